From an optimization exercise on the open Yosys and OpenROAD flow, aimed at small area and a short achievable clock period; shortcuts taken in it are not production practice. RTL that was checked went through simulation tests only; none was proved equivalent to the original. The runs stand in the order in which they began. Some may have run side by side, so a run need not build on the results above it, and the first need not be the original design. The series may have gaps, and a smaller design here may also do less where the tests do not look. Only the layout flow was run in runs 2 and 10; the RTL was not checked for function there. No activity file was given, so power comes from the tool's default toggle rates.

==> flow/design.v <==
`timescale 1ns / 1ps
module if_layer
(
    input clk,
    input rst,
    input [7:0] spike_in,
    output [1:0] spike_out,
    input [27:0] mem_addr,
    input [31:0] mem_din,
    input mem_wen,
    output [31:0] mem_dout
);
wire        acc_ok = (mem_addr[9:3] == 7'd0);       
wire [2:0]  acc_a  = mem_addr[2:0];
wire        sel1   = (mem_addr[27:10] == 18'd1);
wire        sel0   = (mem_addr[27:10] == 18'd0);
reg  [1:0]  clr;
wire [31:0] rd [0:1];
genvar n;
generate
    for (n = 0; n < 2; n = n + 1) begin : neuron
        wire wsel = mem_wen & acc_ok & (n == 0 ? sel0 : sel1);
        reg [31:0] w [0:7];
        reg [31:0] rdata;
        reg [63:0] pot;
        integer k;
        always @(posedge clk) begin
            for (k = 0; k < 8; k = k + 1)
                if (wsel && acc_a == k)
                    w[k] <= mem_din;
            if (acc_ok)
                rdata <= w[acc_a];
        end
        assign rd[n] = rdata;
        reg [35:0] lo;
        reg [3:0]  negs;
        always @(*) begin
            lo = {4'd0, pot[31:0]};
            negs = 4'd0;
            for (k = 0; k < 8; k = k + 1) begin
                lo = lo + (spike_in[k] ? {4'd0, w[k]} : 36'd0);
                negs = negs + (spike_in[k] & w[k][31]);
            end
        end
        wire [4:0]  delta = {1'b0, lo[35:32]} - {1'b0, negs};
        wire [31:0] hi = pot[63:32] + {{27{delta[4]}}, delta};
        always @(posedge clk) begin
            if (rst | clr[n])
                pot <= 64'd0;
            else
                pot <= {hi, lo[31:0]};
        end
        assign spike_out[n] = (pot >= 64'd15);
    end
endgenerate
always @(posedge clk) begin
    if (rst)
        clr <= 2'b11;
    else if (|clr)
        clr <= 2'b00;
    else
        clr <= spike_out;
end
assign mem_dout = sel1 ? rd[1] : rd[0];
endmodule
==> flow/run.sh <==
#!/bin/bash
# synth_recipe.tcl (not shown) runs the flow's synth.tcl, then flattens the netlist and writes it again
# the make line also repeats each setting of config.mk as NAME=value (left out here)
make -C /OpenROAD-flow-scripts/flow DESIGN_CONFIG=/design/flow/config.mk WORK_HOME=/design/flow/orfs CLKGATE_MAP_FILE= SYNTH_SCRIPT=/design/flow/synth_recipe.tcl finish
==> flow/config.mk <==
export PLATFORM = sky130hd
export DESIGN_NAME = if_layer
export DESIGN_NICKNAME = if_layer
export VERILOG_FILES = /design/flow/design.v
export SDC_FILE = /design/flow/constraint.sdc
export NUM_CORES = 4
export LEC_CHECK = 0
export CAP_MARGIN = 20
export CORE_MARGIN = 2
export CORE_UTILIZATION = 40
export PLACE_DENSITY = 0.6
export SLEW_MARGIN = 20
==> flow/constraint.sdc <==
create_clock -name core_clock -period 12.0 [get_ports {clk}]
set_input_delay 2.4000 -clock core_clock [delete_from_list [all_inputs] [get_ports {clk}]]
set_output_delay 2.4000 -clock core_clock [all_outputs]
set_load 0.01 [all_outputs]
==> metrics.cfg, run 1 <==
[synth]
synth_seq_cells = 706
ys.warnings.count = 3
ys_seq_area_share_pct = 42.7
syn_area_per_cell_sq_um = 11.8
synth_cell_type_count = 90
synth_compound_area_share_pct = 7.65
synth-async-reset-ratio_pct = 0
synth_flop_cell = edfxtp_1
syn_area_sq_um = 46500
synth-xor-area-share_pct = 1.71
synth_edf_count = 576
synth_top_family_by_area = adder cells
netlist_instances = 3940
synth_fa_ha_area_share_pct = 23.7
syn-num-nets = 4613
synth.area.mux_share_pct = 6.07
yosys.area_share.simple_pct = 12.3

[detailed_routing]
drc = 0
routed_via_density = 5.35
wire_per_inst_um = 23.1
drt_pass1_iterations = 5
drtAntennaViolNets = 0
drtIter0Drc = 2518
num_vias = 31600
wl_um = 136000

[worst_setup_path]
worst_setup_path_start_kind = input port
cp_data_required_time_ns = 12.54
arrival_ns = 12.18
path_max_fanout = 21
crit_top_cell = fa_1
crit_slowest_cell = fa_1
crit_path_max_incr_delay_ns = 0.55
cp-end-kind = flop
crit_type = in2reg

[sta]
slew_headroom_pct = 21.9
min_period_ns = 11.64
fin_crit_sh_pct = 97.0
tightest_slew_ns = 1.17
skew_ns = 0.0355
slew_violations = 0
finalSetupViolCount = 0
timing_hold_violations_final = 0
timing.fmax_ghz = 0.0859

[grt]
antenna_found_initial = 10
grt_max_degree = 89
grt_pass1_wl_um = 204000
grt-ovfl-total = 0
grt_util_all_layers_pct = 22.8
grt_pass1_vias = 32700

[pwr]
combPwrFrac_pct = 63.9
irDropWorstVdd_mv = 0.255
finalPower_mw = 15.1
pwr-share-clk_pct = 17.2
p_int_mw = 8.89
p_sw_mw = 6.21
p_leak_nw = 22.4
power_density_nw_per_um2 = 277
p_sw_share_pct = 41.1
pwr-share-seq_pct = 18.9

[clock_network]
clk_pin_slew_worst_paths_ns = 0.06
insertion_delay_ns = 0.68
clock_sinks = 706
postCtsHoldBufs = 0
cts_max_path_buffers = 3
cts_buffers = 83
cts_max_level = 3
cts_tree = built
cts_root_buf = clkbuf_16

[worst_hold_path]
hp-class = reg2reg

[run_status]
status = timing/DRC/antenna clean

[cells_and_area]
final_cell_mix = edfxtp_1, inv_1, fa_1
final_cell_count_no_fill = 5905
finalNetCount = 4983
drive_gt1_share_pct = 15.3
syn2layout_area_growth_pct = 17.3
mostFrequentLayoutCell = edfxtp_1
fill_cells = 10500

[run]
maxCapViolations = 0

[floorplan]
dieArea_sq_um = 119000
rows = 125
core_sq_um = 116000
io-pin-count = 105
die_w_um = 345
fp.dieH_um = 345
start_util_pct = 40.2

[place]
dp_cells = 5746
gp_congestion = 0.882
numPortBuffers = 104
hpwl_um = 97900

==> logic make-up (layout without fill, tap and decap cells) <==
family | count (synthesis) | count (layout)
buf+inv | 721 | 1159
flops | 706 | 706
mux | 184 | 184
other cells | 0 | 3
xor+xnor | 91 | 91
simple gates | 1120 | 1120
compound gates | 514 | 514
fa+ha+maj | 604 | 604
==> layout make-up <==
class / instances / area [sq um] / area share [%]
clock buffers: 107 / 2240 / 4.10
inverters: 569 / 2140 / 3.91
well taps: 1524 / 1910 / 3.49
repair buffers: 437 / 3720 / 6.81
clock inverters: 46 / 553 / 1.01
diodes: 3 / 7.51 / 0.0137
flip-flops and latches: 706 / 19900 / 36.4
multi-input cells: 2513 / 24100 / 44.2
==> per-stage QoR <==
step                area [sq um]  setup TNS, ns  utilization, %  hold WS [ns]  setup slack [ns]
floorplan                  46600              0               -         0.531           0.00455
global placement           51700          -4.14            44.6         0.546            -0.322
detailed placement         51700          -6.36            44.6         0.548            -0.415
CTS                        54500              0            47.1         0.562             0.270
global route               54600       -0.00784            47.2         0.600          -0.00784
finish                     54600              0            47.2         0.561             0.364
==> timing repair <==
item | 4_1_cts | 5_1_grt
resized for setup | 0 | 28
setup buffers | 0 | 2
endpoints found under the setup margin | 0 | 29
==> state kept, by name, indices dropped and copies added, names as in the netlist <==
register / count
clr: 2
neuron.w: 512
neuron.rdata: 64
neuron.pot: 128
==> worst max-delay path, delay by kind of cell <==
family	cells	cell delay, ns
fa+ha+maj	11	4.69
compound gates	14	3.02
buf+inv	6	1.14
xor+xnor	3	0.51
simple gates	3	0.40
==> worst paths after layout <==
kind | startpoint | endpoint | slack [ns] | depth (start not counted)
worst max-delay path | spike_in[5] | neuron[1].pot[63] | 0.36 | 37
worst min-delay path | neuron[1].w[0][22] | neuron[1].rdata[22] | 0.56 | 2
worst max register to register | neuron[0].w[0][22] | neuron[0].pot[63] | 2.00 | 37
worst min register to register | neuron[1].w[0][22] | neuron[1].rdata[22] | 0.56 | 2
==> power groups by stage <==
stage	Clock (mW)	Sequential, mW	Combinational, mW
2_1_floorplan	0	2.86	6.12
3_3_place_gp	0	2.90	9.38
3_5_place_dp	0	2.90	9.49
4_1_cts	2.64	2.85	9.56
5_1_grt	2.74	2.86	10.8
6_report	2.60	2.85	9.65
==> cell usage after synthesis (19+ instances only) <==
cell type	number	area, sq um
a211oi_1	29	218
a21o_1	56	420
a21oi_1	142	711
a221oi_1	25	219
and2_1	377	2360
clkbuf_1	128	480
dfxtp_1	130	2600
edfxtp_1	576	17300
fa_1	462	9250
ha_1	140	1750
inv_1	568	2130
mux2_2	75	845
mux2i_1	38	380
mux4_2	71	1600
nand2_1	256	961
nand2b_1	19	119
nand3_1	29	145
nand4_1	27	169
nor2_1	240	901
nor2b_1	24	150
nor3_1	48	240
nor4_1	41	257
o21ai_0	68	340
o21bai_1	19	143
xnor2_1	53	464
xor2_1	38	333
==> metal layers <==
metal | track usage [%] | wire length, um | part of all wire (%)
met2 | 36.5 | 62600 | 46
met5 | 0.400 | 121 | 0.089
met3 | 4.70 | 10600 | 7.8
met1 | 31.8 | 59800 | 44
met4 | 5.64 | 3110 | 2.3
==> run 2: too many edits to list; what changed since run 1 <==
flow/design.v: 65 -> 1388 lines; modules unchanged: 0
  if_layer: edited, 64 -> 1387 lines, shown in part
==> module if_layer, changes in run 2, first 57 of 1413 lines <==
@@ -14,44 +14,1367 @@
 wire        sel1   = (mem_addr[27:10] == 18'd1);
 wire        sel0   = (mem_addr[27:10] == 18'd0);
 reg  [1:0]  clr;
-wire [31:0] rd [0:1];
-genvar n;
-generate
-    for (n = 0; n < 2; n = n + 1) begin : neuron
-        wire wsel = mem_wen & acc_ok & (n == 0 ? sel0 : sel1);
-        reg [31:0] w [0:7];
-        reg [31:0] rdata;
-        reg [63:0] pot;
-        integer k;
-        always @(posedge clk) begin
-            for (k = 0; k < 8; k = k + 1)
-                if (wsel && acc_a == k)
-                    w[k] <= mem_din;
-            if (acc_ok)
-                rdata <= w[acc_a];
-        end
-        assign rd[n] = rdata;
-        reg [35:0] lo;
-        reg [3:0]  negs;
-        always @(*) begin
-            lo = {4'd0, pot[31:0]};
-            negs = 4'd0;
-            for (k = 0; k < 8; k = k + 1) begin
-                lo = lo + (spike_in[k] ? {4'd0, w[k]} : 36'd0);
-                negs = negs + (spike_in[k] & w[k][31]);
-            end
-        end
-        wire [4:0]  delta = {1'b0, lo[35:32]} - {1'b0, negs};
-        wire [31:0] hi = pot[63:32] + {{27{delta[4]}}, delta};
-        always @(posedge clk) begin
-            if (rst | clr[n])
-                pot <= 64'd0;
-            else
-                pot <= {hi, lo[31:0]};
-        end
-        assign spike_out[n] = (pot >= 64'd15);
-    end
-endgenerate
+wire [31:0] rd0, rd1;
+wire n0_wsel = mem_wen & acc_ok & sel0;
+reg [31:0] n0_w0;
+reg [31:0] n0_w1;
+reg [31:0] n0_w2;
+reg [31:0] n0_w3;
+reg [31:0] n0_w4;
+reg [31:0] n0_w5;
+reg [31:0] n0_w6;
+reg [31:0] n0_w7;
+reg [31:0] n0_rdata;
+always @(posedge clk) begin
+    if (n0_wsel && acc_a == 3'd0) n0_w0 <= mem_din;
+    if (n0_wsel && acc_a == 3'd1) n0_w1 <= mem_din;
+    if (n0_wsel && acc_a == 3'd2) n0_w2 <= mem_din;
--- a/flow/config.mk
+++ b/flow/config.mk
@@ -9,4 +9,5 @@
 export CORE_MARGIN = 2
 export CORE_UTILIZATION = 40
 export PLACE_DENSITY = 0.6
+export SETUP_SLACK_MARGIN = 5
 export SLEW_MARGIN = 20
==> run 2 against run 1 <==
  * The layout now fails its checks (setup timing)
  * Clock power grew 7%
  * Critical endpoint is now n1_ps[63]
  * Critical path type unchanged
  * Power shrank 37%
  * Synthesized cell count shrank 4.4%
  * Worst setup slack lost 2.5 ns
  * Largest cell class unchanged
  * Non-clock buffer count shrank 219
  * Cell area shrank 1.6%
  * Highest routed layer unchanged
  * Utilization shrank 1.0 points
  * Register-to-register slack lost 2.7 ns
  * Count of clock-buffer cells in the layout grew 14
==> metrics.cfg, run 2 <==
[clock_network]
cts_max_level = 3
insertion_delay_ns = 0.67
postCtsHoldBufs = 0
clk_pin_slew_worst_paths_ns = 0.06
clock_sinks = 772
cts_buffers = 89
cts_root_buf = clkbuf_16
cts_max_path_buffers = 3
cts_tree = built

[grt]
grt_util_all_layers_pct = 23.1
antenna_found_initial = 18
grt_pass1_wl_um = 203000
grt-ovfl-total = 0
grt_max_degree = 76
grt_pass1_vias = 30900

[floorplan]
fp.dieH_um = 347
dieArea_sq_um = 120000
core_sq_um = 116000
io-pin-count = 105
die_w_um = 347
start_util_pct = 40.4
rows = 125

[synth]
synth_area_leaders = edfxtp_1, fa_1, dfxtp_1
syn_area_sq_um = 47000
syn_area_per_cell_sq_um = 12.5
synth_edf_count = 576
yosysTopAreaCell = edfxtp_1
synth-async-reset-ratio_pct = 0
syn-num-nets = 4528
synth_top_area_share_pct = 36.8
netlist_top_cells_count = inv_1, edfxtp_1, and2_1, fa_1, dfxtp_1
synth_cell_type_count = 54
ys_seq_area_share_pct = 45.1
ys.warnings.count = 1
synth_seq_cells = 772
netlist_instances = 3765
synth_flop_cell = edfxtp_1
yosysMostFrequentCell = inv_1

[sta]
timing_hold_violations_final = 0
min_period_ns = 14.17
timing.fmax_ghz = 0.0706
tightest_slew_ns = 1.08
setup-tns-final_ns = -19.09
skew_ns = 0.0370
fin_ws_ns = -2.17
slew_headroom_pct = 27.9
rsz0062_at_grt = yes
slew_violations = 0
fin_crit_sh_pct = 118
finalSetupViolCount = 16

[worst_setup_path]
cp-end-kind = flop
crit_path_max_incr_delay_ns = 0.47
arrival_ns = 14.67
worst_setup_path_start_kind = input port
crit_top_cell = fa_2
rrSetupSlack_ns = -0.69
timing.critical_path.buf_inv = 5
crit_type = in2reg
path_max_fanout = 10
cp_data_required_time_ns = 12.50
crit_slowest_cell = fa_1
crit_family = adder cells

[cells_and_area]
final_cell_mix = inv_1, edfxtp_1, and2_1
drive_gt1_share_pct = 12.3
finalNetCount = 4686
mostFrequentLayoutCell = inv_1
largest_registers = n0_ps: 64 flops, n1_ps: 64 flops
syn2layout_area_growth_pct = 14.3
final_util_pct = 46.2

[worst_hold_path]
hp-class = reg2reg

[pwr]
p_int_mw = 6.23
p_leak_nw = 21.1
irDropWorstVdd_mv = 0.113
p_sw_share_pct = 35.0
pwr-share-seq_pct = 33.7
pwr-share-clk_pct = 29.0
combPwrFrac_pct = 37.3
finalPower_mw = 9.58
power_density_nw_per_um2 = 178
p_sw_mw = 3.35

[detailed_routing]
drc = 0
num_vias = 28800
drtIter0Drc = 2835
wl_um = 137000
wire_per_inst_um = 24.9
routed_via_density = 5.21
drtAntennaViolNets = 0
drt_pass1_iterations = 7

[run_status]
status = complete, but fails checks
so_faults = setup timing

[place]
gp_congestion = 0.865
numPortBuffers = 104
hpwl_um = 93500

[run]
maxCapViolations = 0

run 2: cell families (layout without fill, tap and decap cells):
logic type	Yosys count	in the layout	share of synthesized area [%]
AOI/OAI and AO/OA	260	260	3.78
xor gates and xnor gates	70	70	1.30
adders and majority gates	692	692	27.5
buffers and inverters	849	1080	6.85
DFF	772	772	45.1
muxes	128	128	3.77
other	0	2	0
and+or+nand+nor	994	994	11.7
run 2: worst paths after layout:
path,startpoint,endpoint,cells past startpoint
setup / recovery,spike_in[3],n1_ps[63],42
hold / removal,n1_w0[17],n1_rdata[17],2
setup reg to reg,n1_w2[30],n1_ps[63],41
hold reg to reg,n1_w0[17],n1_rdata[17],2
run 2: cell type report:
| cell class | count | area (sq um) |
|---|---|---|
| clock buffer | 121 | 2490 |
| sequential | 772 | 21200 |
| tap | 1524 | 1910 |
| inverter | 698 | 2620 |
| multi-input combinational | 2144 | 23000 |
| fill | 10500 | 62600 |
| antenna | 2 | 5.00 |
| timing repair buffer | 218 | 1990 |
| clock inverter | 43 | 449 |
run 2: layer usage:
metal | part of all wire, % | global-route usage [%]
met1 | 42 | 32.5
met2 | 46 | 36.4
met3 | 9.4 | 4.59
met4 | 2.7 | 6.56
met5 | 0.029 | 0
run 2: tightest hold or removal path, delay by kind of cell (launching register included):
family           cells  cell delay, ns
DFF                  1            0.34
and+or+nand+nor      2            0.14
run 2: stage by stage:
step	hold WS (ns)	worst slack (ns)	instances	cell area (sq um)
after floorplan	0.527	-2.59	3765	47400
after global placement	0.569	-3.06	5343	50400
after global routing	0.621	-2.40	5521	53700
final	0.602	-2.17	5522	53700
after CTS	0.594	-2.14	5518	53700
after detailed placement	0.575	-3.12	5343	50400
run 2: power by group through the flow:
stage	Clock, mW	Sequential [mW]	Combinational [mW]
after global placement	0	3.28	3.46
after floorplan	0	3.23	2.50
after detailed placement	0	3.28	3.55
after global routing	2.92	3.26	4.17
final	2.78	3.23	3.57
after CTS	2.81	3.23	3.60
run 2: what timing repair did:
| item | CTS | global route |
|---|---|---|
| gates cloned | 2 | 1 |
| resized for setup | 122 | 7 |
| pin swaps | 28 | 9 |
| endpoints found under the setup margin | 78 | 76 |
| setup buffers | 9 | 1 |
--- run 3: outline of the changes from run 2 ---
flow/design.v: 1388 -> 1054 lines; modules unchanged: 0
  if_layer: edited, 1387 -> 1053 lines, shown in part
==> module if_layer as of run 3, first 52 of 1053 lines <==
module if_layer
(
    input clk,
    input rst,
    input [7:0] spike_in,
    output [1:0] spike_out,
    input [27:0] mem_addr,
    input [31:0] mem_din,
    input mem_wen,
    output [31:0] mem_dout
);
wire        acc_ok = (mem_addr[9:3] == 7'd0);       
wire [2:0]  acc_a  = mem_addr[2:0];
wire        sel1   = (mem_addr[27:10] == 18'd1);
wire        sel0   = (mem_addr[27:10] == 18'd0);
reg  [1:0]  clr;
wire [31:0] rd0, rd1;
wire n0_wsel = mem_wen & acc_ok & sel0;
reg [31:0] n0_w0;
reg [31:0] n0_w1;
reg [31:0] n0_w2;
reg [31:0] n0_w3;
reg [31:0] n0_w4;
reg [31:0] n0_w5;
reg [31:0] n0_w6;
reg [31:0] n0_w7;
reg [31:0] n0_rdata;
always @(posedge clk) begin
    if (n0_wsel && acc_a == 3'd0) n0_w0 <= mem_din;
    if (n0_wsel && acc_a == 3'd1) n0_w1 <= mem_din;
    if (n0_wsel && acc_a == 3'd2) n0_w2 <= mem_din;
    if (n0_wsel && acc_a == 3'd3) n0_w3 <= mem_din;
    if (n0_wsel && acc_a == 3'd4) n0_w4 <= mem_din;
    if (n0_wsel && acc_a == 3'd5) n0_w5 <= mem_din;
    if (n0_wsel && acc_a == 3'd6) n0_w6 <= mem_din;
    if (n0_wsel && acc_a == 3'd7) n0_w7 <= mem_din;
    if (acc_ok) case (acc_a)
        3'd0: n0_rdata <= n0_w0;
        3'd1: n0_rdata <= n0_w1;
        3'd2: n0_rdata <= n0_w2;
        3'd3: n0_rdata <= n0_w3;
        3'd4: n0_rdata <= n0_w4;
        3'd5: n0_rdata <= n0_w5;
        3'd6: n0_rdata <= n0_w6;
        3'd7: n0_rdata <= n0_w7;
    endcase
end
assign rd0 = n0_rdata;
wire [31:0] n0_y0 = {spike_in[0] & n0_w0[31], ~({31{spike_in[0]}} & n0_w0[30:0])};   
wire [31:0] n0_y1 = {spike_in[1] & n0_w1[31], ~({31{spike_in[1]}} & n0_w1[30:0])};   
wire [31:0] n0_y2 = {spike_in[2] & n0_w2[31], ~({31{spike_in[2]}} & n0_w2[30:0])};   
wire [31:0] n0_y3 = {spike_in[3] & n0_w3[31], ~({31{spike_in[3]}} & n0_w3[30:0])};   
removed: flow/run.sh
==> flow/flow/run.sh (new file) <==
#!/bin/bash
# Own flow: the standard layout (standard.sh), with a larger setup
# margin for repair_timing so that the layout is optimised beyond the 12 ns
# target. The SDC (clock period, I/O delays, loads) is the standard flow's, unchanged.
set -euo pipefail
bash standard.sh SETUP_SLACK_MARGIN=6.0 CTS_BUF_LIST=sky130_fd_sc_hd__clkbuf_8 finish > standard_flow.log 2>&1
==> flow/standard.sh (new file) <==
#!/bin/bash
# synth_recipe.tcl (not shown) runs the flow's synth.tcl, then flattens the netlist and writes it again
# the make line also repeats each setting of config.mk as NAME=value (left out here)
make -C /OpenROAD-flow-scripts/flow DESIGN_CONFIG=/design/flow/config.mk WORK_HOME=/design/flow/orfs CLKGATE_MAP_FILE= SYNTH_SCRIPT=/design/flow/synth_recipe.tcl "${@:-finish}"
--- a/flow/config.mk
+++ b/flow/config.mk
@@ -9,5 +9,4 @@
 export CORE_MARGIN = 2
 export CORE_UTILIZATION = 40
 export PLACE_DENSITY = 0.6
-export SETUP_SLACK_MARGIN = 5
 export SLEW_MARGIN = 20
==> run 3 against run 2 <==
  * Now clean on timing, DRC and antenna
  * Synthesized cell count up 2.4%
  * Clock power down 15%
  * Global-route usage up 3.4 points
  * Area after synthesis down 4.3%
  * Clock skew up 0.028 ns
  * Flip-flop and latch count down 66
  * Power up 40%
  * Combinational power up 120%
  * Wire length up 12%
  * Fmax up 100%
  * Sequential power down 6.8%
  * Critical path type unchanged
  * Largest cell class unchanged
==> metrics.cfg, run 3 <==
[synth]
synth_cell_type_count = 87
synth_edf_count = 576
yosysMostFrequentCell = edfxtp_1
synth_area_leaders = edfxtp_1, fa_1, and2_1
synth_top_area_share_pct = 38.5
synth_top_family_by_area = adder cells
synth-xor-area-share_pct = 0.896
yosysTopAreaCell = edfxtp_1
netlist_instances = 3857
synth_flop_cell = edfxtp_1
synth_compound_area_share_pct = 8.14
synth_fa_ha_area_share_pct = 21.9
syn_area_sq_um = 45000
yosys.area_share.simple_pct = 14.6
synth-async-reset-ratio_pct = 0
synth_seq_cells = 706
syn-num-nets = 4446
netlist_top_cells_count = edfxtp_1, and2_1, inv_1, fa_1, nand2_1
ys.warnings.count = 1
synth.area.mux_share_pct = 4.73
syn_area_per_cell_sq_um = 11.7
ys_seq_area_share_pct = 44.2

[detailed_routing]
routed_via_density = 5.59
wire_per_inst_um = 26.1
num_vias = 32900
drtAntennaViolNets = 0
drc = 0
drtIter0Drc = 3429
wl_um = 154000
drt_pass1_iterations = 6

[sta]
slew_headroom_pct = 29.5
timing_hold_violations_final = 0
fin_crit_sh_pct = 57.9
rsz0062_at_grt = yes
min_period_ns = 6.95
setup-tns-final_ns = 0
timing.fmax_ghz = 0.144
hold-worst-slack_ns = 0.540
tightest_slew_ns = 1.06
slew_violations = 0
finalSetupViolCount = 0
skew_ns = 0.0650

[floorplan]
rows = 123
start_util_pct = 40.2
core_sq_um = 112000
fp.dieH_um = 339
io-pin-count = 105
dieArea_sq_um = 115000
die_w_um = 339

[worst_setup_path]
arrival_ns = 7.71
r2r_cells = 20
path_max_fanout = 7
crit_slowest_cell = fa_1
cp-end-kind = flop
crit_chain = buf_16, buf_16, buf_12, and2_1, fa_2, fa_1, inv_2, fa_2, fa_1, inv_1, ha_4, a21oi_1, o31ai_4, a22oi_2, a2111oi_4, o2111a_2, buf_6, o2111ai_4, or4_1, and3_1, o21ai_1
rrSetupSlack_ns = 6.49
worst_setup_path_start_kind = input port
crit_path_max_incr_delay_ns = 0.56
crit_type = in2reg
r2r-start = n0_w5[2]
r2r-end = n0_npot[58]
cp_data_required_time_ns = 12.76

[cells_and_area]
fin_area_sq_um = 56900
drive_gt1_share_pct = 26.9
register_area_sq_um = 19900
syn2layout_area_growth_pct = 26.5
largest_registers = n0_npot: 64 flops, n1_npot: 64 flops
final_cell_count_no_fill = 5874
fill_cells = 9723
multi_input_area_sq_um = 25400
final_cell_mix = edfxtp_1, inv_1, and2_1
finalNetCount = 4850
mostFrequentLayoutCell = edfxtp_1

[place]
hpwl_um = 90600
dp_cells = 5348
gp_congestion = 0.862
numPortBuffers = 104
place_area_sq_um = 48100

[clock_network]
cts_buffers = 133
cts_root_buf = clkbuf_8
cts_max_level = 4
clock_sinks = 706
insertion_delay_ns = 0.84
cts_max_path_buffers = 3
clk_pin_slew_worst_paths_ns = 0.06
cts_tree = built

[run]
maxCapViolations = 0

[grt]
grt_pass1_wl_um = 223000
grt_util_all_layers_pct = 26.5
grt_max_degree = 87
antenna_found_initial = 22
grt_pass1_vias = 33500
grt-ovfl-total = 0

[worst_hold_path]
min_from = n0_npot[62]
holdPathEnd = n0_npot[62]
hold_depth = 2
hp-class = reg2reg

[run_status]
status = timing/DRC/antenna clean

[pwr]
power_density_nw_per_um2 = 235
finalPower_mw = 13.4
p_leak_nw = 22.6
irDropWorstVdd_mv = 0.135

-- run 3: changes by cell type in the layout (fill, tap and decap cells not counted), sizes merged, moves of 35 or more --
cell / delta
buf: +234
inv: -174
fa: -118
nand2: +117
and2: -76
o21ai: +68
dfxtp: -66
a21oi: +62
ha: -56
mux2i: +49
a21o: +35
nor3: +35
-- run 3: power breakdown --
part	internal [mW]	switching [mW]
sequential	2.82	0.192
clock	1.27	1.10
combinational	3.84	4.14
total	7.92	5.44
-- run 3: cell families after synthesis --
group,Yosys count
XOR/XNOR,46
adder cells (fa/ha/maj),518
multiplexers,168
buffers and inverters,650
AO/OA/AOI/OAI,544
AND/OR/NAND/NOR,1225
flip-flops,706
-- run 3: routing by layer --
metal | track usage, % | wire, um
met3 | 6.75 | 16700
met1 | 36.6 | 62200
met4 | 8.78 | 4700
met5 | 0 | 100
met2 | 40.8 | 69800
-- run 3: cell type report --
type | count | share of cell area [%]
Antenna cell | 10 | 0.0440
Timing Repair Buffer | 429 | 9.26
Multi-Input combinational cell | 2504 | 44.6
Tap cell | 1500 | 3.30
Inverter | 487 | 3.21
Sequential cell | 706 | 35.0
Clock inverter | 100 | 1.22
Clock buffer | 138 | 3.34
-- run 3: metrics by stage --
| step | setup slack (ns) | util (%) |
|---|---|---|
| CTS | 5.09 | 49.7 |
| finish | 5.05 | 50.8 |
| floorplan | 4.66 | - |
| detailed placement | 2.94 | 42.9 |
| global placement | 2.91 | 42.9 |
| global route | 4.96 | 50.8 |
-- run 3: worst max path at each step --
stage / start / endpoint / slack [ns] / depth (start not counted)
floorplan: spike_in[4] / n0_npot[58] / 4.66 / 20
global placement: spike_in[6] / n1_npot[59] / 2.91 / 20
detailed placement: spike_in[6] / n1_npot[43] / 2.94 / 19
CTS: mem_addr[15] / mem_dout[0] / 5.09 / 12
global route: spike_in[4] / n1_npot[39] / 4.96 / 24
finish: spike_in[4] / n0_npot[58] / 5.05 / 21
-- run 3: worst max-delay path: cells and delay by family --
family | cells | cell delay (ns)
and+or+nand+nor | 3 | 0.81
buffers and inverters | 6 | 0.70
adders and majority gates | 5 | 2.17
AOI/OAI and AO/OA | 7 | 1.59
-- run 3: timing repair --
action | CTS | global route
hold buffers | 0 | 0
endpoints found under the hold margin | 0 | 0
buffers inserted | 180 | 59
setup endpoints to repair | 148 | 136
gates resized for setup | 804 | 195
pin swaps | 270 | 158
gates cloned | 39 | 0
==> inputs of run 4 (changes only) <==
==> flow/flow/run.sh (replaced) <==
#!/bin/bash
# Own flow: the standard layout (standard.sh), with a larger setup
# margin for repair_timing so that the layout is optimised beyond the 12 ns
# target. The SDC (clock period, I/O delays, loads) is the standard flow's, unchanged.
set -euo pipefail
bash standard.sh SETUP_SLACK_MARGIN=6.0 finish > standard_flow.log 2>&1
==> run 4 against run 3 <==
  * Still clean
  * Power down 0.11%
  * Flip-flop and latch count unchanged
  * First-iteration DRC count grew 3.8%
  * Wire length shrank 1.5%
  * Synthesized cell count stayed put
  * Register-to-register slack barely moved
  * Cell area decreased by 1.5%
  * Area after synthesis stayed put
==> metrics.cfg, run 4 <==
[synth]
syn-num-nets = 4446
syn_area_per_cell_sq_um = 11.7
ys_seq_area_share_pct = 44.2
synth_cell_type_count = 87
synth-async-reset-ratio_pct = 0
synth_top_area_share_pct = 38.5
netlist_instances = 3857
yosysTopAreaCell = edfxtp_1
synth_area_leaders = edfxtp_1, fa_1, and2_1
netlist_top_cells_count = edfxtp_1, and2_1, inv_1, fa_1, nand2_1
synth_flop_cell = edfxtp_1
synth_edf_count = 576
yosysMostFrequentCell = edfxtp_1
ys.warnings.count = 1
synth_seq_cells = 706
syn_area_sq_um = 45000

[sta]
slew_violations = 0
skew_ns = 0.0360
slew_headroom_pct = 27.7
min_period_ns = 7.19
fin_crit_sh_pct = 59.9
finalSetupViolCount = 0
timing.fmax_ghz = 0.139
tightest_slew_ns = 1.07
setup-tns-final_ns = 0
rsz0062_at_grt = yes
timing_hold_violations_final = 0

[cells_and_area]
final_cell_count_no_fill = 5739
mostFrequentLayoutCell = edfxtp_1
final_cell_mix = edfxtp_1, and2_1, inv_1
finalNetCount = 4747
fin_area_sq_um = 56100
final_util_pct = 50.0
register_area_sq_um = 19900
drive_gt1_share_pct = 23.0
multi_input_area_sq_um = 25200
syn2layout_area_growth_pct = 24.6
largest_registers = n0_npot: 64 flops, n1_npot: 64 flops
fill_cells = 9701

[clock_network]
cts_buffers = 83
clock_sinks = 706
clk_pin_slew_worst_paths_ns = 0.06
cts_max_level = 3
cts_max_path_buffers = 3
insertion_delay_ns = 0.68
cts_tree = built
postCtsHoldBufs = 0
cts_root_buf = clkbuf_16

[grt]
grt_util_all_layers_pct = 25.5
grt_max_degree = 87
grt-ovfl-total = 0
grt_pass1_wl_um = 216000
grt_pass1_vias = 32400
antenna_found_initial = 16

[floorplan]
io-pin-count = 105
die_w_um = 339
core_sq_um = 112000
fp.dieH_um = 339
rows = 123
dieArea_sq_um = 115000
start_util_pct = 40.2

[run]
maxCapViolations = 0

[place]
dp_cells = 5348
gp_congestion = 0.862
numPortBuffers = 104
hpwl_um = 90600
place_area_sq_um = 48100

[worst_setup_path]
cp_data_required_time_ns = 12.60
rrSetupSlack_ns = 6.48
cp-end-kind = flop
endpoint = n0_npot[53]
worst_setup_path_start_kind = input port
r2r-end = n0_npot[53]
setup.worst_path.start = spike_in[7]
arrival_ns = 7.78
r2r_cells = 21
r2r-start = n0_w7[2]
path_max_fanout = 7
crit_type = in2reg

[pwr]
p_leak_nw = 22.1
irDropWorstVdd_mv = 0.184
power_density_nw_per_um2 = 238

[detailed_routing]
routed_via_density = 5.62
drtIter0Drc = 3559
met2WireLength_um = 68800
top_layer = met5
drtAntennaViolNets = 0
drt-met1-wl_um = 62000
wl_met3_um = 16200
num_vias = 32300
wl_um = 151000
drt_pass1_iterations = 6
drc = 0
wire_per_inst_um = 26.4

[worst_hold_path]
hp-class = reg2reg

[run_status]
status = timing/DRC/antenna clean

==> run 4: cell counts after synthesis <==
No cell type changed its count.
==> run 4: power breakdown <==
| part | total, mW | internal, mW | switching, mW |
|---|---|---|---|
| clock network | 2.61 | 1.52 | 1.09 |
| logic | 7.74 | 3.63 | 4.11 |
| registers | 3.00 | 2.81 | 0.191 |
==> run 4: worst min path at each step <==
stage                      from     endpoint  cells after the start
CTS                 n0_npot[62]  n0_npot[62]                      2
global placement    n0_npot[62]  n0_npot[62]                      2
global route        n0_npot[41]  n0_npot[41]                      2
finish              n0_npot[62]  n0_npot[62]                      2
detailed placement  n0_npot[63]  n0_npot[63]                      2
floorplan                clr[0]   n0_npot[0]                      1
==> run 4: final cells by class <==
| cell class | count | area share [%] |
|---|---|---|
| clock buffer | 108 | 3.93 |
| clock inverter | 46 | 0.966 |
| inverter | 487 | 3.26 |
| timing repair buffer | 374 | 8.02 |
| multi-input combinational | 2506 | 44.9 |
| tap | 1500 | 3.35 |
| antenna | 12 | 0.0536 |
| sequential | 706 | 35.5 |
==> run 4: metrics by stage <==
step / worst slack [ns] / hold WS, ns / power (mW)
2_1_floorplan: 4.66 / 0.488 / 7.03
3_3_place_gp: 2.91 / 0.520 / 8.19
3_5_place_dp: 2.94 / 0.529 / 8.24
4_1_cts: 4.93 / 0.546 / 12.2
5_1_grt: 4.70 / 0.588 / 14.1
6_report: 4.81 / 0.535 / 13.4
==> run 4: kinds of logic after synthesis <==
group           after synthesis  share of synthesized area, %
flops                       706                          44.2
mux                         168                          4.73
fa+ha+maj                   518                          21.9
compound gates              544                          8.14
buf+inv                     650                          5.51
xor+xnor                     46                         0.896
simple gates               1225                          14.6
==> run 4: worst max-delay path, cell delays in order <==
cell and delay (ns):
buf_16 0.14, buf_16 0.17, and2_4 0.15, fa_2 0.38, fa_1 0.55, inv_1 0.05, fa_1 0.53, inv_2 0.05
fa_1 0.58, ha_4 0.15, fa_2 0.24, a211oi_4 0.07, o21ai_2 0.17, nand4_1 0.13, buf_6 0.15, a2111oi_4 0.39
o2111a_2 0.32, buf_6 0.12, o21ai_4 0.07, buf_6 0.16, or4_4 0.43, and3b_1 0.21, o21ai_2 0.12
==> run 4: repair_timing <==
| item | in CTS | in global routing |
|---|---|---|
| endpoints found under the hold margin | 0 | 0 |
| setup buffers | 122 | 69 |
| resized for setup | 622 | 244 |
| setup endpoints to repair | 151 | 142 |
| pin swaps | 126 | 188 |
| gates cloned | 30 | 4 |
==> run 4: metal layers <==
| metal | vias to the layer above | global-route usage, % |
|---|---|---|
| met5 | - | 0 |
| met4 | 10 | 7.15 |
| met3 | 266 | 6.06 |
| met2 | 1599 | 39.6 |
| met1 | 16600 | 35.8 |
| li1 | 13800 | - |
==> inputs of run 5 (changes only) <==
==> flow/run.sh (new file) <==
#!/bin/bash
# synth_recipe.tcl (not shown) runs the flow's synth.tcl, then flattens the netlist and writes it again
# the make line also repeats each setting of config.mk as NAME=value (left out here)
make -C /OpenROAD-flow-scripts/flow DESIGN_CONFIG=/design/flow/config.mk WORK_HOME=/design/flow/orfs CLKGATE_MAP_FILE= SYNTH_SCRIPT=/design/flow/synth_recipe.tcl finish
--- a/flow/config.mk
+++ b/flow/config.mk
@@ -9,4 +9,5 @@
 export CORE_MARGIN = 2
 export CORE_UTILIZATION = 40
 export PLACE_DENSITY = 0.6
+export SETUP_SLACK_MARGIN = 5
 export SLEW_MARGIN = 20
removed: flow/flow/run.sh
removed: flow/standard.sh
==> run 5 against run 4 <==
  * Clock skew decreased by 0.0057 ns
  * Flip-flop and latch count unchanged
  * Cell count decreased by 1.4%
  * Worst setup slack improved by 0.063 ns
  * Still clean on timing, DRC and antenna
  * Die area unchanged
  * Highest routed layer unchanged
  * Fmax increased by 0.89%
  * Clock power decreased by 5%
  * Sequential share of layout area increased by 1.0 points
==> metrics.cfg, run 5 <==
[run_status]
status = timing/DRC/antenna clean

[sta]
slew_headroom_pct = 26.1
tightest_slew_ns = 1.11
hold-worst-slack_ns = 0.539
timing_hold_violations_final = 0
fin_crit_sh_pct = 59.4
rsz0062_at_grt = yes
timing.fmax_ghz = 0.140
setup-tns-final_ns = 0
finalSetupViolCount = 0
slew_violations = 0
skew_ns = 0.0303
min_period_ns = 7.12

[pwr]
finalPower_mw = 12.2
power_density_nw_per_um2 = 225
irDropWorstVdd_mv = 0.177
p_leak_nw = 21.5

[detailed_routing]
wire_per_inst_um = 26.1
drtAntennaViolNets = 0
routed_via_density = 5.58
wl_um = 148000
num_vias = 31600
drc = 0
drt_pass1_iterations = 6
drtIter0Drc = 3078

[grt]
grt_pass1_vias = 32100
grt_util_all_layers_pct = 25.0
grt_max_degree = 88
grt_pass1_wl_um = 212000
antenna_found_initial = 12
grt-ovfl-total = 0

[clock_network]
cts_buffers = 82
postCtsHoldBufs = 0
cts_max_path_buffers = 3
clock_sinks = 706
clk_pin_slew_worst_paths_ns = 0.06
cts_root_buf = clkbuf_16
cts_max_level = 3
insertion_delay_ns = 0.65
cts_tree = built

[place]
place_area_sq_um = 48600
dp_cells = 5348
gp_congestion = 0.846
numPortBuffers = 104
hpwl_um = 91400

[synth]
syn-num-nets = 4446
synth_seq_cells = 706
netlist_instances = 3857
synth_area_leaders = edfxtp_1, fa_1, and2_1
synth_top_area_share_pct = 38.5
ys_seq_area_share_pct = 44.2
synth_edf_count = 576
netlist_top_cells_count = edfxtp_1, and2_1, inv_1, fa_1, nand2_1
synth_flop_cell = edfxtp_1
syn_area_sq_um = 45000
synth_cell_type_count = 87
ys.warnings.count = 1
syn_area_per_cell_sq_um = 11.7
yosysMostFrequentCell = edfxtp_1
yosysTopAreaCell = edfxtp_1
synth-async-reset-ratio_pct = 0

[cells_and_area]
fin_area_sq_um = 54400
drive_gt1_share_pct = 19.0
mostFrequentLayoutCell = edfxtp_1
largest_registers = n0_npot: 64 flops, n1_npot: 64 flops
final_cell_count_no_fill = 5661
fill_cells = 9870
multi_input_area_sq_um = 24500
final_cell_mix = edfxtp_1, inv_1, and2_1
register_area_sq_um = 19900
syn2layout_area_growth_pct = 21.0
finalNetCount = 4682

[worst_setup_path]
crit_family = adder cells
cp-end-kind = flop
path_max_fanout = 5
crit_slowest_cell = fa_2
crit_type = in2reg
worst_setup_path_start_kind = input port
timing.critical_path.buf_inv = 6
crit_path_max_incr_delay_ns = 0.59
arrival_ns = 7.71
cp_data_required_time_ns = 12.59
crit_chain = buf_12, buf_16, buf_16, and2_1, fa_2, fa_1, inv_1, fa_1, inv_1, fa_2, fa_2, a211oi_4, o21ai_2, nand4_1, buf_6, a2111oi_4, o2111a_2, o21ai_4, or4_4, and3_4, o21ai_1
crit_top_cell = fa_2
rrSetupSlack_ns = 6.61

[floorplan]
start_util_pct = 40.2
rows = 123
die_w_um = 339
io-pin-count = 105
fp.dieH_um = 339
core_sq_um = 112000
dieArea_sq_um = 115000

[run]
maxCapViolations = 0

[worst_hold_path]
hp-class = reg2reg

==> run 5: through the flow <==
stage	worst slack (ns)	util [%]
2_1_floorplan	4.56	-
3_3_place_gp	2.88	43.3
3_5_place_dp	2.82	43.3
4_1_cts	4.93	47.5
5_1_grt	4.75	48.6
6_report	4.88	48.6
==> run 5: final timing paths <==
kind                from          end  depth (start not counted)
max          spike_in[1]  n0_npot[47]                         21
min          n1_npot[46]  n1_npot[46]                          2
max reg2reg     n0_w4[3]  n0_npot[47]                         18
min reg2reg  n1_npot[46]  n1_npot[46]                          2
==> run 5: power breakdown <==
group	internal [mW]	switching, mW	total, mW
clock network	1.43	1.05	2.48
registers	2.81	0.187	3.00
logic	3.09	3.67	6.77
==> run 5: logic make-up (layout without fill, tap and decap cells) <==
| logic type | count (synthesis) | after routing | share of synthesized area (%) |
|---|---|---|---|
| buf+inv | 650 | 945 | 5.51 |
| simple gates | 1225 | 1227 | 14.6 |
| fa+ha+maj | 518 | 518 | 21.9 |
| compound gates | 544 | 547 | 8.14 |
| mux | 168 | 168 | 4.73 |
| flops | 706 | 706 | 44.2 |
| xor+xnor | 46 | 46 | 0.896 |
| other cells | 0 | 4 | 0 |
==> run 5: final cells by class <==
cell class,instances,area share (%)
sequential,706,36.6
multi-input combinational,2506,45.1
antenna,4,0.0184
timing repair buffer,310,6.74
inverter,487,3.36
tap,1500,3.45
clock inverter,48,0.770
clock buffer,100,4.01
==> run 5: metal layers <==
layer,GRT usage (%),up-vias,wire length [um]
met4,7.10,6,4510
met1,34.2,16200,60800
met3,4.84,248,13400
met5,0,-,33
li1,-,13700,-
met2,40.5,1476,69200
==> run 5: worst min-delay path, cell delays in order (launching register included) <==
cell     delay, ns
dfxtp_1       0.33
nor2_1        0.10
mux2i_1       0.06
==> run 5: repair_timing <==
action / CTS / global route
endpoints found under the hold margin: 0 / 0
buffers inserted: 66 / 58
setup endpoints to repair: 130 / 91
cloned: 26 / 11
resized for setup: 356 / 131
pin swaps: 86 / 110
==> inputs of run 6 (changes only) <==
--- a/flow/config.mk
+++ b/flow/config.mk
@@ -5,6 +5,7 @@
 export SDC_FILE = /design/flow/constraint.sdc
 export NUM_CORES = 4
 export LEC_CHECK = 0
+export ABC_CLOCK_PERIOD_IN_PS = 3000
 export CAP_MARGIN = 20
 export CORE_MARGIN = 2
 export CORE_UTILIZATION = 40
==> run 6 against run 5 <==
  * Utilization unchanged
  * Still clean on timing, DRC and antenna
  * Clock power about the same
  * Combinational power about the same
  * Highest routed layer unchanged
  * Power unchanged
  * Die area did not move
  * Wire length is the same
  * Worst setup slack unchanged
  * Via count unchanged
  * Critical path depth stayed put
  * Largest power group unchanged
  * Count of clock-buffer cells in the layout stayed put
  * Register-to-register slack barely moved
  * Fmax did not move
==> metrics.cfg, run 6 <==
[clock_network]
cts_max_path_buffers = 3
cts_root_buf = clkbuf_16
postCtsHoldBufs = 0
clk_pin_slew_worst_paths_ns = 0.06
cts_buffers = 82
insertion_delay_ns = 0.65
clock_sinks = 706
cts_tree = built
cts_max_level = 3

[synth]
synth_top_area_share_pct = 38.5
synth_seq_cells = 706
synth-async-reset-ratio_pct = 0
synth_cell_type_count = 87
synth_area_leaders = edfxtp_1, fa_1, and2_1
synth_compound_area_share_pct = 8.14
synth_flop_cell = edfxtp_1
netlist_instances = 3857
syn_area_sq_um = 45000
syn_area_per_cell_sq_um = 11.7
ys.warnings.count = 1
synth_top_family_by_area = adder cells
yosysTopAreaCell = edfxtp_1
yosysMostFrequentCell = edfxtp_1
synth_edf_count = 576
netlist_top_cells_count = edfxtp_1, and2_1, inv_1, fa_1, nand2_1
synth-xor-area-share_pct = 0.896
ys_seq_area_share_pct = 44.2
synth.area.mux_share_pct = 4.73
yosys.area_share.simple_pct = 14.6
syn-num-nets = 4446
synth_fa_ha_area_share_pct = 21.9

[cells_and_area]
final_cell_count_no_fill = 5661
syn2layout_area_growth_pct = 21.0
drive_gt1_share_pct = 19.0
finalNetCount = 4682
final_cell_mix = edfxtp_1, inv_1, and2_1
largest_registers = n0_npot: 64 flops, n1_npot: 64 flops
mostFrequentLayoutCell = edfxtp_1

[detailed_routing]
wire_per_inst_um = 26.1
drt_pass1_iterations = 6
routed_via_density = 5.58
drc = 0
drtIter0Drc = 3078
drtAntennaViolNets = 0
num_vias = 31600
wl_um = 148000

[worst_setup_path]
worst_setup_path_start_kind = input port
cp_data_required_time_ns = 12.59
arrival_ns = 7.71
cp-end-kind = flop
path_max_fanout = 5
crit_type = in2reg

[pwr]
finalPower_mw = 12.2
irDropWorstVdd_mv = 0.177
p_leak_nw = 21.5
power_density_nw_per_um2 = 225

[sta]
finalSetupViolCount = 0
tightest_slew_ns = 1.11
timing_hold_violations_final = 0
fin_crit_sh_pct = 59.4
min_period_ns = 7.12
skew_ns = 0.0303
rsz0062_at_grt = yes
setup-tns-final_ns = 0
slew_violations = 0
slew_headroom_pct = 26.1
timing.fmax_ghz = 0.140

[place]
hpwl_um = 91400
dp_cells = 5348
numPortBuffers = 104
gp_congestion = 0.846

[grt]
grt_pass1_wl_um = 212000
grt-ovfl-total = 0
grt_util_all_layers_pct = 25.0
grt_max_degree = 88
antenna_found_initial = 12
grt_pass1_vias = 32100

[run]
maxCapViolations = 0

[floorplan]
dieArea_sq_um = 115000
core_sq_um = 112000
die_w_um = 339
fp.dieH_um = 339
io-pin-count = 105
start_util_pct = 40.2
rows = 123

[worst_hold_path]
hp-class = reg2reg

[run_status]
status = timing/DRC/antenna clean

==> run 6: cell counts after synthesis <==
Identical to the previous run, type by type.
==> run 6: logic make-up after synthesis <==
family | after synthesis
AND/OR/NAND/NOR | 1225
flip-flops | 706
buffers and inverters | 650
AO/OA/AOI/OAI | 544
adder cells (fa/ha/maj) | 518
multiplexers | 168
XOR/XNOR | 46
==> run 6: cell type report <==
class / instances / area, sq um
tap: 1500 / 1880
inverter: 487 / 1830
sequential: 706 / 19900
timing repair buffer: 310 / 3670
antenna: 4 / 10.0
clock buffer: 100 / 2180
clock inverter: 48 / 419
multi-input combinational: 2506 / 24500
fill: 9870 / 57600
==> run 6: metrics by stage <==
step	area, sq um	worst slack, ns	utilization (%)	hold WS, ns
after floorplan	46200	4.56	-	0.488
after global placement	48600	2.88	43.3	0.515
after detailed placement	48600	2.82	43.3	0.533
after CTS	53200	4.93	47.5	0.546
after global routing	54400	4.75	48.6	0.582
final	54400	4.88	48.6	0.539
==> run 6: final timing paths <==
path	start	endpoint	slack, ns	cells after the start
worst max-delay path	spike_in[1]	n0_npot[47]	4.88	21
worst min-delay path	n1_npot[46]	n1_npot[46]	0.54	2
worst max register to register	n0_w4[3]	n0_npot[47]	6.61	18
worst min register to register	n1_npot[46]	n1_npot[46]	0.54	2
==> run 6: worst max-delay path, cell delays in order <==
cell	delay, ns
buf_12	0.13
buf_16	0.15
buf_16	0.18
and2_1	0.16
fa_2	0.36
fa_1	0.50
inv_1	0.07
fa_1	0.53
inv_1	0.07
fa_2	0.59
fa_2	0.25
a211oi_4	0.08
o21ai_2	0.15
nand4_1	0.13
buf_6	0.16
a2111oi_4	0.41
o2111a_2	0.41
o21ai_4	0.11
or4_4	0.54
and3_4	0.18
o21ai_1	0.11
==> run 6: power by group <==
group	leakage, nW	internal, mW	total (mW)	switching, mW
Sequential	6.26	2.81	3.00	0.187
Combinational	14.0	3.09	6.77	3.67
Clock	1.26	1.43	2.48	1.05
==> run 6: repair_timing <==
item / 4_1_cts / 5_1_grt
gates resized for setup: 356 / 131
endpoints found under the setup margin: 130 / 91
gates cloned: 26 / 11
pin swaps: 86 / 110
setup buffers: 66 / 58
==> run 6: layer usage <==
layer | global-route usage, % | vias to the layer above | wire length, um
met2 | 40.5 | 1476 | 69200
met4 | 7.10 | 6 | 4510
li1 | - | 13700 | -
met1 | 34.2 | 16200 | 60800
met3 | 4.84 | 248 | 13400
met5 | 0 | - | 33
==> inputs of run 7 (changes only) <==
==> flow/flow/run.sh (new file) <==
#!/bin/bash
# Own flow: the standard synthesis and layout (standard.sh), with one
# netlist clean-up in between: flow/polarity.py flips full adders (self-dual)
# and 2-input gates to their complements where that removes inverters. It
# changes no register and no port. Each tool's output goes to a log here.
set -euo pipefail
R=orfs/results/sky130hd/if_layer/base
bash standard.sh synth > synth_standard.log 2>&1
cp $R/1_2_yosys.v 1_2_yosys.standard.v
python3 flow/polarity.py 1_2_yosys.standard.v $R/1_2_yosys.v > polarity.log 2>&1
rm -f $R/1_synth.odb $R/1_synth.sdc
bash standard.sh "BUFFER_PORTS_ARGS=-buffer_cell sky130_fd_sc_hd__buf_2" finish > layout_standard.log 2>&1
==> flow/flow/polarity.py (new file) <==
#!/usr/bin/env python3
"""Polarity clean-up of a Yosys netlist written by ORFS synthesis (1_2_yosys.v).

Yosys's extract_fa finds full adders in either polarity and leaves inverters
between them, and ABC maps AND gates feeding adders as and2 where a nand2
would do. A full adder is self-dual (FA(~a,~b,~c) = ~FA(a,b,c)), so each
adder may be flipped: all of its inputs and both of its outputs inverted.
Likewise and2/nand2, or2/nor2 and xor2/xnor2 may be swapped for their
complement. This script chooses a flip for every such cell that minimises
the cell area of the flipped cells plus the inverters still needed, and
rewrites the netlist. Registers and ports are untouched.

usage: polarity.py IN.v OUT.v
"""
import re, sys, collections, random

AREA = {"inv_1": 3.7536, "and2_1": 6.256, "nand2_1": 3.7536, "or2_1": 6.256,
        "nor2_1": 3.7536, "xor2_1": 8.7584, "xnor2_1": 8.7584, "fa_1": 20.0192}
COMP = {"and2_1": "nand2_1", "nand2_1": "and2_1", "or2_1": "nor2_1", "nor2_1": "or2_1",
        "xor2_1": "xnor2_1", "xnor2_1": "xor2_1", "fa_1": "fa_1"}
OUTPINS = {"X", "Y", "Q", "Q_N", "SUM", "COUT", "HI", "LO"}
P = "sky130_fd_sc_hd__"

src = open(sys.argv[1]).read()
inst_re = re.compile(r"^  (\S+) (\S+ ?) ?\(\n(.*?)\n  \);\n", re.S | re.M)
pin_re = re.compile(r"\.(\w+)\((.*?)\)(?:,)?\s*$")

cells = []   # dict(type, name, pins: list of [pin, net])
spans = []
for m in inst_re.finditer(src):
    typ, name, body = m.group(1), m.group(2), m.group(3)
    pins = []
    for line in body.split("\n"):
        pm = pin_re.search(line.strip())
        if not pm:
            raise SystemExit("cannot parse pin line: " + line)
        pins.append([pm.group(1), pm.group(2).strip()])
    cells.append({"type": typ, "name": name, "pins": pins})
    spans.append((m.start(), m.end()))

ports = set()
for m in re.finditer(r"^\s*(input|output)\s*(\[\d+:\d+\])?\s*(\S+);", src, re.M):
    rng, nm = m.group(2), m.group(3)
    if rng:
        hi, lo = map(int, rng[1:-1].split(":"))
        for k in range(min(hi, lo), max(hi, lo) + 1):
            ports.add(f"{nm}[{k}]")
    ports.add(nm)

def short(t):
    return t[len(P):] if t.startswith(P) else None

driver = {}
for ci, c in enumerate(cells):
    for pin, net in c["pins"]:
        if pin in OUTPINS:
            driver[net] = (ci, pin)

isinv = [short(c["type"]) == "inv_1" for c in cells]
def pin_of(c, p):
    for q, n in c["pins"]:
        if q == p:
            return n
    return None

def base(net):
    """(base net, parity) stripping inverters."""
    q = 0
    seen = 0
    while net in driver and isinv[driver[net][0]] and net not in ports and seen < 10:
        net = pin_of(cells[driver[net][0]], "A")
        q ^= 1
        seen += 1
    return net, q

flippable = []
for ci, c in enumerate(cells):
    s = short(c["type"])
    if s in COMP and (s in __import__("os").environ.get("ONLY", s)):
        outs = [n for p, n in c["pins"] if p in OUTPINS]
        if any(o in ports for o in outs):
            continue
        flippable.append(ci)
fidx = {ci: k for k, ci in enumerate(flippable)}
isfa = set(ci for ci in flippable if short(cells[ci]["type"]) == "fa_1")
def flin(ci):
    """does flipping cell ci invert what it needs at its inputs (full adders only)"""
    return flip[fidx[ci]] if ci in isfa else 0

# loads: every non-inverter input pin, expressed on its base net
# net_loads[base] = list of (load cell index or -1, parity q)
net_loads = collections.defaultdict(list)
for ci, c in enumerate(cells):
    if isinv[ci]:
        continue
    for pin, net in c["pins"]:
        if pin in OUTPINS:
            continue
        b, q = base(net)
        net_loads[b].append((ci, q))
# output ports driven through inverters count as loads
port_loads = []
for ci, c in enumerate(cells):
    if isinv[ci]:
        y = pin_of(c, "Y")
        if y in ports:
            b, q = base(y)
            net_loads[b].append((-1, q))

# nets by driver: base nets driven by flippable cells
drv_of = {}
for b in net_loads:
    if b in driver and driver[b][0] in fidx:
        drv_of[b] = driver[b][0]

flip = [0] * len(flippable)
def fl(ci):
    return flip[fidx[ci]] if ci in fidx else 0

def net_cost(b):
    d = fl(drv_of[b]) if b in drv_of else 0
    need = False
    for ci, q in net_loads[b]:
        r = q ^ d ^ (flin(ci) if ci >= 0 else 0)
        if r:
            need = True
            break
    return AREA["inv_1"] if need else 0.0

def cell_cost(ci):
    s = short(cells[ci]["type"])
    return AREA[COMP[s]] if fl(ci) else AREA[s]

# nets touching each flippable cell
touch = collections.defaultdict(set)
for b, loads in net_loads.items():
    for ci, q in loads:
        if ci in fidx:
            touch[ci].add(b)
    if b in drv_of:
        touch[drv_of[b]].add(b)

def total():
    return sum(net_cost(b) for b in net_loads) + sum(cell_cost(ci) for ci in flippable)

orig_inv = sum(isinv) * AREA["inv_1"] + sum(AREA[short(cells[ci]["type"])] for ci in flippable)
def optimise(allflip):
    global flip
    start = total()
    import math
    if allflip:
        for ci in flippable:
            if short(cells[ci]["type"]) in ("fa_1", "and2_1"):
                flip[fidx[ci]] = 1
        cur0 = total()
        sys.stderr.write(f"all flipped start {cur0:.1f}\n")
        start = cur0
    def delta_flip(ci):
        before = sum(net_cost(b) for b in touch[ci]) + cell_cost(ci)
        flip[fidx[ci]] ^= 1
        after = sum(net_cost(b) for b in touch[ci]) + cell_cost(ci)
        return after - before
    rng = random.Random(1)
    cur = start
    best = cur
    best_flip = list(flip)
    moves = 400 * len(flippable)
    T0, T1 = 3.0, 0.02
    for it in range(moves):
        T = T0 * (T1 / T0) ** (it / moves)
        ci = flippable[rng.randrange(len(flippable))]
        d = delta_flip(ci)
        if d <= 0 or rng.random() < math.exp(-d / T):
            cur += d
            if cur < best - 1e-9:
                best = cur
                best_flip = list(flip)
        else:
            flip[fidx[ci]] ^= 1
    flip[:] = best_flip
    improved = True
    rounds = 0
    while improved and rounds < 50:
        improved = False
        rounds += 1
        for ci in flippable:
            if delta_flip(ci) < -1e-9:
                improved = True
            else:
                flip[fidx[ci]] ^= 1
    
    return total(), list(flip), start

results = []
for af in (False, True):
    flip[:] = [0] * len(flippable)
    results.append(optimise(af))
best = min(results, key=lambda r: r[0])
flip[:] = best[1]
start = best[2]
rounds = 0
end = total()
sys.stderr.write(f"polarity: inverters+flippable area before {orig_inv:.1f}, model start {start:.1f}, after {end:.1f}, flipped {sum(flip)} of {len(flippable)}, rounds {rounds}\n")

# rewrite
newcells = []
extra_wires = []
ninv = 0
phys_inv = {}   # base net -> inverted net name
def inverted(b):
    global ninv
    if b not in phys_inv:
        nm = f"_pol_n{len(phys_inv)}_"
        phys_inv[b] = nm
        extra_wires.append(nm)
    return phys_inv[b]

# physical net of a base net b carries b ^ flip(driver)
flipnet = {}
for b, ci in drv_of.items():
    if fl(ci):
        flipnet[b] = f"_pol_f{len(flipnet)}_"
        extra_wires.append(flipnet[b])

def phys(b):
    return flipnet.get(b, b)

def phys_parity(b):
    return fl(drv_of[b]) if b in drv_of else 0

def connect(b, want):
    """net carrying value (b ^ want) physically"""
    r = want ^ phys_parity(b)
    return inverted(b) if r else phys(b)

out_cells = []
for ci, c in enumerate(cells):
    if isinv[ci]:
        y = pin_of(c, "Y")
        if y in ports:
            b, q = base(y)
            # drive the port from the right polarity: buffer-free, keep an inverter if needed
            r = q ^ phys_parity(b)
            if r:
                out_cells.append((P + "inv_1", c["name"], [["A", phys(b)], ["Y", y]]))
            else:
                out_cells.append((P + "buf_1", c["name"], [["A", phys(b)], ["X", y]]))
        continue
    s = short(c["type"])
    f = fl(ci)
    typ = P + COMP[s] if (ci in fidx and f) else c["type"]
    pins = []
    for pin, net in c["pins"]:
        if pin in OUTPINS:
            if typ != c["type"] and pin in ("X", "Y"):
                pin = "Y" if short(typ) in ("nand2_1", "nor2_1", "xnor2_1") else "X"
            pins.append([pin, flipnet.get(net, net) if ci in fidx else net])
        else:
            b, q = base(net)
            pins.append([pin, connect(b, q ^ (f if ci in isfa else 0))])
    out_cells.append((typ, c["name"], pins))
for b, nm in phys_inv.items():
    out_cells.append((P + "inv_1", f"_pol_i{nm[6:-1]}_ ", [["A", phys(b)], ["Y", nm]]))

def fmt(t, n, pins):
    body = ",\n".join(f"    .{p}({net}{' ' if net.startswith(chr(92)) else ''})" for p, net in pins)
    if not n.endswith(" "):
        n = n + " "
    return f"  {t} {n}(\n{body}\n  );\n"

first, last = spans[0][0], spans[-1][1]
for (a1, b1), (a2, b2) in zip(spans, spans[1:]):
    assert src[b1:a2].strip() == "", "unparsed text between cells: " + src[b1:a2][:200]
head = src[:first]
# declare new wires after the last existing wire declaration in head
decl = "".join(f"  wire {w};\n" for w in extra_wires)
out = head + decl + "".join(fmt(*x) for x in out_cells) + src[last:]
open(sys.argv[2], "w").write(out)
newarea = sum(AREA.get(short(t), 0) for t, n, p in out_cells if short(t) in ("inv_1",) ) + \
    sum(AREA[short(t)] for t, n, p in out_cells if short(t) in AREA and short(t) != "inv_1")
sys.stderr.write(f"polarity: inverters now {sum(1 for t,n,p in out_cells if short(t)=='inv_1')} (were {sum(isinv)})\n")
if len(sys.argv) > 3:  # diagnostics
    c = collections.Counter()
    for b in net_loads:
        if net_cost(b) > 0:
            dt = short(cells[driver[b][0]]["type"]) if b in driver else ("port" if b in ports else "?")
            lt = tuple(sorted(set((short(cells[ci]["type"]) if ci >= 0 else "port") + ("*" if (q ^ (fl(drv_of[b]) if b in drv_of else 0) ^ (flin(ci) if ci >= 0 else 0)) else "") for ci, q in net_loads[b])))
            c[(dt, lt)] += 1
    for k, v in c.most_common(20):
        print(v, k)
    c2 = collections.Counter((short(cells[ci]["type"]), fl(ci)) for ci in flippable)
    print(c2)
==> flow/standard.sh (new file) <==
#!/bin/bash
# synth_recipe.tcl (not shown) runs the flow's synth.tcl, then flattens the netlist and writes it again
# the make line also repeats each setting of config.mk as NAME=value (left out here)
make -C /OpenROAD-flow-scripts/flow DESIGN_CONFIG=/design/flow/config.mk WORK_HOME=/design/flow/orfs CLKGATE_MAP_FILE= SYNTH_SCRIPT=/design/flow/synth_recipe.tcl "${@:-finish}"
--- a/flow/config.mk
+++ b/flow/config.mk
@@ -5,10 +5,11 @@
 export SDC_FILE = /design/flow/constraint.sdc
 export NUM_CORES = 4
 export LEC_CHECK = 0
-export ABC_CLOCK_PERIOD_IN_PS = 3000
 export CAP_MARGIN = 20
 export CORE_MARGIN = 2
 export CORE_UTILIZATION = 40
+export CTS_CLUSTER_DIAMETER = 100
+export CTS_CLUSTER_SIZE = 30
 export PLACE_DENSITY = 0.6
 export SETUP_SLACK_MARGIN = 5
 export SLEW_MARGIN = 20
removed: flow/run.sh
==> run 7 against run 6 <==
  * Flip-flop and latch count unchanged
  * First-iteration DRC count increased by 26%
  * Wire length decreased by 3.7%
  * Sequential power about the same
  * Worst hold slack better by 0.011 ns
  * Synthesized cell count fell by 8.0%
  * Clock skew is 0.0038 ns lower
  * Combinational power decreased by 7.1%
  * Critical path type unchanged
==> metrics.cfg, run 7 <==
[run_status]
status = timing/DRC/antenna clean

[cells_and_area]
largest_registers = n0_npot: 64 flops, n1_npot: 64 flops
mostFrequentLayoutCell = nand2_1
final_cell_mix = nand2_1, edfxtp_1, fa_1
fill_cells = 9409
final_cell_count_no_fill = 5116
drive_gt1_share_pct = 19.4
syn2layout_area_growth_pct = 15.9
finalNetCount = 4282

[detailed_routing]
drtAntennaViolNets = 0
drt_pass1_iterations = 6
drc = 0
drtIter0Drc = 3870
num_vias = 30400
routed_via_density = 5.94
wl_um = 142000
wire_per_inst_um = 27.8

[clock_network]
postCtsHoldBufs = 0
cts_buffers = 34
cts_max_path_buffers = 3
cts_tree = built
cts_max_level = 2
cts_root_buf = clkbuf_16
clk_pin_slew_worst_paths_ns = 0.11
clock_sinks = 706
insertion_delay_ns = 0.62

[sta]
slew_headroom_pct = 7.01
setup-tns-final_ns = 0
rsz0062_at_grt = yes
slew_violations = 0
skew_ns = 0.0265
fin_crit_sh_pct = 58.7
tightest_slew_ns = 1.38
finalSetupViolCount = 0
timing_hold_violations_final = 0
min_period_ns = 7.05
timing.fmax_ghz = 0.142
hold-worst-slack_ns = 0.550

[floorplan]
fp.dieH_um = 331
die_w_um = 331
dieArea_sq_um = 109000
io-pin-count = 105
start_util_pct = 40.5
rows = 119
core_sq_um = 106000

[grt]
grt_pass1_wl_um = 204000
grt_util_all_layers_pct = 25.7
grt_use_met2_pct = 39.5
grt.busiest_layer = met2
use_met3_pct = 4.77
grt-ovfl-total = 0
use_met1_pct = 37.6
grt_max_degree = 94
grt_pass1_vias = 30100
antenna_found_initial = 16

[run]
maxCapViolations = 0

[place]
gp_congestion = 0.898
numPortBuffers = 104
hpwl_um = 89300
dp_cells = 4932

[worst_setup_path]
cp-end-kind = flop
path_max_fanout = 8
cp_data_required_time_ns = 12.55
timing.critical_path.buf_inv = 7
crit_chain = buf_16, buf_16, buf_12, nand2_1, fa_2, fa_2, fa_1, fa_1, inv_1, ha_4, inv_1, o31ai_4, a22oi_2, a2111oi_4, buf_4, o2111a_2, buf_6, o21ai_4, or4_4, and3_4, o21ai_1
arrival_ns = 7.60
worst_setup_path_start_kind = input port
crit_type = in2reg
crit_path_max_incr_delay_ns = 0.55
crit_family = adder cells
crit_slowest_cell = fa_1

[synth]
netlist_instances = 3547
syn_area_sq_um = 42700
syn-num-nets = 4136
ys.warnings.count = 1
syn_area_per_cell_sq_um = 12.0

[pwr]
irDropWorstVdd_mv = 0.150
power_density_nw_per_um2 = 218
p_leak_nw = 17.5

[worst_hold_path]
hp-class = reg2reg

## run 7: metal layers
| layer | wire, um | up-vias |
|---|---|---|
| met2 | 63100 | 1726 |
| met3 | 16000 | 227 |
| li1 | - | 12800 |
| met4 | 3870 | 10 |
| met1 | 59400 | 15700 |
| met5 | 64 | - |
## run 7: where the power goes
group / leakage [nW] / switching, mW / internal (mW)
Combinational: 10.7 / 3.50 / 2.79
Sequential: 6.26 / 0.212 / 2.81
Clock: 0.554 / 0.878 / 0.599
Total: 17.5 / 4.59 / 6.20
## run 7: final cells by class
| class | count | area (sq um) | area share, % |
|---|---|---|---|
| diodes | 7 | 17.5 | 0.0354 |
| well taps | 1391 | 1740 | 3.52 |
| repair buffers | 269 | 2980 | 6.01 |
| flip-flops and latches | 706 | 19900 | 40.2 |
| clock buffers | 44 | 941 | 1.90 |
| clock inverters | 17 | 199 | 0.402 |
| multi-input cells | 2505 | 23100 | 46.6 |
| inverters | 177 | 664 | 1.34 |
## run 7: repair_timing
item / 4_1_cts / 5_1_grt
setup buffers: 39 / 44
setup endpoints to repair: 121 / 67
resized for setup: 118 / 150
cloned: 18 / 15
pin swaps: 26 / 83
## run 7: final timing paths
check | startpoint | endpoint | slack (ns) | cells past startpoint
setup / recovery | spike_in[5] | n0_npot[47] | 4.95 | 21
hold / removal | n1_npot[46] | n1_npot[46] | 0.55 | 2
setup reg to reg | n0_w7[4] | n0_npot[47] | 6.66 | 18
hold reg to reg | n1_npot[46] | n1_npot[46] | 0.55 | 2
## run 7: through the flow
step / cell area, sq um / power, mW / setup slack [ns] / utilization, %
floorplan: 44000 / 7.26 / 4.56 / -
global placement: 45600 / 8.45 / 2.82 / 43.2
detailed placement: 45600 / 8.50 / 2.73 / 43.2
CTS: 48200 / 10.3 / 4.97 / 45.7
global route: 49500 / 11.5 / 4.85 / 46.9
finish: 49500 / 10.8 / 4.95 / 46.9
## run 7: worst reg2reg max path, delay by kind of cell (launching register included)
| kind | cells | cell delay [ns] |
|---|---|---|
| AND/OR/NAND/NOR | 4 | 1.07 |
| adder cells (fa/ha/maj) | 5 | 2.23 |
| buffers and inverters | 3 | 0.38 |
| AO/OA/AOI/OAI | 6 | 1.14 |
| flip-flops | 1 | 0.43 |
==> inputs of run 8 (changes only) <==
--- a/flow/config.mk
+++ b/flow/config.mk
@@ -8,8 +8,8 @@
 export CAP_MARGIN = 20
 export CORE_MARGIN = 2
 export CORE_UTILIZATION = 40
-export CTS_CLUSTER_DIAMETER = 100
-export CTS_CLUSTER_SIZE = 30
+export CTS_CLUSTER_DIAMETER = 80
+export CTS_CLUSTER_SIZE = 24
 export PLACE_DENSITY = 0.6
 export SETUP_SLACK_MARGIN = 5
 export SLEW_MARGIN = 20
==> run 8 against run 7 <==
  * Worst hold slack worse by 0.0039 ns
  * Worst setup slack better by 0.077 ns
  * Largest power group unchanged
  * Largest cell class unchanged
  * Cell area up 1.8%
  * Fmax up 1.1%
  * Highest routed layer unchanged
  * Non-clock buffer count up 50
==> metrics.cfg, run 8 <==
[pwr]
combPwrFrac_pct = 58.0
irDropWorstVdd_mv = 0.148
p_leak_nw = 17.9
p_sw_share_pct = 42.2
p_int_mw = 6.45
pwr-share-clk_pct = 14.8
pwr-share-seq_pct = 27.1
power_density_nw_per_um2 = 221
finalPower_mw = 11.2
p_sw_mw = 4.70

[place]
gp_congestion = 0.898
numPortBuffers = 104
hpwl_um = 89300

[cells_and_area]
drive_gt1_share_pct = 21.6
syn2layout_area_growth_pct = 18.0
final_cell_mix = nand2_1, edfxtp_1, fa_1
mostFrequentLayoutCell = nand2_1
largest_registers = n0_npot: 64 flops, n1_npot: 64 flops
final_util_pct = 47.7
finalNetCount = 4339

[clock_network]
cts_max_level = 2
clk_pin_slew_worst_paths_ns = 0.09
cts_buffers = 43
cts_tree = built
postCtsHoldBufs = 0
cts_max_path_buffers = 3
insertion_delay_ns = 0.65
cts_root_buf = clkbuf_16
clock_sinks = 706

[floorplan]
core_sq_um = 106000
dieArea_sq_um = 109000
die_w_um = 331
start_util_pct = 40.5
rows = 119
io-pin-count = 105
fp.dieH_um = 331

[sta]
slew_headroom_pct = 16.1
min_period_ns = 6.97
slew_violations = 0
skew_ns = 0.0415
rsz0062_at_grt = yes
timing.fmax_ghz = 0.143
tightest_slew_ns = 1.24
timing_hold_violations_final = 0
finalSetupViolCount = 0
setup-tns-final_ns = 0
fin_crit_sh_pct = 58.1

[worst_setup_path]
cp-end-kind = flop
r2r_cells = 18
worst_setup_path_start_kind = input port
cp_data_required_time_ns = 12.55
crit_type = in2reg
arrival_ns = 7.52
r2r-end = n0_npot[46]
rrSetupSlack_ns = 6.71
r2r-start = n0_w1[3]
endpoint = n0_npot[46]
setup.worst_path.start = spike_in[3]
path_max_fanout = 8

[grt]
grt_pass1_vias = 30100
grt_max_degree = 94
grt-ovfl-total = 0
grt_use_met2_pct = 39.2
grt_util_all_layers_pct = 25.7
antenna_found_initial = 15
grt_pass1_wl_um = 205000
grt.busiest_layer = met2
use_met1_pct = 37.2
use_met3_pct = 5.62

[synth]
syn_area_sq_um = 42700
syn-num-nets = 4136
netlist_instances = 3547
syn_area_per_cell_sq_um = 12.0
ys.warnings.count = 1

[run]
maxCapViolations = 0

[detailed_routing]
drtIter0Drc = 3674
wire_per_inst_um = 28.1
wl_um = 145000
drt_pass1_iterations = 5
routed_via_density = 5.90
drc = 0
num_vias = 30500
drtAntennaViolNets = 0

[worst_hold_path]
hp-class = reg2reg

[run_status]
status = timing/DRC/antenna clean

[run 8: layer usage]
| layer | vias up | part of all wire (%) |
|---|---|---|
| met3 | 248 | 12 |
| met5 | - | 0.079 |
| li1 | 12900 | - |
| met1 | 15700 | 41 |
| met2 | 1699 | 44 |
| met4 | 18 | 2.9 |
[run 8: worst min-delay path by stage]
| stage | cells after the start | end | start | slack, ns |
|---|---|---|---|---|
| floorplan | 1 | n0_npot[0] | clr[0] | 0.49 |
| global placement | 2 | n1_npot[46] | n1_npot[46] | 0.52 |
| detailed placement | 2 | n0_npot[62] | n0_npot[62] | 0.54 |
| CTS | 2 | n0_npot[62] | n0_npot[62] | 0.55 |
| global route | 2 | n0_npot[62] | n0_npot[62] | 0.56 |
| finish | 2 | n1_npot[46] | n1_npot[46] | 0.55 |
[run 8: layout make-up]
class	instances	area (sq um)
Fill cell	9339	55200
Tap cell	1391	1740
Multi-Input combinational cell	2503	23200
Timing Repair Buffer	319	3470
Sequential cell	706	19900
Inverter	177	664
Clock inverter	22	267
Antenna cell	4	10.0
Clock buffer	52	1140
[run 8: repair_timing]
action,4_1_cts,5_1_grt
setup endpoints to repair,120,70
buffers inserted,37,91
resized for setup,110,216
pin swaps,18,147
gates cloned,19,17
[run 8: critical path, stage by stage]
cell and delay [ns]:
buf_16 0.14, bufbuf_16 0.30, nand2_1 0.07, fa_1 0.43
fa_2 0.56, fa_2 0.44, fa_1 0.60, inv_1 0.09
ha_4 0.27, a21o_1 0.16, a21o_1 0.18, a221oi_2 0.28
o21ai_2 0.13, o2111a_2 0.34, buf_6 0.14, o21ai_4 0.31
nor3_2 0.10, or4_1 0.39, and2_1 0.16
[run 8: power by group through the flow]
stage	Clock (mW)	Sequential (mW)	Combinational [mW]
6_report	1.66	3.02	6.47
5_1_grt	1.75	3.05	7.07
4_1_cts	1.67	3.02	5.73
3_5_place_dp	0	3.07	5.43
3_3_place_gp	0	3.07	5.38
2_1_floorplan	0	2.99	4.27
[run 8: through the flow]
stage / setup slack, ns / instance area (sq um) / hold WS, ns / instances
finish: 5.03 / 50400 / 0.546 / 5174
global route: 4.90 / 50400 / 0.555 / 5172
CTS: 4.97 / 48500 / 0.551 / 5062
detailed placement: 2.73 / 45600 / 0.536 / 4932
global placement: 2.82 / 45600 / 0.522 / 4932
floorplan: 4.56 / 44000 / 0.488 / 3547
==> inputs of run 9 (changes only) <==
--- a/flow/config.mk
+++ b/flow/config.mk
@@ -11,5 +11,5 @@
 export CTS_CLUSTER_DIAMETER = 80
 export CTS_CLUSTER_SIZE = 24
 export PLACE_DENSITY = 0.6
-export SETUP_SLACK_MARGIN = 5
+export SETUP_SLACK_MARGIN = 4.6
 export SLEW_MARGIN = 20
==> run 9 against run 8 <==
  * Cell count is 2.0% lower
  * Count of clock-buffer cells in the layout is 4 higher
  * First-iteration DRC count is 8.7% lower
  * Non-clock buffer count is 111 lower
  * Largest cell class unchanged
  * Critical endpoint is now n0_npot[58]
  * Clock power is 12% higher
  * Clock skew is 0.0053 ns lower
  * Register-to-register slack worse by 0.19 ns
==> metrics.cfg, run 9 <==
[run_status]
status = timing/DRC/antenna clean

[worst_setup_path]
worst_setup_path_start_kind = input port
path_max_fanout = 15
cp-end-kind = flop
crit_type = in2reg
cp_data_required_time_ns = 12.58
r2r_cells = 17
arrival_ns = 7.86

[cells_and_area]
mostFrequentLayoutCell = nand2_1
final_cell_mix = nand2_1, edfxtp_1, fa_1
diodes = 0
drive_gt1_share_pct = 14.2
largest_registers = n0_npot: 64 flops, n1_npot: 64 flops
syn2layout_area_growth_pct = 12.7
finalNetCount = 4231

[sta]
min_period_ns = 7.28
timing_hold_violations_final = 0
fin_crit_sh_pct = 60.7
rsz0062_at_grt = yes
slew_headroom_pct = 9.27
timing.fmax_ghz = 0.137
hold-worst-slack_ns = 0.551
fin_ws_ns = 4.72
tightest_slew_ns = 1.34
skew_ns = 0.0362
finalSetupViolCount = 0
setup-tns-final_ns = 0
slew_violations = 0

[synth]
netlist_instances = 3547
syn_area_sq_um = 42700
syn-num-nets = 4136
syn_area_per_cell_sq_um = 12.0
ys.warnings.count = 1

[floorplan]
core_sq_um = 106000
rows = 119
die_w_um = 331
fp.dieH_um = 331
dieArea_sq_um = 109000
io-pin-count = 105
start_util_pct = 40.5

[clock_network]
cts_root_buf = clkbuf_16
cts_tree = built
insertion_delay_ns = 0.66
cts_max_path_buffers = 3
clk_pin_slew_worst_paths_ns = 0.09
cts_max_level = 2
clock_sinks = 706
cts_buffers = 46
postCtsHoldBufs = 0

[place]
numPortBuffers = 104
hpwl_um = 86700
gp_congestion = 0.878
dp_slack_ns = 2.65

[detailed_routing]
drtIter0Drc = 3356
drc = 0
wire_per_inst_um = 26.5
drtAntennaViolNets = 0
drt_pass1_iterations = 6
wl_um = 134000
routed_via_density = 5.81
num_vias = 29500

[grt]
grt-ovfl-total = 0
grt_util_all_layers_pct = 24.2
use_met1_pct = 34.9
grt_pass1_vias = 29400
grt_use_met2_pct = 38.1
grt_max_degree = 78
antenna_found_initial = 8
grt_pass1_wl_um = 194000
grt.busiest_layer = met2
use_met3_pct = 4.82

[pwr]
pwr-share-clk_pct = 17.8
p_sw_mw = 4.37
combPwrFrac_pct = 53.4
power_density_nw_per_um2 = 217
p_sw_share_pct = 41.8
p_leak_nw = 17.0
irDropWorstVdd_mv = 0.138
p_int_mw = 6.09
pwr-share-seq_pct = 28.9

[run]
maxCapViolations = 0

[worst_hold_path]
hp-class = reg2reg
hold_depth = 2

## run 9: path summary, 6_finish.rpt
check         startpoint          end  slack, ns
min reg2reg  n0_npot[62]  n0_npot[62]       0.55
max reg2reg     n0_w7[4]  n0_npot[58]       6.52
max          spike_in[7]  n0_npot[58]       4.72
min          n0_npot[62]  n0_npot[62]       0.55
## run 9: layer usage
layer,wire [um],part of all wire [%],vias up
met2,61000,45,1497
met1,56400,42,15000
met4,3120,2.3,10
met3,13800,10,210
li1,-,-,12700
met5,55,0.041,-
## run 9: power by group through the flow
stage	clock, mW	combinational (mW)	sequential (mW)
2_1_floorplan	0	3.93	2.99
3_3_place_gp	0	5.01	3.07
3_5_place_dp	0	5.03	3.07
4_1_cts	1.89	5.15	3.02
5_1_grt	1.96	6.21	3.05
6_report	1.86	5.58	3.02
## run 9: per-stage QoR
step           instances  area [sq um]  power [mW]  util (%)
2_1_floorplan       3547         42900        6.92         -
4_1_cts             5030         47100        10.0      44.6
6_report            5069         48100        10.5      45.6
3_5_place_dp        4929         45000        8.10      42.6
3_3_place_gp        4929         45000        8.07      42.6
5_1_grt             5069         48100        11.2      45.6
## run 9: final cells by class
class / instances / area [sq um]
clock buffer: 56 / 1260
clock inverter: 28 / 392
fill: 9550 / 57400
inverter: 177 / 664
multi-input combinational: 2503 / 22200
sequential: 706 / 19900
tap: 1391 / 1740
timing repair buffer: 208 / 1940
## run 9: worst max-delay path: stages
cell and delay (ns):
buf_8 0.21, buf_16 0.19, nand2_1 0.09, fa_1 0.49
fa_2 0.62, fa_2 0.48, fa_1 0.54, inv_1 0.07
ha_4 0.30, a21oi_1 0.10, o31ai_4 0.24, a22oi_2 0.16
a2111oi_4 0.35, buf_4 0.20, o2111a_2 0.33, o2111ai_4 0.18
or4_4 0.58, and3_1 0.18, o21ai_1 0.11
## run 9: what timing repair did
item | in CTS | in global routing
setup buffers | 12 | 29
endpoints found under the setup margin | 88 | 57
pin swaps | 7 | 42
cloned | 5 | 10
gates resized for setup | 57 | 117
endpoints found under the hold margin | 0 | 0
==> inputs of run 10 (changes only) <==
--- a/flow/design.v
+++ b/flow/design.v
@@ -511,7 +511,10 @@
 wire n0_tc225 = (n0_npot[35] & 1'b0) | (n0_tc224 & (n0_npot[35] ^ 1'b0));
 wire [37:0] n0_ra = {1'b1, n0_tc225, n0_ts225, n0_ts224, n0_tc222, n0_tc219, n0_tc212, n0_tc205, n0_tc198, n0_tc191, n0_tc184, n0_tc177, n0_tc170, n0_tc163, n0_tc156, n0_tc149, n0_tc142, n0_tc135, n0_tc128, n0_tc121, n0_tc114, n0_tc107, n0_tc100, n0_tc93, n0_tc86, n0_tc79, n0_tc72, n0_tc65, n0_tc58, n0_tc51, n0_tc44, n0_tc37, n0_tc30, n0_tc23, n0_tc16, n0_ts16, n0_ts9, n0_ts3};
 wire [37:0] n0_rb = {1'b1, 1'b1, 1'b1, 1'b1, n0_ts223, n0_ts222, n0_ts219, n0_ts212, n0_ts205, n0_ts198, n0_ts191, n0_ts184, n0_ts177, n0_ts170, n0_ts163, n0_ts156, n0_ts149, n0_ts142, n0_ts135, n0_ts128, n0_ts121, n0_ts114, n0_ts107, n0_ts100, n0_ts93, n0_ts86, n0_ts79, n0_ts72, n0_ts65, n0_ts58, n0_ts51, n0_ts44, n0_ts37, n0_ts30, n0_ts23, 1'b1, 1'b1, 1'b1};
-wire [37:0] n0_lo = ~n0_ra + ~n0_rb;
+wire [37:0] n0_a = ~n0_ra, n0_b = ~n0_rb;
+wire [36:0] n0_lo = n0_a[35:0] + n0_b[35:0];
+wire n0_c36 = n0_lo[36];
+wire [1:0] n0_t0 = n0_a[37:36] + n0_b[37:36];
 wire [27:0] n0_ph = n0_pot[63:36];
 wire [27:0] n0_ones, n0_zeros;   
 assign n0_ones[0] = 1'b1;
@@ -521,9 +524,11 @@
     assign n0_ones[n0_g] = &n0_ph[n0_g-1:0];
     assign n0_zeros[n0_g] = ~|n0_ph[n0_g-1:0];
 end endgenerate
-wire n0_inc = n0_lo[37];
-wire n0_dec = ~n0_lo[37] & ~n0_lo[36];
-wire [27:0] n0_hi = n0_ph ^ (({28{n0_inc}} & n0_ones) | ({28{n0_dec}} & n0_zeros));
+wire [27:0] n0_pinc = n0_ph ^ n0_ones;
+wire [27:0] n0_pdec = n0_ph ^ n0_zeros;
+wire n0_inc = n0_c36 ? (n0_t0 == 2'd1) : (n0_t0 == 2'd2);
+wire n0_dec = ~n0_c36 & (n0_t0 == 2'd0);
+wire [27:0] n0_hi = n0_inc ? n0_pinc : n0_dec ? n0_pdec : n0_ph;
 always @(posedge clk) begin
     if (rst | clr[0]) n0_npot <= ~64'd0;
     else n0_npot <= ~{n0_hi, n0_lo[35:0]};
@@ -1024,7 +1029,10 @@
 wire n1_tc225 = (n1_npot[35] & 1'b0) | (n1_tc224 & (n1_npot[35] ^ 1'b0));
 wire [37:0] n1_ra = {1'b1, n1_tc225, n1_ts225, n1_ts224, n1_tc222, n1_tc219, n1_tc212, n1_tc205, n1_tc198, n1_tc191, n1_tc184, n1_tc177, n1_tc170, n1_tc163, n1_tc156, n1_tc149, n1_tc142, n1_tc135, n1_tc128, n1_tc121, n1_tc114, n1_tc107, n1_tc100, n1_tc93, n1_tc86, n1_tc79, n1_tc72, n1_tc65, n1_tc58, n1_tc51, n1_tc44, n1_tc37, n1_tc30, n1_tc23, n1_tc16, n1_ts16, n1_ts9, n1_ts3};
 wire [37:0] n1_rb = {1'b1, 1'b1, 1'b1, 1'b1, n1_ts223, n1_ts222, n1_ts219, n1_ts212, n1_ts205, n1_ts198, n1_ts191, n1_ts184, n1_ts177, n1_ts170, n1_ts163, n1_ts156, n1_ts149, n1_ts142, n1_ts135, n1_ts128, n1_ts121, n1_ts114, n1_ts107, n1_ts100, n1_ts93, n1_ts86, n1_ts79, n1_ts72, n1_ts65, n1_ts58, n1_ts51, n1_ts44, n1_ts37, n1_ts30, n1_ts23, 1'b1, 1'b1, 1'b1};
-wire [37:0] n1_lo = ~n1_ra + ~n1_rb;
+wire [37:0] n1_a = ~n1_ra, n1_b = ~n1_rb;
+wire [36:0] n1_lo = n1_a[35:0] + n1_b[35:0];
+wire n1_c36 = n1_lo[36];
+wire [1:0] n1_t0 = n1_a[37:36] + n1_b[37:36];
 wire [27:0] n1_ph = n1_pot[63:36];
 wire [27:0] n1_ones, n1_zeros;   
 assign n1_ones[0] = 1'b1;
@@ -1034,9 +1042,11 @@
     assign n1_ones[n1_g] = &n1_ph[n1_g-1:0];
     assign n1_zeros[n1_g] = ~|n1_ph[n1_g-1:0];
 end endgenerate
-wire n1_inc = n1_lo[37];
-wire n1_dec = ~n1_lo[37] & ~n1_lo[36];
-wire [27:0] n1_hi = n1_ph ^ (({28{n1_inc}} & n1_ones) | ({28{n1_dec}} & n1_zeros));
+wire [27:0] n1_pinc = n1_ph ^ n1_ones;
+wire [27:0] n1_pdec = n1_ph ^ n1_zeros;
+wire n1_inc = n1_c36 ? (n1_t0 == 2'd1) : (n1_t0 == 2'd2);
+wire n1_dec = ~n1_c36 & (n1_t0 == 2'd0);
+wire [27:0] n1_hi = n1_inc ? n1_pinc : n1_dec ? n1_pdec : n1_ph;
 always @(posedge clk) begin
     if (rst | clr[1]) n1_npot <= ~64'd0;
     else n1_npot <= ~{n1_hi, n1_lo[35:0]};
==> flow/flow/run.sh (replaced) <==
#!/bin/bash
# Own flow: the standard synthesis and layout (standard.sh), with one
# netlist clean-up in between: flow/polarity.py flips full adders (self-dual)
# and 2-input gates to their complements where that removes inverters. It
# changes no register and no port. repair_timing aims 5.6 ns above the
# (unchanged) 12 ns constraint. Each tool's output goes to a log here.
set -euo pipefail
R=orfs/results/sky130hd/if_layer/base
bash standard.sh synth > synth_standard.log 2>&1
cp $R/1_2_yosys.v 1_2_yosys.standard.v
python3 flow/polarity.py 1_2_yosys.standard.v $R/1_2_yosys.v > polarity.log 2>&1
rm -f $R/1_synth.odb $R/1_synth.sdc
bash standard.sh SETUP_SLACK_MARGIN=5.6 "BUFFER_PORTS_ARGS=-buffer_cell sky130_fd_sc_hd__buf_2" finish > layout_standard.log 2>&1
--- a/flow/config.mk
+++ b/flow/config.mk
@@ -11,5 +11,4 @@
 export CTS_CLUSTER_DIAMETER = 80
 export CTS_CLUSTER_SIZE = 24
 export PLACE_DENSITY = 0.6
-export SETUP_SLACK_MARGIN = 4.6
 export SLEW_MARGIN = 20
==> run 10 against run 9 <==
  * Worst hold slack got worse by 0.026 ns
  * Non-clock buffer count up 205
  * Fmax grew 3.7%
  * Sequential power about the same
  * Worst setup slack improved by 0.26 ns
  * Global-route usage is 1.8 points higher
  * Register-to-register slack gained 0.10 ns
==> metrics.cfg, run 10 <==
[cells_and_area]
fill_cells = 9200
final_cell_mix = nand2_1, edfxtp_1, fa_1
syn2layout_area_growth_pct = 23.8
largest_registers = n0_npot: 37 flops, n1_npot: 37 flops
final_util_pct = 49.8
drive_gt1_share_pct = 29.3
finalNetCount = 4516
mostFrequentLayoutCell = nand2_1

[detailed_routing]
wl_um = 147000
num_vias = 31500
drc = 0
wire_per_inst_um = 27.6
drtIter0Drc = 3412
drt_pass1_iterations = 6
routed_via_density = 5.89
drtAntennaViolNets = 0

[worst_setup_path]
arrival_ns = 7.56
cp_data_required_time_ns = 12.54
path_max_fanout = 16
worst_setup_path_start_kind = input port
crit_chain = buf_16, buf_6, bufbuf_16, nand2_1, fa_1, fa_2, fa_2, fa_1, inv_1, ha_4, a21oi_4, o21ai_2, a22o_1, a31oi_4, o31a_1, o21ai_2, nand2_2, inv_2, ha_4, buf_6, buf_12, a21o_1, a211o_1, a311o_1
r2r_cells = 23
cp-end-kind = flop
crit_path_max_incr_delay_ns = 0.57
crit_slowest_cell = fa_2
crit_type = in2reg

[floorplan]
start_util_pct = 40.3
core_sq_um = 107000
io-pin-count = 105
rows = 120
fp.dieH_um = 332
die_w_um = 332
dieArea_sq_um = 110000

[pwr]
power_density_nw_per_um2 = 231
p_leak_nw = 19.1
irDropWorstVdd_mv = 0.168

[sta]
hold-worst-slack_ns = 0.525
rsz0062_at_grt = yes
skew_ns = 0.0487
fin_crit_sh_pct = 58.5
timing_hold_violations_final = 0
slew_violations = 0
min_period_ns = 7.02
finalSetupViolCount = 0
tightest_slew_ns = 1.18
timing.fmax_ghz = 0.142
setup-tns-final_ns = 0
slew_headroom_pct = 20.8

[synth]
ys.warnings.count = 1
syn-num-nets = 4249
syn_area_per_cell_sq_um = 11.8
netlist_instances = 3638
syn_area_sq_um = 43100

[place]
numPortBuffers = 104
hpwl_um = 86300
gp_congestion = 0.854

[grt]
grt_pass1_wl_um = 211000
grt_util_all_layers_pct = 26.0
antenna_found_initial = 9
grt_max_degree = 59
grt-ovfl-total = 0
grt_pass1_vias = 31300

[clock_network]
cts_max_level = 2
postCtsHoldBufs = 0
cts_tree = built
clk_pin_slew_worst_paths_ns = 0.10
cts_root_buf = clkbuf_16
cts_max_path_buffers = 3
insertion_delay_ns = 0.65
clock_sinks = 706
cts_buffers = 43

[run]
maxCapViolations = 0

[worst_hold_path]
hold_depth = 2
hp-class = reg2reg

[run_status]
status = timing/DRC/antenna clean

==> run 10: path summary, 6_finish.rpt <==
| check | from | end | slack [ns] |
|---|---|---|---|
| hold reg to reg | flop | flop | 0.52 |
| setup reg to reg | n0_w7[2] | flop | 6.62 |
| setup / recovery | spike_in[0] | flop | 4.98 |
| hold / removal | flop | flop | 0.52 |
==> run 10: power breakdown <==
part	internal [mW]	leakage [nW]	switching, mW
registers	2.79	6.26	0.227
logic	3.66	12.2	3.95
clock network	0.722	0.665	0.943
total	7.17	19.1	5.12
==> run 10: worst max-delay path, delay by kind of cell <==
family / cells / cell delay, ns
AO/OA/AOI/OAI: 9 / 1.66
adder cells (fa/ha/maj): 6 / 2.30
buffers and inverters: 7 / 0.97
AND/OR/NAND/NOR: 2 / 0.20
==> run 10: per-layer routing <==
layer / global-route usage (%) / up-vias / part of all wire (%)
met5: 0 / - / 0.026
li1: - / 13300 / -
met4: 9.43 / 6 / 4.3
met2: 41.7 / 1771 / 47
met3: 4.63 / 317 / 9.7
met1: 35.5 / 16100 / 39
==> run 10: layout make-up <==
class / instances / area (sq um) / area share (%)
multi-input cells: 2552 / 24500 / 46.0
well taps: 1403 / 1760 / 3.29
clock buffers: 51 / 1110 / 2.08
inverters: 189 / 728 / 1.37
flip-flops and latches: 706 / 19900 / 37.3
diodes: 4 / 10.0 / 0.0188
clock inverters: 26 / 293 / 0.550
repair buffers: 413 / 4960 / 9.32
==> run 10: what timing repair did <==
item / CTS / global route
gates cloned: 41 / 10
endpoints found under the setup margin: 144 / 108
setup buffers: 148 / 67
gates resized for setup: 487 / 218
pin swaps: 202 / 168
==> run 10: stage by stage <==
step / total power, mW / cell area, sq um / setup slack [ns] / cells
6_report: 12.3 / 53300 / 4.98 / 5344
5_1_grt: 13.0 / 53300 / 4.89 / 5343
4_1_cts: 11.3 / 51700 / 5.08 / 5263
3_5_place_dp: 8.22 / 45900 / 2.35 / 4997
3_3_place_gp: 8.19 / 45900 / 2.45 / 4997
2_1_floorplan: 7.24 / 44700 / 4.55 / 3638
==> inputs of run 11 (changes only) <==
==> flow/design.v: back to that of run 3 <==
==> flow/flow/run.sh (replaced) <==
#!/bin/bash
# Own flow: the standard synthesis and layout (standard.sh), with one
# netlist clean-up in between: flow/polarity.py flips full adders (self-dual)
# and 2-input gates to their complements where that removes inverters. It
# changes no register and no port. Each tool's output goes to a log here.
set -euo pipefail
R=orfs/results/sky130hd/if_layer/base
bash standard.sh synth > synth_standard.log 2>&1
cp $R/1_2_yosys.v 1_2_yosys.standard.v
python3 flow/polarity.py 1_2_yosys.standard.v $R/1_2_yosys.v > polarity.log 2>&1
rm -f $R/1_synth.odb $R/1_synth.sdc
bash standard.sh "BUFFER_PORTS_ARGS=-buffer_cell sky130_fd_sc_hd__buf_2" finish > layout_standard.log 2>&1
--- a/flow/config.mk
+++ b/flow/config.mk
@@ -7,8 +7,9 @@
 export LEC_CHECK = 0
 export CAP_MARGIN = 20
 export CORE_MARGIN = 2
-export CORE_UTILIZATION = 40
+export CORE_UTILIZATION = 55
 export CTS_CLUSTER_DIAMETER = 80
 export CTS_CLUSTER_SIZE = 24
-export PLACE_DENSITY = 0.6
+export PLACE_DENSITY = 0.72
+export SETUP_SLACK_MARGIN = 5
 export SLEW_MARGIN = 20
==> run 11 against run 10 <==
  * Global-route usage increased by 5.9 points
  * Sequential power barely moved
  * Die area fell by 28%
  * Count of clock-buffer cells in the layout is 2 higher
  * Worst hold slack improved by 0.018 ns
  * Area after synthesis decreased by 0.81%
  * Largest cell class unchanged
  * Highest routed layer unchanged
==> metrics.cfg, run 11 <==
[clock_network]
cts_max_level = 2
clock_sinks = 706
cts_max_path_buffers = 3
cts_tree = built
clk_pin_slew_worst_paths_ns = 0.09
insertion_delay_ns = 0.65
cts_buffers = 43
cts_root_buf = clkbuf_16

[worst_setup_path]
cp-end-kind = flop
crit_top_cell = fa_1
r2r-start = n0_w7[5]
cp_data_required_time_ns = 12.55
r2r-end = n0_npot[58]
timing.critical_path.buf_inv = 3
crit_type = in2reg
crit_slowest_cell = fa_1
crit_path_max_incr_delay_ns = 0.56
cp.depth = 17
worst_setup_path_start_kind = input port
rrSetupSlack_ns = 6.67
crit_family = adder cells
r2r_cells = 16
arrival_ns = 7.56
crit_chain = buf_16, buf_16, nand2_1, fa_1, fa_1, fa_1, fa_1, inv_1, ha_4, and3_4, nand4_1, a2111oi_4, o2111a_2, o2111ai_4, or4_4, and3_4, o21ai_1
path_max_fanout = 14

[sta]
rsz0062_at_grt = yes
setup-tns-final_ns = 0
fin_crit_sh_pct = 58.4
skew_ns = 0.0398
tightest_slew_ns = 1.38
slew_headroom_pct = 6.99
fin_ws_ns = 4.99
timing.fmax_ghz = 0.143
slew_violations = 0
finalSetupViolCount = 0
min_period_ns = 7.01
hold-worst-slack_ns = 0.543
timing_hold_violations_final = 0

[detailed_routing]
routed_via_density = 6.35
drt-met1-wl_um = 48400
met2WireLength_um = 60200
drc = 0
drt_pass1_iterations = 6
drtIter0Drc = 3964
wl_um = 131000
drtAntennaViolNets = 0
top_layer = met5
wire_per_inst_um = 27.5
wl_met3_um = 16700
num_vias = 30300

[pwr]
combPwrFrac_pct = 56.5
p_sw_share_pct = 41.6
pwr-share-clk_pct = 15.7
pwr-share-seq_pct = 27.8
irDropWorstVdd_mv = 0.167
p_leak_nw = 17.5
p_int_mw = 6.35
finalPower_mw = 10.9
p_sw_mw = 4.52
power_density_nw_per_um2 = 220

[floorplan]
fp.dieH_um = 283
core_sq_um = 77200
io-pin-count = 105
start_util_pct = 55.3
rows = 102
dieArea_sq_um = 79900
die_w_um = 283

[run]
maxCapViolations = 0

[place]
dp_cells = 4572
place_area_sq_um = 45100
hpwl_um = 80400
gp_congestion = 0.877
numPortBuffers = 104
dp_slack_ns = 2.73

[worst_hold_path]
hold_depth = 2
holdPathEnd = n1_npot[46]
min_from = n1_npot[46]
hp-class = reg2reg

[cells_and_area]
final_util_pct = 63.8
finalNetCount = 4290
final_cell_count_no_fill = 4776
final_cell_mix = nand2_1, edfxtp_1, fa_1
mostFrequentLayoutCell = nand2_1
fin_area_sq_um = 49300
syn2layout_area_growth_pct = 15.4
fill_cells = 5645
drive_gt1_share_pct = 19.3
largest_registers = n0_npot: 64 flops, n1_npot: 64 flops

[grt]
grt_util_all_layers_pct = 31.9
grt_pass1_wl_um = 187000
grt-ovfl-total = 0
antenna_found_initial = 10
grt_max_degree = 71
grt_pass1_vias = 29800

[synth]
syn_area_sq_um = 42700
syn_area_per_cell_sq_um = 12.0
netlist_instances = 3547
syn-num-nets = 4136
ys.warnings.count = 1

[run_status]
status = timing/DRC/antenna clean

## run 11: tightest hold or removal path: cells and delay by family, from the launching register on
| kind | cells | cell delay (ns) |
|---|---|---|
| flops | 1 | 0.34 |
| simple gates | 1 | 0.10 |
| mux | 1 | 0.06 |
## run 11: final cells by class
class,count,area [sq um],share of cell area [%]
Timing Repair Buffer,266,2860,5.81
Sequential cell,706,19900,40.4
Tap cell,1040,1300,2.64
Multi-Input combinational cell,2507,23100,46.8
Inverter,177,664,1.35
Clock inverter,25,348,0.706
Antenna cell,2,5.00,0.0102
Clock buffer,53,1130,2.30
## run 11: worst max-delay path by stage
stage                      startpoint     endpoint  slack (ns)
final                     spike_in[0]  n0_npot[58]        4.99
after global routing      spike_in[4]  n0_npot[47]        4.87
after CTS                 spike_in[6]  n1_npot[45]        4.98
after detailed placement  spike_in[3]  n1_npot[43]        2.73
after global placement    spike_in[3]  n1_npot[43]        2.83
after floorplan           mem_addr[5]     n1_w5[0]        4.56
## run 11: routing by layer
layer	GRT usage, %	vias to the layer above
met1	43.6	15400
met3	7.08	334
li1	-	12800
met2	50.4	1839
met4	12.1	10
met5	0	-
## run 11: power by group through the flow
stage / Clock [mW] / Sequential (mW) / Combinational (mW)
global placement: 0 / 3.06 / 5.21
global route: 1.79 / 3.05 / 6.75
CTS: 1.71 / 3.01 / 5.53
floorplan: 0 / 2.99 / 4.27
finish: 1.70 / 3.02 / 6.14
detailed placement: 0 / 3.06 / 5.30
## run 11: repair_timing
action	CTS	global route
gates cloned	14	24
pin swaps	16	45
hold buffers	0	0
setup endpoints to repair	133	71
setup buffers	26	60
resized for setup	113	145
==> inputs of run 12 (changes only) <==
--- a/flow/config.mk
+++ b/flow/config.mk
@@ -5,11 +5,12 @@
 export SDC_FILE = /design/flow/constraint.sdc
 export NUM_CORES = 4
 export LEC_CHECK = 0
+export ABC_AREA = 1
 export CAP_MARGIN = 20
 export CORE_MARGIN = 2
-export CORE_UTILIZATION = 55
+export CORE_UTILIZATION = 40
 export CTS_CLUSTER_DIAMETER = 80
 export CTS_CLUSTER_SIZE = 24
-export PLACE_DENSITY = 0.72
+export PLACE_DENSITY = 0.6
 export SETUP_SLACK_MARGIN = 5
 export SLEW_MARGIN = 20
==> run 12 against run 11 <==
  * Global-route usage shrank 7.7 points
  * Area after synthesis rose by 1.8%
  * Utilization down 19 points
  * First-iteration DRC count down 3.9%
  * Clock skew decreased by 0.012 ns
  * Count of clock-buffer cells in the layout down 1
  * Cell count is 19% higher
  * Sequential share of layout area rose by 0.98 points
  * Critical endpoint is now mem_dout[12]
  * Largest cell class unchanged
  * Highest routed layer unchanged
==> metrics.cfg, run 12 <==
[sta]
timing_hold_violations_final = 0
tightest_slew_ns = 0.878
timing.fmax_ghz = 0.144
slew_violations = 0
rsz0062_at_grt = no
setup-tns-final_ns = 0
slew_headroom_pct = 41.4
skew_ns = 0.0280
fin_crit_sh_pct = 57.7
finalSetupViolCount = 0
hold-worst-slack_ns = 0.505
min_period_ns = 6.93

[pwr]
pwr-share-clk_pct = 18.6
irDropWorstVdd_mv = 0.117
pwr-share-seq_pct = 30.3
combPwrFrac_pct = 51.1
power_density_nw_per_um2 = 201
p_sw_share_pct = 44.9
p_sw_mw = 4.35
p_leak_nw = 19.5
p_int_mw = 5.34

[clock_network]
clock_sinks = 706
cts_root_buf = clkbuf_16
insertion_delay_ns = 0.65
cts_max_level = 2
clk_pin_slew_worst_paths_ns = 0.10
cts_tree = built
cts_buffers = 45
cts_max_path_buffers = 3

[cells_and_area]
fill_cells = 10000
drive_gt1_share_pct = 9.46
mostFrequentLayoutCell = nand2_1
final_cell_mix = nand2_1, inv_1, edfxtp_1
finalNetCount = 4826
largest_registers = n0_npot: 64 flops, n1_npot: 64 flops
syn2layout_area_growth_pct = 10.7

[detailed_routing]
routed_via_density = 5.65
drc = 0
drtAntennaViolNets = 0
drt_pass1_iterations = 6
wl_um = 139000
drtIter0Drc = 3808
wire_per_inst_um = 24.5
num_vias = 32100

[grt]
grt-ovfl-total = 0
antenna_found_initial = 14
grt_max_degree = 65
grt_util_all_layers_pct = 24.2
grt_pass1_wl_um = 202000
grt_pass1_vias = 31800

[worst_setup_path]
cp_data_required_time_ns = 9.60
path_max_fanout = 32
setup.worst_path.start = mem_addr[17]
r2r-end = n1_npot[38]
crit_type = in2out
rrSetupSlack_ns = 7.23
arrival_ns = 4.53
cp-end-kind = primary output
worst_setup_path_start_kind = input port
r2r_cells = 15
r2r-start = n1_w6[28]

[floorplan]
io-pin-count = 105
rows = 120
start_util_pct = 40.4
core_sq_um = 108000
fp.dieH_um = 334
dieArea_sq_um = 111000
die_w_um = 334

[synth]
syn-num-nets = 4748
syn_area_per_cell_sq_um = 10.5
ys.warnings.count = 1
netlist_instances = 4159
syn_area_sq_um = 43500

[worst_hold_path]
holdPathEnd = n1_npot[63]
hp-class = reg2reg
hold_depth = 2
min_from = n1_npot[63]

[place]
hpwl_um = 86700
gp_congestion = 0.901
numPortBuffers = 104

[run_status]
status = timing/DRC/antenna clean

[run]
maxCapViolations = 0

==> run 12: cell types whose count changed in the layout (fill, tap and decap cells not counted), sizes merged, moves of 35 or more <==
cell	change
nand4	+66
nand3	+289
o22ai	+68
nand2	+191
a21o	-37
o21ai	-35
inv	+447
mux2	-36
mux2i	-71
buf	-77
==> run 12: through the flow <==
step / worst slack [ns] / cells / utilization, % / power (mW) / cell area [sq um]
final: 5.07 / 5678 / 44.8 / 9.68 / 48100
after global routing: 4.99 / 5675 / 44.8 / 10.5 / 48100
after CTS: 5.01 / 5654 / 44.3 / 9.50 / 47600
after detailed placement: 3.41 / 5560 / 42.5 / 7.65 / 45600
after global placement: 3.48 / 5560 / 42.5 / 7.59 / 45600
after floorplan: 4.55 / 4159 / - / 6.48 / 43500
==> run 12: area by class of cell <==
class / count / area (sq um) / area share, %
sequential: 706 / 19900 / 41.3
antenna: 5 / 12.5 / 0.0260
clock buffer: 52 / 1230 / 2.55
timing repair buffer: 179 / 1500 / 3.11
inverter: 619 / 2320 / 4.83
multi-input combinational: 2686 / 21100 / 43.7
tap: 1403 / 1760 / 3.65
clock inverter: 28 / 363 / 0.754
==> run 12: how the worst max path moves through the flow <==
stage | to | slack [ns] | cells past startpoint
3_5_place_dp | n0_npot[51] | 3.41 | 18
3_3_place_gp | n1_npot[41] | 3.48 | 19
6_report | mem_dout[12] | 5.07 | 6
5_1_grt | n0_npot[35] | 4.99 | 21
2_1_floorplan | n0_w0[0] | 4.55 | 6
4_1_cts | n1_npot[31] | 5.01 | 21
==> run 12: worst max-delay path, stage by stage <==
cell     delay, ns
buf_2         0.10
or4_1         0.54
nor2_1        0.20
nand3_4       0.47
mux2_1        0.61
buf_2         0.18
==> run 12: what timing repair did <==
item                                    in CTS  in global routing
pin swaps                                    3                  3
hold buffers                                 0                  0
buffers inserted                             8                  4
gates cloned                                 6                 14
endpoints found under the setup margin     125                 70
resized for setup                           49                 47
==> run 12: routing by layer <==
layer	GRT usage, %	part of all wire, %
met3	3.65	9.9
met5	0	0.062
met4	6.93	2.9
met1	34.3	41
met2	38.8	46
==> run 12: power groups by stage <==
stage               clock network [mW]  logic, mW  registers, mW
global placement                     0       4.60           2.99
floorplan                            0       3.54           2.94
CTS                               1.82       4.74           2.93
finish                            1.80       4.95           2.93
detailed placement                   0       4.66           2.99
global route                      1.90       5.59           2.95
==> inputs of run 13 (changes only) <==
--- a/flow/config.mk
+++ b/flow/config.mk
@@ -8,9 +8,9 @@
 export ABC_AREA = 1
 export CAP_MARGIN = 20
 export CORE_MARGIN = 2
-export CORE_UTILIZATION = 40
+export CORE_UTILIZATION = 55
 export CTS_CLUSTER_DIAMETER = 80
 export CTS_CLUSTER_SIZE = 24
-export PLACE_DENSITY = 0.6
+export PLACE_DENSITY = 0.72
 export SETUP_SLACK_MARGIN = 5
 export SLEW_MARGIN = 20
==> run 13 against run 12 <==
  * Still clean on timing, DRC and antenna
  * Combinational power shrank 3%
  * Power decreased by 2.2%
  * Clock skew increased by 0.029 ns
  * Count of clock-buffer cells in the layout up 4
  * Register-to-register slack worse by 0.16 ns
  * Non-clock buffer count fell by 13
  * Cell area fell by 1.8%
  * Wire length fell by 6.0%
  * Worst hold slack better by 0.0029 ns
  * Sequential power is essentially flat
  * Largest power group unchanged
  * Highest routed layer unchanged
==> metrics.cfg, run 13 <==
[pwr]
p_leak_nw = 19.2
power_density_nw_per_um2 = 200
irDropWorstVdd_mv = 0.183
pwr-share-seq_pct = 31.0
combPwrFrac_pct = 50.9
p_int_mw = 5.29
p_sw_share_pct = 44.1
pwr-share-clk_pct = 18.1
finalPower_mw = 9.46
p_sw_mw = 4.17

[synth]
netlist_instances = 4159
syn_area_per_cell_sq_um = 10.5
syn_area_sq_um = 43500
syn-num-nets = 4748
ys.warnings.count = 1

[clock_network]
clock_sinks = 706
cts_root_buf = clkbuf_16
cts_max_level = 2
cts_buffers = 42
clk_pin_slew_worst_paths_ns = 0.09
postCtsHoldBufs = 0
cts_max_path_buffers = 3
insertion_delay_ns = 0.64
cts_tree = built

[worst_setup_path]
cp-end-kind = flop
crit_type = in2reg
arrival_ns = 7.40
cp_data_required_time_ns = 12.48
worst_setup_path_start_kind = input port
path_max_fanout = 28

[grt]
grt_pass1_vias = 31900
grt_pass1_wl_um = 192000
grt_util_all_layers_pct = 31.5
grt-ovfl-total = 0
antenna_found_initial = 8
grt_max_degree = 66

[detailed_routing]
drt_pass1_iterations = 9
met2WireLength_um = 60000
top_layer = met5
wire_per_inst_um = 24.7
wl_um = 131000
num_vias = 32100
drtAntennaViolNets = 0
routed_via_density = 6.07
wl_met3_um = 17900
drtIter0Drc = 3948
drc = 0
drt-met1-wl_um = 47700

[floorplan]
fp.dieH_um = 285
io-pin-count = 105
rows = 103
die_w_um = 285
core_sq_um = 78600
dieArea_sq_um = 81300
start_util_pct = 55.3

[sta]
finalSetupViolCount = 0
fin_crit_sh_pct = 57.6
setup-tns-final_ns = 0
fin_ws_ns = 5.09
skew_ns = 0.0567
slew_violations = 0
timing.fmax_ghz = 0.145
slew_headroom_pct = 32.0
min_period_ns = 6.91
rsz0062_at_grt = yes
timing_hold_violations_final = 0
tightest_slew_ns = 1.02

[cells_and_area]
largest_registers = n0_npot: 64 flops, n1_npot: 64 flops
final_cell_mix = nand2_1, inv_1, edfxtp_1
finalNetCount = 4803
fill_cells = 6362
mostFrequentLayoutCell = nand2_1
syn2layout_area_growth_pct = 8.73
fin_area_sq_um = 47300
drive_gt1_share_pct = 8.50
final_util_pct = 60.1

[place]
dp_slack_ns = 3.35
hpwl_um = 81100
numPortBuffers = 104
gp_congestion = 0.953
place_area_sq_um = 45200

[worst_hold_path]
hp-class = reg2reg

[run_status]
status = timing/DRC/antenna clean

[run]
maxCapViolations = 0

-- run 13: path summary, 6_finish.rpt --
kind,startpoint,end,slack (ns),cells after the start
setup / recovery,spike_in[2],n0_npot[35],5.09,20
hold / removal,n1_npot[58],n1_npot[58],0.51,2
setup reg to reg,n0_w7[2],n0_npot[35],7.07,18
hold reg to reg,n1_npot[58],n1_npot[58],0.51,2
-- run 13: final cells by class --
class	instances	area (sq um)	share of cell area (%)
inverter	619	2320	4.91
clock inverter	21	318	0.672
multi-input combinational	2679	20900	44.1
sequential	706	19900	42.1
clock buffer	56	1150	2.44
antenna	1	2.50	0.00529
timing repair buffer	166	1410	2.97
tap	1050	1310	2.78
-- run 13: worst max-delay path, cell delays in order --
cell and delay (ns):
buf_6 0.35, buf_16 0.25, nand2_1 0.09, fa_1 0.40, fa_1 0.50, fa_1 0.52
fa_1 0.56, inv_1 0.04, ha_1 0.28, fa_1 0.51, nand3_1 0.09, nand3_1 0.16
a21oi_2 0.29, inv_1 0.18, a21oi_1 0.21, inv_1 0.11, nand3b_1 0.10, nand2_1 0.08
a21boi_0 0.15, o21ai_0 0.09
-- run 13: power groups by stage --
stage	clock network (mW)	logic, mW	registers, mW
6_report	1.71	4.82	2.94
2_1_floorplan	0	3.54	2.94
4_1_cts	1.72	4.70	2.93
3_5_place_dp	0	4.63	2.99
3_3_place_gp	0	4.53	2.99
5_1_grt	1.80	5.45	2.96
-- run 13: per-stage QoR --
step,cells,hold WS (ns)
after floorplan,4159,0.461
after global placement,5202,0.480
after detailed placement,5202,0.489
after CTS,5283,0.512
after global routing,5297,0.531
final,5298,0.508
-- run 13: what timing repair did --
| action | CTS | global route |
|---|---|---|
| pin swaps | 2 | 5 |
| setup endpoints to repair | 94 | 65 |
| buffers inserted | 0 | 4 |
| gates resized for setup | 41 | 24 |
| gates cloned | 4 | 10 |
-- run 13: per-layer routing --
| layer | global-route usage (%) | vias to the layer above |
|---|---|---|
| met5 | 0 | - |
| met4 | 10.6 | 10 |
| met3 | 6.71 | 356 |
| met2 | 50.5 | 2172 |
| met1 | 43.1 | 15600 |
| li1 | - | 14000 |
==> inputs of run 14 (changes only) <==
==> flow/flow/run.sh (replaced) <==
#!/bin/bash
# Own flow: the standard synthesis and layout (standard.sh), with one
# netlist clean-up in between: flow/polarity2.py re-chooses the polarity of full adders (self-dual)
# and simple gates (complement or De Morgan dual) to remove inverters. It
# changes no register and no port. repair_timing aims 6.0 ns above the
# (unchanged) 12 ns constraint. Each tool's output goes to a log here.
set -euo pipefail
R=orfs/results/sky130hd/if_layer/base
bash standard.sh synth > synth_standard.log 2>&1
cp $R/1_2_yosys.v 1_2_yosys.standard.v
python3 flow/polarity2.py 1_2_yosys.standard.v $R/1_2_yosys.v > polarity.log 2>&1
rm -f $R/1_synth.odb $R/1_synth.sdc
bash standard.sh SETUP_SLACK_MARGIN=6.0 "BUFFER_PORTS_ARGS=-buffer_cell sky130_fd_sc_hd__buf_2" finish > layout_standard.log 2>&1
==> flow/flow/polarity2.py (new file) <==
#!/usr/bin/env python3
"""Polarity clean-up of a Yosys netlist written by ORFS synthesis (1_2_yosys.v).

Yosys's extract_fa finds full adders in either polarity and leaves inverters
between them and the logic around them. This script removes most of those
inverters by re-choosing, for every full adder and every simple gate, which
polarity it works in:
  * a full adder is self-dual, FA(~a,~b,~c) = ~FA(a,b,c), so it may take all
    its inputs inverted and give both outputs inverted;
  * a simple gate may be swapped for its complement (output inverted, e.g.
    nand2 -> and2), its De Morgan dual (all inputs inverted, nand2 -> or2),
    or both (nand2 -> nor2).
The choice minimises the area of these cells plus the inverters still needed
(simulated annealing, then greedy descent). Registers, ports and every other
cell are untouched; the function of the netlist is unchanged.

usage: polarity2.py IN.v OUT.v
"""
import re, sys, collections, random, math

P = "sky130_fd_sc_hd__"
LIB = "/OpenROAD-flow-scripts/flow/platforms/sky130hd/lib/sky130_fd_sc_hd__tt_025C_1v80.lib"
AREA = {}
cur = None
for line in open(LIB):
    m = re.match(r'\s*cell \("sky130_fd_sc_hd__(\w+)"\)', line)
    if m:
        cur = m.group(1)
    m = re.match(r'\s*area : ([\d.]+)', line)
    if m and cur and cur not in AREA:
        AREA[cur] = float(m.group(1))

# families: [base, complement (output inverted), dual (inputs inverted), both]
FAMS = [
    ["nand2", "and2", "or2", "nor2"], ["nand3", "and3", "or3", "nor3"], ["nand4", "and4", "or4", "nor4"],
    ["a21oi", "a21o", "o21a", "o21ai"], ["a22oi", "a22o", "o22a", "o22ai"],
    ["a211oi", "a211o", "o211a", "o211ai"], ["a31oi", "a31o", "o31a", "o31ai"],
    ["a221oi", "a221o", "o221a", "o221ai"], ["a32oi", "a32o", "o32a", "o32ai"],
    ["xor2", "xnor2", "xor2", "xnor2"],
]
VARIANT = {}   # short cell name -> list of 4 short names indexed by state (bit0 out, bit1 in)
def size_of(fn, drive):
    for d in (drive, "1", "0", "2"):
        if fn + "_" + d in AREA:
            return fn + "_" + d
    return None
for fam in FAMS:
    for k, fn in enumerate(fam):
        for drive in ("0", "1"):
            name = fn + "_" + drive
            if name not in AREA:
                continue
            vs = []
            for s in range(4):
                # state s relative to this member: index k ^ s in the family
                vs.append(size_of(fam[k ^ s], drive))
            if all(vs):
                VARIANT[name] = vs
VARIANT["fa_1"] = ["fa_1", None, None, "fa_1"]
INVERTING = lambda fn: fn.startswith(("nand", "nor", "xnor")) or fn.rsplit("_", 1)[0].endswith(("oi", "ai"))

OUTPINS = {"X", "Y", "Q", "Q_N", "SUM", "COUT", "HI", "LO"}
src = open(sys.argv[1]).read()
inst_re = re.compile(r"^  (\S+) (\S+ ?) ?\(\n(.*?)\n  \);\n", re.S | re.M)
pin_re = re.compile(r"\.(\w+)\((.*?)\)(?:,)?\s*$")
cells, spans = [], []
for m in inst_re.finditer(src):
    pins = []
    for line in m.group(3).split("\n"):
        pm = pin_re.search(line.strip())
        if not pm:
            raise SystemExit("cannot parse pin line: " + line)
        pins.append([pm.group(1), pm.group(2).strip()])
    cells.append({"type": m.group(1), "name": m.group(2), "pins": pins})
    spans.append((m.start(), m.end()))
for (a1, b1), (a2, b2) in zip(spans, spans[1:]):
    assert src[b1:a2].strip() == "", "unparsed text between cells"

ports = set()
for m in re.finditer(r"^\s*(input|output)\s*(\[\d+:\d+\])?\s*(\S+);", src, re.M):
    rng, nm = m.group(2), m.group(3)
    if rng:
        hi, lo = map(int, rng[1:-1].split(":"))
        for k in range(min(hi, lo), max(hi, lo) + 1):
            ports.add(f"{nm}[{k}]")
    ports.add(nm)

def short(t):
    return t[len(P):] if t.startswith(P) else None
def pin_of(c, p):
    for q, n in c["pins"]:
        if q == p:
            return n
    return None

driver = {}
for ci, c in enumerate(cells):
    for pin, net in c["pins"]:
        if pin in OUTPINS:
            driver[net] = ci
isinv = [short(c["type"]) == "inv_1" for c in cells]

def base(net):
    q = 0
    for _ in range(10):
        if net in driver and isinv[driver[net]] and net not in ports:
            net = pin_of(cells[driver[net]], "A")
            q ^= 1
        else:
            break
    return net, q

flippable = []
for ci, c in enumerate(cells):
    s = short(c["type"])
    if s in VARIANT:
        outs = [n for p, n in c["pins"] if p in OUTPINS]
        if any(o in ports for o in outs):
            continue
        flippable.append(ci)
fidx = {ci: k for k, ci in enumerate(flippable)}
state = [0] * len(flippable)
isfa = set(ci for ci in flippable if short(cells[ci]["type"]) == "fa_1")

def oflip(ci):
    return state[fidx[ci]] & 1 if ci in fidx else 0
def iflip(ci):
    return (state[fidx[ci]] >> 1) & 1 if ci in fidx else 0

net_loads = collections.defaultdict(list)
for ci, c in enumerate(cells):
    if isinv[ci]:
        y = pin_of(c, "Y")
        if y in ports:
            b, q = base(y)
            net_loads[b].append((-1, q))
        continue
    for pin, net in c["pins"]:
        if pin in OUTPINS:
            continue
        b, q = base(net)
        net_loads[b].append((ci, q))
drv_of = {b: driver[b] for b in net_loads if b in driver and driver[b] in fidx}

def net_cost(b):
    d = oflip(drv_of[b]) if b in drv_of else 0
    for ci, q in net_loads[b]:
        if q ^ d ^ (iflip(ci) if ci >= 0 else 0):
            return AREA["inv_1"]
    return 0.0
def cell_cost(ci):
    return AREA[VARIANT[short(cells[ci]["type"])][state[fidx[ci]]]]
touch = collections.defaultdict(set)
for b, loads in net_loads.items():
    for ci, q in loads:
        if ci in fidx:
            touch[ci].add(b)
    if b in drv_of:
        touch[drv_of[b]].add(b)
def total():
    return sum(net_cost(b) for b in net_loads) + sum(cell_cost(ci) for ci in flippable)
def local(ci):
    return sum(net_cost(b) for b in touch[ci]) + cell_cost(ci)
def choices(ci):
    return (0, 3) if ci in isfa else (0, 1, 2, 3)

before = total() + sum(AREA["inv_1"] for i in range(len(cells)) if isinv[i]) - sum(net_cost(b) for b in net_loads)
def optimise(seed, fa_start):
    rng = random.Random(seed)
    state[:] = [3 if (fa_start and ci in isfa) else 0 for ci in flippable]
    if fa_start == 2:
        # gates whose output feeds only full adders start complemented
        for ci in flippable:
            if ci in isfa:
                continue
            outs = [n for p, n in cells[ci]["pins"] if p in OUTPINS]
            if outs and all(net_loads.get(o) and all(l in isfa for l, q in net_loads[o]) for o in outs):
                state[fidx[ci]] = 1
    cur = total()
    best, best_state = cur, list(state)
    moves = 300 * len(flippable)
    T0, T1 = 3.0, 0.02
    for it in range(moves):
        T = T0 * (T1 / T0) ** (it / moves)
        ci = flippable[rng.randrange(len(flippable))]
        k = fidx[ci]
        old = state[k]
        new = rng.choice([s for s in choices(ci) if s != old])
        b0 = local(ci)
        state[k] = new
        d = local(ci) - b0
        if d <= 0 or rng.random() < math.exp(-d / T):
            cur += d
            if cur < best - 1e-9:
                best, best_state = cur, list(state)
        else:
            state[k] = old
    state[:] = best_state
    improved = True
    while improved:
        improved = False
        for ci in flippable:
            k = fidx[ci]
            old = state[k]
            b0 = local(ci)
            bestv, bests = b0, old
            for s in choices(ci):
                state[k] = s
                v = local(ci)
                if v < bestv - 1e-9:
                    bestv, bests = v, s
            state[k] = bests
            if bests != old:
                improved = True
    return total(), list(state)
res = [optimise(s, f) for s in (1, 2) for f in (0, 1, 2)]
end, st = min(res)
state[:] = st

# rewrite
extra_wires = []
phys_inv = {}
def inverted(b):
    if b not in phys_inv:
        phys_inv[b] = f"_pol_n{len(phys_inv)}_"
        extra_wires.append(phys_inv[b])
    return phys_inv[b]
flipnet = {}
for b, ci in drv_of.items():
    if oflip(ci):
        flipnet[b] = f"_pol_f{len(flipnet)}_"
        extra_wires.append(flipnet[b])
def phys(b):
    return flipnet.get(b, b)
def connect(b, want):
    r = want ^ (oflip(drv_of[b]) if b in drv_of else 0)
    return inverted(b) if r else phys(b)

out_cells = []
for ci, c in enumerate(cells):
    if isinv[ci]:
        y = pin_of(c, "Y")
        if y in ports:
            b, q = base(y)
            r = q ^ (oflip(drv_of[b]) if b in drv_of else 0)
            if r:
                out_cells.append((P + "inv_1", c["name"], [["A", phys(b)], ["Y", y]]))
            else:
                out_cells.append((P + "buf_1", c["name"], [["A", phys(b)], ["X", y]]))
        continue
    typ = c["type"]
    inv_in = 0
    if ci in fidx:
        typ = P + VARIANT[short(c["type"])][state[fidx[ci]]]
        inv_in = iflip(ci)
    pins = []
    for pin, net in c["pins"]:
        if pin in OUTPINS:
            if pin in ("X", "Y") and typ != c["type"]:
                pin = "Y" if INVERTING(short(typ)) else "X"
            pins.append([pin, flipnet.get(net, net) if ci in fidx else net])
        else:
            b, q = base(net)
            pins.append([pin, connect(b, q ^ inv_in)])
    out_cells.append((typ, c["name"], pins))
for b, nm in phys_inv.items():
    out_cells.append((P + "inv_1", f"_pol_i{nm[6:-1]}_ ", [["A", phys(b)], ["Y", nm]]))

def fmt(t, n, pins):
    body = ",\n".join(f"    .{p}({net}{' ' if net.startswith(chr(92)) else ''})" for p, net in pins)
    if not n.endswith(" "):
        n = n + " "
    return f"  {t} {n}(\n{body}\n  );\n"
first, last = spans[0][0], spans[-1][1]
out = src[:first] + "".join(f"  wire {w};\n" for w in extra_wires) + "".join(fmt(*x) for x in out_cells) + src[last:]
open(sys.argv[2], "w").write(out)
n_inv = sum(1 for t, n, p in out_cells if short(t) == "inv_1")
sys.stderr.write(f"polarity2: cells+inverters area {before:.1f} -> {end:.1f}; inverters {sum(isinv)} -> {n_inv}; changed cells {sum(1 for s in state if s)} of {len(flippable)}\n")
--- a/flow/config.mk
+++ b/flow/config.mk
@@ -8,9 +8,8 @@
 export ABC_AREA = 1
 export CAP_MARGIN = 20
 export CORE_MARGIN = 2
-export CORE_UTILIZATION = 55
+export CORE_UTILIZATION = 40
 export CTS_CLUSTER_DIAMETER = 80
 export CTS_CLUSTER_SIZE = 24
-export PLACE_DENSITY = 0.72
-export SETUP_SLACK_MARGIN = 5
+export PLACE_DENSITY = 0.6
 export SLEW_MARGIN = 20
removed: flow/flow/polarity.py
==> run 14 against run 13 <==
  * Cell count grew 6.1%
  * Via count grew 3.2%
  * Still clean on timing, DRC and antenna
  * Highest routed layer unchanged
  * Clock power shrank 2%
  * Wire length grew 24%
==> metrics.cfg, run 14 <==
[run_status]
status = timing/DRC/antenna clean

[clock_network]
cts_root_buf = clkbuf_16
cts_max_level = 2
clock_sinks = 706
clk_pin_slew_worst_paths_ns = 0.09
cts_max_path_buffers = 3
insertion_delay_ns = 0.65
cts_tree = built
cts_buffers = 42

[sta]
min_period_ns = 6.42
fin_ws_ns = 5.58
fin_crit_sh_pct = 53.5
slew_headroom_pct = 19.0
rsz0062_at_grt = yes
hold-worst-slack_ns = 0.487
setup-tns-final_ns = 0
timing_hold_violations_final = 0
tightest_slew_ns = 1.21
timing.fmax_ghz = 0.156
slew_violations = 0
finalSetupViolCount = 0
skew_ns = 0.0375

[place]
place_area_sq_um = 46600
hpwl_um = 97400
gp_congestion = 0.898
dp_slack_ns = 3.68
numPortBuffers = 104

[detailed_routing]
wl_um = 163000
routed_via_density = 5.90
drtAntennaViolNets = 0
drt_pass1_iterations = 6
drtIter0Drc = 3845
num_vias = 33200
wire_per_inst_um = 28.9
drc = 0

[synth]
syn_area_per_cell_sq_um = 11.1
ys.warnings.count = 1
netlist_instances = 3853
syn_area_sq_um = 42900
syn-num-nets = 4442

[grt]
grt_util_all_layers_pct = 29.2
grt-ovfl-total = 0
antenna_found_initial = 16
grt_max_degree = 63
grt_pass1_wl_um = 231000
grt_pass1_vias = 32900

[floorplan]
fp.dieH_um = 331
io-pin-count = 105
die_w_um = 331
rows = 120
core_sq_um = 107000
start_util_pct = 40.2
dieArea_sq_um = 110000

[cells_and_area]
largest_registers = n0_npot: 64 flops, n1_npot: 64 flops
final_cell_mix = nand2_1, edfxtp_1, inv_1
fin_area_sq_um = 54200
drive_gt1_share_pct = 31.1
mostFrequentLayoutCell = nand2_1
final_util_pct = 50.9
finalNetCount = 4767
syn2layout_area_growth_pct = 26.6

[worst_hold_path]
hp-class = reg2reg
holdPathEnd = n0_npot[55]
min_from = n0_npot[55]
hold_depth = 2

[worst_setup_path]
cp_data_required_time_ns = 9.60
setup.worst_path.start = mem_addr[17]
arrival_ns = 4.02
path_max_fanout = 32
rrSetupSlack_ns = 7.36
r2r-start = n0_w4[24]
r2r-end = n0_npot[34]
r2r_cells = 16
cp-end-kind = primary output
worst_setup_path_start_kind = input port
crit_type = in2out

[pwr]
p_leak_nw = 20.4
irDropWorstVdd_mv = 0.169
power_density_nw_per_um2 = 226

[run]
maxCapViolations = 0

==> run 14: worst max-delay path, cell delays in order <==
cell and delay, ns:
buf_2 0.09, or4_4 0.53, nor2_2 0.11, nand3_2 0.09, buf_12 0.23, mux2_2 0.38, buf_2 0.16
==> run 14: how the worst max path moves through the flow <==
| stage | to | slack [ns] | depth (start not counted) |
|---|---|---|---|
| 2_1_floorplan | n0_npot[49] | 5.34 | 25 |
| 3_3_place_gp | n1_npot[42] | 3.75 | 22 |
| 3_5_place_dp | n1_npot[42] | 3.68 | 21 |
| 4_1_cts | mem_dout[15] | 5.56 | 7 |
| 5_1_grt | n0_npot[53] | 5.54 | 23 |
| 6_report | mem_dout[16] | 5.58 | 7 |
==> run 14: layout make-up <==
class	instances	area [sq um]
diodes	9	22.5
clock buffers	58	1180
clock inverters	19	218
fillers	9064	52400
inverters	313	1180
multi-input cells	2689	24800
flip-flops and latches	706	19900
well taps	1403	1760
repair buffers	426	5230
==> run 14: through the flow <==
stage | instances | power (mW)
5_1_grt | 5618 | 13.0
6_report | 5623 | 12.3
3_3_place_gp | 5246 | 8.45
4_1_cts | 5538 | 11.3
3_5_place_dp | 5247 | 8.52
2_1_floorplan | 3853 | 7.21
==> run 14: report_power, final <==
group	switching (mW)	total [mW]	internal [mW]
combinational	4.33	7.66	3.34
sequential	0.154	2.94	2.79
clock	0.942	1.67	0.733
total	5.42	12.3	6.86
==> run 14: timing repair <==
| item | in CTS | in global routing |
|---|---|---|
| pin swaps | 220 | 219 |
| gates resized for setup | 415 | 219 |
| gates cloned | 59 | 6 |
| endpoints found under the setup margin | 150 | 119 |
| hold endpoints to repair | 0 | 0 |
| buffers inserted | 155 | 70 |
| hold buffers | 0 | 0 |
==> run 14: per-layer routing <==
metal | up-vias | global-route usage (%) | part of all wire, %
met5 | - | 0 | 0.052
met4 | 12 | 15.4 | 6.6
met3 | 465 | 6.49 | 10
met2 | 1910 | 46.1 | 45
met1 | 16800 | 37.6 | 38
li1 | 14000 | - | -
==> inputs of run 15 (changes only) <==
==> flow/flow/run.sh (replaced) <==
#!/bin/bash
# Own flow: the standard synthesis and layout (standard.sh), with one
# netlist clean-up in between: flow/polarity2.py re-chooses the polarity of full adders (self-dual)
# and simple gates (complement or De Morgan dual) to remove inverters. It
# changes no register and no port. repair_timing aims 5.5 ns above the
# (unchanged) 12 ns constraint. Each tool's output goes to a log here.
set -euo pipefail
R=orfs/results/sky130hd/if_layer/base
bash standard.sh synth > synth_standard.log 2>&1
cp $R/1_2_yosys.v 1_2_yosys.standard.v
python3 flow/polarity2.py 1_2_yosys.standard.v $R/1_2_yosys.v > polarity.log 2>&1
rm -f $R/1_synth.odb $R/1_synth.sdc
bash standard.sh SETUP_SLACK_MARGIN=5.5 "BUFFER_PORTS_ARGS=-buffer_cell sky130_fd_sc_hd__buf_2" finish > layout_standard.log 2>&1
==> run 15 against run 14 <==
  * Still clean
  * Count of clock-buffer cells in the layout down 8
  * Fmax down 2.5%
  * Wire length down 9.3%
  * Combinational power down 24%
  * First-iteration DRC count down 5.1%
  * Critical path type unchanged
  * Critical endpoint is now mem_dout[31]
  * Largest cell class unchanged
  * Largest power group unchanged
==> metrics.cfg, run 15 <==
[cells_and_area]
fill_cells = 9642
fin_area_sq_um = 50100
final_cell_mix = nand2_1, edfxtp_1, inv_1
syn2layout_area_growth_pct = 16.8
finalNetCount = 4583
mostFrequentLayoutCell = nand2_1
final_cell_count_no_fill = 5433
largest_registers = n0_npot: 64 flops, n1_npot: 64 flops
drive_gt1_share_pct = 20.0
final_util_pct = 47.0

[place]
numPortBuffers = 104
dp_cells = 5242
dp_slack_ns = 3.43
gp_congestion = 0.884
hpwl_um = 92100
place_area_sq_um = 46300

[floorplan]
rows = 120
core_sq_um = 107000
dieArea_sq_um = 110000
start_util_pct = 40.2
io-pin-count = 105
die_w_um = 331
fp.dieH_um = 331

[clock_network]
insertion_delay_ns = 0.68
postCtsHoldBufs = 0
cts_root_buf = clkbuf_16
cts_buffers = 43
cts_tree = built
clk_pin_slew_worst_paths_ns = 0.09
clock_sinks = 706
cts_max_path_buffers = 3
cts_max_level = 2

[sta]
timing.fmax_ghz = 0.152
rsz0062_at_grt = yes
slew_headroom_pct = 27.1
fin_crit_sh_pct = 54.9
skew_ns = 0.0463
min_period_ns = 6.59
setup-tns-final_ns = 0
finalSetupViolCount = 0
fin_ws_ns = 5.41
hold-worst-slack_ns = 0.507
slew_violations = 0
timing_hold_violations_final = 0
tightest_slew_ns = 1.09

[pwr]
combPwrFrac_pct = 55.5
irDropWorstVdd_mv = 0.104
power_density_nw_per_um2 = 209
p_sw_mw = 4.56
p_sw_share_pct = 43.7
p_int_mw = 5.89
pwr-share-seq_pct = 28.1
finalPower_mw = 10.5
p_leak_nw = 18.7
pwr-share-clk_pct = 16.4

[grt]
antenna_found_initial = 15
grt_pass1_vias = 31100
grt-ovfl-total = 0
grt_pass1_wl_um = 207000
grt_max_degree = 63
grt_util_all_layers_pct = 25.5

[detailed_routing]
wl_um = 148000
drtAntennaViolNets = 0
num_vias = 31300
drt_pass1_iterations = 5
drtIter0Drc = 3648
wire_per_inst_um = 27.2
drc = 0
routed_via_density = 5.76

[worst_setup_path]
crit_type = in2out
worst_setup_path_start_kind = input port
r2r_cells = 20
path_max_fanout = 32
cp_data_required_time_ns = 9.60
arrival_ns = 4.19
cp-end-kind = primary output

[synth]
netlist_instances = 3853
syn-num-nets = 4442
ys.warnings.count = 1
syn_area_per_cell_sq_um = 11.1
syn_area_sq_um = 42900

[worst_hold_path]
hp-class = reg2reg
hold_depth = 3

[run_status]
status = timing/DRC/antenna clean

[run]
maxCapViolations = 0

==> run 15: worst paths after layout <==
| kind | endpoint | slack [ns] | startpoint |
|---|---|---|---|
| setup reg to reg | n0_npot[34] | 7.27 | n0_w4[3] |
| setup / recovery | mem_dout[31] | 5.41 | mem_addr[17] |
| hold reg to reg | n0_npot[63] | 0.51 | n0_npot[63] |
| hold / removal | n0_npot[63] | 0.51 | n0_npot[63] |
==> run 15: worst max-delay path, cell delays in order <==
cell and delay [ns]:
buf_2 0.10, or4_4 0.62, nor2_1 0.16, nand3_2 0.10, buf_12 0.20, mux2_4 0.39
buf_2 0.16
==> run 15: power by group through the flow <==
stage | sequential [mW] | combinational, mW | clock (mW)
detailed placement | 3.00 | 5.39 | 0
global placement | 3.00 | 5.34 | 0
global route | 2.96 | 6.51 | 1.80
CTS | 2.94 | 5.54 | 1.73
floorplan | 2.94 | 4.15 | 0
finish | 2.94 | 5.80 | 1.71
==> run 15: layer usage <==
layer / up-vias / track usage (%) / wire, um / part of all wire, %
met5: - / 0 / 96 / 0.065
met4: 14 / 8.44 / 6500 / 4.4
met3: 313 / 4.85 / 14500 / 9.8
met2: 1660 / 41.4 / 67900 / 46
met1: 15700 / 34.6 / 58700 / 40
li1: 13600 / - / - / -
==> run 15: layout make-up <==
class	count	area, sq um	area share (%)
timing repair buffer	247	2780	5.55
clock buffer	50	1120	2.24
clock inverter	28	332	0.662
inverter	313	1180	2.35
tap	1403	1760	3.51
antenna	3	7.51	0.0150
multi-input combinational	2683	23000	45.9
sequential	706	19900	39.7
==> run 15: timing repair <==
item,in CTS,in global routing
setup buffers,15,51
setup endpoints to repair,145,94
pin swaps,7,17
cloned,17,27
gates resized for setup,88,64
==> inputs of run 16 (changes only) <==
--- a/flow/config.mk
+++ b/flow/config.mk
@@ -8,8 +8,8 @@
 export ABC_AREA = 1
 export CAP_MARGIN = 20
 export CORE_MARGIN = 2
-export CORE_UTILIZATION = 40
+export CORE_UTILIZATION = 55
 export CTS_CLUSTER_DIAMETER = 80
 export CTS_CLUSTER_SIZE = 24
-export PLACE_DENSITY = 0.6
+export PLACE_DENSITY = 0.72
 export SLEW_MARGIN = 20
==> run 16 against run 15 <==
  * Worst hold slack worse by 0.0026 ns
  * Worst setup slack better by 0.044 ns
  * Fmax is 0.67% higher
  * Critical path depth is 12 higher
  * Power is 1.2% higher
  * Still clean on timing, DRC and antenna
  * Largest cell class unchanged
  * Clock skew hardly changed
  * Register-to-register slack hardly changed
  * Non-clock buffer count is 17 higher
  * Utilization is 17 points higher
==> metrics.cfg, run 16 <==
[pwr]
pwr-share-clk_pct = 15.6
irDropWorstVdd_mv = 0.195
pwr-share-seq_pct = 27.8
power_density_nw_per_um2 = 212
p_sw_share_pct = 44.0
p_sw_mw = 4.65
p_leak_nw = 18.7
combPwrFrac_pct = 56.6
p_int_mw = 5.92

[detailed_routing]
drt_pass1_iterations = 7
drc = 0
routed_via_density = 6.38
wire_per_inst_um = 28.0
num_vias = 32400
wl_um = 143000
drtIter0Drc = 4235
drtAntennaViolNets = 0

[clock_network]
cts_root_buf = clkbuf_16
cts_max_level = 2
cts_buffers = 43
cts_max_path_buffers = 3
clk_pin_slew_worst_paths_ns = 0.08
insertion_delay_ns = 0.64
clock_sinks = 706
cts_tree = built
postCtsHoldBufs = 0

[worst_hold_path]
min_from = n1_npot[58]
hp-class = reg2reg
hold_depth = 2
holdPathEnd = n1_npot[58]

[cells_and_area]
drive_gt1_share_pct = 20.8
mostFrequentLayoutCell = nand2_1
fin_area_sq_um = 49800
finalNetCount = 4600
syn2layout_area_growth_pct = 16.3
largest_registers = n0_npot: 64 flops, n1_npot: 64 flops
final_util_pct = 64.4
final_cell_mix = nand2_1, edfxtp_1, inv_1

[sta]
setup-tns-final_ns = 0
slew_violations = 0
tightest_slew_ns = 1.00
timing_hold_violations_final = 0
fin_crit_sh_pct = 54.5
skew_ns = 0.0459
rsz0062_at_grt = yes
slew_headroom_pct = 33.3
min_period_ns = 6.54
timing.fmax_ghz = 0.153
finalSetupViolCount = 0

[grt]
grt-ovfl-total = 0
grt_util_all_layers_pct = 34.6
grt_pass1_vias = 32000
antenna_found_initial = 15
grt_pass1_wl_um = 205000
grt_max_degree = 63

[floorplan]
rows = 102
core_sq_um = 77300
io-pin-count = 105
start_util_pct = 55.4
fp.dieH_um = 283
dieArea_sq_um = 80200
die_w_um = 283

[worst_setup_path]
crit_type = in2reg
worst_setup_path_start_kind = input port
r2r-start = n0_w2[18]
rrSetupSlack_ns = 7.28
cp-end-kind = flop
r2r-end = n0_npot[34]
crit_path_max_incr_delay_ns = 0.57
crit_family = adder cells
r2r_cells = 16
crit_slowest_cell = fa_2
path_max_fanout = 8
setup.worst_path.start = spike_in[2]
arrival_ns = 7.06
crit_chain = buf_16, buf_16, buf_4, nand2_1, fa_1, fa_2, fa_2, fa_1, inv_1, ha_4, nand2_1, or4_4, or3_4, nand3_4, nand2_2, nand3_2, and2_4, nor3_1, or3_1
cp_data_required_time_ns = 12.51
timing.critical_path.buf_inv = 4

[place]
numPortBuffers = 104
place_area_sq_um = 45900
gp_congestion = 0.939
hpwl_um = 87100

[synth]
ys.warnings.count = 1
syn_area_sq_um = 42900
syn-num-nets = 4442
netlist_instances = 3853
syn_area_per_cell_sq_um = 11.1

[run_status]
status = timing/DRC/antenna clean

[run]
maxCapViolations = 0

==> run 16: per-layer routing <==
layer,global-route usage (%),wire (um),vias up
met3,8.55,19500,476
met1,46.6,50400,15900
met5,0,111,-
li1,-,-,13600
met2,53.8,64700,2424
met4,15.1,7850,14
==> run 16: area by class of cell <==
type                       count  area [sq um]
sequential                   706         19900
fill                        5784         27500
clock buffer                  54          1120
clock inverter                24           262
multi-input combinational   2683         23200
timing repair buffer         264          2900
antenna                        5          12.5
inverter                     313          1170
tap                         1040          1300
==> run 16: power groups by stage <==
stage          Clock (mW)  Combinational, mW  Sequential (mW)
2_1_floorplan           0               4.15             2.94
3_3_place_gp            0               5.27             2.99
3_5_place_dp            0               5.38             2.99
4_1_cts              1.64               5.60             2.94
5_1_grt              1.73               6.61             2.96
6_report             1.65               5.98             2.94
==> run 16: worst max path at each step <==
stage               depth (start not counted)     endpoint  slack [ns]
floorplan                                  25  n0_npot[49]        5.35
finish                                     19  n0_npot[34]        5.46
global route                               23  n1_npot[42]        5.38
global placement                           18  n1_npot[42]        3.63
CTS                                        19  n1_npot[42]        5.42
detailed placement                         17  n1_npot[42]        3.54
==> run 16: worst min-delay path, stage by stage, from the launching register on <==
cell and delay [ns]:
dfxtp_1 0.31, nand3_1 0.08, nand3_1 0.07
==> run 16: what timing repair did <==
item                                    in CTS  in global routing
endpoints found under the hold margin        0                  0
pin swaps                                   11                 55
gates resized for setup                    102                 98
gates cloned                                27                 11
buffers inserted                            41                 47
endpoints found under the setup margin     118                 67
==> run 16: per-stage QoR <==
stage | setup slack, ns | power, mW | hold slack, ns | cells
after global routing | 5.38 | 11.3 | 0.525 | 5087
final | 5.46 | 10.6 | 0.505 | 5089
after CTS | 5.42 | 10.2 | 0.507 | 5026
after floorplan | 5.35 | 7.09 | 0.461 | 3853
after detailed placement | 3.54 | 8.38 | 0.485 | 4880
after global placement | 3.63 | 8.26 | 0.474 | 4880
==> inputs of run 17 (changes only) <==
==> flow/flow/run.sh (replaced) <==
#!/bin/bash
# Own flow: the standard synthesis and layout (standard.sh), with one
# netlist clean-up in between: flow/polarity.py flips full adders (self-dual)
# and 2-input gates to their complements where that removes inverters. It
# changes no register and no port. repair_timing aims 5.5 ns above the
# (unchanged) 12 ns constraint. Each tool's output goes to a log here.
set -euo pipefail
R=orfs/results/sky130hd/if_layer/base
bash standard.sh synth > synth_standard.log 2>&1
cp $R/1_2_yosys.v 1_2_yosys.standard.v
python3 flow/polarity.py 1_2_yosys.standard.v $R/1_2_yosys.v > polarity.log 2>&1
rm -f $R/1_synth.odb $R/1_synth.sdc
bash standard.sh SETUP_SLACK_MARGIN=5.5 "BUFFER_PORTS_ARGS=-buffer_cell sky130_fd_sc_hd__buf_2" finish > layout_standard.log 2>&1
==> flow/flow/polarity.py: back to that of run 7 <==
removed: flow/flow/polarity2.py
==> run 17 against run 16 <==
  * Still clean on timing, DRC and antenna
  * Critical path depth is 11 lower
  * Register-to-register slack improved by 0.08 ns
  * Flip-flop and latch count is the same
  * Die area up 1.4%
  * Power shrank 5.9%
  * Sequential power about the same
  * Worst hold slack improved by 0.0074 ns
  * Worst setup slack better by 0.024 ns
  * Utilization is 1.7 points lower
  * Cell area down 1.1%
  * Critical endpoint is now mem_dout[10]
  * Largest cell class unchanged
  * Highest routed layer unchanged
==> metrics.cfg, run 17 <==
[run_status]
status = timing/DRC/antenna clean

[cells_and_area]
final_cell_mix = nand2_1, inv_1, edfxtp_1
syn2layout_area_growth_pct = 13.4
fin_area_sq_um = 49300
drive_gt1_share_pct = 12.3
final_util_pct = 62.7
finalNetCount = 4888
fill_cells = 6011
largest_registers = n0_npot: 64 flops, n1_npot: 64 flops
mostFrequentLayoutCell = nand2_1

[detailed_routing]
num_vias = 33200
drtIter0Drc = 4278
wl_um = 144000
drtAntennaViolNets = 0
routed_via_density = 6.17
drt_pass1_iterations = 8
wire_per_inst_um = 26.7
drc = 0

[worst_setup_path]
arrival_ns = 4.12
cp_data_required_time_ns = 9.60
crit_type = in2out
worst_setup_path_start_kind = input port
cp-end-kind = primary output
path_max_fanout = 10

[grt]
grt_util_all_layers_pct = 34.0
grt_max_degree = 92
antenna_found_initial = 10
grt-ovfl-total = 0
grt_pass1_vias = 33000
grt_pass1_wl_um = 204000

[floorplan]
die_w_um = 285
fp.dieH_um = 285
core_sq_um = 78600
start_util_pct = 55.3
rows = 103
io-pin-count = 105
dieArea_sq_um = 81300

[sta]
timing.fmax_ghz = 0.153
slew_violations = 0
timing_hold_violations_final = 0
fin_crit_sh_pct = 54.3
rsz0062_at_grt = yes
min_period_ns = 6.52
fin_ws_ns = 5.48
finalSetupViolCount = 0
skew_ns = 0.0267
setup-tns-final_ns = 0
hold-worst-slack_ns = 0.512
tightest_slew_ns = 1.02
slew_headroom_pct = 31.8

[clock_network]
cts_buffers = 42
cts_tree = built
cts_max_path_buffers = 3
insertion_delay_ns = 0.64
clk_pin_slew_worst_paths_ns = 0.09
cts_max_level = 2
postCtsHoldBufs = 0
cts_root_buf = clkbuf_16
clock_sinks = 706

[synth]
syn_area_sq_um = 43500
netlist_instances = 4159
ys.warnings.count = 1
syn_area_per_cell_sq_um = 10.5
syn-num-nets = 4748

[run]
maxCapViolations = 0

[place]
hpwl_um = 81400
place_area_sq_um = 45300
gp_congestion = 0.973
numPortBuffers = 104
dp_slack_ns = 3.50

[pwr]
power_density_nw_per_um2 = 202
irDropWorstVdd_mv = 0.225
p_leak_nw = 20.0

[worst_hold_path]
hp-class = reg2reg

## run 17: path summary, 6_finish.rpt
path	start	to	slack, ns	cells after the start
setup / recovery	mem_addr[14]	mem_dout[10]	5.48	8
hold / removal	n1_npot[63]	n1_npot[63]	0.51	2
setup reg to reg	n1_w7[10]	n1_npot[41]	7.36	19
hold reg to reg	n1_npot[63]	n1_npot[63]	0.51	2
## run 17: layer usage
metal / GRT usage [%] / up-vias / share of wire, %
li1: - / 14200 / -
met1: 44.6 / 16100 / 35
met2: 52.2 / 2379 / 43
met3: 9.33 / 526 / 15
met4: 17.0 / 12 / 6.6
met5: 0 / - / 0.049
## run 17: final cells by class
cell class / instances / area [sq um] / share of cell area [%]
multi-input cells: 2692 / 21600 / 43.8
well taps: 1050 / 1310 / 2.67
diodes: 5 / 12.5 / 0.0254
repair buffers: 238 / 2730 / 5.53
clock buffers: 54 / 1160 / 2.35
clock inverters: 20 / 263 / 0.533
flip-flops and latches: 706 / 19900 / 40.4
inverters: 619 / 2320 / 4.71
## run 17: power by group
part	switching [mW]	internal (mW)
clock network	0.925	0.766
logic	3.39	1.93
registers	0.149	2.79
total	4.46	5.49
## run 17: worst max-delay path, cell delays in order
cell and delay (ns):
buf_6 0.09, or4_4 0.54, nor2_4 0.17, buf_12 0.13
nand3_4 0.10, buf_12 0.20, mux2_2 0.32, buf_2 0.15
## run 17: per-stage QoR
step           cells  power, mW
6_report        5384       9.95
5_1_grt         5379       10.6
4_1_cts         5312       9.50
3_5_place_dp    5198       7.69
3_3_place_gp    5198       7.59
2_1_floorplan   4159       6.55
## run 17: what timing repair did
item / in CTS / in global routing
pin swaps: 10 / 27
endpoints found under the setup margin: 147 / 92
resized for setup: 100 / 104
cloned: 25 / 26
buffers inserted: 15 / 41
==> inputs of run 18 (changes only) <==
==> flow/flow/run.sh (replaced) <==
#!/bin/bash
# Own flow: the standard synthesis and layout (standard.sh), with one
# netlist clean-up in between: flow/polarity.py flips full adders (self-dual)
# and 2-input gates to their complements where that removes inverters. It
# changes no register and no port. repair_timing aims 5.3 ns above the
# (unchanged) 12 ns constraint. Each tool's output goes to a log here.
set -euo pipefail
R=orfs/results/sky130hd/if_layer/base
bash standard.sh synth > synth_standard.log 2>&1
cp $R/1_2_yosys.v 1_2_yosys.standard.v
python3 flow/polarity.py 1_2_yosys.standard.v $R/1_2_yosys.v > polarity.log 2>&1
rm -f $R/1_synth.odb $R/1_synth.sdc
bash standard.sh SETUP_SLACK_MARGIN=5.3 "BUFFER_PORTS_ARGS=-buffer_cell sky130_fd_sc_hd__buf_2" finish > layout_standard.log 2>&1
--- a/flow/config.mk
+++ b/flow/config.mk
@@ -8,8 +8,8 @@
 export ABC_AREA = 1
 export CAP_MARGIN = 20
 export CORE_MARGIN = 2
-export CORE_UTILIZATION = 55
+export CORE_UTILIZATION = 40
 export CTS_CLUSTER_DIAMETER = 80
 export CTS_CLUSTER_SIZE = 24
-export PLACE_DENSITY = 0.72
+export PLACE_DENSITY = 0.6
 export SLEW_MARGIN = 20
==> run 18 against run 17 <==
  * Sequential power barely moved
  * Clock skew rose by 0.0013 ns
  * Cell area fell by 0.98%
  * Register-to-register slack got worse by 0.08 ns
  * Die area rose by 37%
  * Global-route usage fell by 9.7 points
  * Count of clock-buffer cells in the layout did not move
  * First-iteration DRC count fell by 20%
  * Power fell by 1.3%
==> metrics.cfg, run 18 <==
[place]
hpwl_um = 85400
numPortBuffers = 104
gp_congestion = 0.910
place_area_sq_um = 45600

[cells_and_area]
fin_area_sq_um = 48800
finalNetCount = 4858
syn2layout_area_growth_pct = 12.3
fill_cells = 9895
final_cell_mix = nand2_1, inv_1, edfxtp_1
mostFrequentLayoutCell = nand2_1
largest_registers = n0_npot: 64 flops, n1_npot: 64 flops
drive_gt1_share_pct = 10.7

[pwr]
combPwrFrac_pct = 52.1
pwr-share-clk_pct = 18.0
p_sw_share_pct = 45.1
irDropWorstVdd_mv = 0.118
p_leak_nw = 19.7
p_sw_mw = 4.43
p_int_mw = 5.39
power_density_nw_per_um2 = 201
pwr-share-seq_pct = 29.9

[worst_setup_path]
r2r_cells = 16
cp_data_required_time_ns = 9.60
crit_type = in2out
worst_setup_path_start_kind = input port
arrival_ns = 4.26
path_max_fanout = 31
cp-end-kind = primary output

[detailed_routing]
num_vias = 32100
wire_per_inst_um = 24.5
routed_via_density = 5.62
met2WireLength_um = 64300
wl_um = 140000
top_layer = met5
drtAntennaViolNets = 0
drt_pass1_iterations = 6
drt-met1-wl_um = 55400
wl_met3_um = 15000
drc = 0
drtIter0Drc = 3441

[floorplan]
start_util_pct = 40.4
rows = 120
io-pin-count = 105
fp.dieH_um = 334
dieArea_sq_um = 111000
die_w_um = 334
core_sq_um = 108000

[sta]
setup-tns-final_ns = 0
rsz0062_at_grt = yes
min_period_ns = 6.66
timing_hold_violations_final = 0
hold-worst-slack_ns = 0.503
timing.fmax_ghz = 0.150
skew_ns = 0.0280
slew_headroom_pct = 31.0
slew_violations = 0
tightest_slew_ns = 1.04
fin_crit_sh_pct = 55.5
finalSetupViolCount = 0

[clock_network]
cts_max_level = 2
postCtsHoldBufs = 0
clock_sinks = 706
cts_tree = built
cts_root_buf = clkbuf_16
cts_buffers = 45
insertion_delay_ns = 0.65
clk_pin_slew_worst_paths_ns = 0.08
cts_max_path_buffers = 3

[worst_hold_path]
hp-class = reg2reg
hold_depth = 2

[grt]
grt_pass1_vias = 31800
grt_util_all_layers_pct = 24.2
grt_max_degree = 65
grt_pass1_wl_um = 201000
antenna_found_initial = 13
grt-ovfl-total = 0

[synth]
syn-num-nets = 4748
syn_area_sq_um = 43500
syn_area_per_cell_sq_um = 10.5
netlist_instances = 4159
ys.warnings.count = 1

[run_status]
status = timing/DRC/antenna clean

[run]
maxCapViolations = 0

run 18: cell count changes in the layout (fill, tap and decap cells not counted), moves of 12 or more:
cell	delta
ha_1	+13
buf_12	-14
ha_4	-12
fa_2	-12
fa_1	+12
run 18: routing by layer:
| metal | track usage, % | up-vias |
|---|---|---|
| met2 | 38.8 | 1677 |
| met5 | 0 | - |
| met4 | 8.43 | 12 |
| met3 | 4.66 | 300 |
| met1 | 33.0 | 15900 |
| li1 | - | 14100 |
run 18: repair_timing:
item,4_1_cts,5_1_grt
pin swaps,5,12
setup buffers,10,23
setup endpoints to repair,112,72
gates resized for setup,75,91
cloned,12,22
endpoints found under the hold margin,0,0
run 18: stage by stage:
step	utilization, %	std cells	setup WS [ns]	power [mW]
2_1_floorplan	-	4159	4.97	6.48
3_3_place_gp	42.4	5558	3.40	7.62
3_5_place_dp	42.4	5558	3.36	7.67
4_1_cts	44.6	5660	5.30	9.53
5_1_grt	45.4	5705	5.25	10.6
6_report	45.4	5708	5.34	9.82
run 18: final timing paths:
| path | from | to | slack, ns |
|---|---|---|---|
| max | mem_addr[17] | mem_dout[12] | 5.34 |
| min | n0_npot[50] | n0_npot[50] | 0.50 |
| max reg2reg | n1_w7[27] | n1_npot[38] | 7.28 |
| min reg2reg | n0_npot[50] | n0_npot[50] | 0.50 |
run 18: final cells by class:
class,instances,area (sq um),area share (%)
multi-input combinational,2691,21300,43.5
sequential,706,19900,40.8
inverter,619,2320,4.76
timing repair buffer,206,2010,4.11
tap,1403,1760,3.60
clock buffer,54,1210,2.48
clock inverter,26,348,0.713
antenna,3,7.51,0.0154
run 18: power groups by stage:
| stage | sequential (mW) | clock (mW) | combinational, mW |
|---|---|---|---|
| after floorplan | 2.94 | 0 | 3.54 |
| after global placement | 2.99 | 0 | 4.64 |
| after detailed placement | 2.99 | 0 | 4.68 |
| after CTS | 2.93 | 1.79 | 4.81 |
| after global routing | 2.96 | 1.87 | 5.75 |
| final | 2.93 | 1.76 | 5.12 |
run 18: worst max-delay path, cell delays in order:
cell	delay, ns
buf_2	0.09
or4_1	0.54
nor2_1	0.13
nand3_2	0.09
buf_4	0.27
mux2_1	0.50
buf_2	0.19

-- static timing again, ports no longer ideal --
No port has a modelled driver above. Below, the same layouts with a new extraction and two added sets of constraints.
Step 1, drivers: a clkbuf_16 drives clk and a buf_2 each remaining input, both assumed.
Step 2 adds t to the input delays and takes it off the output delays; t is the mean of the earliest and latest rising clock arrival at the registers after step 1. Input paths then give back, and output paths get back, about the clock's delay inside the block.
a / b / c = no drivers / after step 1 / after step 2; a / b = the first two.
run	shift t [ns]	slack for setup (ns)	latest minus earliest clock arrival (ns)
run 1	0.730	0.364 / 0.329 / -0.400	0.037 / 0.037
run 2	0.716	-2.166 / -2.226 / -2.942	0.041 / 0.040
run 3	0.880	5.047 / 4.945 / 4.065	0.068 / 0.068
run 4	0.740	4.814 / 4.762 / 4.021	0.039 / 0.039
run 5	0.716	4.877 / 4.788 / 4.072	0.032 / 0.032
run 6	0.716	4.877 / 4.788 / 4.072	0.032 / 0.032
run 7	0.675	4.952 / 4.744 / 4.069	0.030 / 0.031
run 8	0.696	5.028 / 4.828 / 4.133	0.043 / 0.043
run 9	0.712	4.722 / 4.603 / 3.891	0.040 / 0.040
run 10	0.692	4.980 / 4.634 / 3.943	0.049 / 0.049
run 11	0.694	4.990 / 4.766 / 4.072	0.043 / 0.044
run 12	0.710	5.071 / 5.051 / 4.476	0.031 / 0.031
run 13	0.680	5.086 / 5.108 / 4.428	0.058 / 0.058
run 14	0.701	5.578 / 5.427 / 4.726	0.039 / 0.039
run 15	0.716	5.412 / 5.363 / 4.647	0.053 / 0.053
run 16	0.689	5.456 / 5.315 / 4.626	0.052 / 0.052
run 17	0.692	5.480 / 5.382 / 4.690	0.036 / 0.036
run 18	0.704	5.341 / 5.299 / 4.594	0.031 / 0.031
Met with ideal ports but missed after step 2: setup timing in run 1. The setup slack of run 10, which loses most, moves by -0.346 ns with the drivers and by -1.037 ns with both steps.
